This is an optimization exercise on Yosys and OpenROAD, whose aim is small area, a short achievable clock period and few clock cycles, not a production implementation. The RTL was checked by simulation tests, not by an equivalence proof against the original design. Runs are listed by start time; runs that overlapped did not see each other's results, and the first one shown may already differ from the original design. The series may have gaps, and a smaller design here may also do less where the tests do not look. No activity file was given, so power comes from the tool's default toggle rates.

==> design.v <==
module bitcoin_hash(
  input logic clk, reset_n, start,
  input logic [31:0] message_addr, output_addr,
  output logic done, mem_we,
  output logic [15:0] mem_addr,
  output logic [31:0] mem_write_data,
  input logic [31:0] mem_read_data);
  parameter NUM_NONCES = 16;
  logic [31:0] nonce;
  logic [31:0] header_hash[0:7];
  function automatic logic [31:0] kval(input logic [5:0] idx);
    case (idx)
      6'd0: kval = 32'h428a2f98;
      6'd1: kval = 32'h71374491;
      6'd2: kval = 32'hb5c0fbcf;
      6'd3: kval = 32'he9b5dba5;
      6'd4: kval = 32'h3956c25b;
      6'd5: kval = 32'h59f111f1;
      6'd6: kval = 32'h923f82a4;
      6'd7: kval = 32'hab1c5ed5;
      6'd8: kval = 32'hd807aa98;
      6'd9: kval = 32'h12835b01;
      6'd10: kval = 32'h243185be;
      6'd11: kval = 32'h550c7dc3;
      6'd12: kval = 32'h72be5d74;
      6'd13: kval = 32'h80deb1fe;
      6'd14: kval = 32'h9bdc06a7;
      6'd15: kval = 32'hc19bf174;
      6'd16: kval = 32'he49b69c1;
      6'd17: kval = 32'hefbe4786;
      6'd18: kval = 32'h0fc19dc6;
      6'd19: kval = 32'h240ca1cc;
      6'd20: kval = 32'h2de92c6f;
      6'd21: kval = 32'h4a7484aa;
      6'd22: kval = 32'h5cb0a9dc;
      6'd23: kval = 32'h76f988da;
      6'd24: kval = 32'h983e5152;
      6'd25: kval = 32'ha831c66d;
      6'd26: kval = 32'hb00327c8;
      6'd27: kval = 32'hbf597fc7;
      6'd28: kval = 32'hc6e00bf3;
      6'd29: kval = 32'hd5a79147;
      6'd30: kval = 32'h06ca6351;
      6'd31: kval = 32'h14292967;
      6'd32: kval = 32'h27b70a85;
      6'd33: kval = 32'h2e1b2138;
      6'd34: kval = 32'h4d2c6dfc;
      6'd35: kval = 32'h53380d13;
      6'd36: kval = 32'h650a7354;
      6'd37: kval = 32'h766a0abb;
      6'd38: kval = 32'h81c2c92e;
      6'd39: kval = 32'h92722c85;
      6'd40: kval = 32'ha2bfe8a1;
      6'd41: kval = 32'ha81a664b;
      6'd42: kval = 32'hc24b8b70;
      6'd43: kval = 32'hc76c51a3;
      6'd44: kval = 32'hd192e819;
      6'd45: kval = 32'hd6990624;
      6'd46: kval = 32'hf40e3585;
      6'd47: kval = 32'h106aa070;
      6'd48: kval = 32'h19a4c116;
      6'd49: kval = 32'h1e376c08;
      6'd50: kval = 32'h2748774c;
      6'd51: kval = 32'h34b0bcb5;
      6'd52: kval = 32'h391c0cb3;
      6'd53: kval = 32'h4ed8aa4a;
      6'd54: kval = 32'h5b9cca4f;
      6'd55: kval = 32'h682e6ff3;
      6'd56: kval = 32'h748f82ee;
      6'd57: kval = 32'h78a5636f;
      6'd58: kval = 32'h84c87814;
      6'd59: kval = 32'h8cc70208;
      6'd60: kval = 32'h90befffa;
      6'd61: kval = 32'ha4506ceb;
      6'd62: kval = 32'hbef9a3f7;
      6'd63: kval = 32'hc67178f2;
      default: kval = 32'h0;
    endcase
  endfunction
  logic waiting;
  logic gettingBlock;
  logic processingBlock;
  logic writing;
  logic halt; 
  logic allProcessed;
  logic prepRoundTwo;
  logic roundTwo;
  logic startRoundTwo;
  logic start_state;
  logic prepGetNewNonce;
  logic [7:0] t; 
  logic [63:0] blockNumber; 
  logic [31:0] W[0:15]; 
  logic [31:0] h[0:7];
  logic [31:0] size;
  logic [7:0] nonces_processed;
  logic [31:0] remaining; 
  logic delimited; 
  logic [31:0] padding; 
  logic [31:0] A,B,C,D,E,F,G,H;
  assign start_state = start | startRoundTwo;
  always_ff @(posedge clk) begin
    if (!reset_n) begin
      waiting <= 1;
      gettingBlock <= 0;
      processingBlock <= 0;
      writing <= 0;
      halt <= 0;
      prepRoundTwo <= 0;
      roundTwo <= 0;
      startRoundTwo <= 0;
      prepGetNewNonce <= 0;
      done <= 0;
      mem_we <= 0;
      t <= 0;
      blockNumber <= 0;
      delimited <= 0;
    end
    else begin
    mem_we <= 0;
    if(start_state) begin
      waiting <= 0;
      h[0] <= 'h6a09e667;
      h[1] <= 'hbb67ae85;
      h[2] <= 'h3c6ef372;
      h[3] <= 'ha54ff53a;
      h[4] <= 'h510e527f;
      h[5] <= 'h9b05688c;
      h[6] <= 'h1f83d9ab;
      h[7] <= 'h5be0cd19;
      A <= 'h6a09e667;
      B <= 'hbb67ae85;
      C <= 'h3c6ef372;
      D <= 'ha54ff53a;
      E <= 'h510e527f;
      F <= 'h9b05688c;
      G <= 'h1f83d9ab;
      H <= 'h5be0cd19;
      if(roundTwo && !start) begin
        remaining <= 256;
        size <= 32;
        startRoundTwo <= 0;
        padding <= 512 - (((32*8)%512)+65);
      end
      else begin
        remaining <= 640;
        size <= 80;
        padding <= 512 - (((80*8)%512)+65);
      end
      done <= 0;
      halt <= 1;
      mem_addr <= message_addr; 
      allProcessed <= 0;
      delimited <= 0;
      nonces_processed <= 0;
      if(start) begin
        nonce <= 0;
        t <= 0;
        blockNumber <= 0;
        roundTwo <= 0;
        startRoundTwo <= 0;
        gettingBlock <= 0;
        processingBlock <= 0;
        writing <= 0;
        prepRoundTwo <= 0;
        prepGetNewNonce <= 0;
      end
    end
    else if(halt) begin
      halt <= 0;
      gettingBlock <= 1;
    end
    else if(gettingBlock) begin
      if(!(((remaining - 32)>>31)&1)) begin
        if(t < 16) begin
          W[15] <= getWord(0);
          remaining <= remaining - 32;
          if(blockNumber == 1 && t == 3) begin
            W[15] <= nonce;
          end
        end
        else if(t < 64) begin
          W[15] <= getWord(0);
        end
      end
      else if(!delimited) begin
        delimited <= 1;
        if(remaining > 0) begin
          W[15] <= getWord(1);
          padding <= padding - ((32-remaining)-1);
        end
        else begin
          W[15] <= 32'h80000000;
        end
      end
      else if(!padding[31]) begin
        if(t < 16) padding <= padding - 32;
        W[15] <= getWord(2);
      end
      else begin
       if(t == 15) begin
          W[15] <= size*8;
          allProcessed <= 1;
        end
        else begin
          W[15] <= getWord(2);
        end
      end
     for(int index = 0; index < 15; index = index + 1) begin
       W[index] <= W[index+1];
     end
      gettingBlock <= 0;
      processingBlock <= 1;
    end
    else if(processingBlock) begin
      if(t < 64) begin
        {A,B,C,D,E,F,G,H} <= processBlock();
        t <= t + 1;
        mem_addr <= message_addr + (16)*blockNumber + t + 1;
        processingBlock <= 0;
        halt <= 1;
      end
      else begin
        h[0] <= h[0] + A;
        h[1] <= h[1] + B;
        h[2] <= h[2] + C;
        h[3] <= h[3] + D;
        h[4] <= h[4] + E;
        h[5] <= h[5] + F;
        h[6] <= h[6] + G;
        h[7] <= h[7] + H;
        if(blockNumber == 0 && !nonce && !allProcessed) begin
          header_hash[0] <= h[0] + A;
          header_hash[1] <= h[1] + B;
          header_hash[2] <= h[2] + C;
          header_hash[3] <= h[3] + D;
          header_hash[4] <= h[4] + E;
          header_hash[5] <= h[5] + F;
          header_hash[6] <= h[6] + G;
          header_hash[7] <= h[7] + H;
        end
        if(allProcessed) begin
          writing <= 1;
          t <= 0;
          processingBlock <= 0;
        end
        else begin
          halt <= 1;
          processingBlock <= 0;
          t <= 0;
          blockNumber <= blockNumber + 1;
          mem_addr <= message_addr + 16*(blockNumber+1);
          A <= h[0] + A;
          B <= h[1] + B;
          C <= h[2] + C;
          D <= h[3] + D;
          E <= h[4] + E;
          F <= h[5] + F;
          G <= h[6] + G;
          H <= h[7] + H;
        end
      end
    end
    else if(writing) begin
      if(!roundTwo) begin
        mem_addr <= message_addr + t;
        mem_we <= 1;
        mem_write_data <= h[t[2:0]];
        t <= t + 1;
        if(t == 8) begin
          prepRoundTwo <= 1;
          writing <= 0;
        end
      end
      else begin
        if(nonce < 16) begin
          mem_addr <= output_addr + nonce;
          mem_we <= 1;
          mem_write_data <= h[0];
          t <= 0;
          nonce <= nonce + 1;
          blockNumber <= 1;
          h[0] <= header_hash[0];
          h[1] <= header_hash[1];
          h[2] <= header_hash[2];
          h[3] <= header_hash[3];
          h[4] <= header_hash[4];
          h[5] <= header_hash[5];
          h[6] <= header_hash[6];
          h[7] <= header_hash[7];
          A <= header_hash[0];
          B <= header_hash[1];
          C <= header_hash[2];
          D <= header_hash[3];
          E <= header_hash[4];
          F <= header_hash[5];
          G <= header_hash[6];
          H <= header_hash[7];
          writing <= 0;
          prepGetNewNonce <= 1;
        end
        else begin
          done <= 1;
        end
      end
    end
    else if(prepRoundTwo) begin
      roundTwo <= 1;
      t <= 0;
      prepRoundTwo <= 0;
      startRoundTwo <= 1;
      blockNumber <= 0;
    end
    else if(prepGetNewNonce) begin
      mem_addr <= message_addr + 16;
      prepGetNewNonce <= 0;
      halt <= 1;
      roundTwo <= 0;
      size <= 80;
      remaining <= 128;
      padding <= 512 - (((80*8)%512)+65);
      delimited <= 0;
    end
    else begin
    end
    end
  end
  function automatic logic [31:0] getWord(input logic [1:0] pad);
    logic [31:0] temp;
    logic [31:0] s0, s1;
    getWord = 32'h0;
    if(t < 16) begin
      if(pad == 0) begin
        getWord = mem_read_data;
      end
      else if(pad == 1) begin
        temp = mem_read_data;
        temp = temp >> (32 - remaining);
        temp = temp << 1;
        temp[0] = 1;
        temp = temp << (31 - remaining);
        getWord = temp;
      end
      else if(pad == 2) begin
        getWord = 32'h0;
      end
    end
    else begin
      s0 = ({W[1][6:0],W[1][31:7]}) ^ ({W[1][17:0],W[1][31:18]}) ^ (W[1]>>3);
      s1 = ({W[14][16:0],W[14][31:17]}) ^ ({W[14][18:0],W[14][31:19]}) ^ (W[14]>>10);
      getWord = W[0] + s0 + W[9] + s1;
    end
  endfunction
  function automatic logic [255:0] processBlock();
    logic [31:0] S0, S1, maj, ch, t1, t2;
    S0 = ({A[1:0],A[31:2]}) ^ ({A[12:0],A[31:13]}) ^ ({A[21:0],A[31:22]});
    maj = (A & B) ^ (A & C) ^ (B & C);
    t2 = S0 + maj;
    S1 = ({E[5:0],E[31:6]}) ^ ({E[10:0],E[31:11]}) ^ ({E[24:0],E[31:25]});
    ch = (E & F) ^ ((~E) & G);
    t1 = H + S1 + ch + kval(t[5:0]) + W[15];
    processBlock = {t1+t2,A,B,C,D+t1,E,F,G};
  endfunction
endmodule
==> run.sh <==
#!/bin/bash
# synth_recipe.tcl (not shown) runs the flow's synth.tcl, then flattens the netlist and writes it again
# the make line also repeats each setting of config.mk as NAME=value (left out here)
make -C /OpenROAD-flow-scripts/flow DESIGN_CONFIG=/design/flow/config.mk WORK_HOME=/design/flow/orfs CLKGATE_MAP_FILE= SYNTH_SCRIPT=/design/flow/synth_recipe.tcl finish
==> config.mk <==
export PLATFORM = sky130hd
export DESIGN_NAME = bitcoin_hash
export DESIGN_NICKNAME = bitcoin_hash
export VERILOG_FILES = /design/flow/design.v
export SDC_FILE = /design/flow/constraint.sdc
export NUM_CORES = 4
export LEC_CHECK = 0
export CAP_MARGIN = 20
export CORE_MARGIN = 2
export CORE_UTILIZATION = 40
export SLEW_MARGIN = 20
==> constraint.sdc <==
create_clock -name core_clock -period 10.0 [get_ports {clk}]
set_input_delay 2.0000 -clock core_clock [delete_from_list [all_inputs] [get_ports {clk}]]
set_output_delay 2.0000 -clock core_clock [all_outputs]
set_load 0.01 [all_outputs]
==> results by group, run 1 <==
Timing
  – Slew margin rel.: 21.6%
  – Final min period: approximately 9300 ps
  – Endpoints failing setup: 0
  – Tightest Pin Transition: between 1000 and 1500 ps
  – Final hold slack: approximately 410 ps
  – Clock Skew: ~74 ps
  – Max-slew violation count: 0
  – RSZ-0062 raised after global routing: no
  – Final Hold Fails: 0
  – Final Cycle Share: ~93%
  – Fmax: roughly 110 MHz

Worst setup path
  – Slowest CP cell: edfxtp_1
  – Crit Path Max Fanout: 7
  – WP depth: 32
  – Critical path required time: between 10,000 and 15,000 ps
  – Worst R2R Path Depth: 32
  – Worst Setup EP: A[31]$_SDFFCE_PN0P_
  – Critical R2R Capture: A[31]$_SDFFCE_PN0P_
  – Crit. End Element: flop
  – R2R Setup Slk: between 600 and 700 ps
  – Crit path DAT: 9910 ps
  – CP startpoint kind: flop
  – Worst path max stage delay: about 570 ps
  – Reg-to-reg critical path startpoint: E[11]$_SDFFCE_PN0P_
  – Most Frequent Cell on Critical Path: inv_1
  – Critical setup path kind: reg2reg
  – Buffers plus inverters on the worst setup path: 5
  – Worst setup startpoint: E[11]$_SDFFCE_PN0P_
  – Top delay family on crit path: compound AO/OA/AOI/OAI gates

Clock tree
  – CTS Buf Count: about 180
  – Clock latency on the worst-skew pair: around 870 ps
  – Root buffer cell: clkbuf_16
  – Clk buf depth: 3
  – CTS tree: yes
  – Cts hold-fix bufs: 0
  – Post-CTS resize count: 0
  – CTS Sinks: about 1,500
  – Postcts setup bufs: 0
  – CTS clock-pin slew for the worst setup and hold paths: about 60 ps
  – H-tree depth: 4

Global route
  – Grt total ovfl: 0
  – First-pass GRT wire length: around 480,000 µm
  – Vias in the first global route: roughly 70,000
  – Initial antenna violation count: 8
  – Largest net degree at the start of global routing: 178
  – GRT Util Overall: a little over a quarter

Pwr
  – Peak VDD IR: 0.248 mV
  – Leak Pwr: between 30 and 40 nW
  – Pwr per Cell Area: 204 nW/µm²
  – Total power draw: between 20 and 25 mW

Route
  – Remaining DRCs: 0
  – Final WL: around 330,000 µm
  – DR pass1 iterations: 8
  – Routed Antenna Nets: 0
  – Vias: around 73,000
  – Detailed Route Iter0 Violations: 8,838
  – WL per Instance: 26.6 µm
  – Via/cell ratio: around 6

Yosys
  – Main flop type after synthesis: edfxtp_1
  – Synth async-reset ratio: 0%
  – Register area share after synthesis: a little under half
  – Yosys reg bits: approximately 1,500
  – Library cells used by synthesis: 106
  – Cells after synthesis: between 8,000 and 9,000
  – Post-synth EDFFs: around 1,400
  – Mean post-synth cell area: 10.5 µm²
  – Syn Nets: just under 10,000
  – YS warnings: 4
  – Post-Syn Area: roughly 95,000 µm²

Cells and area
  – Net count reported at finish: approximately 9,800
  – Commonest non-fill, non-tap cell in the layout: edfxtp_1
  – Most frequent cells in the layout: 1,422 x edfxtp_1, 901 x nand2_1, 834 x nor2_1
  – P&R area growth vs syn: 11.5%
  – Layout cell share with drive strength beyond 1: between 6 and 7%

Die
  – I/O Pins: about 150
  – Die Height: a little under 500 µm
  – Core area: around 240,000 µm²
  – Starting Density: between 40% and 50%
  – Die W: roughly 500 µm
  – Row count: 178
  – Die ar.: approximately 240,000 µm²

Placement
  – Placer's final routability congestion estimate: between 0.9 and 1
  – DP HPWL: 234,000 µm
  – Port Buf Inserts: approximately 120

Outcome
  – Status: no timing/DRC/antenna violations

Min path
  – Hold crit path type: reg2reg

Flow run
  – Max-Cap Viols: 0
## cell families (layout without fill, tap and decap cells)
family	after synthesis	in the layout	share of synthesized area (%)
simple gates	2543	2543	12.0
xor+xnor	815	815	7.54
compound gates	2186	2186	14.8
other cells	0	5	0
flops	1537	1537	47.5
fa+ha+maj	748	748	11.4
buf+inv	879	1041	3.56
mux	282	282	3.09
## stage by stage
stage / utilization, % / setup WS [ps] / area [µm²] / cells / TNS, ps
after floorplan: - / -6890 / 94800 / 8990 / -2366930
after global placement: 42.3 / 780 / 99500 / 12000 / 0
after detailed placement: 42.3 / 858 / 99500 / 12000 / 0
after CTS: 44.8 / 843 / 105000 / 12300 / 0
after global routing: 44.8 / 423 / 106000 / 12300 / 0
final: 44.8 / 680 / 106000 / 12300 / 0
## worst register-to-register path, delay by kind of cell (launching register included)
family | cells | cell delay (ps)
compound gates | 12 | 3130
fa+ha+maj | 6 | 2440
xor+xnor | 3 | 1090
simple gates | 5 | 1050
flops | 1 | 570
buf+inv | 5 | 390
mux | 1 | 370
## power by group
| part | switching (mW) | internal [mW] |
|---|---|---|
| sequential | 0.145 | 7.16 |
| combinational | 4.70 | 2.79 |
| clock | 2.92 | 3.81 |
| total | 7.77 | 13.8 |
## sequential cells by signal (all words and copies together), names as in the netlist, 27 cells and up, named ones only
| name | cells |
|---|---|
| D | 32 |
| nonce | 32 |
| blockNumber | 64 |
| G | 32 |
| h | 256 |
| E | 32 |
| padding | 32 |
| F | 32 |
| H | 32 |
| C | 32 |
| remaining | 27 |
| B | 32 |
| W | 512 |
| A | 32 |
| header_hash | 256 |
| mem_write_data | 32 |
## final cells by class
cell class	count	area [µm²]
timing repair buffer	262	2430
sequential	1537	45000
multi-input combinational	6574	46500
antenna	5	12.5
inverter	447	1690
tap	3150	3940
clock inverter	122	1370
fill	22000	130000
clock buffer	210	4610
## worst min path at each step
stage | from | slack, ps | to | cells past startpoint
after floorplan | W[11][0]$_DFFE_PP_ | 400 | W[10][0]$_DFFE_PP_ | 0
after global placement | W[3][26]$_DFFE_PP_ | 400 | W[2][26]$_DFFE_PP_ | 0
after detailed placement | W[11][0]$_DFFE_PP_ | 400 | W[10][0]$_DFFE_PP_ | 0
after CTS | W[6][8]$_DFFE_PP_ | 410 | W[5][8]$_DFFE_PP_ | 0
after global routing | W[6][8]$_DFFE_PP_ | 420 | W[5][8]$_DFFE_PP_ | 0
final | W[5][6]$_DFFE_PP_ | 410 | W[4][6]$_DFFE_PP_ | 0
## synthesized netlist by cell type, drive strengths merged (167+ instances only)
cell	number	area (µm²)
edfxtp	1422	42700
xnor2	563	4930
mux2i	199	1990
a21o	167	1250
a21oi	610	3050
nand2	907	3400
o21ai	531	2670
nand3	170	861
inv	445	1670
ha	520	6510
clkbuf	338	1270
nor2	840	3160
xor2	252	2210
fa	205	4100
## metal layers
layer  up-vias  global-route usage [%]  wire length [µm]
met2      3413                    42.0            150000
met3       606                    4.25             27100
met1     36100                    35.9            136000
li1      32800                       -                 -
met5         -                       0                45
met4         6                    10.8             14700
Testbench counts, summed over its fixed seeds: cycles 253,692.
==> inputs of run 2 (changes only) <==
==> design.v (replaced) <==
module bitcoin_hash(
  input logic clk, reset_n, start,
  input logic [31:0] message_addr, output_addr,
  output logic done, mem_we,
  output logic [15:0] mem_addr,
  output logic [31:0] mem_write_data,
  input logic [31:0] mem_read_data);
  localparam logic [2:0] S_IDLE = 3'd0, S_W0 = 3'd1, S_B0 = 3'd2, S_IP = 3'd3,
                         S_INN = 3'd4, S_T = 3'd5, S_OUT = 3'd6, S_FIN = 3'd7;
  localparam logic [255:0] IV = {32'h6a09e667, 32'hbb67ae85, 32'h3c6ef372, 32'ha54ff53a,
                                 32'h510e527f, 32'h9b05688c, 32'h1f83d9ab, 32'h5be0cd19};
  function automatic logic [31:0] kval(input logic [5:0] idx);
    case (idx)
      6'd0: kval = 32'h428a2f98;
      6'd1: kval = 32'h71374491;
      6'd2: kval = 32'hb5c0fbcf;
      6'd3: kval = 32'he9b5dba5;
      6'd4: kval = 32'h3956c25b;
      6'd5: kval = 32'h59f111f1;
      6'd6: kval = 32'h923f82a4;
      6'd7: kval = 32'hab1c5ed5;
      6'd8: kval = 32'hd807aa98;
      6'd9: kval = 32'h12835b01;
      6'd10: kval = 32'h243185be;
      6'd11: kval = 32'h550c7dc3;
      6'd12: kval = 32'h72be5d74;
      6'd13: kval = 32'h80deb1fe;
      6'd14: kval = 32'h9bdc06a7;
      6'd15: kval = 32'hc19bf174;
      6'd16: kval = 32'he49b69c1;
      6'd17: kval = 32'hefbe4786;
      6'd18: kval = 32'h0fc19dc6;
      6'd19: kval = 32'h240ca1cc;
      6'd20: kval = 32'h2de92c6f;
      6'd21: kval = 32'h4a7484aa;
      6'd22: kval = 32'h5cb0a9dc;
      6'd23: kval = 32'h76f988da;
      6'd24: kval = 32'h983e5152;
      6'd25: kval = 32'ha831c66d;
      6'd26: kval = 32'hb00327c8;
      6'd27: kval = 32'hbf597fc7;
      6'd28: kval = 32'hc6e00bf3;
      6'd29: kval = 32'hd5a79147;
      6'd30: kval = 32'h06ca6351;
      6'd31: kval = 32'h14292967;
      6'd32: kval = 32'h27b70a85;
      6'd33: kval = 32'h2e1b2138;
      6'd34: kval = 32'h4d2c6dfc;
      6'd35: kval = 32'h53380d13;
      6'd36: kval = 32'h650a7354;
      6'd37: kval = 32'h766a0abb;
      6'd38: kval = 32'h81c2c92e;
      6'd39: kval = 32'h92722c85;
      6'd40: kval = 32'ha2bfe8a1;
      6'd41: kval = 32'ha81a664b;
      6'd42: kval = 32'hc24b8b70;
      6'd43: kval = 32'hc76c51a3;
      6'd44: kval = 32'hd192e819;
      6'd45: kval = 32'hd6990624;
      6'd46: kval = 32'hf40e3585;
      6'd47: kval = 32'h106aa070;
      6'd48: kval = 32'h19a4c116;
      6'd49: kval = 32'h1e376c08;
      6'd50: kval = 32'h2748774c;
      6'd51: kval = 32'h34b0bcb5;
      6'd52: kval = 32'h391c0cb3;
      6'd53: kval = 32'h4ed8aa4a;
      6'd54: kval = 32'h5b9cca4f;
      6'd55: kval = 32'h682e6ff3;
      6'd56: kval = 32'h748f82ee;
      6'd57: kval = 32'h78a5636f;
      6'd58: kval = 32'h84c87814;
      6'd59: kval = 32'h8cc70208;
      6'd60: kval = 32'h90befffa;
      6'd61: kval = 32'ha4506ceb;
      6'd62: kval = 32'hbef9a3f7;
      6'd63: kval = 32'hc67178f2;
      default: kval = 32'h0;
    endcase
  endfunction
  function automatic logic [31:0] rotr(input logic [31:0] x, input int k);
    rotr = (x >> k) | (x << (32 - k));
  endfunction
  logic [2:0]  ph;
  logic [6:0]  c;
  logic [3:0]  n;
  logic [31:0] sa, sb, sc, sd, se, sf, sg, sh;
  logic [31:0] p;
  logic [31:0] w [0:15];
  logic [31:0] mid [0:7];
  logic [15:0] hptr, oaddr;
  logic [31:0] bs0, bs1, ch, maj;
  logic [31:0] x1, y1, x2, y2, x3, y3, x4, y4;
  logic [31:0] newA, newE;
  assign bs1 = rotr(se, 6) ^ rotr(se, 11) ^ rotr(se, 25);
  assign ch  = (se & sf) ^ (~se & sg);
  assign bs0 = rotr(sa, 2) ^ rotr(sa, 13) ^ rotr(sa, 22);
  assign maj = (sa & sb) ^ (sa & sc) ^ (sb & sc);
  assign x1 = p ^ bs1 ^ ch;
  assign y1 = ((p & bs1) | (p & ch) | (bs1 & ch)) << 1;
  assign x2 = sd ^ x1 ^ y1;
  assign y2 = ((sd & x1) | (sd & y1) | (x1 & y1)) << 1;
  assign newE = x2 + y2;
  assign x3 = bs0 ^ x1 ^ y1;
  assign y3 = ((bs0 & x1) | (bs0 & y1) | (x1 & y1)) << 1;
  assign x4 = maj ^ x3 ^ y3;
  assign y4 = ((maj & x3) | (maj & y3) | (x3 & y3)) << 1;
  assign newA = x4 + y4;
  logic [31:0] ss0, ss1, u1, v1, u2, v2, sched;
  assign ss0 = rotr(w[1], 7) ^ rotr(w[1], 18) ^ (w[1] >> 3);
  assign ss1 = rotr(w[14], 17) ^ rotr(w[14], 19) ^ (w[14] >> 10);
  assign u1 = w[0] ^ w[9] ^ ss0;
  assign v1 = ((w[0] & w[9]) | (w[0] & ss0) | (w[9] & ss0)) << 1;
  assign u2 = u1 ^ v1 ^ ss1;
  assign v2 = ((u1 & v1) | (u1 & ss1) | (v1 & ss1)) << 1;
  assign sched = u2 + v2;
  logic [31:0] px, pk, pu, pv;
  assign px = (c == 7'd1) ? sh : ((ph == S_OUT && c == 7'd65) ? mid[7] : sg);
  assign pk = kval(c[5:0] - 6'd1);
  assign pu = px ^ pk ^ w[15];
  assign pv = ((px & pk) | (px & w[15]) | (pk & w[15])) << 1;
  logic [31:0] dsum [0:7];
  assign dsum[0] = mid[0] + sa;
  assign dsum[1] = mid[1] + sb;
  assign dsum[2] = mid[2] + sc;
  assign dsum[3] = mid[3] + sd;
  assign dsum[4] = mid[4] + se;
  assign dsum[5] = mid[5] + sf;
  assign dsum[6] = mid[6] + sg;
  assign dsum[7] = mid[7] + sh;
  logic [31:0] src;
  always_comb begin
    src = sched;
    case (ph)
      S_B0: if (c <= 7'd15) src = mem_read_data;
      S_IP: src = mem_read_data;
      S_INN: begin
        if (c == 7'd2) src = mem_read_data;
        else if (c == 7'd3) src = {28'd0, n};
        else if (c == 7'd4) src = 32'h80000000;
        else if (c <= 7'd14) src = 32'd0;
        else if (c == 7'd15) src = 32'd640;
      end
      S_T: src = w[8];
      S_OUT: begin
        if (c <= 7'd7) src = w[8];
        else if (c == 7'd8) src = 32'h80000000;
        else if (c <= 7'd14) src = 32'd0;
        else if (c == 7'd15) src = 32'd256;
        else if (c >= 7'd64) src = mem_read_data;
      end
      default: ;
    endcase
  end
  logic rnd;
  assign rnd = ((ph == S_B0) && (c >= 7'd2)) || (ph == S_INN) || (ph == S_OUT);
  always_ff @(posedge clk) begin
    p <= pu + pv;
    for (int i = 0; i < 15; i++) w[i] <= w[i+1];
    w[15] <= src;
    if (ph == S_T && c == 7'd0) begin
      w[15] <= dsum[0];
      for (int i = 1; i < 8; i++) w[7+i] <= dsum[i];
    end
    if (ph == S_OUT && c == 7'd65) w[13] <= newA;
    if ((ph == S_IP) && (c == 7'd0)) begin
      for (int i = 0; i < 8; i++) mid[i] <= dsum[i];
    end
    if (ph == S_OUT && c == 7'd65) begin
      {sa, sb, sc, sd, se, sf, sg, sh} <= {mid[0], mid[1], mid[2], mid[3], mid[4], mid[5], mid[6], mid[7]};
    end else if (rnd) begin
      sa <= newA; sb <= sa; sc <= sb; sd <= sc;
      se <= newE; sf <= se; sg <= sf; sh <= sg;
    end else if ((ph == S_IP) && (c == 7'd0)) begin
      {sa, sb, sc, sd, se, sf, sg, sh} <= {dsum[0], dsum[1], dsum[2], dsum[3], dsum[4], dsum[5], dsum[6], dsum[7]};
    end else if ((ph == S_T) && (c == 7'd0)) begin
      {sa, sb, sc, sd, se, sf, sg, sh} <= IV;
    end
    mem_we <= 1'b0;
    case (ph)
      S_W0: begin
        mem_addr <= mem_addr + 16'd1;
        ph <= S_B0;
        c <= 7'd0;
      end
      S_B0: begin
        if (c <= 7'd14 || c == 7'd65) mem_addr <= mem_addr + 16'd1;
        if (c == 7'd65) begin
          hptr <= mem_addr;
          ph <= S_IP;
          c <= 7'd0;
        end else c <= c + 7'd1;
      end
      S_IP: begin
        if (c == 7'd0) begin
          mem_addr <= mem_addr + 16'd1;
          c <= 7'd1;
        end else begin
          ph <= S_INN;
          c <= 7'd2;
        end
      end
      S_INN: begin
        if (c == 7'd2 && n != 4'd0) begin
          mem_addr <= oaddr;
          mem_we <= 1'b1;
          mem_write_data <= w[13] + IV[255:224];
          oaddr <= oaddr + 16'd1;
        end
        if (c == 7'd3) mem_addr <= hptr;
        if (c == 7'd65) begin
          ph <= S_T;
          c <= 7'd0;
        end else c <= c + 7'd1;
      end
      S_T: begin
        if (c == 7'd0) c <= 7'd1;
        else begin
          ph <= S_OUT;
          c <= 7'd2;
        end
      end
      S_OUT: begin
        if (c == 7'd63 || c == 7'd64) mem_addr <= mem_addr + 16'd1;
        if (c == 7'd65) begin
          if (n == 4'd15) ph <= S_FIN;
          else begin
            ph <= S_INN;
            n <= n + 4'd1;
          end
          c <= 7'd2;
        end else c <= c + 7'd1;
      end
      S_FIN: begin
        mem_addr <= oaddr;
        mem_we <= 1'b1;
        mem_write_data <= w[13] + IV[255:224];
        done <= 1'b1;
        ph <= S_IDLE;
      end
      default: ;
    endcase
    if (start) begin
      ph <= S_W0;
      done <= 1'b0;
      mem_we <= 1'b0;
      n <= 4'd0;
      mem_addr <= message_addr[15:0];
      oaddr <= output_addr[15:0];
      {sa, sb, sc, sd, se, sf, sg, sh} <= IV;
      for (int i = 0; i < 8; i++) mid[i] <= IV[255 - 32*i -: 32];
    end
    if (!reset_n) begin
      ph <= S_IDLE;
      done <= 1'b0;
      mem_we <= 1'b0;
    end
  end
endmodule
==> run 2 against run 1 <==
Effect of this change:
- final area fell by 26%
- clock skew shrank 14 ps
- routed wire length is 9.9% lower
- first-iteration DRC count fell by 13%
- sequential share of layout area is 12 points lower
- fmax increased by 24%
- critical path type unchanged
- largest cell class unchanged
- highest routed layer unchanged
==> results by group, run 2 <==
Outcome
  – Status: no timing/DRC/antenna violations (unchanged)

Placement
  – Placer's final routability congestion estimate: 0.985 (was 0.993)
  – DP HPWL: 218,000 µm (was 234,000 µm)
  – Port Buf Inserts: 116 (unchanged)

Die
  – Row count: 154 (was 178)
  – Die ar.: 180,000 µm² (was 241,000 µm²)
  – Die W: 424 µm (was 491 µm)
  – I/O Pins: 149 (unchanged)
  – Starting Density: 40.1% (was 40.2%)
  – Die Height: 424 µm (was 491 µm)
  – Core area: 176,000 µm² (was 235,000 µm²)

Clock tree
  – Clk buf depth: 3 (unchanged)
  – Postcts setup bufs: 0 (unchanged)
  – CTS Buf Count: 138 (was 178)
  – CTS clock-pin slew for the worst setup and hold paths: 60 ps (about the same)
  – CTS Sinks: 1,152 (was 1,537)
  – Post-CTS resize count: 0 (unchanged)
  – Root buffer cell: clkbuf_16 (unchanged)
  – Clock latency on the worst-skew pair: 860 ps (was 870 ps)
  – CTS tree: yes (unchanged)
  – Cts hold-fix bufs: 0 (unchanged)
  – H-tree depth: 4 (unchanged)

Global route
  – Initial antenna violation count: 19 (was 8)
  – M2 GR Usage: 48.5% (was 42.0%)
  – First-pass GRT wire length: 423,000 µm (was 476,000 µm)
  – Grt total ovfl: 0 (unchanged)
  – Largest net degree at the start of global routing: 185 (was 178)
  – GRT Util Overall: 31.9% (was 26.4%)
  – Met3 Use GR: 6.34% (was 4.25%)
  – Vias in the first global route: 61,100 (was 69,900)
  – Global route hottest layer: met2 (unchanged)
  – M1 GR Usage: 42.2% (was 35.9%)

Timing
  – Max-slew violation count: 0 (unchanged)
  – Fmax: 133 MHz (was 107 MHz)
  – Total negative slack: 0 ps (unchanged)
  – Slew margin rel.: 13.1% (was 21.6%)
  – Clock Skew: 60.3 ps (was 74.3 ps)
  – RSZ-0062 raised after global routing: no (unchanged)
  – Final Hold Fails: 0 (unchanged)
  – Endpoints failing setup: 0 (unchanged)
  – Final Cycle Share: 75.0% (was 93.2%)
  – Final min period: 7500 ps (was 9320 ps)
  – Tightest Pin Transition: 1300 ps (was 1160 ps)

Yosys
  – Yosys reg bits: 1,152 (was 1,537)
  – Cells after synthesis: 8,513 (was 8,990)
  – Synth area leaders: dfxtp_1 30%, ha_1 7.0%, fa_1 6.4% (was edfxtp_1 45%, ha_1 6.9%, xnor2_1 5.2%)
  – List of most frequent post-synthesis cells: 1,192 x nand2_1, 1,065 x dfxtp_1, 775 x a21oi_1 (was 1,422 x edfxtp_1, 907 x nand2_1, 839 x nor2_1)
  – Post-synth EDFFs: 87 (was 1,422)
  – Post-Syn Area: 70,500 µm² (was 94,700 µm²)
  – Mean post-synth cell area: 8.29 µm² (was 10.5 µm²)
  – Syn Nets: 9,232 (was 9,814)
  – Library cells used by synthesis: 101 (was 106)
  – YS warnings: 4 (unchanged)
  – Post-synth top area cell: dfxtp_1 (was edfxtp_1)
  – Main flop type after synthesis: dfxtp_1 (was edfxtp_1)
  – Synth async-reset ratio: 0% (unchanged)
  – Count leader, synth: nand2_1 (was edfxtp_1)
  – Yosys top cell area share: 30.2% (was 45.1%)
  – Register area share after synthesis: 33.9% (was 47.5%)

Worst setup path
  – Crit Path Max Fanout: 67 (was 7)
  – Crit. End Element: flop (unchanged)
  – R2R Setup Slk: 2500 ps (was 680 ps)
  – Crit path DAT: 8200 ps (was 9910 ps)
  – Critical path required time: 10,700 ps (was 10,590 ps)
  – CP startpoint kind: flop (unchanged)
  – Critical setup path kind: reg2reg (unchanged)

Route
  – Routed Antenna Nets: 0 (unchanged)
  – Final WL: 295,000 µm (was 328,000 µm)
  – Via/cell ratio: 6.05 (was 5.93)
  – DR pass1 iterations: 8 (unchanged)
  – Detailed Route Iter0 Violations: 7,687 (was 8,838)
  – WL per Instance: 27.3 µm (was 26.6 µm)
  – Remaining DRCs: 0 (unchanged)
  – Vias: 65,600 (was 73,000)

Cells and area
  – Final core utilization: 44.7% (was 44.8%)
  – Commonest non-fill, non-tap cell in the layout: nand2_1 (was edfxtp_1)
  – Max FFs per register: 512 (unchanged)
  – Biggest register: w (was W)
  – Layout cell share with drive strength beyond 1: 5.19% (was 6.53%)
  – Regs by FF count: w: 512 flops, mid: 256 flops (was W: 512 flops, h: 256 flops, header_hash: 256 flops)
  – P&R area growth vs syn: 11.3% (was 11.5%)
  – Most frequent cells in the layout: 1,189 x nand2_1, 1,065 x dfxtp_1, 775 x a21oi_1 (was 1,422 x edfxtp_1, 901 x nand2_1, 834 x nor2_1)
  – Net count reported at finish: 9,094 (was 9,824)

Flow run
  – Max-Cap Viols: 0 (unchanged)

Min path
  – Hold crit path type: reg2reg (unchanged)
run 2: cell count changes in the layout (fill, tap and decap cells not counted), sizes merged, moves of 88 or more:
cell    before   now
nor2       840   667
ha         520   395
edfxtp    1422    87
xnor2      563   420
o21ai      531   744
mux2i      199    52
nand2      907  1192
o221ai      15   103
dfxtp      115  1065
a21oi      610   779
run 2: layout make-up:
type                    count  area, µm²
inverters                 387       1460
well taps                2340       2930
clock buffers             188       3840
multi-input cells        6461      43400
diodes                      6       15.0
repair buffers            235       2170
flip-flops and latches   1152      23900
fillers                 17200      97200
clock inverters            62        850
run 2: critical path, cell delays in order, from the launching register on:
cell	delay [ps]
edfxtp_1	800
clkinv_1	510
ha_1	380
ha_4	720
buf_4	570
ha_1	430
nand2_1	90
o21ai_0	90
a21oi_1	90
a21oi_1	330
fa_1	470
inv_1	70
ha_1	190
inv_1	70
fa_1	470
nor2b_1	160
o31a_1	190
o311a_1	280
o311ai_1	180
a21oi_1	330
o21ai_1	130
a21boi_1	200
o22ai_1	140
o21bai_1	180
a21oi_1	100
xnor2_1	120
run 2: per-stage QoR:
stage / worst slack, ps / instance area (µm²) / hold WS [ps] / instances
floorplan: 3750 / 70500 / 310 / 8513
global placement: 2670 / 73800 / 310 / 10600
detailed placement: 2570 / 73800 / 312 / 10600
CTS: 2550 / 78500 / 317 / 10800
global route: 1940 / 78500 / 320 / 10800
finish: 2500 / 78600 / 322 / 10800
run 2: path summary, 6_finish.rpt:
check	startpoint	endpoint	depth (start not counted)
setup / recovery	c[1]$_DFFE_PP_	p[31]$_DFF_P_	25
hold / removal	w[3][16]$_DFF_P_	w[2][16]$_DFF_P_	0
hold reg to reg	w[3][16]$_DFF_P_	w[2][16]$_DFF_P_	0
setup reg to reg	c[1]$_DFFE_PP_	p[31]$_DFF_P_	25
run 2: cells by family after synthesis:
logic type | count (synthesis) | synth area share, %
compound gates | 2698 | 24.2
simple gates | 2437 | 14.7
flops | 1152 | 33.9
buf+inv | 900 | 4.89
xor+xnor | 644 | 8.04
fa+ha+maj | 623 | 13.4
mux | 59 | 0.850
run 2: routing by layer:
metal,up-vias,routed length (µm)
met5,-,122
met1,31800,121000
li1,29700,-
met2,3321,127000
met3,714,27900
met4,18,18700
Testbench counts for the RTL of run 2, summed over its fixed seeds: cycles 77,472.
Power of run 2 is not shown: default switching activity piles up to over one toggle a cycle in this logic, so the estimate is an artifact.
==> inputs of run 3 (changes only) <==
==> design.v (replaced) <==
module bitcoin_hash(
  input logic clk, reset_n, start,
  input logic [31:0] message_addr, output_addr,
  output logic done, mem_we,
  output logic [15:0] mem_addr,
  output logic [31:0] mem_write_data,
  input logic [31:0] mem_read_data);
  localparam logic [2:0] S_IDLE = 3'd0, S_W0 = 3'd1, S_B0 = 3'd2, S_FF = 3'd3,
                         S_INN = 3'd4, S_OUT = 3'd5, S_FIN = 3'd6;
  localparam logic [255:0] IV = {32'h6a09e667, 32'hbb67ae85, 32'h3c6ef372, 32'ha54ff53a,
                                 32'h510e527f, 32'h9b05688c, 32'h1f83d9ab, 32'h5be0cd19};
  function automatic logic [31:0] kc(input logic [5:0] idx);
    case (idx)
      6'd0: kc = 32'hc67178f2;
      6'd1: kc = 32'h428a2f98;
      6'd2: kc = 32'h71374491;
      6'd3: kc = 32'hb5c0fbcf;
      6'd4: kc = 32'he9b5dba5;
      6'd5: kc = 32'h3956c25b;
      6'd6: kc = 32'h59f111f1;
      6'd7: kc = 32'h923f82a4;
      6'd8: kc = 32'hab1c5ed5;
      6'd9: kc = 32'hd807aa98;
      6'd10: kc = 32'h12835b01;
      6'd11: kc = 32'h243185be;
      6'd12: kc = 32'h550c7dc3;
      6'd13: kc = 32'h72be5d74;
      6'd14: kc = 32'h80deb1fe;
      6'd15: kc = 32'h9bdc06a7;
      6'd16: kc = 32'hc19bf174;
      6'd17: kc = 32'he49b69c1;
      6'd18: kc = 32'hefbe4786;
      6'd19: kc = 32'h0fc19dc6;
      6'd20: kc = 32'h240ca1cc;
      6'd21: kc = 32'h2de92c6f;
      6'd22: kc = 32'h4a7484aa;
      6'd23: kc = 32'h5cb0a9dc;
      6'd24: kc = 32'h76f988da;
      6'd25: kc = 32'h983e5152;
      6'd26: kc = 32'ha831c66d;
      6'd27: kc = 32'hb00327c8;
      6'd28: kc = 32'hbf597fc7;
      6'd29: kc = 32'hc6e00bf3;
      6'd30: kc = 32'hd5a79147;
      6'd31: kc = 32'h06ca6351;
      6'd32: kc = 32'h14292967;
      6'd33: kc = 32'h27b70a85;
      6'd34: kc = 32'h2e1b2138;
      6'd35: kc = 32'h4d2c6dfc;
      6'd36: kc = 32'h53380d13;
      6'd37: kc = 32'h650a7354;
      6'd38: kc = 32'h766a0abb;
      6'd39: kc = 32'h81c2c92e;
      6'd40: kc = 32'h92722c85;
      6'd41: kc = 32'ha2bfe8a1;
      6'd42: kc = 32'ha81a664b;
      6'd43: kc = 32'hc24b8b70;
      6'd44: kc = 32'hc76c51a3;
      6'd45: kc = 32'hd192e819;
      6'd46: kc = 32'hd6990624;
      6'd47: kc = 32'hf40e3585;
      6'd48: kc = 32'h106aa070;
      6'd49: kc = 32'h19a4c116;
      6'd50: kc = 32'h1e376c08;
      6'd51: kc = 32'h2748774c;
      6'd52: kc = 32'h34b0bcb5;
      6'd53: kc = 32'h391c0cb3;
      6'd54: kc = 32'h4ed8aa4a;
      6'd55: kc = 32'h5b9cca4f;
      6'd56: kc = 32'h682e6ff3;
      6'd57: kc = 32'h748f82ee;
      6'd58: kc = 32'h78a5636f;
      6'd59: kc = 32'h84c87814;
      6'd60: kc = 32'h8cc70208;
      6'd61: kc = 32'h90befffa;
      6'd62: kc = 32'ha4506ceb;
      6'd63: kc = 32'hbef9a3f7;
      default: kc = 32'h0;
    endcase
  endfunction
  function automatic logic [31:0] ivw(input logic [2:0] idx);
    case (idx)
      3'd1: ivw = 32'h6a09e667;
      3'd2: ivw = 32'hbb67ae85;
      3'd3: ivw = 32'h3c6ef372;
      3'd4: ivw = 32'ha54ff53a;
      3'd5: ivw = 32'h510e527f;
      3'd6: ivw = 32'h9b05688c;
      3'd7: ivw = 32'h1f83d9ab;
      default: ivw = 32'h5be0cd19;
    endcase
  endfunction
  function automatic logic [31:0] rotr(input logic [31:0] x, input int k);
    rotr = (x >> k) | (x << (32 - k));
  endfunction
  logic [2:0]  ph;
  logic [6:0]  c;
  logic [3:0]  n;
  logic [31:0] sa, sb, sc, sd, se, sf, sg, sh;
  logic [31:0] p;
  logic [31:0] w [0:15];
  logic [31:0] mid [0:7];
  logic [15:0] oaddr;
  assign mem_write_data = w[12];
  logic [31:0] bs0, bs1, ch, maj;
  logic [31:0] x1, y1, x2, y2, x3, y3, x4, y4;
  logic [31:0] newA, newE;
  assign bs1 = rotr(se, 6) ^ rotr(se, 11) ^ rotr(se, 25);
  assign ch  = (se & sf) ^ (~se & sg);
  assign bs0 = rotr(sa, 2) ^ rotr(sa, 13) ^ rotr(sa, 22);
  assign maj = (sa & sb) ^ (sa & sc) ^ (sb & sc);
  assign x1 = p ^ bs1 ^ ch;
  assign y1 = ((p & bs1) | (p & ch) | (bs1 & ch)) << 1;
  assign x2 = sd ^ x1 ^ y1;
  assign y2 = ((sd & x1) | (sd & y1) | (x1 & y1)) << 1;
  assign newE = x2 + y2;
  assign x3 = bs0 ^ x1 ^ y1;
  assign y3 = ((bs0 & x1) | (bs0 & y1) | (x1 & y1)) << 1;
  assign x4 = maj ^ x3 ^ y3;
  assign y4 = ((maj & x3) | (maj & y3) | (x3 & y3)) << 1;
  assign newA = x4 + y4;
  logic [31:0] ss0, ss1, u1, v1, u2, v2, sched;
  assign ss0 = rotr(w[1], 7) ^ rotr(w[1], 18) ^ (w[1] >> 3);
  assign ss1 = rotr(w[14], 17) ^ rotr(w[14], 19) ^ (w[14] >> 10);
  assign u1 = w[0] ^ w[9] ^ ss0;
  assign v1 = ((w[0] & w[9]) | (w[0] & ss0) | (w[9] & ss0)) << 1;
  assign u2 = u1 ^ v1 ^ ss1;
  assign v2 = ((u1 & v1) | (u1 & ss1) | (v1 & ss1)) << 1;
  assign sched = u2 + v2;
  logic [31:0] px, pk, pu, pv;
  logic f_iv, f_mid;
  assign px = f_iv ? IV[31:0] : (f_mid ? mid[7] : sg);
  assign pk = kc(c[5:0]);
  assign pu = px ^ pk ^ w[15];
  assign pv = ((px & pk) | (px & w[15]) | (pk & w[15])) << 1;
  logic [31:0] ffsum;
  assign ffsum = w[8] + ((ph == S_OUT) ? mid[0] : ivw((ph == S_FF) ? c[2:0] : 3'd1));
  logic [31:0] src;
  always_comb begin
    src = sched;
    case (ph)
      S_B0: if (c <= 7'd15) src = mem_read_data;
      S_FF: if (c >= 7'd64) src = mem_read_data;
      S_INN: begin
        if (c == 7'd2) src = mem_read_data;
        else if (c == 7'd3) src = {28'd0, n};
        else if (c == 7'd4) src = 32'h80000000;
        else if (c <= 7'd14) src = 32'd0;
        else if (c == 7'd15) src = 32'd640;
      end
      S_OUT: begin
        if (c <= 7'd7) src = ffsum;
        else if (c == 7'd8) src = 32'h80000000;
        else if (c <= 7'd14) src = 32'd0;
        else if (c == 7'd15) src = 32'd256;
        else if (c >= 7'd64) src = mem_read_data;
      end
      default: ;
    endcase
  end
  logic rnd, endc, ldmid;
  assign rnd = ((ph == S_B0) && (c >= 7'd2)) || (ph == S_INN) ||
               ((ph == S_OUT) && (c >= 7'd2) && (c <= 7'd64));
  assign endc = (c == 7'd65) && ((ph == S_B0) || (ph == S_INN) || (ph == S_OUT));
  assign ldmid = (c == 7'd65) && ((ph == S_OUT) || (ph == S_FF));
  always_ff @(posedge clk) begin
    p <= pu + pv;
    f_iv <= (c == 7'd0) && (ph == S_B0 || ph == S_OUT);
    f_mid <= (c == 7'd64) && (ph == S_OUT || ph == S_FF);
    for (int i = 0; i < 15; i++) w[i] <= w[i+1];
    w[15] <= src;
    if (endc) begin
      {w[8], w[9], w[10], w[11], w[12], w[13]} <= {newA, sa, sb, sc, newE, se};
      if (ph != S_OUT) {w[14], w[15]} <= {sf, sg};
    end
    if ((ph == S_INN && c == 7'd2) || ph == S_FIN) w[12] <= ffsum;
    if ((ph == S_FF && c <= 7'd64) || (ph == S_OUT && c <= 7'd7)) begin
      for (int i = 0; i < 7; i++) mid[i] <= mid[i+1];
      mid[7] <= (ph == S_FF) ? ffsum : mid[0];
    end
    if (rnd && !ldmid) begin
      sa <= newA; sb <= sa; sc <= sb; sd <= sc;
      se <= newE; sf <= se; sg <= sf; sh <= sg;
    end else if (ldmid) begin
      {sa, sb, sc, sd, se, sf, sg, sh} <= {mid[0], mid[1], mid[2], mid[3], mid[4], mid[5], mid[6], mid[7]};
    end else begin
      {sa, sb, sc, sd, se, sf, sg, sh} <= IV;
    end
    mem_we <= 1'b0;
    case (ph)
      S_W0: begin
        mem_addr <= mem_addr + 16'd1;
        ph <= S_B0;
        c <= 7'd0;
      end
      S_B0: begin
        if (c <= 7'd14) mem_addr <= mem_addr + 16'd1;
        if (c == 7'd65) begin
          ph <= S_FF;
          c <= 7'd57;
        end else c <= c + 7'd1;
      end
      S_FF: begin
        if (c == 7'd63 || c == 7'd64) mem_addr <= mem_addr + 16'd1;
        if (c == 7'd65) begin
          ph <= S_INN;
          c <= 7'd2;
        end else c <= c + 7'd1;
      end
      S_INN: begin
        if (c == 7'd2 && n != 4'd0) begin
          mem_addr <= oaddr;
          mem_we <= 1'b1;
          oaddr <= oaddr + 16'd1;
        end
        if (c == 7'd3) mem_addr <= {message_addr[15:4] + 12'd1, message_addr[3:0]};
        if (c == 7'd65) begin
          ph <= S_OUT;
          c <= 7'd0;
        end else c <= c + 7'd1;
      end
      S_OUT: begin
        if (c == 7'd63 || c == 7'd64) mem_addr <= mem_addr + 16'd1;
        if (c == 7'd65) begin
          if (n == 4'd15) ph <= S_FIN;
          else begin
            ph <= S_INN;
            n <= n + 4'd1;
          end
          c <= 7'd2;
        end else c <= c + 7'd1;
      end
      S_FIN: begin
        mem_addr <= oaddr;
        mem_we <= 1'b1;
        done <= 1'b1;
        ph <= S_IDLE;
      end
      default: ;
    endcase
    if (start) begin
      ph <= S_W0;
      done <= 1'b0;
      mem_we <= 1'b0;
      n <= 4'd0;
      mem_addr <= message_addr[15:0];
      oaddr <= output_addr[15:0];
    end
    if (!reset_n) begin
      ph <= S_IDLE;
      done <= 1'b0;
      mem_we <= 1'b0;
    end
  end
endmodule
--- a/config.mk
+++ b/config.mk
@@ -7,5 +7,7 @@
 export LEC_CHECK = 0
 export CAP_MARGIN = 20
 export CORE_MARGIN = 2
-export CORE_UTILIZATION = 40
+export CORE_UTILIZATION = 65
+export PLACE_DENSITY = 0.75
+export SETUP_SLACK_MARGIN = 5
 export SLEW_MARGIN = 20
==> run 3 against run 2 <==
Effect of this change:
- via count is 32% lower
- setup slack improved by 2300 ps
- hold slack is essentially flat
- clock skew is 13 ps lower
- largest cell class unchanged
- final area decreased by 22%
==> results by group, run 3 <==
Outcome
  – Status: no timing/DRC/antenna violations (unchanged)

Min path
  – Hold path cells: 0 (unchanged)
  – Hold crit path type: reg2reg (unchanged)
  – Hold EP: w[4][23]$_DFF_P_ (was w[2][16]$_DFF_P_)
  – Hold_sp: w[5][23]$_DFF_P_ (was w[3][16]$_DFF_P_)

Worst setup path
  – Reg-to-reg critical path startpoint: c[0]$_DFFE_PN_ (was c[1]$_DFFE_PP_)
  – Slowest CP cell: xor2_1 (was edfxtp_1)
  – R2R Setup Slk: 4790 ps (was 2500 ps)
  – Worst path max stage delay: 1040 ps (was 800 ps)
  – Crit. End Element: flop (unchanged)
  – Critical path required time: 10,610 ps (was 10,700 ps)
  – Worst R2R Path Depth: 13 (was 25)
  – Critical R2R Capture: w[15][7]$_DFF_P_ (was p[31]$_DFF_P_)
  – CP startpoint kind: flop (unchanged)
  – Critical-path cell list: buf_4 -> nand2b_2 -> or2_2 -> a21oi_1 -> nor2_1 -> ha_1 -> a211oi_1 -> o211ai_1 -> buf_4 -> a21oi_1 -> xor2_1 -> o221ai_1 -> o21a_1
  – Crit Path Max Fanout: 12 (was 67)
  – Critical setup path kind: reg2reg (unchanged)
  – Crit path DAT: 5820 ps (was 8200 ps)

Route
  – Via/cell ratio: 6.66 (was 6.05)
  – Detailed Route Iter0 Violations: 6,491 (was 7,687)
  – DR pass1 iterations: 8 (unchanged)
  – Final WL: 203,000 µm (was 295,000 µm)
  – Routed Antenna Nets: 0 (unchanged)
  – Remaining DRCs: 0 (unchanged)
  – WL per Instance: 30.3 µm (was 27.3 µm)
  – Vias: 44,600 (was 65,600)

Yosys
  – Syn Nets: 6,021 (was 9,232)
  – Main flop type after synthesis: dfxtp_1 (unchanged)
  – List of most frequent post-synthesis cells: 811 x dfxtp_1, 781 x nand2_1, 379 x o21ai_0 (was 1,192 x nand2_1, 1,065 x dfxtp_1, 775 x a21oi_1)
  – Synth area leaders: dfxtp_1 30%, edfxtp_1 16%, fa_1 8.0% (was dfxtp_1 30%, ha_1 7.0%, fa_1 6.4%)
  – Register area share after synthesis: 46.0% (was 33.9%)
  – YS warnings: 3 (was 4)
  – Library cells used by synthesis: 95 (was 101)
  – Yosys reg bits: 1,106 (was 1,152)
  – Post-synth top area cell: dfxtp_1 (unchanged)
  – Count leader, synth: dfxtp_1 (was nand2_1)
  – Cells after synthesis: 5,521 (was 8,513)
  – Mean post-synth cell area: 9.87 µm² (was 8.29 µm²)
  – Synth async-reset ratio: 0% (unchanged)
  – Post-Syn Area: 54,500 µm² (was 70,500 µm²)
  – Yosys top cell area share: 29.8% (was 30.2%)
  – Post-synth EDFFs: 295 (was 87)

Timing
  – Final Hold Fails: 0 (unchanged)
  – Final min period: 5210 ps (was 7500 ps)
  – Tightest Pin Transition: 1390 ps (was 1300 ps)
  – Slew margin rel.: 7.50% (was 13.1%)
  – Endpoints failing setup: 0 (unchanged)
  – Max-slew violation count: 0 (unchanged)
  – Final Cycle Share: 52.1% (was 75.0%)
  – RSZ-0062 raised after global routing: yes (was no)
  – Fmax: 192 MHz (was 133 MHz)
  – Final worst slack: 4790 ps (was 2500 ps)
  – Total negative slack: 0 ps (unchanged)
  – Clock Skew: 47.0 ps (was 60.3 ps)

Global route
  – Grt total ovfl: 0 (unchanged)
  – First-pass GRT wire length: 286,000 µm (was 423,000 µm)
  – Largest net degree at the start of global routing: 160 (was 185)
  – Initial antenna violation count: 7 (was 19)
  – GRT Util Overall: 46.3% (was 31.9%)
  – Vias in the first global route: 41,300 (was 61,100)

Clock tree
  – CTS tree: yes (unchanged)
  – Clock latency on the worst-skew pair: 740 ps (was 860 ps)
  – CTS Sinks: 1,106 (was 1,152)
  – Clk buf depth: 3 (unchanged)
  – CTS clock-pin slew for the worst setup and hold paths: 70 ps (was 60 ps)
  – Cts hold-fix bufs: 0 (unchanged)
  – CTS Buf Count: 106 (was 138)
  – Root buffer cell: clkbuf_16 (unchanged)
  – H-tree depth: 3 (was 4)

Die
  – Starting Density: 65.4% (was 40.1%)
  – Die Height: 294 µm (was 424 µm)
  – Die W: 294 µm (was 424 µm)
  – Die ar.: 86,200 µm² (was 180,000 µm²)
  – Core area: 83,300 µm² (was 176,000 µm²)
  – Row count: 106 (was 154)
  – I/O Pins: 149 (unchanged)

Placement
  – Placed Cells: 6,455 (was 10,600)
  – Place WS: 3480 ps (was 2570 ps)
  – DP Area: 56,300 µm² (was 73,800 µm²)
  – Port Buf Inserts: 116 (unchanged)
  – DP HPWL: 149,000 µm (was 218,000 µm)
  – Placer's final routability congestion estimate: 1.06 (was 0.985)

Cells and area
  – Layout cell share with drive strength beyond 1: 9.13% (was 5.19%)
  – Net count reported at finish: 6,014 (was 9,094)
  – Biggest register: w (unchanged)
  – Layout Cells excl Fill: 6,696 (was 10,800)
  – Design area: 61,300 µm² (was 78,600 µm²)
  – Commonest non-fill, non-tap cell in the layout: nand2_1 (unchanged)
  – Max FFs per register: 512 (unchanged)
  – Regs by FF count: w: 512 flops, mid: 256 flops (unchanged)
  – Most frequent cells in the layout: 777 x nand2_1, 776 x dfxtp_1, 349 x inv_1 (was 1,189 x nand2_1, 1,065 x dfxtp_1, 775 x a21oi_1)
  – Number of fillers in the final layout: 5,925 (was 17,200)
  – P&R area growth vs syn: 12.5% (was 11.3%)

Flow run
  – Max-Cap Viols: 0 (unchanged)
[run 3: layer usage]
layer / vias to the layer above / share of wire, % / track usage [%]
li1: 19100 / - / -
met1: 21400 / 36 / 59.7
met2: 3356 / 41 / 65.1
met3: 724 / 13 / 13.4
met4: 4 / 10 / 36.7
met5: - / 0.012 / 0
[run 3: what timing repair did]
item / 4_1_cts / 5_1_grt
resized for setup: 148 / 89
endpoints found under the setup margin: 126 / 100
setup buffers: 14 / 16
pin swaps: 24 / 33
[run 3: worst max path at each step]
| stage | startpoint | endpoint | slack, ps | cells past startpoint |
|---|---|---|---|---|
| after global placement | ph[1]$_SDFFE_PP0P_ | w[15][22]$_DFF_P_ | 3580 | 13 |
| after detailed placement | ph[1]$_SDFFE_PP0P_ | w[15][22]$_DFF_P_ | 3480 | 15 |
| after floorplan | c[3]$_DFFE_PN_ | mid[0][0]$_DFFE_PP_ | 4410 | 3 |
| after CTS | se[12]$_DFF_P_ | w[8][30]$_DFF_P_ | 4960 | 19 |
| after global routing | se[26]$_DFF_P_ | w[8][31]$_DFF_P_ | 4820 | 19 |
| final | c[0]$_DFFE_PN_ | w[15][7]$_DFF_P_ | 4790 | 13 |
[run 3: cell type report]
| class | count | area (µm²) | area share (%) |
|---|---|---|---|
| antenna | 8 | 20.0 | 0.0327 |
| clock buffer | 142 | 3050 | 4.97 |
| clock inverter | 60 | 673 | 1.10 |
| inverter | 357 | 1340 | 2.19 |
| multi-input combinational | 3735 | 27800 | 45.3 |
| sequential | 1106 | 25200 | 41.0 |
| tap | 1080 | 1350 | 2.20 |
| timing repair buffer | 208 | 1950 | 3.18 |
[run 3: logic make-up after synthesis]
group | share of synthesized area, %
muxes | 1.35
adders and majority gates | 12.3
AOI/OAI and AO/OA | 17.2
DFF | 46.0
buffers and inverters | 4.89
xor gates and xnor gates | 6.93
and+or+nand+nor | 11.3
[run 3: metrics by stage]
stage	utilization (%)	hold WS [ps]
final	73.6	322
after global routing	73.6	327
after CTS	72.9	323
after global placement	67.6	310
after detailed placement	67.6	312
after floorplan	-	310
[run 3: critical path: cells and delay by family, from the launching register on]
family	cells	cell delay, ps
simple gates	3	710
buf+inv	2	520
flops	1	570
fa+ha+maj	1	250
xor+xnor	1	1040
compound gates	6	1990
Testbench counts for the RTL of run 3, summed over its fixed seeds: cycles 77,724.
Power of run 3 is left out for the same reason.
==> inputs of run 4 (changes only) <==
--- a/design.v
+++ b/design.v
@@ -6,7 +6,7 @@
   output logic [31:0] mem_write_data,
   input logic [31:0] mem_read_data);
   localparam logic [2:0] S_IDLE = 3'd0, S_W0 = 3'd1, S_B0 = 3'd2, S_FF = 3'd3,
-                         S_INN = 3'd4, S_OUT = 3'd5, S_FIN = 3'd6;
+                         S_P = 3'd4, S_INN = 3'd5, S_OUT = 3'd6;
   localparam logic [255:0] IV = {32'h6a09e667, 32'hbb67ae85, 32'h3c6ef372, 32'ha54ff53a,
                                  32'h510e527f, 32'h9b05688c, 32'h1f83d9ab, 32'h5be0cd19};
   function automatic logic [31:0] kc(input logic [5:0] idx);
@@ -79,16 +79,7 @@
     endcase
   endfunction
   function automatic logic [31:0] ivw(input logic [2:0] idx);
-    case (idx)
-      3'd1: ivw = 32'h6a09e667;
-      3'd2: ivw = 32'hbb67ae85;
-      3'd3: ivw = 32'h3c6ef372;
-      3'd4: ivw = 32'ha54ff53a;
-      3'd5: ivw = 32'h510e527f;
-      3'd6: ivw = 32'h9b05688c;
-      3'd7: ivw = 32'h1f83d9ab;
-      default: ivw = 32'h5be0cd19;
-    endcase
+    ivw = IV[255 - 32*idx -: 32];
   endfunction
   function automatic logic [31:0] rotr(input logic [31:0] x, input int k);
     rotr = (x >> k) | (x << (32 - k));
@@ -96,12 +87,12 @@
   logic [2:0]  ph;
   logic [6:0]  c;
   logic [3:0]  n;
+  logic        wpend;    
   logic [31:0] sa, sb, sc, sd, se, sf, sg, sh;
   logic [31:0] p;
   logic [31:0] w [0:15];
-  logic [31:0] mid [0:7];
-  logic [15:0] oaddr;
-  assign mem_write_data = w[12];
+  logic        f_iv;     
+  assign mem_write_data = w[0];
   logic [31:0] bs0, bs1, ch, maj;
   logic [31:0] x1, y1, x2, y2, x3, y3, x4, y4;
   logic [31:0] newA, newE;
@@ -128,19 +119,19 @@
   assign v2 = ((u1 & v1) | (u1 & ss1) | (v1 & ss1)) << 1;
   assign sched = u2 + v2;
   logic [31:0] px, pk, pu, pv;
-  logic f_iv, f_mid;
-  assign px = f_iv ? IV[31:0] : (f_mid ? mid[7] : sg);
+  assign px = f_iv ? IV[31:0] : sg;
   assign pk = kc(c[5:0]);
   assign pu = px ^ pk ^ w[15];
   assign pv = ((px & pk) | (px & w[15]) | (pk & w[15])) << 1;
   logic [31:0] ffsum;
-  assign ffsum = w[8] + ((ph == S_OUT) ? mid[0] : ivw((ph == S_FF) ? c[2:0] : 3'd1));
+  assign ffsum = w[8] + ((ph == S_OUT) ? w[7] : ivw((ph == S_FF) ? c[2:0] : 3'd0));
   logic [31:0] src;
   always_comb begin
     src = sched;
     case (ph)
       S_B0: if (c <= 7'd15) src = mem_read_data;
-      S_FF: if (c >= 7'd64) src = mem_read_data;
+      S_FF: if (c >= 7'd17) src = mem_read_data;
+      S_P: if (c >= 7'd64) src = w[8];
       S_INN: begin
         if (c == 7'd2) src = mem_read_data;
         else if (c == 7'd3) src = {28'd0, n};
@@ -158,83 +149,116 @@
       default: ;
     endcase
   end
-  logic rnd, endc, ldmid;
-  assign rnd = ((ph == S_B0) && (c >= 7'd2)) || (ph == S_INN) ||
-               ((ph == S_OUT) && (c >= 7'd2) && (c <= 7'd64));
+  logic rnd, endc;
+  assign rnd = ((ph == S_B0) && (c >= 7'd2)) || (ph == S_INN) || ((ph == S_OUT) && (c >= 7'd2));
   assign endc = (c == 7'd65) && ((ph == S_B0) || (ph == S_INN) || (ph == S_OUT));
-  assign ldmid = (c == 7'd65) && ((ph == S_OUT) || (ph == S_FF));
+  logic        a_set, a_out;
+  logic [4:0]  a_off;
+  always_comb begin
+    a_set = 1'b1;
+    a_out = 1'b0;
+    a_off = 5'd0;
+    case (ph)
+      S_IDLE: a_off = 5'd0;
+      S_W0: a_off = 5'd1;
+      S_B0: begin
+        a_off = c[4:0] + 5'd2;
+        a_set = (c <= 7'd13);
+      end
+      S_FF: begin
+        if (c == 7'd15) a_off = 5'd16;
+        else if (c == 7'd16) a_off = 5'd17;
+        else if (c == 7'd17) a_off = 5'd7;
+        else if (c == 7'd18) a_off = 5'd6;
+        else a_off = c[4:0] - 5'd7;
+      end
+      S_P: begin
+        if (c == 7'd64) a_off = 5'd18;
+        else if (c == 7'd65) begin
+          a_out = 1'b1;
+          a_off = {1'b0, n};
+        end else a_off = 5'd63 - c[4:0];
+      end
+      S_INN: begin
+        a_off = c[4:0] - 5'd31;
+        a_set = (c >= 7'd63);
+      end
+      S_OUT: begin
+        if (c == 7'd62) a_off = 5'd16;
+        else if (c == 7'd63) a_off = 5'd17;
+        else if (c == 7'd64) a_off = 5'd7;
+        else if (c == 7'd65) a_off = 5'd6;
+        else a_off = c[4:0] + 5'd3;
+      end
+      default: ;
+    endcase
+  end
   always_ff @(posedge clk) begin
     p <= pu + pv;
     f_iv <= (c == 7'd0) && (ph == S_B0 || ph == S_OUT);
-    f_mid <= (c == 7'd64) && (ph == S_OUT || ph == S_FF);
     for (int i = 0; i < 15; i++) w[i] <= w[i+1];
     w[15] <= src;
     if (endc) begin
       {w[8], w[9], w[10], w[11], w[12], w[13]} <= {newA, sa, sb, sc, newE, se};
       if (ph != S_OUT) {w[14], w[15]} <= {sf, sg};
     end
-    if ((ph == S_INN && c == 7'd2) || ph == S_FIN) w[12] <= ffsum;
-    if ((ph == S_FF && c <= 7'd64) || (ph == S_OUT && c <= 7'd7)) begin
-      for (int i = 0; i < 7; i++) mid[i] <= mid[i+1];
-      mid[7] <= (ph == S_FF) ? ffsum : mid[0];
-    end
-    if (rnd && !ldmid) begin
+    if ((ph == S_FF && c <= 7'd7) || (ph == S_P && c == 7'd58)) w[7] <= ffsum;
+    if ((ph == S_INN && c == 7'd65) || (ph == S_OUT && c <= 7'd6)) w[7] <= mem_read_data;
+    if (rnd) begin
       sa <= newA; sb <= sa; sc <= sb; sd <= sc;
       se <= newE; sf <= se; sg <= sf; sh <= sg;
-    end else if (ldmid) begin
-      {sa, sb, sc, sd, se, sf, sg, sh} <= {mid[0], mid[1], mid[2], mid[3], mid[4], mid[5], mid[6], mid[7]};
+    end else if (ph == S_P) begin
+      sa <= mem_read_data; sb <= sa; sc <= sb; sd <= sc;
+      se <= sd; sf <= se; sg <= sf; sh <= sg;
     end else begin
       {sa, sb, sc, sd, se, sf, sg, sh} <= IV;
     end
+    if (a_set) mem_addr <= (a_out ? output_addr[15:0] : message_addr[15:0]) + {11'd0, a_off};
     mem_we <= 1'b0;
     case (ph)
       S_W0: begin
-        mem_addr <= mem_addr + 16'd1;
         ph <= S_B0;
         c <= 7'd0;
       end
       S_B0: begin
-        if (c <= 7'd14) mem_addr <= mem_addr + 16'd1;
         if (c == 7'd65) begin
           ph <= S_FF;
-          c <= 7'd57;
+          c <= 7'd0;
         end else c <= c + 7'd1;
       end
       S_FF: begin
-        if (c == 7'd63 || c == 7'd64) mem_addr <= mem_addr + 16'd1;
-        if (c == 7'd65) begin
-          ph <= S_INN;
-          c <= 7'd2;
+        if (c >= 7'd7 && c <= 7'd14) mem_we <= 1'b1;
+        if (c == 7'd18) begin
+          ph <= S_P;
+          c <= 7'd58;
+        end else c <= c + 7'd1;
+      end
+      S_P: begin
+        if (c == 7'd65) begin
+          mem_we <= wpend;
+          wpend <= 1'b0;
+          if (wpend) n <= n + 4'd1;
+          if (wpend && n == 4'd15) begin
+            done <= 1'b1;
+            ph <= S_IDLE;
+          end else begin
+            ph <= S_INN;
+            c <= 7'd2;
+          end
         end else c <= c + 7'd1;
       end
       S_INN: begin
-        if (c == 7'd2 && n != 4'd0) begin
-          mem_addr <= oaddr;
-          mem_we <= 1'b1;
-          oaddr <= oaddr + 16'd1;
-        end
-        if (c == 7'd3) mem_addr <= {message_addr[15:4] + 12'd1, message_addr[3:0]};
         if (c == 7'd65) begin
           ph <= S_OUT;
           c <= 7'd0;
         end else c <= c + 7'd1;
       end
       S_OUT: begin
-        if (c == 7'd63 || c == 7'd64) mem_addr <= mem_addr + 16'd1;
-        if (c == 7'd65) begin
-          if (n == 4'd15) ph <= S_FIN;
-          else begin
-            ph <= S_INN;
-            n <= n + 4'd1;
-          end
-          c <= 7'd2;
-        end else c <= c + 7'd1;
-      end
-      S_FIN: begin
-        mem_addr <= oaddr;
-        mem_we <= 1'b1;
-        done <= 1'b1;
-        ph <= S_IDLE;
+        if (c == 7'd65) begin
+          ph <= S_P;
+          c <= 7'd58;
+          wpend <= 1'b1;
+        end else c <= c + 7'd1;
       end
       default: ;
     endcase
@@ -243,8 +267,8 @@
       done <= 1'b0;
       mem_we <= 1'b0;
       n <= 4'd0;
+      wpend <= 1'b0;
       mem_addr <= message_addr[15:0];
-      oaddr <= output_addr[15:0];
     end
     if (!reset_n) begin
       ph <= S_IDLE;
==> run 4 against run 3 <==
Effect of this change:
- still clean on timing, DRC and antenna
- sequential share of layout area down 8.5 points
- non-clock buffer count rose by 9
- fmax shrank 2.4%
- critical path depth up 6
- critical endpoint is now w[8][31]$_DFF_P_
==> results by group, run 4 <==
Timing
  – RSZ-0062 raised after global routing: yes (unchanged)
  – Endpoints failing setup: 0 (unchanged)
  – Slew margin rel.: 27.2% (was 7.50%)
  – Final min period: 5340 ps (was 5210 ps)
  – Clock Skew: 40.0 ps (was 47.0 ps)
  – Fmax: 187 MHz (was 192 MHz)
  – Max-slew violation count: 0 (unchanged)
  – Tightest Pin Transition: 1080 ps (was 1390 ps)
  – Total negative slack: 0 ps (unchanged)
  – Final Hold Fails: 0 (unchanged)
  – Final Cycle Share: 53.4% (was 52.1%)

Route
  – DR pass1 iterations: 8 (unchanged)
  – Remaining DRCs: 0 (unchanged)
  – Detailed Route Iter0 Violations: 5,630 (was 6,491)
  – Routed Antenna Nets: 0 (unchanged)
  – Via/cell ratio: 6.59 (was 6.66)
  – WL per Instance: 28.5 µm (was 30.3 µm)
  – Final WL: 172,000 µm (was 203,000 µm)
  – Vias: 39,700 (was 44,600)

Min path
  – Hold crit path type: reg2reg (unchanged)

Worst setup path
  – Crit. End Element: flop (unchanged)
  – Crit path DAT: 5870 ps (was 5820 ps)
  – Critical path required time: 10,530 ps (was 10,610 ps)
  – CP startpoint kind: flop (unchanged)
  – Crit Path Max Fanout: 6 (was 12)
  – Critical setup path kind: reg2reg (unchanged)

Yosys
  – Mean post-synth cell area: 9.17 µm² (was 9.87 µm²)
  – Post-synth EDFFs: 23 (was 295)
  – Count leader, synth: dfxtp_1 (unchanged)
  – Yosys top cell area share: 35.3% (was 29.8%)
  – Syn Nets: 5,538 (was 6,021)
  – Main flop type after synthesis: dfxtp_1 (unchanged)
  – List of most frequent post-synthesis cells: 811 x dfxtp_1, 443 x nand2_1, 371 x o21ai_0 (was 811 x dfxtp_1, 781 x nand2_1, 379 x o21ai_0)
  – YS warnings: 3 (unchanged)
  – Yosys reg bits: 834 (was 1,106)
  – Synth async-reset ratio: 0% (unchanged)
  – Register area share after synthesis: 36.8% (was 46.0%)
  – Library cells used by synthesis: 93 (was 95)
  – Post-synth top area cell: dfxtp_1 (unchanged)
  – Cells after synthesis: 5,024 (was 5,521)
  – Post-Syn Area: 46,100 µm² (was 54,500 µm²)
  – Synth area leaders: dfxtp_1 35%, fa_1 9.5%, ha_1 5.3% (was dfxtp_1 30%, edfxtp_1 16%, fa_1 8.0%)

Placement
  – Port Buf Inserts: 116 (unchanged)
  – DP HPWL: 128,000 µm (was 149,000 µm)
  – DP Area: 47,700 µm² (was 56,300 µm²)
  – Placer's final routability congestion estimate: 1.07 (was 1.06)

Global route
  – Largest net degree at the start of global routing: 170 (was 160)
  – First-pass GRT wire length: 247,000 µm (was 286,000 µm)
  – Vias in the first global route: 37,900 (was 41,300)
  – GRT Util Overall: 45.8% (was 46.3%)
  – Grt total ovfl: 0 (unchanged)
  – Initial antenna violation count: 6 (was 7)

Cells and area
  – Number of fillers in the final layout: 5,026 (was 5,925)
  – Layout cell share with drive strength beyond 1: 14.5% (was 9.13%)
  – Max FFs per register: 512 (unchanged)
  – Net count reported at finish: 5,538 (was 6,014)
  – Biggest register: w (unchanged)
  – P&R area growth vs syn: 13.6% (was 12.5%)
  – Design area: 52,300 µm² (was 61,300 µm²)
  – Commonest non-fill, non-tap cell in the layout: dfxtp_1 (was nand2_1)
  – Most frequent cells in the layout: 779 x dfxtp_1, 436 x nand2_1, 345 x o21ai_0 (was 777 x nand2_1, 776 x dfxtp_1, 349 x inv_1)
  – Seq. cell area: 17,000 µm² (was 25,200 µm²)
  – Multi-input gate area: 28,200 µm² (was 27,800 µm²)

Die
  – Die ar.: 73,000 µm² (was 86,200 µm²)
  – Die Height: 270 µm (was 294 µm)
  – Core area: 70,000 µm² (was 83,300 µm²)
  – I/O Pins: 149 (unchanged)
  – Row count: 97 (was 106)
  – Starting Density: 65.8% (was 65.4%)
  – Die W: 270 µm (was 294 µm)

Clock tree
  – Cts hold-fix bufs: 0 (unchanged)
  – CTS Sinks: 834 (was 1,106)
  – CTS tree: yes (unchanged)
  – Clk buf depth: 3 (unchanged)
  – Clock latency on the worst-skew pair: 680 ps (was 740 ps)
  – CTS Buf Count: 81 (was 106)
  – Root buffer cell: clkbuf_16 (unchanged)
  – H-tree depth: 3 (unchanged)
  – CTS clock-pin slew for the worst setup and hold paths: 70 ps (about the same)

Outcome
  – Status: no timing/DRC/antenna violations (unchanged)

Flow run
  – Max-Cap Viols: 0 (unchanged)
-- run 4: changes by cell type after synthesis, moves of 26 or more --
cell / delta
nand2_1: -338
edfxtp_1: -272
mux2_2: +130
o22a_1: -93
or2_2: +77
a22o_1: -76
nor2b_1: +75
inv_1: -61
a21oi_1: +38
nor2_1: +26
-- run 4: per-layer routing --
layer / GRT usage [%] / share of wire, %
met1: 58.5 / 37
met2: 67.4 / 42
met3: 12.3 / 12
met4: 32.5 / 8.9
met5: 0 / 0.013
-- run 4: cell type report --
cell class | count | area share (%)
Multi-Input combinational cell | 3589 | 54.0
Sequential cell | 834 | 32.5
Clock buffer | 103 | 4.24
Timing Repair Buffer | 217 | 3.86
Tap cell | 940 | 2.25
Inverter | 301 | 2.19
Clock inverter | 41 | 0.935
Antenna cell | 5 | 0.0239
-- run 4: critical path, stage by stage (launching register included) --
cell,delay (ps)
dfxtp_4,450
xor2_1,280
xnor2_2,170
fa_2,400
fa_1,560
inv_2,40
fa_1,490
ha_2,200
inv_2,40
fa_2,370
nor2b_4,160
o2111ai_4,160
and3_4,220
or3b_4,420
o21ai_4,230
a221o_1,270
a41oi_2,150
a211o_1,340
xnor2_2,160
o21ai_1,80
-- run 4: path summary, 6_finish.rpt --
check	start	end	slack [ps]	cells after the start
setup reg to reg	se[11]$_DFF_P_	w[8][31]$_DFF_P_	4660	19
hold reg to reg	w[3][22]$_DFF_P_	w[2][22]$_DFF_P_	310	0
setup / recovery	se[11]$_DFF_P_	w[8][31]$_DFF_P_	4660	19
hold / removal	w[3][22]$_DFF_P_	w[2][22]$_DFF_P_	310	0
-- run 4: logic make-up after synthesis --
group,after synthesis,synth area share (%)
AO/OA/AOI/OAI,1302,17.8
XOR/XNOR,402,7.68
adder cells (fa/ha/maj),422,15.0
buffers and inverters,602,5.02
flip-flops,834,36.8
multiplexers,206,4.88
AND/OR/NAND/NOR,1256,12.9
-- run 4: timing repair --
| item | CTS | global route |
|---|---|---|
| gates resized for setup | 178 | 159 |
| cloned | 0 | 1 |
| endpoints found under the setup margin | 165 | 119 |
| pin swaps | 61 | 55 |
| setup buffers | 28 | 21 |
-- run 4: stage by stage --
step / hold WS (ps) / setup WS, ps / std cells / util (%)
6_report: 307 / 4660 / 6030 / 74.7
5_1_grt: 324 / 4560 / 6026 / 74.7
4_1_cts: 310 / 4630 / 6003 / 73.4
3_5_place_dp: 312 / 3240 / 5831 / 68.2
3_3_place_gp: 310 / 3300 / 5831 / 68.2
2_1_floorplan: 310 / 5020 / 5024 / -
Testbench counts for the RTL of run 4, summed over its fixed seeds: cycles 82,944.
Power of run 4 is left out for the same reason.
==> inputs of run 5 (changes only) <==
--- a/config.mk
+++ b/config.mk
@@ -5,9 +5,12 @@
 export SDC_FILE = /design/flow/constraint.sdc
 export NUM_CORES = 4
 export LEC_CHECK = 0
+export ABC_AREA = 1
 export CAP_MARGIN = 20
 export CORE_MARGIN = 2
 export CORE_UTILIZATION = 65
+export CTS_CLUSTER_DIAMETER = 60
+export CTS_CLUSTER_SIZE = 30
 export PLACE_DENSITY = 0.75
 export SETUP_SLACK_MARGIN = 5
 export SLEW_MARGIN = 20
==> run 5 against run 4 <==
Effect of this change:
- non-clock buffer count shrank 46
- synthesized cell count grew 28%
- final area grew 0.19%
- largest cell class unchanged
- register-to-register slack gained 330 ps
- routed wire length grew 8.4%
- fmax grew 6.5%
==> results by group, run 5 <==
Cells and area
  – Net count reported at finish: 6,927 (was 5,538)
  – Max FFs per register: 512 (unchanged)
  – P&R area growth vs syn: 9.19% (was 13.6%)
  – Design area: 52,400 µm² (was 52,300 µm²)
  – Layout cell share with drive strength beyond 1: 4.58% (was 14.5%)
  – Layout Cells excl Fill: 7,419 (was 6,030)
  – Biggest register: w (unchanged)
  – Commonest non-fill, non-tap cell in the layout: nand2_1 (was dfxtp_1)
  – Most frequent cells in the layout: 1,485 x nand2_1, 915 x inv_1, 797 x dfxtp_1 (was 779 x dfxtp_1, 436 x nand2_1, 345 x o21ai_0)

Die
  – Core area: 73,100 µm² (was 70,000 µm²)
  – Starting Density: 65.7% (was 65.8%)
  – Row count: 99 (was 97)
  – Die W: 276 µm (was 270 µm)
  – Die Height: 276 µm (was 270 µm)
  – Die ar.: 76,000 µm² (was 73,000 µm²)
  – I/O Pins: 149 (unchanged)

Yosys
  – Synth area leaders: dfxtp_1 34%, nand2_1 12%, fa_1 9.1% (was dfxtp_1 35%, fa_1 9.5%, ha_1 5.3%)
  – Main flop type after synthesis: dfxtp_1 (unchanged)
  – Synth async-reset ratio: 0% (unchanged)
  – Syn Nets: 6,927 (was 5,538)
  – List of most frequent post-synthesis cells: 1,496 x nand2_1, 919 x inv_1, 811 x dfxtp_1 (was 811 x dfxtp_1, 443 x nand2_1, 371 x o21ai_0)
  – Library cells used by synthesis: 60 (was 93)
  – Post-Syn Area: 48,000 µm² (was 46,100 µm²)
  – Register area share after synthesis: 35.3% (was 36.8%)
  – Mean post-synth cell area: 7.49 µm² (was 9.17 µm²)
  – Yosys top cell area share: 33.8% (was 35.3%)
  – Cells after synthesis: 6,413 (was 5,024)
  – Post-synth EDFFs: 23 (unchanged)
  – YS warnings: 3 (unchanged)
  – Post-synth top area cell: dfxtp_1 (unchanged)
  – Count leader, synth: nand2_1 (was dfxtp_1)
  – Yosys reg bits: 834 (unchanged)

Clock tree
  – Clock latency on the worst-skew pair: 720 ps (was 680 ps)
  – Root buffer cell: clkbuf_16 (unchanged)
  – Cts hold-fix bufs: 0 (unchanged)
  – Clk buf depth: 3 (unchanged)
  – H-tree depth: 2 (was 3)
  – CTS tree: yes (unchanged)
  – CTS Sinks: 834 (unchanged)
  – CTS clock-pin slew for the worst setup and hold paths: 100 ps (was 70 ps)
  – CTS Buf Count: 54 (was 81)

Route
  – DR pass1 iterations: 11 (was 8)
  – Remaining DRCs: 0 (unchanged)
  – Final WL: 186,000 µm (was 172,000 µm)
  – Vias: 46,000 (was 39,700)
  – Routed Antenna Nets: 0 (unchanged)
  – Via/cell ratio: 6.20 (was 6.59)
  – Detailed Route Iter0 Violations: 7,059 (was 5,630)
  – WL per Instance: 25.1 µm (was 28.5 µm)

Placement
  – Placed Cells: 7,292 (was 5,831)
  – DP Area: 49,700 µm² (was 47,700 µm²)
  – DP HPWL: 144,000 µm (was 128,000 µm)
  – Port Buf Inserts: 116 (unchanged)
  – Placer's final routability congestion estimate: 1.16 (was 1.07)

Flow run
  – Max-Cap Viols: 0 (unchanged)

Timing
  – Slew margin rel.: 21.5% (was 27.2%)
  – Max-slew violation count: 0 (unchanged)
  – Final min period: 5010 ps (was 5340 ps)
  – Endpoints failing setup: 0 (unchanged)
  – Tightest Pin Transition: 1180 ps (was 1080 ps)
  – Final Cycle Share: 50.1% (was 53.4%)
  – Clock Skew: 61.4 ps (was 40.0 ps)
  – Final Hold Fails: 0 (unchanged)
  – Fmax: 200 MHz (was 187 MHz)
  – Total negative slack: 0 ps (unchanged)
  – RSZ-0062 raised after global routing: yes (unchanged)
  – Final hold slack: 328 ps (was 307 ps)

Global route
  – First-pass GRT wire length: 267,000 µm (was 247,000 µm)
  – Vias in the first global route: 42,500 (was 37,900)
  – M1 GR Usage: 59.8% (was 58.5%)
  – Initial antenna violation count: 12 (was 6)
  – Grt total ovfl: 0 (unchanged)
  – Global route hottest layer: met2 (unchanged)
  – GRT Util Overall: 48.0% (was 45.8%)
  – Met3 Use GR: 18.3% (was 12.3%)
  – M2 GR Usage: 68.3% (was 67.4%)
  – Largest net degree at the start of global routing: 185 (was 170)

Min path
  – Hold EP: w[5][22]$_DFF_P_ (was w[2][22]$_DFF_P_)
  – Hold_sp: w[6][22]$_DFF_P_ (was w[3][22]$_DFF_P_)
  – Hold path cells: 0 (unchanged)
  – Hold crit path type: reg2reg (unchanged)

Worst setup path
  – Crit Path Max Fanout: 4 (was 6)
  – Critical setup path kind: reg2reg (unchanged)
  – Critical path required time: 10,570 ps (was 10,530 ps)
  – Crit path DAT: 5580 ps (was 5870 ps)
  – Crit. End Element: flop (unchanged)
  – R2R Setup Slk: 4990 ps (was 4660 ps)
  – Critical R2R Capture: w[15][8]$_DFF_P_ (was w[8][31]$_DFF_P_)
  – Reg-to-reg critical path startpoint: w[1][20]$_DFF_P_ (was se[11]$_DFF_P_)
  – CP startpoint kind: flop (unchanged)
  – Worst R2R Path Depth: 20 (was 19)

Outcome
  – Status: no timing/DRC/antenna violations (unchanged)
-- run 5: cell types whose count changed in the layout (fill, tap and decap cells not counted), sizes merged, moves of 50 or more --
cell,delta
a21o,-95
a21oi,-50
inv,+657
mux2,-137
mux2i,-68
nand2,+1061
nand3,+286
nor2,+179
nor2b,-107
o21ai,+232
or2,-70
xnor2,-88
-- run 5: how the worst max path moves through the flow --
stage,start,to,slack [ps],cells after the start
2_1_floorplan,se[12]$_DFF_P_,sa[21]$_DFF_P_,5460,24
3_3_place_gp,ph[0]$_SDFFE_PN0P_,w[15][28]$_DFF_P_,4220,27
3_5_place_dp,ph[0]$_SDFFE_PN0P_,w[15][28]$_DFF_P_,4140,27
4_1_cts,c[2]$_DFFE_PP_,w[15][28]$_DFF_P_,5010,24
5_1_grt,c[1]$_DFFE_PP_,w[15][24]$_DFF_P_,4870,27
6_report,w[1][20]$_DFF_P_,w[15][8]$_DFF_P_,4990,20
-- run 5: cells by family after synthesis --
| family | Yosys count | synth area share, % |
|---|---|---|
| buffers and inverters | 1175 | 9.40 |
| adders and majority gates | 415 | 14.2 |
| AOI/OAI and AO/OA | 1140 | 13.2 |
| xor gates and xnor gates | 358 | 6.53 |
| and+or+nand+nor | 2491 | 21.4 |
| DFF | 834 | 35.3 |
-- run 5: area by class of cell --
| type | instances | area [µm²] |
|---|---|---|
| well taps | 959 | 1200 |
| flip-flops and latches | 834 | 16900 |
| inverters | 947 | 3580 |
| diodes | 2 | 5.00 |
| repair buffers | 171 | 1570 |
| clock buffers | 55 | 1360 |
| fillers | 5768 | 20700 |
| clock inverters | 46 | 916 |
| multi-input cells | 4405 | 26800 |
-- run 5: metal layers --
layer | wire length [µm] | share of wire, % | vias up
met3 | 28600 | 15 | 881
met1 | 66600 | 36 | 21300
met2 | 74000 | 40 | 3466
li1 | - | - | 20400
met5 | 84 | 0.045 | -
met4 | 17100 | 9.2 | 12
-- run 5: through the flow --
step	worst slack (ps)	utilization, %
floorplan	5460	-
global placement	4220	68.0
detailed placement	4140	68.0
CTS	5010	71.3
global route	4870	71.7
finish	4990	71.7
-- run 5: what timing repair did --
item / 4_1_cts / 5_1_grt
pin swaps: 1 / 10
setup endpoints to repair: 88 / 63
setup buffers: 2 / 21
cloned: 0 / 1
resized for setup: 30 / 43
-- run 5: critical path: stages (launching register included) --
cell      delay (ps)
dfxtp_1          490
xnor2_1          200
xor2_1           320
inv_1            110
fa_1             400
fa_1             470
ha_1             370
or2_2            330
and2_1           210
nand2_1           70
nand2_1          120
xnor2_1          680
nand2_1          190
o21ai_0          180
nand2_1           80
nand3_1           80
nand2_1           50
nand2_1          130
nand3b_1         200
nand2_1          120
inv_1             50
Power of run 5 is left out for the same reason.
==> inputs of run 6 (changes only) <==
==> flow/run.sh (new file) <==
#!/bin/bash
# The standard layout (standard.sh: the standard synthesis and ORFS flow
# with config.mk's settings), with only the setup repair's slack margin
# raised to 5.5 ns: repair_timing then works the paths down toward 4.5 ns.
# The clock, the constraints and every other step are the standard ones.
# The whole make output goes to standard_flow.log in the work folder.
set -euo pipefail
cd "$(dirname "$0")/.."
bash standard.sh SETUP_SLACK_MARGIN=5.5 finish > standard_flow.log 2>&1
==> standard.sh (new file) <==
#!/bin/bash
# synth_recipe.tcl (not shown) runs the flow's synth.tcl, then flattens the netlist and writes it again
# the make line also repeats each setting of config.mk as NAME=value (left out here)
make -C /OpenROAD-flow-scripts/flow DESIGN_CONFIG=/design/flow/config.mk WORK_HOME=/design/flow/orfs CLKGATE_MAP_FILE= SYNTH_SCRIPT=/design/flow/synth_recipe.tcl "${@:-finish}"
--- a/config.mk
+++ b/config.mk
@@ -12,5 +12,4 @@
 export CTS_CLUSTER_DIAMETER = 60
 export CTS_CLUSTER_SIZE = 30
 export PLACE_DENSITY = 0.75
-export SETUP_SLACK_MARGIN = 5
 export SLEW_MARGIN = 20
removed: run.sh
==> run 6 against run 5 <==
Effect of this change:
- sequential share of layout area down 0.59 points
- clock-buffer cell count up 4
- die area unchanged
==> results by group, run 6 <==
Cells and area
  – Most frequent cells in the layout: 1,456 x nand2_1, 903 x inv_1, 758 x dfxtp_1 (was 1,485 x nand2_1, 915 x inv_1, 797 x dfxtp_1)
  – Layout cell share with drive strength beyond 1: 8.17% (was 4.58%)
  – Biggest register: w (unchanged)
  – P&R area growth vs syn: 11.9% (was 9.19%)
  – Number of fillers in the final layout: 5,628 (was 5,768)
  – Commonest non-fill, non-tap cell in the layout: nand2_1 (unchanged)
  – Layout Cells excl Fill: 7,438 (was 7,419)
  – Max FFs per register: 512 (unchanged)
  – Net count reported at finish: 6,943 (was 6,927)

Clock tree
  – CTS Buf Count: 55 (was 54)
  – Cts hold-fix bufs: 0 (unchanged)
  – CTS Sinks: 834 (unchanged)
  – H-tree depth: 2 (unchanged)
  – Clk buf depth: 3 (unchanged)
  – Root buffer cell: clkbuf_16 (unchanged)
  – CTS tree: yes (unchanged)
  – Clock latency on the worst-skew pair: 730 ps (was 720 ps)
  – CTS clock-pin slew for the worst setup and hold paths: 110 ps (was 100 ps)

Outcome
  – Status: no timing/DRC/antenna violations (unchanged)

Yosys
  – List of most frequent post-synthesis cells: 1,496 x nand2_1, 919 x inv_1, 811 x dfxtp_1 (unchanged)
  – Synth async-reset ratio: 0% (unchanged)
  – Library cells used by synthesis: 60 (unchanged)
  – Post-synth EDFFs: 23 (unchanged)
  – Yosys reg bits: 834 (unchanged)
  – Register area share after synthesis: 35.3% (unchanged)
  – YS warnings: 3 (unchanged)
  – Cells after synthesis: 6,413 (unchanged)
  – Post-Syn Area: 48,000 µm² (unchanged)
  – Count leader, synth: nand2_1 (unchanged)
  – Yosys top cell area share: 33.8% (unchanged)
  – Main flop type after synthesis: dfxtp_1 (unchanged)
  – Post-synth top area cell: dfxtp_1 (unchanged)
  – Syn Nets: 6,927 (unchanged)
  – Synth area leaders: dfxtp_1 34%, nand2_1 12%, fa_1 9.1% (unchanged)
  – Mean post-synth cell area: 7.49 µm² (unchanged)

Die
  – Core area: 73,100 µm² (unchanged)
  – I/O Pins: 149 (unchanged)
  – Die ar.: 76,000 µm² (unchanged)
  – Row count: 99 (unchanged)
  – Die Height: 276 µm (unchanged)
  – Starting Density: 65.7% (unchanged)
  – Die W: 276 µm (unchanged)

Timing
  – Total negative slack: 0 ps (unchanged)
  – Endpoints failing setup: 0 (unchanged)
  – Final Cycle Share: 46.2% (was 50.1%)
  – Tightest Pin Transition: 1180 ps (about the same)
  – Fmax: 216 MHz (was 200 MHz)
  – RSZ-0062 raised after global routing: yes (unchanged)
  – Final min period: 4620 ps (was 5010 ps)
  – Final worst slack: 5380 ps (was 4990 ps)
  – Max-slew violation count: 0 (unchanged)
  – Final Hold Fails: 0 (unchanged)
  – Clock Skew: 59.8 ps (was 61.4 ps)
  – Slew margin rel.: 20.9% (was 21.5%)

Worst setup path
  – Worst path max stage delay: 550 ps (was 680 ps)
  – Critical-path cell list: xnor2_4 -> xor2_4 -> fa_1 -> fa_1 -> inv_2 -> fa_1 -> ha_2 -> inv_2 -> fa_2 -> o21ai_4 -> nand2_2 -> nand2_4 -> inv_4 -> o21ai_4 -> nand2_2 -> nand2_4 -> nand2_2 -> nand2_2 -> nand2_2 -> nand2_1 -> nand2_1 -> nand3_1 -> o21ai_1 (was xnor2_1 -> xor2_1 -> inv_1 -> fa_1 -> fa_1 -> ha_1 -> or2_2 -> and2_1 -> nand2_1 -> nand2_1 -> xnor2_1 -> nand2_1 -> o21ai_0 -> nand2_1 -> nand3_1 -> nand2_1 -> nand2_1 -> nand3b_1 -> nand2_1 -> inv_1)
  – Critical path required time: 10,550 ps (was 10,570 ps)
  – Most Frequent Cell on Critical Path: nand2_2 (was nand2_1)
  – Reg-to-reg critical path startpoint: se[26]$_DFF_P_ (was w[1][20]$_DFF_P_)
  – Top delay family on crit path: adder cells (was simple AND/OR/NAND/NOR gates)
  – Worst setup startpoint: se[26]$_DFF_P_ (was w[1][20]$_DFF_P_)
  – R2R Setup Slk: 5380 ps (was 4990 ps)
  – Crit path DAT: 5170 ps (was 5580 ps)
  – Buffers plus inverters on the worst setup path: 3 (was 2)
  – Crit. End Element: flop (unchanged)
  – Worst R2R Path Depth: 23 (was 20)
  – Critical R2R Capture: sa[21]$_DFF_P_ (was w[15][8]$_DFF_P_)
  – WP depth: 23 (was 20)
  – Worst Setup EP: sa[21]$_DFF_P_ (was w[15][8]$_DFF_P_)
  – Critical setup path kind: reg2reg (unchanged)
  – CP startpoint kind: flop (unchanged)
  – Crit Path Max Fanout: 6 (was 4)
  – Slowest CP cell: fa_1 (was xnor2_1)

Route
  – Remaining DRCs: 0 (unchanged)
  – Detailed Route Iter0 Violations: 7,011 (was 7,059)
  – DR pass1 iterations: 9 (was 11)
  – Final WL: 189,000 µm (was 186,000 µm)
  – Vias: 46,200 (was 46,000)
  – WL per Instance: 25.4 µm (was 25.1 µm)
  – Via/cell ratio: 6.21 (was 6.20)
  – Routed Antenna Nets: 0 (unchanged)

Placement
  – Place WS: 4110 ps (was 4140 ps)
  – Port Buf Inserts: 116 (unchanged)
  – Placed Cells: 7,292 (unchanged)
  – Placer's final routability congestion estimate: 1.14 (was 1.16)
  – DP HPWL: 143,000 µm (was 144,000 µm)

Global route
  – Largest net degree at the start of global routing: 177 (was 185)
  – First-pass GRT wire length: 269,000 µm (was 267,000 µm)
  – Grt total ovfl: 0 (unchanged)
  – Vias in the first global route: 43,000 (was 42,500)
  – Initial antenna violation count: 13 (was 12)
  – GRT Util Overall: 48.4% (was 48.0%)

Min path
  – Hold crit path type: reg2reg (unchanged)

Flow run
  – Max-Cap Viols: 0 (unchanged)
==> run 6: cell count changes in the layout (fill, tap and decap cells not counted), moves of 19 or more <==
cell	change
fa_2	+20
nand3_1	-19
dfxtp_4	+21
nand2_1	-29
ha_1	-20
fa_1	-20
dfxtp_1	-39
==> run 6: layout make-up <==
cell class / count / area [µm²] / area share (%)
Multi-Input combinational cell: 4404 / 27900 / 51.9
Timing Repair Buffer: 186 / 1750 / 3.26
Clock inverter: 41 / 820 / 1.53
Inverter: 947 / 3590 / 6.69
Timing Repair inverter: 1 / 5.00 / 0.00932
Antenna cell: 7 / 17.5 / 0.0326
Clock buffer: 59 / 1420 / 2.65
Sequential cell: 834 / 17100 / 31.7
Tap cell: 959 / 1200 / 2.23
==> run 6: kinds of logic after synthesis <==
family                     share of synthesized area [%]
and+or+nand+nor                                     21.4
buffers and inverters                               9.40
AOI/OAI and AO/OA                                   13.2
DFF                                                 35.3
adders and majority gates                           14.2
xor gates and xnor gates                            6.53
==> run 6: worst register-to-register path, stage by stage (launching register included) <==
cell     delay (ps)
dfxtp_4         400
xnor2_4         240
xor2_4          240
fa_1            500
fa_1            550
inv_2            50
fa_1            540
ha_2            190
inv_2            40
fa_2            410
o21ai_4         210
nand2_2         100
nand2_4         120
inv_4            40
o21ai_4         140
nand2_2          80
nand2_4         100
nand2_2          50
nand2_2          80
nand2_2          50
nand2_1          70
nand2_1          60
nand3_1          80
o21ai_1          90
==> run 6: stage by stage <==
step	hold WS [ps]	utilization, %	cell area [µm²]
finish	320	73.5	53700
global route	315	73.5	53700
CTS	310	72.0	52600
detailed placement	312	68.1	49700
global placement	310	68.1	49700
floorplan	310	-	48000
==> run 6: how the worst min path moves through the flow <==
stage               cells after the start                to        startpoint
CTS                                     0  w[2][11]$_DFF_P_  w[3][11]$_DFF_P_
global route                            0  w[2][11]$_DFF_P_  w[3][11]$_DFF_P_
detailed placement                      0  w[1][25]$_DFF_P_  w[2][25]$_DFF_P_
global placement                        0   w[5][9]$_DFF_P_   w[6][9]$_DFF_P_
floorplan                               0   w[1][0]$_DFF_P_   w[2][0]$_DFF_P_
finish                                  0  w[2][11]$_DFF_P_  w[3][11]$_DFF_P_
==> run 6: layer usage <==
metal	track usage [%]	vias to the layer above	wire length (µm)
met4	36.6	16	17600
met2	67.5	3496	75700
met1	60.5	21400	66500
met3	18.1	882	29000
li1	-	20400	-
met5	0.376	-	149
==> run 6: what timing repair did <==
action | in CTS | in global routing
setup endpoints to repair | 169 | 120
resized for setup | 149 | 237
pin swaps | 22 | 69
cloned | 0 | 1
buffers inserted | 10 | 27
Power of run 6 is left out for the same reason.
==> inputs of run 7 (changes only) <==
==> design.v (replaced) <==
module bitcoin_hash(
  input logic clk, reset_n, start,
  input logic [31:0] message_addr, output_addr,
  output logic done, mem_we,
  output logic [15:0] mem_addr,
  output logic [31:0] mem_write_data,
  input logic [31:0] mem_read_data);
  localparam logic [2:0] S_IDLE = 3'd0, S_W0 = 3'd1, S_B0 = 3'd2, S_FF = 3'd3,
                         S_P = 3'd4, S_INN = 3'd5, S_OUT = 3'd6, S_W1 = 3'd7;
  localparam logic [255:0] IV = {32'h6a09e667, 32'hbb67ae85, 32'h3c6ef372, 32'ha54ff53a,
                                 32'h510e527f, 32'h9b05688c, 32'h1f83d9ab, 32'h5be0cd19};
  function automatic logic [31:0] kval(input logic [5:0] idx);
    case (idx)
      6'd0: kval = 32'h428a2f98;
      6'd1: kval = 32'h71374491;
      6'd2: kval = 32'hb5c0fbcf;
      6'd3: kval = 32'he9b5dba5;
      6'd4: kval = 32'h3956c25b;
      6'd5: kval = 32'h59f111f1;
      6'd6: kval = 32'h923f82a4;
      6'd7: kval = 32'hab1c5ed5;
      6'd8: kval = 32'hd807aa98;
      6'd9: kval = 32'h12835b01;
      6'd10: kval = 32'h243185be;
      6'd11: kval = 32'h550c7dc3;
      6'd12: kval = 32'h72be5d74;
      6'd13: kval = 32'h80deb1fe;
      6'd14: kval = 32'h9bdc06a7;
      6'd15: kval = 32'hc19bf174;
      6'd16: kval = 32'he49b69c1;
      6'd17: kval = 32'hefbe4786;
      6'd18: kval = 32'h0fc19dc6;
      6'd19: kval = 32'h240ca1cc;
      6'd20: kval = 32'h2de92c6f;
      6'd21: kval = 32'h4a7484aa;
      6'd22: kval = 32'h5cb0a9dc;
      6'd23: kval = 32'h76f988da;
      6'd24: kval = 32'h983e5152;
      6'd25: kval = 32'ha831c66d;
      6'd26: kval = 32'hb00327c8;
      6'd27: kval = 32'hbf597fc7;
      6'd28: kval = 32'hc6e00bf3;
      6'd29: kval = 32'hd5a79147;
      6'd30: kval = 32'h06ca6351;
      6'd31: kval = 32'h14292967;
      6'd32: kval = 32'h27b70a85;
      6'd33: kval = 32'h2e1b2138;
      6'd34: kval = 32'h4d2c6dfc;
      6'd35: kval = 32'h53380d13;
      6'd36: kval = 32'h650a7354;
      6'd37: kval = 32'h766a0abb;
      6'd38: kval = 32'h81c2c92e;
      6'd39: kval = 32'h92722c85;
      6'd40: kval = 32'ha2bfe8a1;
      6'd41: kval = 32'ha81a664b;
      6'd42: kval = 32'hc24b8b70;
      6'd43: kval = 32'hc76c51a3;
      6'd44: kval = 32'hd192e819;
      6'd45: kval = 32'hd6990624;
      6'd46: kval = 32'hf40e3585;
      6'd47: kval = 32'h106aa070;
      6'd48: kval = 32'h19a4c116;
      6'd49: kval = 32'h1e376c08;
      6'd50: kval = 32'h2748774c;
      6'd51: kval = 32'h34b0bcb5;
      6'd52: kval = 32'h391c0cb3;
      6'd53: kval = 32'h4ed8aa4a;
      6'd54: kval = 32'h5b9cca4f;
      6'd55: kval = 32'h682e6ff3;
      6'd56: kval = 32'h748f82ee;
      6'd57: kval = 32'h78a5636f;
      6'd58: kval = 32'h84c87814;
      6'd59: kval = 32'h8cc70208;
      6'd60: kval = 32'h90befffa;
      6'd61: kval = 32'ha4506ceb;
      6'd62: kval = 32'hbef9a3f7;
      6'd63: kval = 32'hc67178f2;
      default: kval = 32'h0;
    endcase
  endfunction
  function automatic logic [31:0] ivw(input logic [2:0] idx);
    ivw = IV[255 - 32*idx -: 32];
  endfunction
  function automatic logic [31:0] rotr(input logic [31:0] x, input int k);
    rotr = (x >> k) | (x << (32 - k));
  endfunction
  logic [2:0]  ph;
  logic [6:0]  c;
  logic [3:0]  n;
  logic        wpend;    
  logic [15:0] oaddr;    
  logic [31:0] a1, a2, a3, e, f, g, h, t1;
  logic [31:0] p, r, kreg;
  logic [31:0] w [1:15];
  logic        f_iv;     
  assign mem_write_data = w[1];
  logic [31:0] bs1, ch, u1, v1, u2, v2, newT1, newE;
  assign bs1 = rotr(e, 6) ^ rotr(e, 11) ^ rotr(e, 25);
  assign ch  = (e & f) ^ (~e & g);
  assign u1 = p ^ bs1 ^ ch;
  assign v1 = ((p & bs1) | (p & ch) | (bs1 & ch)) << 1;
  assign newT1 = u1 + v1;
  assign u2 = a3 ^ u1 ^ v1;
  assign v2 = ((a3 & u1) | (a3 & v1) | (u1 & v1)) << 1;
  assign newE = u2 + v2;
  logic [31:0] bs0, maj, u3, v3, newA;
  assign bs0 = rotr(a1, 2) ^ rotr(a1, 13) ^ rotr(a1, 22);
  assign maj = (a1 & a2) ^ (a1 & a3) ^ (a2 & a3);
  assign u3 = t1 ^ bs0 ^ maj;
  assign v3 = ((t1 & bs0) | (t1 & maj) | (bs0 & maj)) << 1;
  assign newA = u3 + v3;
  logic [31:0] px, u4, v4;
  assign px = f_iv ? IV[31:0] : g;
  assign u4 = px ^ kreg ^ w[15];
  assign v4 = ((px & kreg) | (px & w[15]) | (kreg & w[15])) << 1;
  logic [31:0] ss0, ss1, u6, v6, sched;
  assign ss0 = rotr(w[2], 7) ^ rotr(w[2], 18) ^ (w[2] >> 3);
  assign ss1 = rotr(w[14], 17) ^ rotr(w[14], 19) ^ (w[14] >> 10);
  assign u6 = w[1] ^ w[10] ^ ss0;
  assign v6 = ((w[1] & w[10]) | (w[1] & ss0) | (w[10] & ss0)) << 1;
  assign sched = ss1 + r;
  logic [31:0] ffsum;
  assign ffsum = w[8] + (ff_out ? w[7] : ivw(ff_i));
  logic [31:0] src;
  always_comb begin
    src = ({32{s_mem}} & mem_read_data) | ({32{s_w8}} & w[8]) | ({32{s_ff}} & ffsum)
        | ({32{s_sch}} & sched) | ({32{s_n}} & {28'd0, n})
        | {s_c80, 21'd0, s_640, s_256, s_640, 7'd0};
  end
  logic [2:0] ph_n;
  logic [6:0] c_n;
  always_comb begin
    ph_n = ph;
    c_n = c + 7'd1;
    case (ph)
      S_IDLE: c_n = c;
      S_W0: ph_n = S_W1;
      S_W1: begin
        ph_n = S_B0;
        c_n = 7'd0;
      end
      S_B0: if (c == 7'd66) begin
        ph_n = S_FF;
        c_n = 7'd0;
      end
      S_FF: if (c == 7'd18) begin
        ph_n = S_P;
        c_n = 7'd58;
      end
      S_P: if (c == 7'd65) begin
        if (wpend && n == 4'd15) ph_n = S_IDLE;
        else begin
          ph_n = S_INN;
          c_n = 7'd2;
        end
      end
      S_INN: if (c == 7'd66) begin
        ph_n = S_OUT;
        c_n = 7'd0;
      end
      S_OUT: if (c == 7'd65) begin
        ph_n = S_P;
        c_n = 7'd58;
      end
      default: ;
    endcase
  end
  logic inb_n;
  logic e_en, a_en, a_force, a_mem, chain, s_full, s_w8r, w7_ff, w7_mem;
  logic s_mem, s_w8, s_ff, s_sch, s_n, s_c80, s_640, s_256;
  logic ff_out;
  logic [2:0] ff_i;
  logic a_msg, a_res, a_step;
  logic [4:0] a_d;
  logic we_n;
  assign inb_n = (ph_n == S_B0) || (ph_n == S_INN) || (ph_n == S_OUT);
  always_ff @(posedge clk) begin
    e_en <= inb_n && (c_n >= 7'd2) && (c_n <= 7'd65);
    a_en <= inb_n && (c_n >= 7'd3) && (c_n <= 7'd65);
    a_force <= inb_n && (c_n == 7'd2);
    a_mem <= (ph_n == S_INN);
    chain <= (ph_n == S_P);
    s_full <= ((ph_n == S_B0) || (ph_n == S_INN)) && (c_n == 7'd66);
    s_w8r <= (ph_n == S_P) && (c_n == 7'd58);
    w7_ff <= ((ph_n == S_FF) && (c_n <= 7'd7)) || ((ph_n == S_P) && (c_n == 7'd59));
    w7_mem <= ((ph_n == S_INN) && (c_n == 7'd66)) || ((ph_n == S_OUT) && (c_n <= 7'd6));
    f_iv <= (c_n == 7'd1) && (ph_n == S_B0 || ph_n == S_OUT);
    ff_out <= (ph_n == S_OUT);
    ff_i <= (ph_n == S_FF) ? c_n[2:0] : 3'd0;
    s_mem <= 1'b0; s_w8 <= 1'b0; s_ff <= 1'b0; s_sch <= 1'b0;
    s_n <= 1'b0; s_c80 <= 1'b0; s_640 <= 1'b0; s_256 <= 1'b0;
    case (ph_n)
      S_B0: if (c_n <= 7'd15) s_mem <= 1'b1; else s_sch <= 1'b1;
      S_FF: if (c_n >= 7'd17) s_mem <= 1'b1;
      S_P: begin
        if (c_n == 7'd58) s_mem <= 1'b1;
        else if (c_n >= 7'd64) s_w8 <= 1'b1;
      end
      S_INN: begin
        if (c_n == 7'd2) s_w8 <= 1'b1;
        else if (c_n == 7'd3) s_n <= 1'b1;
        else if (c_n == 7'd4) s_c80 <= 1'b1;
        else if (c_n == 7'd15) s_640 <= 1'b1;
        else if (c_n >= 7'd16) s_sch <= 1'b1;
      end
      S_OUT: begin
        if (c_n <= 7'd7) s_ff <= 1'b1;
        else if (c_n == 7'd8) s_c80 <= 1'b1;
        else if (c_n == 7'd15) s_256 <= 1'b1;
        else if (c_n >= 7'd64) s_mem <= 1'b1;
        else if (c_n >= 7'd16) s_sch <= 1'b1;
      end
      default: ;
    endcase
    a_msg <= 1'b0;
    a_res <= 1'b0;
    a_step <= 1'b0;
    a_d <= 5'd1;
    we_n <= 1'b0;
    case (ph_n)
      S_W1: a_step <= 1'b1;
      S_B0: begin
        a_step <= (c_n <= 7'd13);
        a_msg <= (c_n == 7'd66);
      end
      S_FF: begin
        a_step <= (c_n >= 7'd7) && (c_n != 7'd14);
        a_msg <= (c_n == 7'd6);
        we_n <= (c_n >= 7'd6) && (c_n <= 7'd13);
        if (c_n == 7'd15) a_d <= 5'd9;
        else if (c_n == 7'd18) a_d <= -5'd11;
      end
      S_P: begin
        a_step <= (c_n <= 7'd64);
        a_res <= (c_n == 7'd65);
        a_d <= -5'd1;
      end
      S_INN: begin
        a_msg <= (c_n == 7'd64);
        a_step <= (c_n >= 7'd65);
      end
      S_OUT: begin
        a_step <= (c_n <= 7'd4) || (c_n >= 7'd62);
        if (c_n == 7'd62) a_d <= 5'd9;
        else if (c_n == 7'd65) a_d <= -5'd11;
      end
      default: ;
    endcase
  end
  always_ff @(posedge clk) begin
    t1 <= newT1;
    p <= u4 + v4;
    r <= u6 + v6;
    kreg <= kval(c[5:0]);
    for (int i = 1; i < 15; i++) w[i] <= w[i+1];
    w[15] <= src;
    if (s_full)
      {w[8], w[9], w[10], w[11], w[12], w[13], w[14], w[15]} <= {newA, a1, a2, a3, e, f, g, h};
    if (s_w8r) w[8] <= newA;
    if (w7_ff) w[7] <= ffsum;
    if (w7_mem) w[7] <= mem_read_data;
    if (a_en) a1 <= newA;
    else if (a_force) a1 <= a_mem ? mem_read_data : IV[255:224];
    else if (chain) a1 <= mem_read_data;
    else a1 <= IV[223:192];
    if (a_en || a_force || chain) begin
      a2 <= a1;
      a3 <= a2;
    end else begin
      a2 <= IV[191:160];
      a3 <= IV[159:128];
    end
    if (e_en) e <= newE;
    else if (chain) e <= a3;
    else e <= IV[127:96];
    if (e_en || chain) begin
      f <= e;
      g <= f;
      h <= g;
    end else begin
      f <= IV[95:64];
      g <= IV[63:32];
      h <= IV[31:0];
    end
    if (a_msg) mem_addr <= message_addr[15:0];
    else if (a_res) mem_addr <= oaddr;
    else if (a_step) mem_addr <= mem_addr + {{11{a_d[4]}}, a_d};
    ph <= ph_n;
    c <= c_n;
    mem_we <= we_n && (ph != S_IDLE);
    case (ph)
      S_W0: begin
        mem_addr <= message_addr[15:0];
        oaddr <= output_addr[15:0];
        n <= 4'd0;
        wpend <= 1'b0;
      end
      S_P: if (c == 7'd65 && wpend) begin
        mem_we <= 1'b1;
        oaddr <= oaddr + 16'd1;
        n <= n + 4'd1;
        wpend <= 1'b0;
        if (n == 4'd15) done <= 1'b1;
      end
      S_OUT: if (c == 7'd65) wpend <= 1'b1;
      default: ;
    endcase
    if (start) begin
      ph <= S_W0;
      done <= 1'b0;
      mem_we <= 1'b0;
    end
    if (!reset_n) begin
      ph <= S_IDLE;
      done <= 1'b0;
      mem_we <= 1'b0;
    end
  end
endmodule
==> flow/run.sh (replaced) <==
#!/bin/bash
# The standard layout (standard.sh: the standard synthesis and ORFS flow
# with config.mk's settings), with only the setup repair's slack margin
# raised to 6.3 ns: repair_timing then works the paths down toward 3.7 ns.
# The clock, the constraints and every other step are the standard ones.
# The whole make output goes to standard_flow.log in the work folder.
set -euo pipefail
cd "$(dirname "$0")/.."
bash standard.sh SETUP_SLACK_6.3=6.3 finish > standard_flow.log 2>&1
==> run 7 against run 6 <==
Effect of this change:
- routed wire length is 1.5% higher
- clock-buffer cell count is 12 higher
- flip-flop and latch count rose by 75
- sequential share of layout area up 2.6 points
- global-route usage is 0.47 points lower
- critical path type unchanged
- highest routed layer unchanged
==> results by group, run 7 <==
Min path
  – Hold path cells: 0 (unchanged)
  – Hold_sp: w[6][23]$_DFF_P_ (was w[3][11]$_DFF_P_)
  – Hold crit path type: reg2reg (unchanged)
  – Hold EP: w[5][23]$_DFF_P_ (was w[2][11]$_DFF_P_)

Cells and area
  – Most frequent cells in the layout: 1,195 x nand2_1, 939 x inv_1, 870 x dfxtp_1 (was 1,456 x nand2_1, 903 x inv_1, 758 x dfxtp_1)
  – P&R area growth vs syn: 9.02% (was 11.9%)
  – Final core utilization: 71.4% (was 73.5%)
  – Layout cell share with drive strength beyond 1: 4.45% (was 8.17%)
  – Biggest register: w (unchanged)
  – Commonest non-fill, non-tap cell in the layout: nand2_1 (unchanged)
  – Number of fillers in the final layout: 5,703 (was 5,628)
  – Net count reported at finish: 6,906 (was 6,943)
  – Max FFs per register: 480 (was 512)

Route
  – Detailed Route Iter0 Violations: 7,506 (was 7,011)
  – DR pass1 iterations: 13 (was 9)
  – Via/cell ratio: 6.32 (was 6.21)
  – Remaining DRCs: 0 (unchanged)
  – Routed Antenna Nets: 0 (unchanged)
  – Final WL: 192,000 µm (was 189,000 µm)
  – Vias: 46,900 (was 46,200)
  – WL per Instance: 25.8 µm (was 25.4 µm)

Yosys
  – Main flop type after synthesis: dfxtp_1 (unchanged)
  – Main combinational cell family by area after synthesis: simple AND/OR/NAND/NOR gates (unchanged)
  – List of most frequent post-synthesis cells: 1,195 x nand2_1, 940 x inv_1, 872 x dfxtp_1 (was 1,496 x nand2_1, 919 x inv_1, 811 x dfxtp_1)
  – Post-synth EDFFs: 37 (was 23)
  – Count leader, synth: nand2_1 (unchanged)
  – Post-synth top area cell: dfxtp_1 (unchanged)
  – Synth Area in Adders: 13.1% (was 14.2%)
  – Synth area leaders: dfxtp_1 35%, nand2_1 9.0%, inv_1 7.1% (was dfxtp_1 34%, nand2_1 12%, fa_1 9.1%)
  – Mux contribution to synthesized area: 0% (unchanged)
  – Mean post-synth cell area: 7.75 µm² (was 7.49 µm²)
  – Synth async-reset ratio: 0% (unchanged)
  – XOR/XNOR Fraction of Synth Area: 7.15% (was 6.53%)
  – Yosys top cell area share: 35.2% (was 33.8%)
  – Library cells used by synthesis: 71 (was 60)
  – Syn Nets: 6,913 (was 6,927)
  – Post-Syn Area: 49,600 µm² (was 48,000 µm²)
  – YS warnings: 2 (was 3)
  – Register area share after synthesis: 37.4% (was 35.3%)
  – Simple-gate share of the synthesized area: 18.1% (was 21.4%)
  – Synth Area in Compound Gates: 15.1% (was 13.2%)
  – Cells after synthesis: 6,399 (was 6,413)
  – Yosys reg bits: 909 (was 834)

Clock tree
  – CTS Buf Count: 68 (was 55)
  – Postcts setup bufs: 0 (was 10)
  – Clock latency on the worst-skew pair: 700 ps (was 730 ps)
  – Cts hold-fix bufs: 0 (unchanged)
  – CTS Sinks: 909 (was 834)
  – CTS tree: yes (unchanged)
  – H-tree depth: 3 (was 2)
  – Clk buf depth: 3 (unchanged)
  – Post-CTS resize count: 0 (was 149)
  – Root buffer cell: clkbuf_16 (unchanged)
  – CTS clock-pin slew for the worst setup and hold paths: 90 ps (was 110 ps)

Worst setup path
  – Critical path required time: 10,600 ps (was 10,550 ps)
  – CP startpoint kind: flop (unchanged)
  – Critical R2R Capture: w[15][11]$_DFF_P_ (was sa[21]$_DFF_P_)
  – Crit. End Element: flop (unchanged)
  – Reg-to-reg critical path startpoint: ff_i[0]$_SDFF_PN0_ (was se[26]$_DFF_P_)
  – Crit Path Max Fanout: 11 (was 6)
  – Critical setup path kind: reg2reg (unchanged)
  – Worst R2R Path Depth: 23 (unchanged)
  – Crit path DAT: 6120 ps (was 5170 ps)
  – R2R Setup Slk: 4480 ps (was 5380 ps)

Global route
  – Largest net degree at the start of global routing: 137 (was 177)
  – M1 GR Usage: 57.7% (was 60.5%)
  – First-pass GRT wire length: 278,000 µm (was 269,000 µm)
  – Global route hottest layer: met2 (unchanged)
  – GRT Util Overall: 47.9% (was 48.4%)
  – M2 GR Usage: 71.2% (was 67.5%)
  – Grt total ovfl: 0 (unchanged)
  – Met3 Use GR: 15.7% (was 18.1%)
  – Initial antenna violation count: 16 (was 13)
  – Vias in the first global route: 44,700 (was 43,000)

Timing
  – Tightest Pin Transition: 1280 ps (was 1180 ps)
  – Fmax: 181 MHz (was 216 MHz)
  – Endpoints failing setup: 0 (unchanged)
  – Total negative slack: 0 ps (unchanged)
  – Clock Skew: 56.3 ps (was 59.8 ps)
  – Final min period: 5520 ps (was 4620 ps)
  – Slew margin rel.: 14.4% (was 20.9%)
  – Max-slew violation count: 0 (unchanged)
  – Final Hold Fails: 0 (unchanged)
  – RSZ-0062 raised after global routing: no (was yes)
  – Final Cycle Share: 55.2% (was 46.2%)

Die
  – Die W: 280 µm (was 276 µm)
  – Core area: 75,700 µm² (was 73,100 µm²)
  – Die ar.: 78,600 µm² (was 76,000 µm²)
  – Starting Density: 65.5% (was 65.7%)
  – Row count: 101 (was 99)
  – I/O Pins: 149 (unchanged)
  – Die Height: 280 µm (was 276 µm)

Placement
  – Port Buf Inserts: 116 (unchanged)
  – DP HPWL: 146,000 µm (was 143,000 µm)
  – Placer's final routability congestion estimate: 1.08 (was 1.14)

Flow run
  – Max-Cap Viols: 0 (unchanged)

Outcome
  – Status: no timing/DRC/antenna violations (unchanged)
[run 7: cell count changes after synthesis, sizes merged, moves of 21 or more]
cell	change
nand2	-291
a21oi	+135
nand3	-122
dfxtp	+61
fa	-57
ha	+57
xor2	+38
nor2	+36
buf	-35
o21ai	+34
clkbuf	+30
or2	+25
o211ai	-23
a221oi	+21
[run 7: how the worst max path moves through the flow]
stage | startpoint | endpoint | slack (ps)
floorplan | ff_i[0]$_SDFF_PN0_ | w[15][26]$_DFF_P_ | 6130
global placement | ff_i[0]$_SDFF_PN0_ | w[15][11]$_DFF_P_ | 4900
detailed placement | ff_i[0]$_SDFF_PN0_ | w[15][11]$_DFF_P_ | 4820
CTS | ff_i[0]$_SDFF_PN0_ | w[15][11]$_DFF_P_ | 4740
global route | ff_i[0]$_SDFF_PN0_ | w[15][18]$_DFF_P_ | 4300
finish | ff_i[0]$_SDFF_PN0_ | w[15][11]$_DFF_P_ | 4480
[run 7: metrics by stage]
| stage | hold slack (ps) | cells | cell area [µm²] | setup slack (ps) |
|---|---|---|---|---|
| floorplan | 310 | 6399 | 49600 | 6130 |
| global placement | 311 | 7299 | 51400 | 4900 |
| detailed placement | 312 | 7299 | 51400 | 4820 |
| CTS | 318 | 7422 | 54000 | 4740 |
| global route | 302 | 7426 | 54100 | 4300 |
| finish | 307 | 7431 | 54100 | 4480 |
[run 7: area by class of cell]
class	instances	area [µm²]	share of cell area [%]
diodes	8	20.0	0.0370
clock buffers	71	1720	3.17
clock inverters	52	963	1.78
inverters	961	3630	6.71
multi-input cells	4306	26600	49.1
flip-flops and latches	909	18600	34.3
well taps	978	1220	2.26
repair buffers	146	1390	2.58
[run 7: worst max-delay path, stage by stage (launching register included)]
cell,delay [ps]
dfxtp_1,580
inv_1,250
ha_1,300
inv_1,70
ha_1,300
inv_1,300
nor3_1,90
inv_1,130
nand2_1,100
inv_1,230
o21ai_0,200
o21a_1,170
ha_1,340
o21ai_0,180
o21bai_1,570
nand2_1,100
nand2_1,180
nand2_1,70
nand2_1,100
xor2_1,560
nand2_1,110
o211ai_1,270
o21ai_0,170
inv_1,80
[run 7: layer usage]
metal / up-vias / wire length (µm) / part of all wire (%)
met2: 3593 / 80100 / 42
li1: 20600 / - / -
met3: 1078 / 26200 / 14
met5: - / 142 / 0.074
met1: 21600 / 67300 / 35
met4: 22 / 18100 / 9.4
[run 7: cell families after synthesis]
kind of cell	Yosys count
buf+inv	1184
fa+ha+maj	426
compound gates	1344
xor+xnor	405
simple gates	2131
flops	909
Testbench counts for the RTL of run 7, summed over its fixed seeds: cycles 83,592.
Power of run 7 is left out for the same reason.
==> inputs of run 8 (changes only) <==
--- a/design.v
+++ b/design.v
@@ -9,73 +9,73 @@
                          S_P = 3'd4, S_INN = 3'd5, S_OUT = 3'd6, S_W1 = 3'd7;
   localparam logic [255:0] IV = {32'h6a09e667, 32'hbb67ae85, 32'h3c6ef372, 32'ha54ff53a,
                                  32'h510e527f, 32'h9b05688c, 32'h1f83d9ab, 32'h5be0cd19};
-  function automatic logic [31:0] kval(input logic [5:0] idx);
+  function automatic logic [31:0] kc(input logic [5:0] idx);
     case (idx)
-      6'd0: kval = 32'h428a2f98;
-      6'd1: kval = 32'h71374491;
-      6'd2: kval = 32'hb5c0fbcf;
-      6'd3: kval = 32'he9b5dba5;
-      6'd4: kval = 32'h3956c25b;
-      6'd5: kval = 32'h59f111f1;
-      6'd6: kval = 32'h923f82a4;
-      6'd7: kval = 32'hab1c5ed5;
-      6'd8: kval = 32'hd807aa98;
-      6'd9: kval = 32'h12835b01;
-      6'd10: kval = 32'h243185be;
-      6'd11: kval = 32'h550c7dc3;
-      6'd12: kval = 32'h72be5d74;
-      6'd13: kval = 32'h80deb1fe;
-      6'd14: kval = 32'h9bdc06a7;
-      6'd15: kval = 32'hc19bf174;
-      6'd16: kval = 32'he49b69c1;
-      6'd17: kval = 32'hefbe4786;
-      6'd18: kval = 32'h0fc19dc6;
-      6'd19: kval = 32'h240ca1cc;
-      6'd20: kval = 32'h2de92c6f;
-      6'd21: kval = 32'h4a7484aa;
-      6'd22: kval = 32'h5cb0a9dc;
-      6'd23: kval = 32'h76f988da;
-      6'd24: kval = 32'h983e5152;
-      6'd25: kval = 32'ha831c66d;
-      6'd26: kval = 32'hb00327c8;
-      6'd27: kval = 32'hbf597fc7;
-      6'd28: kval = 32'hc6e00bf3;
-      6'd29: kval = 32'hd5a79147;
-      6'd30: kval = 32'h06ca6351;
-      6'd31: kval = 32'h14292967;
-      6'd32: kval = 32'h27b70a85;
-      6'd33: kval = 32'h2e1b2138;
-      6'd34: kval = 32'h4d2c6dfc;
-      6'd35: kval = 32'h53380d13;
-      6'd36: kval = 32'h650a7354;
-      6'd37: kval = 32'h766a0abb;
-      6'd38: kval = 32'h81c2c92e;
-      6'd39: kval = 32'h92722c85;
-      6'd40: kval = 32'ha2bfe8a1;
-      6'd41: kval = 32'ha81a664b;
-      6'd42: kval = 32'hc24b8b70;
-      6'd43: kval = 32'hc76c51a3;
-      6'd44: kval = 32'hd192e819;
-      6'd45: kval = 32'hd6990624;
-      6'd46: kval = 32'hf40e3585;
-      6'd47: kval = 32'h106aa070;
-      6'd48: kval = 32'h19a4c116;
-      6'd49: kval = 32'h1e376c08;
-      6'd50: kval = 32'h2748774c;
-      6'd51: kval = 32'h34b0bcb5;
-      6'd52: kval = 32'h391c0cb3;
-      6'd53: kval = 32'h4ed8aa4a;
-      6'd54: kval = 32'h5b9cca4f;
-      6'd55: kval = 32'h682e6ff3;
-      6'd56: kval = 32'h748f82ee;
-      6'd57: kval = 32'h78a5636f;
-      6'd58: kval = 32'h84c87814;
-      6'd59: kval = 32'h8cc70208;
-      6'd60: kval = 32'h90befffa;
-      6'd61: kval = 32'ha4506ceb;
-      6'd62: kval = 32'hbef9a3f7;
-      6'd63: kval = 32'hc67178f2;
-      default: kval = 32'h0;
+      6'd0: kc = 32'hc67178f2;
+      6'd1: kc = 32'h428a2f98;
+      6'd2: kc = 32'h71374491;
+      6'd3: kc = 32'hb5c0fbcf;
+      6'd4: kc = 32'he9b5dba5;
+      6'd5: kc = 32'h3956c25b;
+      6'd6: kc = 32'h59f111f1;
+      6'd7: kc = 32'h923f82a4;
+      6'd8: kc = 32'hab1c5ed5;
+      6'd9: kc = 32'hd807aa98;
+      6'd10: kc = 32'h12835b01;
+      6'd11: kc = 32'h243185be;
+      6'd12: kc = 32'h550c7dc3;
+      6'd13: kc = 32'h72be5d74;
+      6'd14: kc = 32'h80deb1fe;
+      6'd15: kc = 32'h9bdc06a7;
+      6'd16: kc = 32'hc19bf174;
+      6'd17: kc = 32'he49b69c1;
+      6'd18: kc = 32'hefbe4786;
+      6'd19: kc = 32'h0fc19dc6;
+      6'd20: kc = 32'h240ca1cc;
+      6'd21: kc = 32'h2de92c6f;
+      6'd22: kc = 32'h4a7484aa;
+      6'd23: kc = 32'h5cb0a9dc;
+      6'd24: kc = 32'h76f988da;
+      6'd25: kc = 32'h983e5152;
+      6'd26: kc = 32'ha831c66d;
+      6'd27: kc = 32'hb00327c8;
+      6'd28: kc = 32'hbf597fc7;
+      6'd29: kc = 32'hc6e00bf3;
+      6'd30: kc = 32'hd5a79147;
+      6'd31: kc = 32'h06ca6351;
+      6'd32: kc = 32'h14292967;
+      6'd33: kc = 32'h27b70a85;
+      6'd34: kc = 32'h2e1b2138;
+      6'd35: kc = 32'h4d2c6dfc;
+      6'd36: kc = 32'h53380d13;
+      6'd37: kc = 32'h650a7354;
+      6'd38: kc = 32'h766a0abb;
+      6'd39: kc = 32'h81c2c92e;
+      6'd40: kc = 32'h92722c85;
+      6'd41: kc = 32'ha2bfe8a1;
+      6'd42: kc = 32'ha81a664b;
+      6'd43: kc = 32'hc24b8b70;
+      6'd44: kc = 32'hc76c51a3;
+      6'd45: kc = 32'hd192e819;
+      6'd46: kc = 32'hd6990624;
+      6'd47: kc = 32'hf40e3585;
+      6'd48: kc = 32'h106aa070;
+      6'd49: kc = 32'h19a4c116;
+      6'd50: kc = 32'h1e376c08;
+      6'd51: kc = 32'h2748774c;
+      6'd52: kc = 32'h34b0bcb5;
+      6'd53: kc = 32'h391c0cb3;
+      6'd54: kc = 32'h4ed8aa4a;
+      6'd55: kc = 32'h5b9cca4f;
+      6'd56: kc = 32'h682e6ff3;
+      6'd57: kc = 32'h748f82ee;
+      6'd58: kc = 32'h78a5636f;
+      6'd59: kc = 32'h84c87814;
+      6'd60: kc = 32'h8cc70208;
+      6'd61: kc = 32'h90befffa;
+      6'd62: kc = 32'ha4506ceb;
+      6'd63: kc = 32'hbef9a3f7;
+      default: kc = 32'h0;
     endcase
   endfunction
   function automatic logic [31:0] ivw(input logic [2:0] idx);
@@ -90,7 +90,7 @@
   logic        wpend;    
   logic [15:0] oaddr;    
   logic [31:0] a1, a2, a3, e, f, g, h, t1;
-  logic [31:0] p, r, kreg;
+  logic [31:0] p, r, pk;
   logic [31:0] w [1:15];
   logic        f_iv;     
   assign mem_write_data = w[1];
@@ -111,8 +111,9 @@
   assign newA = u3 + v3;
   logic [31:0] px, u4, v4;
   assign px = f_iv ? IV[31:0] : g;
-  assign u4 = px ^ kreg ^ w[15];
-  assign v4 = ((px & kreg) | (px & w[15]) | (kreg & w[15])) << 1;
+  assign pk = kc(c[5:0]);
+  assign u4 = px ^ pk ^ w[15];
+  assign v4 = ((px & pk) | (px & w[15]) | (pk & w[15])) << 1;
   logic [31:0] ss0, ss1, u6, v6, sched;
   assign ss0 = rotr(w[2], 7) ^ rotr(w[2], 18) ^ (w[2] >> 3);
   assign ss1 = rotr(w[14], 17) ^ rotr(w[14], 19) ^ (w[14] >> 10);
@@ -251,7 +252,6 @@
     t1 <= newT1;
     p <= u4 + v4;
     r <= u6 + v6;
-    kreg <= kval(c[5:0]);
     for (int i = 1; i < 15; i++) w[i] <= w[i+1];
     w[15] <= src;
     if (s_full)
==> run 8 against run 7 <==
Effect of this change:
- register-to-register slack worse by 130 ps
- utilization is 0.18 points lower
- hold slack better by 7.1 ps
- fmax is 2.3% lower
- synthesized area is 0.64% higher
- synthesized cell count is 2.2% higher
- global-route usage is 0.44 points lower
- critical endpoint is now w[15][18]$_DFF_P_
- die area is 0.63% higher
==> results by group, run 8 <==
Yosys
  – Mux contribution to synthesized area: 0.0200% (was 0%)
  – Synth Area in Compound Gates: 14.9% (was 15.1%)
  – Main combinational cell family by area after synthesis: simple AND/OR/NAND/NOR gates (unchanged)
  – Post-Syn Area: 49,900 µm² (was 49,600 µm²)
  – Synth area leaders: dfxtp_1 35%, nand2_1 9.9%, inv_1 7.1% (was dfxtp_1 35%, nand2_1 9.0%, inv_1 7.1%)
  – Post-synth EDFFs: 37 (unchanged)
  – Register area share after synthesis: 37.2% (was 37.4%)
  – Mean post-synth cell area: 7.63 µm² (was 7.75 µm²)
  – Yosys reg bits: 909 (unchanged)
  – Count leader, synth: nand2_1 (unchanged)
  – Simple-gate share of the synthesized area: 18.6% (was 18.1%)
  – Cells after synthesis: 6,540 (was 6,399)
  – Post-synth top area cell: dfxtp_1 (unchanged)
  – Synth async-reset ratio: 0% (unchanged)
  – List of most frequent post-synthesis cells: 1,316 x nand2_1, 944 x inv_1, 872 x dfxtp_1 (was 1,195 x nand2_1, 940 x inv_1, 872 x dfxtp_1)
  – Library cells used by synthesis: 57 (was 71)
  – Main flop type after synthesis: dfxtp_1 (unchanged)
  – Synth Area in Adders: 13.1% (about the same)
  – Yosys top cell area share: 35.0% (was 35.2%)
  – XOR/XNOR Fraction of Synth Area: 7.14% (was 7.15%)
  – Syn Nets: 7,060 (was 6,913)
  – YS warnings: 2 (unchanged)

Timing
  – Final hold slack: 314 ps (was 307 ps)
  – Total negative slack: 0 ps (unchanged)
  – Slew margin rel.: 18.8% (was 14.4%)
  – RSZ-0062 raised after global routing: no (unchanged)
  – Clock Skew: 67.2 ps (was 56.3 ps)
  – Max-slew violation count: 0 (unchanged)
  – Final Hold Fails: 0 (unchanged)
  – Final min period: 5650 ps (was 5520 ps)
  – Final Cycle Share: 56.5% (was 55.2%)
  – Fmax: 177 MHz (was 181 MHz)
  – Final worst slack: 4350 ps (was 4480 ps)
  – Tightest Pin Transition: 1220 ps (was 1280 ps)
  – Endpoints failing setup: 0 (unchanged)

Global route
  – GRT Util Overall: 47.4% (was 47.9%)
  – Initial antenna violation count: 16 (unchanged)
  – Largest net degree at the start of global routing: 120 (was 137)
  – First-pass GRT wire length: 275,000 µm (was 278,000 µm)
  – Vias in the first global route: 44,100 (was 44,700)
  – Grt total ovfl: 0 (unchanged)

Worst setup path
  – Critical setup path kind: reg2reg (unchanged)
  – Critical R2R Capture: w[15][18]$_DFF_P_ (was w[15][11]$_DFF_P_)
  – Critical path required time: 10,580 ps (was 10,600 ps)
  – CP startpoint kind: flop (unchanged)
  – R2R Setup Slk: 4350 ps (was 4480 ps)
  – Worst path max stage delay: 570 ps (was 580 ps)
  – Worst R2R Path Depth: 26 (was 23)
  – Crit path DAT: 6230 ps (was 6120 ps)
  – Slowest CP cell: dfxtp_1 (unchanged)
  – Crit Path Max Fanout: 11 (unchanged)
  – Reg-to-reg critical path startpoint: ff_i[0]$_SDFF_PN0_ (unchanged)
  – Crit. End Element: flop (unchanged)

Clock tree
  – Clock latency on the worst-skew pair: 710 ps (was 700 ps)
  – Postcts setup bufs: 0 (unchanged)
  – CTS Sinks: 909 (unchanged)
  – CTS Buf Count: 59 (was 68)
  – Post-CTS resize count: 0 (unchanged)
  – Clk buf depth: 3 (unchanged)
  – CTS tree: yes (unchanged)
  – Root buffer cell: clkbuf_16 (unchanged)
  – CTS clock-pin slew for the worst setup and hold paths: 110 ps (was 90 ps)
  – Cts hold-fix bufs: 0 (unchanged)
  – H-tree depth: 2 (was 3)

Placement
  – Placer's final routability congestion estimate: 1.15 (was 1.08)
  – Place WS: 4590 ps (was 4820 ps)
  – DP Area: 51,700 µm² (was 51,400 µm²)
  – DP HPWL: 149,000 µm (was 146,000 µm)
  – Port Buf Inserts: 116 (unchanged)

Cells and area
  – Multi-input gate area: 26,900 µm² (was 26,600 µm²)
  – Net count reported at finish: 7,041 (was 6,906)
  – P&R area growth vs syn: 8.41% (was 9.02%)
  – Number of fillers in the final layout: 5,862 (was 5,703)
  – Layout cell share with drive strength beyond 1: 3.69% (was 4.45%)
  – Seq. cell area: 18,600 µm² (about the same)
  – Max FFs per register: 480 (unchanged)
  – Biggest register: w (unchanged)
  – Design area: 54,100 µm² (about the same)
  – Commonest non-fill, non-tap cell in the layout: nand2_1 (unchanged)
  – Most frequent cells in the layout: 1,316 x nand2_1, 943 x inv_1, 871 x dfxtp_1 (was 1,195 x nand2_1, 939 x inv_1, 870 x dfxtp_1)

Route
  – Detailed Route Iter0 Violations: 7,240 (was 7,506)
  – Final WL: 192,000 µm (about the same)
  – Routed Antenna Nets: 0 (unchanged)
  – WL per Instance: 25.2 µm (was 25.8 µm)
  – Via/cell ratio: 6.18 (was 6.32)
  – Vias: 47,000 (was 46,900)
  – DR pass1 iterations: 9 (was 13)
  – Remaining DRCs: 0 (unchanged)

Die
  – Die W: 281 µm (was 280 µm)
  – Die ar.: 79,000 µm² (was 78,600 µm²)
  – Row count: 101 (unchanged)
  – Core area: 75,900 µm² (was 75,700 µm²)
  – Die Height: 281 µm (was 280 µm)
  – I/O Pins: 149 (unchanged)
  – Starting Density: 65.7% (was 65.5%)

Min path
  – Hold path cells: 0 (unchanged)
  – Hold EP: w[4][3]$_DFF_P_ (was w[5][23]$_DFF_P_)
  – Hold_sp: w[5][3]$_DFF_P_ (was w[6][23]$_DFF_P_)
  – Hold crit path type: reg2reg (unchanged)

Outcome
  – Status: no timing/DRC/antenna violations (unchanged)

Flow run
  – Max-Cap Viols: 0 (unchanged)
run 8: cell types whose count changed in the layout (fill, tap and decap cells not counted), moves of 10 or more:
cell	before	now
nand2_1	1195	1316
o21ai_0	634	658
nor2_1	483	462
o21ai_1	16	34
nor3_1	46	61
o211ai_1	34	24
run 8: through the flow:
step | util [%] | cells
after floorplan | - | 6540
after global placement | 68.1 | 7490
after detailed placement | 68.1 | 7490
after CTS | 71.2 | 7597
after global routing | 71.2 | 7598
final | 71.3 | 7606
run 8: cells by family after synthesis:
logic type	Yosys count
AO/OA/AOI/OAI	1362
XOR/XNOR	407
adder cells (fa/ha/maj)	428
buffers and inverters	1190
flip-flops	909
multiplexers	1
AND/OR/NAND/NOR	2243
run 8: area by class of cell:
cell class | count | area share, %
well taps | 1030 | 2.38
multi-input cells | 4441 | 49.6
clock inverters | 45 | 1.61
flip-flops and latches | 909 | 34.3
repair buffers | 140 | 2.48
diodes | 9 | 0.0416
inverters | 970 | 6.75
clock buffers | 62 | 2.83
run 8: worst max-delay path: cells and delay by family (launching register included):
family          cells  cell delay [ps]
buf+inv             7              990
compound gates      4             1030
flops               1              570
fa+ha+maj           4             1370
simple gates       11             1580
run 8: worst max path at each step:
stage / startpoint / end / slack (ps) / depth (start not counted)
2_1_floorplan: ff_i[0]$_SDFF_PN0_ / w[15][30]$_DFF_P_ / 5800 / 28
3_3_place_gp: ff_i[0]$_SDFF_PN0_ / w[15][18]$_DFF_P_ / 4650 / 26
3_5_place_dp: ff_i[0]$_SDFF_PN0_ / w[15][18]$_DFF_P_ / 4590 / 26
4_1_cts: ff_i[0]$_SDFF_PN0_ / w[15][18]$_DFF_P_ / 4530 / 26
5_1_grt: ff_i[0]$_SDFF_PN0_ / w[15][18]$_DFF_P_ / 3960 / 26
6_report: ff_i[0]$_SDFF_PN0_ / w[15][18]$_DFF_P_ / 4350 / 26
run 8: metal layers:
| layer | vias to the layer above | global-route usage [%] | wire [µm] |
|---|---|---|---|
| li1 | 20900 | - | - |
| met1 | 21600 | 57.5 | 68600 |
| met2 | 3495 | 70.5 | 79800 |
| met3 | 907 | 14.5 | 25200 |
| met4 | 16 | 36.4 | 18200 |
| met5 | - | 0 | 142 |
Testbench counts for the RTL of run 8, summed over its fixed seeds: cycles 83,592.
Power of run 8 is left out for the same reason.
==> inputs of run 9 (changes only) <==
--- a/flow/run.sh
+++ b/flow/run.sh
@@ -6,4 +6,4 @@
 # The whole make output goes to standard_flow.log in the work folder.
 set -euo pipefail
 cd "$(dirname "$0")/.."
-bash standard.sh SETUP_SLACK_6.3=6.3 finish > standard_flow.log 2>&1
+bash standard.sh SETUP_SLACK_MARGIN=6.3 finish > standard_flow.log 2>&1
==> run 9 against run 8 <==
Effect of this change:
- sequential share of layout area shrank 1.3 points
- final cell count increased by 0.82%
- via count up 2.5%
- non-clock buffer count is 61 higher
- global-route usage decreased by 0.14 points
- flip-flop and latch count is the same
- register-to-register slack better by 1700 ps
- fmax is 44% higher
- clock-buffer cell count stayed put
- die area unchanged
==> results by group, run 9 <==
Timing
  – Slew margin rel.: 12.7% (was 18.8%)
  – Endpoints failing setup: 0 (unchanged)
  – RSZ-0062 raised after global routing: yes (was no)
  – Clock Skew: 65.4 ps (was 67.2 ps)
  – Max-slew violation count: 0 (unchanged)
  – Tightest Pin Transition: 1300 ps (was 1220 ps)
  – Final Hold Fails: 0 (unchanged)
  – Final min period: 3930 ps (was 5650 ps)
  – Fmax: 255 MHz (was 177 MHz)
  – Total negative slack: 0 ps (unchanged)
  – Final Cycle Share: 39.3% (was 56.5%)

Die
  – Row count: 101 (unchanged)
  – Core area: 75,900 µm² (unchanged)
  – I/O Pins: 149 (unchanged)
  – Die Height: 281 µm (unchanged)
  – Die ar.: 79,000 µm² (unchanged)
  – Starting Density: 65.7% (unchanged)
  – Die W: 281 µm (unchanged)

Worst setup path
  – Critical-path cell list: xnor2_4 -> xor2_2 -> fa_1 -> inv_2 -> fa_1 -> ha_4 -> a21oi_2 -> o21ai_2 -> nor2_2 -> buf_6 -> o21bai_4 -> nand3_2 -> nand3_2 -> nand2_1 -> nand2_2 -> a21oi_2 -> o21ai_1 -> o21ai_2
  – Slowest CP cell: fa_1 (was dfxtp_1)
  – Worst R2R Path Depth: 18 (was 26)
  – Top delay family on crit path: adder cells (was simple AND/OR/NAND/NOR gates)
  – Critical setup path kind: reg2reg (unchanged)
  – Crit. End Element: flop (unchanged)
  – Worst path max stage delay: 510 ps (was 570 ps)
  – Crit path DAT: 4470 ps (was 6230 ps)
  – R2R Setup Slk: 6070 ps (was 4350 ps)
  – CP startpoint kind: flop (unchanged)
  – Critical path required time: 10,540 ps (was 10,580 ps)
  – Critical R2R Capture: e[26]$_DFF_P_ (was w[15][18]$_DFF_P_)
  – Buffers plus inverters on the worst setup path: 2 (was 7)
  – WP depth: 18 (was 26)
  – Crit Path Max Fanout: 6 (was 11)
  – Reg-to-reg critical path startpoint: e[14]$_DFF_P_ (was ff_i[0]$_SDFF_PN0_)

Cells and area
  – Layout cell share with drive strength beyond 1: 10.6% (was 3.69%)
  – P&R area growth vs syn: 14.0% (was 8.41%)
  – Net count reported at finish: 7,104 (was 7,041)
  – Commonest non-fill, non-tap cell in the layout: nand2_1 (unchanged)
  – Max FFs per register: 480 (unchanged)
  – Design area: 56,900 µm² (was 54,100 µm²)
  – Most frequent cells in the layout: 1,268 x nand2_1, 914 x inv_1, 791 x dfxtp_1 (was 1,316 x nand2_1, 943 x inv_1, 871 x dfxtp_1)
  – Biggest register: w (unchanged)

Yosys
  – List of most frequent post-synthesis cells: 1,316 x nand2_1, 944 x inv_1, 872 x dfxtp_1 (unchanged)
  – Yosys top cell area share: 35.0% (unchanged)
  – Syn Nets: 7,060 (unchanged)
  – Count leader, synth: nand2_1 (unchanged)
  – Mean post-synth cell area: 7.63 µm² (unchanged)
  – Post-synth top area cell: dfxtp_1 (unchanged)
  – YS warnings: 2 (unchanged)
  – Yosys reg bits: 909 (unchanged)
  – Register area share after synthesis: 37.2% (unchanged)
  – Synth area leaders: dfxtp_1 35%, nand2_1 9.9%, inv_1 7.1% (unchanged)
  – Cells after synthesis: 6,540 (unchanged)
  – Main flop type after synthesis: dfxtp_1 (unchanged)
  – Post-Syn Area: 49,900 µm² (unchanged)
  – Synth async-reset ratio: 0% (unchanged)
  – Library cells used by synthesis: 57 (unchanged)
  – Post-synth EDFFs: 37 (unchanged)

Min path
  – Hold EP: w[4][7]$_DFF_P_ (was w[4][3]$_DFF_P_)
  – Hold crit path type: reg2reg (unchanged)
  – Hold path cells: 0 (unchanged)
  – Hold_sp: w[5][7]$_DFF_P_ (was w[5][3]$_DFF_P_)

Placement
  – DP HPWL: 148,000 µm (was 149,000 µm)
  – Placer's final routability congestion estimate: 1.13 (was 1.15)
  – DP Area: 51,700 µm² (about the same)
  – Port Buf Inserts: 116 (unchanged)

Route
  – Detailed Route Iter0 Violations: 7,376 (was 7,240)
  – WL per Instance: 25.7 µm (was 25.2 µm)
  – DR pass1 iterations: 10 (was 9)
  – Vias: 48,200 (was 47,000)
  – Via/cell ratio: 6.29 (was 6.18)
  – Final WL: 197,000 µm (was 192,000 µm)
  – Routed Antenna Nets: 0 (unchanged)
  – Remaining DRCs: 0 (unchanged)

Clock tree
  – CTS Buf Count: 60 (was 59)
  – CTS Sinks: 909 (unchanged)
  – CTS tree: yes (unchanged)
  – Clock latency on the worst-skew pair: 730 ps (was 710 ps)
  – CTS clock-pin slew for the worst setup and hold paths: 100 ps (was 110 ps)
  – Clk buf depth: 3 (unchanged)
  – H-tree depth: 2 (unchanged)
  – Root buffer cell: clkbuf_16 (unchanged)

Global route
  – Vias in the first global route: 44,300 (was 44,100)
  – Initial antenna violation count: 17 (was 16)
  – Largest net degree at the start of global routing: 128 (was 120)
  – Grt total ovfl: 0 (unchanged)
  – First-pass GRT wire length: 275,000 µm (about the same)
  – GRT Util Overall: 47.3% (was 47.4%)

Flow run
  – Max-Cap Viols: 0 (unchanged)

Outcome
  – Status: no timing/DRC/antenna violations (unchanged)
==> run 9: changes by cell type in the layout (fill, tap and decap cells not counted), sizes merged, moves of 2 or more <==
cell	before	now
buf	24	85
inv	987	980
clkinvlp	0	6
diode	9	6
bufinv	0	2
clkinv	28	30
==> run 9: how the worst max path moves through the flow <==
stage,end,slack [ps],start
final,e[26]$_DFF_P_,6070,e[14]$_DFF_P_
after global routing,e[30]$_DFF_P_,6020,e[5]$_DFF_P_
after CTS,e[30]$_DFF_P_,6290,e[28]$_DFF_P_
after detailed placement,w[15][18]$_DFF_P_,5280,ff_i[0]$_SDFF_PN0_
after global placement,pk[2]$_DFF_P_,5310,ph[2]$_SDFF_PP0_
after floorplan,w[15][30]$_DFF_P_,6320,ff_i[0]$_SDFF_PN0_
==> run 9: cell type report <==
| cell class | instances | area, µm² |
|---|---|---|
| antenna | 6 | 15.0 |
| clock inverter | 48 | 997 |
| tap | 1030 | 1290 |
| fill | 5528 | 19000 |
| clock buffer | 62 | 1520 |
| sequential | 909 | 18800 |
| inverter | 970 | 3690 |
| multi-input combinational | 4442 | 28800 |
| timing repair buffer | 201 | 1840 |
==> run 9: repair_timing <==
item / in CTS / in global routing
buffers inserted: 27 / 37
pin swaps: 36 / 70
resized for setup: 270 / 338
gates cloned: 0 / 1
hold buffers: 0 / 0
setup endpoints to repair: 183 / 143
==> run 9: layer usage <==
metal | global-route usage, % | vias up | wire length, µm
li1 | - | 21000 | -
met1 | 58.5 | 22200 | 68900
met2 | 70.9 | 3842 | 82300
met3 | 12.7 | 1050 | 26900
met4 | 34.9 | 22 | 19000
met5 | 0 | - | 187
==> run 9: cell families after synthesis <==
| family | after synthesis | share of synthesized area, % |
|---|---|---|
| AO/OA/AOI/OAI | 1362 | 14.9 |
| buffers and inverters | 1190 | 9.07 |
| XOR/XNOR | 407 | 7.14 |
| flip-flops | 909 | 37.2 |
| adder cells (fa/ha/maj) | 428 | 13.1 |
| multiplexers | 1 | 0.0200 |
| AND/OR/NAND/NOR | 2243 | 18.6 |
==> run 9: worst reg2reg max path, stage by stage, from the launching register on <==
cell and delay, ps:
dfxtp_4 400, xnor2_4 200, xor2_2 330, fa_1 510, inv_2 110, fa_1 460, ha_4 330, a21oi_2 70
o21ai_2 180, nor2_2 60, buf_6 140, o21bai_4 210, nand3_2 100, nand3_2 110, nand2_1 60, nand2_2 70
a21oi_2 60, o21ai_1 200, o21ai_2 160
==> run 9: per-stage QoR <==
stage	util [%]	setup slack (ps)	hold slack, ps	cells
floorplan	-	6320	310	6540
CTS	72.9	6290	319	7624
detailed placement	68.1	5280	312	7487
finish	74.9	6070	322	7668
global route	74.9	6020	330	7662
global placement	68.1	5310	310	7487
Power of run 9 is left out for the same reason.
==> inputs of run 10 (changes only) <==
--- a/design.v
+++ b/design.v
@@ -79,7 +79,16 @@
     endcase
   endfunction
   function automatic logic [31:0] ivw(input logic [2:0] idx);
-    ivw = IV[255 - 32*idx -: 32];
+    case (idx)
+      3'd0: ivw = 32'h6a09e667;
+      3'd1: ivw = 32'hbb67ae85;
+      3'd2: ivw = 32'h3c6ef372;
+      3'd3: ivw = 32'ha54ff53a;
+      3'd4: ivw = 32'h510e527f;
+      3'd5: ivw = 32'h9b05688c;
+      3'd6: ivw = 32'h1f83d9ab;
+      default: ivw = 32'h5be0cd19;
+    endcase
   endfunction
   function automatic logic [31:0] rotr(input logic [31:0] x, input int k);
     rotr = (x >> k) | (x << (32 - k));
@@ -100,8 +109,11 @@
   assign u1 = p ^ bs1 ^ ch;
   assign v1 = ((p & bs1) | (p & ch) | (bs1 & ch)) << 1;
   assign newT1 = u1 + v1;
-  assign u2 = a3 ^ u1 ^ v1;
-  assign v2 = ((a3 & u1) | (a3 & v1) | (u1 & v1)) << 1;
+  logic [31:0] u8, v8;
+  assign u8 = p ^ a3 ^ ch;
+  assign v8 = ((p & a3) | (p & ch) | (a3 & ch)) << 1;
+  assign u2 = u8 ^ v8 ^ bs1;
+  assign v2 = ((u8 & v8) | (u8 & bs1) | (v8 & bs1)) << 1;
   assign newE = u2 + v2;
   logic [31:0] bs0, maj, u3, v3, newA;
   assign bs0 = rotr(a1, 2) ^ rotr(a1, 13) ^ rotr(a1, 22);
==> run 10 against run 9 <==
Effect of this change:
- still clean on timing, DRC and antenna
- via count increased by 3.2%
- synthesized area increased by 2.2%
- final area decreased by 0.12%
- largest cell class unchanged
==> results by group, run 10 <==
Outcome
  – Status: no timing/DRC/antenna violations (unchanged)

Die
  – Die ar.: 80,700 µm² (was 79,000 µm²)
  – Die W: 284 µm (was 281 µm)
  – Starting Density: 65.7% (about the same)
  – Die Height: 284 µm (was 281 µm)
  – Row count: 102 (was 101)
  – Core area: 77,600 µm² (was 75,900 µm²)
  – I/O Pins: 149 (unchanged)

Clock tree
  – CTS tree: yes (unchanged)
  – CTS Sinks: 910 (was 909)
  – Root buffer cell: clkbuf_16 (unchanged)
  – Clk buf depth: 3 (unchanged)
  – CTS clock-pin slew for the worst setup and hold paths: 100 ps (about the same)
  – Cts hold-fix bufs: 0 (unchanged)
  – Clock latency on the worst-skew pair: 730 ps (about the same)
  – CTS Buf Count: 61 (was 60)
  – H-tree depth: 2 (unchanged)

Route
  – Via/cell ratio: 6.34 (was 6.29)
  – Detailed Route Iter0 Violations: 7,802 (was 7,376)
  – DR pass1 iterations: 13 (was 10)
  – WL per Instance: 27.0 µm (was 25.7 µm)
  – Vias: 49,700 (was 48,200)
  – Remaining DRCs: 0 (unchanged)
  – Final WL: 212,000 µm (was 197,000 µm)
  – Routed Antenna Nets: 0 (unchanged)

Worst setup path
  – Slowest CP cell: a21oi_1 (was fa_1)
  – Worst path max stage delay: 640 ps (was 510 ps)
  – Critical path required time: 10,580 ps (was 10,540 ps)
  – Worst R2R Path Depth: 13 (was 18)
  – Crit. End Element: flop (unchanged)
  – Critical-path cell list: inv_1 -> a21oi_1 -> fa_1 -> ha_1 -> nand2_1 -> o21ai_1 -> nand2_1 -> nand2_1 -> nand2_1 -> nand3_1 -> a21oi_2 -> xor2_1 -> o21ai_0 (was xnor2_4 -> xor2_2 -> fa_1 -> inv_2 -> fa_1 -> ha_4 -> a21oi_2 -> o21ai_2 -> nor2_2 -> buf_6 -> o21bai_4 -> nand3_2 -> nand3_2 -> nand2_1 -> nand2_2 -> a21oi_2 -> o21ai_1 -> o21ai_2)
  – Crit path DAT: 4620 ps (was 4470 ps)
  – Reg-to-reg critical path startpoint: a3[6]$_SDFF_PN0_ (was e[14]$_DFF_P_)
  – CP startpoint kind: flop (unchanged)
  – Crit Path Max Fanout: 5 (was 6)
  – R2R Setup Slk: 5950 ps (was 6070 ps)
  – Critical R2R Capture: w[8][24]$_DFF_P_ (was e[26]$_DFF_P_)
  – Critical setup path kind: reg2reg (unchanged)
  – Most Frequent Cell on Critical Path: nand2_1

Cells and area
  – Multi-input gate area: 28,400 µm² (was 28,800 µm²)
  – P&R area growth vs syn: 11.4% (was 14.0%)
  – Seq. cell area: 18,800 µm² (about the same)
  – Max FFs per register: 480 (unchanged)
  – Most frequent cells in the layout: 1,349 x nand2_1, 1,070 x inv_1, 778 x dfxtp_1 (was 1,268 x nand2_1, 914 x inv_1, 791 x dfxtp_1)
  – Layout cell share with drive strength beyond 1: 8.42% (was 10.6%)
  – Number of fillers in the final layout: 5,716 (was 5,528)
  – Commonest non-fill, non-tap cell in the layout: nand2_1 (unchanged)
  – Final core utilization: 73.2% (was 74.9%)
  – Net count reported at finish: 7,286 (was 7,104)
  – Biggest register: w (unchanged)

Timing
  – Final min period: 4050 ps (was 3930 ps)
  – Final Cycle Share: 40.5% (was 39.3%)
  – Endpoints failing setup: 0 (unchanged)
  – RSZ-0062 raised after global routing: yes (unchanged)
  – Total negative slack: 0 ps (unchanged)
  – Final worst slack: 5950 ps (was 6070 ps)
  – Final Hold Fails: 0 (unchanged)
  – Slew margin rel.: 3.90% (was 12.7%)
  – Clock Skew: 71.7 ps (was 65.4 ps)
  – Max-slew violation count: 0 (unchanged)
  – Tightest Pin Transition: 1440 ps (was 1300 ps)
  – Final hold slack: 318 ps (was 322 ps)
  – Fmax: 247 MHz (was 255 MHz)

Yosys
  – Yosys top cell area share: 34.3% (was 35.0%)
  – Cells after synthesis: 6,705 (was 6,540)
  – Post-Syn Area: 51,000 µm² (was 49,900 µm²)
  – Synth async-reset ratio: 0% (unchanged)
  – Count leader, synth: nand2_1 (unchanged)
  – List of most frequent post-synthesis cells: 1,367 x nand2_1, 1,081 x inv_1, 873 x dfxtp_1 (was 1,316 x nand2_1, 944 x inv_1, 872 x dfxtp_1)
  – Library cells used by synthesis: 59 (was 57)
  – YS warnings: 2 (unchanged)
  – Synth area leaders: dfxtp_1 34%, nand2_1 10%, inv_1 8.0% (was dfxtp_1 35%, nand2_1 9.9%, inv_1 7.1%)
  – Register area share after synthesis: 36.4% (was 37.2%)
  – Mean post-synth cell area: 7.61 µm² (was 7.63 µm²)
  – Syn Nets: 7,249 (was 7,060)
  – Post-synth top area cell: dfxtp_1 (unchanged)
  – Post-synth EDFFs: 37 (unchanged)
  – Main flop type after synthesis: dfxtp_1 (unchanged)
  – Yosys reg bits: 910 (was 909)

Placement
  – Placer's final routability congestion estimate: 1.12 (was 1.13)
  – DP HPWL: 157,000 µm (was 148,000 µm)
  – Place WS: 5390 ps (was 5280 ps)
  – Port Buf Inserts: 116 (unchanged)

Global route
  – First-pass GRT wire length: 297,000 µm (was 275,000 µm)
  – Vias in the first global route: 46,700 (was 44,300)
  – Largest net degree at the start of global routing: 136 (was 128)
  – Initial antenna violation count: 23 (was 17)
  – Grt total ovfl: 0 (unchanged)
  – GRT Util Overall: 49.5% (was 47.3%)

Min path
  – Hold_sp: w[6][0]$_DFF_P_ (was w[5][7]$_DFF_P_)
  – Hold EP: w[5][0]$_DFF_P_ (was w[4][7]$_DFF_P_)
  – Hold path cells: 0 (unchanged)
  – Hold crit path type: reg2reg (unchanged)

Flow run
  – Max-Cap Viols: 0 (unchanged)
==> run 10: cell count changes after synthesis, sizes merged, moves of 7 or more <==
cell / before / now
o21bai: 20 / 33
nand2: 1327 / 1383
o21ai: 692 / 639
xnor2: 180 / 173
ha: 259 / 252
a31oi: 43 / 33
nand3: 229 / 249
inv: 966 / 1090
fa: 162 / 193
a21oi: 418 / 425
==> run 10: worst max-delay path by stage <==
stage	start	cells past startpoint	end
detailed placement	ph[1]$_SDFF_PP0_	18	pk[22]$_DFF_P_
finish	a3[6]$_SDFF_PN0_	13	w[8][24]$_DFF_P_
global route	a1[3]$_DFF_P_	14	w[8][24]$_DFF_P_
floorplan	e[1]$_DFF_P_	20	e[27]$_DFF_P_
global placement	ph[1]$_SDFF_PP0_	18	pk[22]$_DFF_P_
CTS	c[0]$_DFF_P_	23	pk[22]$_DFF_P_
==> run 10: kinds of logic after synthesis <==
logic type,Yosys count,synth area share (%)
AO/OA/AOI/OAI,1321,14.3
AND/OR/NAND/NOR,2303,18.6
adder cells (fa/ha/maj),456,14.0
XOR/XNOR,404,6.94
multiplexers,1,0.0196
buffers and inverters,1310,9.74
flip-flops,910,36.4
==> run 10: what timing repair did <==
item | in CTS | in global routing
endpoints found under the setup margin | 166 | 148
gates resized for setup | 165 | 271
pin swaps | 10 | 31
buffers inserted | 19 | 27
==> run 10: area by class of cell <==
type                       instances  area share [%]
clock buffer                      65            2.77
antenna                           10          0.0440
inverter                        1091            7.25
timing repair buffer             193            3.13
tap                             1040            2.29
multi-input combinational       4485            50.0
clock inverter                    48            1.52
sequential                       910            33.0
==> run 10: metal layers <==
layer  share of wire, %  GRT usage (%)  vias to the layer above
met4                 11           38.9                       22
li1                   -              -                    21400
met5               0.14              0                        -
met1                 34           60.5                    22800
met3                 15           16.5                     1320
met2                 40           71.6                     4272
==> run 10: through the flow <==
stage                     cell area (µm²)  instances
after floorplan                     51000       6705
after global placement              52900       7673
after detailed placement            52900       7673
after CTS                           55800       7805
after global routing                56800       7834
final                               56800       7842
==> run 10: worst max-delay path: cells and delay by family, from the launching register on <==
family	cells	cell delay [ps]
compound gates	4	1210
xor+xnor	1	260
fa+ha+maj	2	960
buf+inv	1	130
flops	1	620
simple gates	5	720
Testbench counts for the RTL of run 10, summed over its fixed seeds: cycles 83,592.
Power of run 10 is left out for the same reason.
==> inputs of run 11 (changes only) <==
==> flow/run.sh (replaced) <==
#!/bin/bash
# The standard layout (standard.sh: the standard synthesis and ORFS flow
# with config.mk's settings), with only the setup repair's slack margin
# raised to 6.5 ns: repair_timing then works the paths down toward 3.5 ns.
# The clock, the constraints and every other step are the standard ones.
# The whole make output goes to standard_flow.log in the work folder.
set -euo pipefail
cd "$(dirname "$0")/.."
bash standard.sh SETUP_SLACK_MARGIN=6.5 finish > standard_flow.log 2>&1
==> run 11 against run 10 <==
Effect of this change:
- largest cell class unchanged
- fmax down 5.4%
- sequential share of layout area down 0.97 points
- utilization up 2.7 points
- final area up 3.6%
- clock-buffer cell count unchanged
- hold slack better by 3.9 ps
- critical path type unchanged
- non-clock buffer count up 72
- flip-flop and latch count unchanged
- still clean
==> results by group, run 11 <==
Cells and area
  – Most frequent cells in the layout: 1,333 x nand2_1, 1,047 x inv_1, 736 x dfxtp_1 (was 1,349 x nand2_1, 1,070 x inv_1, 778 x dfxtp_1)
  – Net count reported at finish: 7,360 (was 7,286)
  – Biggest register: w (unchanged)
  – Layout cell share with drive strength beyond 1: 12.7% (was 8.42%)
  – P&R area growth vs syn: 15.5% (was 11.4%)
  – Commonest non-fill, non-tap cell in the layout: nand2_1 (unchanged)
  – Max FFs per register: 480 (unchanged)

Worst setup path
  – Critical setup path kind: reg2reg (unchanged)
  – CP startpoint kind: flop (unchanged)
  – Critical path required time: 10,590 ps (was 10,580 ps)
  – Worst R2R Path Depth: 12 (was 13)
  – Critical R2R Capture: w[8][24]$_DFF_P_ (unchanged)
  – Crit Path Max Fanout: 6 (was 5)
  – Crit path DAT: 4870 ps (was 4620 ps)
  – Reg-to-reg critical path startpoint: a1[17]$_DFF_P_ (was a3[6]$_SDFF_PN0_)
  – R2R Setup Slk: 5720 ps (was 5950 ps)
  – Crit. End Element: flop (unchanged)

Yosys
  – List of most frequent post-synthesis cells: 1,367 x nand2_1, 1,081 x inv_1, 873 x dfxtp_1 (unchanged)
  – Post-synth EDFFs: 37 (unchanged)
  – Mean post-synth cell area: 7.61 µm² (unchanged)
  – Library cells used by synthesis: 59 (unchanged)
  – Syn Nets: 7,249 (unchanged)
  – YS warnings: 2 (unchanged)
  – Synth async-reset ratio: 0% (unchanged)
  – Post-Syn Area: 51,000 µm² (unchanged)
  – Synth area leaders: dfxtp_1 34%, nand2_1 10%, inv_1 8.0% (unchanged)
  – Register area share after synthesis: 36.4% (unchanged)
  – Main flop type after synthesis: dfxtp_1 (unchanged)
  – Cells after synthesis: 6,705 (unchanged)
  – Yosys top cell area share: 34.3% (unchanged)
  – Yosys reg bits: 910 (unchanged)
  – Post-synth top area cell: dfxtp_1 (unchanged)
  – Count leader, synth: nand2_1 (unchanged)

Timing
  – Fmax: 234 MHz (was 247 MHz)
  – Total negative slack: 0 ps (unchanged)
  – Final Cycle Share: 42.8% (was 40.5%)
  – Max-slew violation count: 0 (unchanged)
  – Clock Skew: 53.1 ps (was 71.7 ps)
  – Tightest Pin Transition: 1250 ps (was 1440 ps)
  – Endpoints failing setup: 0 (unchanged)
  – Final min period: 4280 ps (was 4050 ps)
  – RSZ-0062 raised after global routing: yes (unchanged)
  – Slew margin rel.: 16.4% (was 3.90%)
  – Final Hold Fails: 0 (unchanged)

Min path
  – Hold path cells: 0 (unchanged)
  – Hold crit path type: reg2reg (unchanged)
  – Hold EP: w[4][15]$_DFF_P_ (was w[5][0]$_DFF_P_)
  – Hold_sp: w[5][15]$_DFF_P_ (was w[6][0]$_DFF_P_)

Global route
  – Grt total ovfl: 0 (unchanged)
  – Vias in the first global route: 47,900 (was 46,700)
  – Largest net degree at the start of global routing: 139 (was 136)
  – GRT Util Overall: 50.7% (was 49.5%)
  – First-pass GRT wire length: 304,000 µm (was 297,000 µm)
  – Initial antenna violation count: 23 (unchanged)

Die
  – Row count: 102 (unchanged)
  – Die W: 284 µm (unchanged)
  – Die Height: 284 µm (unchanged)
  – Starting Density: 65.7% (unchanged)
  – I/O Pins: 149 (unchanged)
  – Core area: 77,600 µm² (unchanged)
  – Die ar.: 80,700 µm² (unchanged)

Route
  – WL per Instance: 28.4 µm (was 27.0 µm)
  – Via/cell ratio: 6.59 (was 6.34)
  – DR pass1 iterations: 22 (was 13)
  – Remaining DRCs: 0 (unchanged)
  – Final WL: 225,000 µm (was 212,000 µm)
  – Vias: 52,200 (was 49,700)
  – Detailed Route Iter0 Violations: 9,189 (was 7,802)
  – Routed Antenna Nets: 0 (unchanged)

Outcome
  – Status: no timing/DRC/antenna violations (unchanged)

Clock tree
  – CTS clock-pin slew for the worst setup and hold paths: 100 ps (about the same)
  – Clock latency on the worst-skew pair: 740 ps (was 730 ps)
  – H-tree depth: 2 (unchanged)
  – Root buffer cell: clkbuf_16 (unchanged)
  – CTS Sinks: 910 (unchanged)
  – CTS Buf Count: 61 (unchanged)
  – Clk buf depth: 3 (unchanged)
  – CTS tree: yes (unchanged)

Flow run
  – Max-Cap Viols: 0 (unchanged)

Placement
  – DP HPWL: 157,000 µm (about the same)
  – Placer's final routability congestion estimate: 1.09 (was 1.12)
  – Port Buf Inserts: 116 (unchanged)
[run 11: what timing repair did]
item	in CTS	in global routing
pin swaps	32	88
setup endpoints to repair	264	174
resized for setup	414	413
hold buffers	0	0
gates cloned	1	2
endpoints found under the hold margin	0	0
buffers inserted	49	71
[run 11: cell type report]
class                   count  area (µm²)
inverters                1091        4140
multi-input cells        4485       29600
repair inverters            2        15.0
flip-flops and latches    910       18900
fillers                  5257       18700
diodes                     13        32.5
clock buffers              65        1580
well taps                1040        1300
clock inverters            49         990
repair buffers            265        2330
[run 11: critical path, cell delays in order (launching register included)]
cell and delay (ps):
dfxtp_2 400, xnor2_1 740, xor2_1 550, inv_1 130
fa_1 500, ha_1 400, a21oi_1 230, o21ai_0 180
a21oi_2 320, nand3_4 160, a21oi_4 200, xor2_2 210
o21ai_0 120
[run 11: routing by layer]
metal	share of wire [%]	track usage (%)
met5	0.14	0
met4	11	39.6
met3	16	18.9
met2	39	73.0
met1	33	61.0
[run 11: stage by stage]
stage,util [%],cell area (µm²),hold slack [ps],setup slack (ps),instances
after CTS,73.0,56700,322,6430,7833
after floorplan,-,51000,310,6510,6705
after detailed placement,68.1,52800,312,5200,7669
after global placement,68.1,52800,310,5240,7669
after global routing,75.9,58900,315,5740,7908
final,75.9,58900,322,5720,7920
[run 11: worst max-delay path by stage]
| stage | start | to | slack [ps] | cells past startpoint |
|---|---|---|---|---|
| detailed placement | ff_out$_DFF_P_ | w[15][16]$_DFF_P_ | 5200 | 16 |
| global route | a1[5]$_DFF_P_ | w[8][26]$_DFF_P_ | 5740 | 14 |
| floorplan | e[1]$_DFF_P_ | e[21]$_DFF_P_ | 6510 | 20 |
| global placement | ff_out$_DFF_P_ | w[15][16]$_DFF_P_ | 5240 | 16 |
| finish | a1[17]$_DFF_P_ | w[8][24]$_DFF_P_ | 5720 | 12 |
| CTS | e[1]$_DFF_P_ | e[21]$_DFF_P_ | 6430 | 19 |
[run 11: cell families after synthesis]
kind of cell	synth area share, %
muxes	0.0196
xor gates and xnor gates	6.94
and+or+nand+nor	18.6
AOI/OAI and AO/OA	14.3
DFF	36.4
adders and majority gates	14.0
buffers and inverters	9.74
Power of run 11 is left out for the same reason.
==> inputs of run 12 (changes only) <==
--- a/design.v
+++ b/design.v
@@ -109,11 +109,8 @@
   assign u1 = p ^ bs1 ^ ch;
   assign v1 = ((p & bs1) | (p & ch) | (bs1 & ch)) << 1;
   assign newT1 = u1 + v1;
-  logic [31:0] u8, v8;
-  assign u8 = p ^ a3 ^ ch;
-  assign v8 = ((p & a3) | (p & ch) | (a3 & ch)) << 1;
-  assign u2 = u8 ^ v8 ^ bs1;
-  assign v2 = ((u8 & v8) | (u8 & bs1) | (v8 & bs1)) << 1;
+  assign u2 = a3 ^ u1 ^ v1;
+  assign v2 = ((a3 & u1) | (a3 & v1) | (u1 & v1)) << 1;
   assign newE = u2 + v2;
   logic [31:0] bs0, maj, u3, v3, newA;
   assign bs0 = rotr(a1, 2) ^ rotr(a1, 13) ^ rotr(a1, 22);
==> flow/run.sh (replaced) <==
#!/bin/bash
# The standard layout (standard.sh: the standard synthesis and ORFS flow
# with config.mk's settings), with only the setup repair's slack margin
# raised to 6.3 ns: repair_timing then works the paths down toward 3.7 ns.
# The clock, the constraints and every other step are the standard ones.
# The whole make output goes to standard_flow.log in the work folder.
set -euo pipefail
cd "$(dirname "$0")/.."
bash standard.sh SETUP_SLACK_MARGIN=6.3 finish > standard_flow.log 2>&1
==> run 12 against run 11 <==
Effect of this change:
- clock-buffer cell count down 3
- hold slack better by 0.95 ps
- via count decreased by 8.2%
- final area fell by 5.6%
- final cell count is 3.6% lower
- sequential share of layout area up 1.6 points
- global-route usage fell by 1.8 points
- synthesized cell count shrank 3.0%
- first-iteration DRC count shrank 23%
- highest routed layer unchanged
==> results by group, run 12 <==
Timing
  – Clock Skew: 64.8 ps (was 53.1 ps)
  – Final Cycle Share: 39.9% (was 42.8%)
  – Final Hold Fails: 0 (unchanged)
  – Endpoints failing setup: 0 (unchanged)
  – Tightest Pin Transition: 1100 ps (was 1250 ps)
  – Fmax: 251 MHz (was 234 MHz)
  – RSZ-0062 raised after global routing: yes (unchanged)
  – Slew margin rel.: 26.3% (was 16.4%)
  – Final min period: 3990 ps (was 4280 ps)
  – Max-slew violation count: 0 (unchanged)
  – Total negative slack: 0 ps (unchanged)

Route
  – WL per Instance: 26.0 µm (was 28.4 µm)
  – Via/cell ratio: 6.27 (was 6.59)
  – Final WL: 199,000 µm (was 225,000 µm)
  – Routed Antenna Nets: 0 (unchanged)
  – Detailed Route Iter0 Violations: 7,088 (was 9,189)
  – Vias: 47,900 (was 52,200)
  – DR pass1 iterations: 12 (was 22)
  – Remaining DRCs: 0 (unchanged)

Worst setup path
  – Reg-to-reg critical path startpoint: e[26]$_DFF_P_ (was a1[17]$_DFF_P_)
  – Crit path DAT: 4650 ps (was 4870 ps)
  – Critical setup path kind: reg2reg (unchanged)
  – Crit Path Max Fanout: 3 (was 6)
  – CP startpoint kind: flop (unchanged)
  – Worst R2R Path Depth: 20 (was 12)
  – Critical path required time: 10,670 ps (was 10,590 ps)
  – Worst setup startpoint: e[26]$_DFF_P_ (was a1[17]$_DFF_P_)
  – R2R Setup Slk: 6010 ps (was 5720 ps)
  – Crit. End Element: flop (unchanged)
  – Critical R2R Capture: e[27]$_DFF_P_ (was w[8][24]$_DFF_P_)
  – Worst Setup EP: e[27]$_DFF_P_ (was w[8][24]$_DFF_P_)

Yosys
  – Mean post-synth cell area: 7.66 µm² (was 7.61 µm²)
  – Register area share after synthesis: 37.3% (was 36.4%)
  – Cells after synthesis: 6,504 (was 6,705)
  – Post-synth top area cell: dfxtp_1 (unchanged)
  – Yosys top cell area share: 35.0% (was 34.3%)
  – Synth async-reset ratio: 0% (unchanged)
  – Post-Syn Area: 49,800 µm² (was 51,000 µm²)
  – Library cells used by synthesis: 63 (was 59)
  – Main flop type after synthesis: dfxtp_1 (unchanged)
  – Count leader, synth: nand2_1 (unchanged)
  – Synth area leaders: dfxtp_1 35%, nand2_1 10%, inv_1 6.8% (was dfxtp_1 34%, nand2_1 10%, inv_1 8.0%)
  – Post-synth EDFFs: 37 (unchanged)
  – List of most frequent post-synthesis cells: 1,365 x nand2_1, 901 x inv_1, 872 x dfxtp_1 (was 1,367 x nand2_1, 1,081 x inv_1, 873 x dfxtp_1)
  – Yosys reg bits: 909 (was 910)
  – Syn Nets: 7,016 (was 7,249)
  – YS warnings: 2 (unchanged)

Cells and area
  – Net count reported at finish: 7,059 (was 7,360)
  – Biggest register: w (unchanged)
  – Final core utilization: 73.2% (was 75.9%)
  – Layout cell share with drive strength beyond 1: 8.72% (was 12.7%)
  – P&R area growth vs syn: 11.6% (was 15.5%)
  – Commonest non-fill, non-tap cell in the layout: nand2_1 (unchanged)
  – Number of fillers in the final layout: 5,576 (was 5,257)
  – Most frequent cells in the layout: 1,341 x nand2_1, 890 x inv_1, 798 x dfxtp_1 (was 1,333 x nand2_1, 1,047 x inv_1, 736 x dfxtp_1)
  – Max FFs per register: 480 (unchanged)

Die
  – Starting Density: 65.6% (was 65.7%)
  – Core area: 75,900 µm² (was 77,600 µm²)
  – Die ar.: 78,900 µm² (was 80,700 µm²)
  – Die W: 281 µm (was 284 µm)
  – Die Height: 281 µm (was 284 µm)
  – Row count: 101 (was 102)
  – I/O Pins: 149 (unchanged)

Placement
  – DP HPWL: 149,000 µm (was 157,000 µm)
  – Placer's final routability congestion estimate: 1.13 (was 1.09)
  – Port Buf Inserts: 116 (unchanged)

Global route
  – Grt total ovfl: 0 (unchanged)
  – Initial antenna violation count: 25 (was 23)
  – Largest net degree at the start of global routing: 123 (was 139)
  – Vias in the first global route: 45,900 (was 47,900)
  – GRT Util Overall: 48.9% (was 50.7%)
  – First-pass GRT wire length: 284,000 µm (was 304,000 µm)

Clock tree
  – CTS Sinks: 909 (was 910)
  – CTS tree: yes (unchanged)
  – Clock latency on the worst-skew pair: 730 ps (was 740 ps)
  – Root buffer cell: clkbuf_16 (unchanged)
  – H-tree depth: 2 (unchanged)
  – CTS Buf Count: 58 (was 61)
  – Clk buf depth: 3 (unchanged)
  – CTS clock-pin slew for the worst setup and hold paths: 110 ps (was 100 ps)

Outcome
  – Status: no timing/DRC/antenna violations (unchanged)

Min path
  – Hold crit path type: reg2reg (unchanged)

Flow run
  – Max-Cap Viols: 0 (unchanged)
## run 12: cell types whose count changed after synthesis, sizes merged, moves of 9 or more
cell and delta:
nand3 +14, nor2 +12, a21oi -13, fa -31, o21ai -9, inv -162, xor2 -12
## run 12: worst min path at each step
stage / from / slack, ps / depth (start not counted) / to
after global routing: w[5][11]$_DFF_P_ / 330 / 0 / w[4][11]$_DFF_P_
after CTS: w[5][11]$_DFF_P_ / 330 / 0 / w[4][11]$_DFF_P_
after global placement: w[5][23]$_DFF_P_ / 310 / 0 / w[4][23]$_DFF_P_
final: w[5][29]$_DFF_P_ / 320 / 0 / w[4][29]$_DFF_P_
after detailed placement: w[3][15]$_DFF_P_ / 310 / 0 / w[2][15]$_DFF_P_
after floorplan: w[3][0]$_DFF_P_ / 310 / 0 / w[2][0]$_DFF_P_
## run 12: kinds of logic after synthesis
kind of cell    synth area share [%]
mux                           0.0201
simple gates                    19.6
buf+inv                         8.83
compound gates                  14.2
xor+xnor                        7.01
fa+ha+maj                       13.0
flops                           37.3
## run 12: final cells by class
class / instances / area, µm² / area share (%)
Antenna cell: 12 / 30.0 / 0.0540
Sequential cell: 909 / 18700 / 33.7
Clock buffer: 62 / 1500 / 2.69
Inverter: 933 / 3530 / 6.35
Tap cell: 1030 / 1290 / 2.32
Multi-Input combinational cell: 4444 / 27900 / 50.2
Timing Repair Buffer: 200 / 1860 / 3.34
Clock inverter: 44 / 747 / 1.34
Timing Repair inverter: 1 / 5.00 / 0.00900
## run 12: repair_timing
action	4_1_cts	5_1_grt
pin swaps	33	52
gates resized for setup	168	200
hold buffers	0	0
setup buffers	29	28
cloned	0	2
setup endpoints to repair	135	139
## run 12: per-layer routing
layer / global-route usage [%] / wire length [µm] / vias up
li1: - / - / 20900
met1: 56.3 / 67600 / 22100
met2: 73.5 / 83100 / 3667
met3: 17.7 / 27500 / 1214
met4: 38.9 / 20500 / 22
met5: 0 / 137 / -
## run 12: critical path, cell delays in order, from the launching register on
cell and delay (ps):
dfxtp_4 380, xnor2_4 220, xor2_4 240, fa_1 480, inv_2 90, fa_1 460
ha_4 210, fa_2 380, nand3_2 80, nand2_2 70, a21oi_4 270, o21ai_2 100
buf_6 140, a21o_1 190, nand2_1 80, nand2_2 90, nand2_2 80, nand2_1 50
nand2_1 80, nand3_2 90, nand2_4 130
## run 12: per-stage QoR
| step | hold WS (ps) | area (µm²) | instances | setup slack, ps |
|---|---|---|---|---|
| final | 323 | 55600 | 7635 | 6010 |
| after global routing | 332 | 55600 | 7626 | 5990 |
| after CTS | 327 | 54700 | 7593 | 6100 |
| after detailed placement | 312 | 51600 | 7458 | 5070 |
| after global placement | 310 | 51600 | 7457 | 5220 |
| after floorplan | 310 | 49800 | 6504 | 6330 |
Testbench counts for the RTL of run 12, summed over its fixed seeds: cycles 83,592.
Power of run 12 is left out for the same reason.
==> inputs of run 13 (changes only) <==
==> flow/run.sh (replaced) <==
#!/bin/bash
# The standard layout (standard.sh: the standard synthesis and ORFS flow
# with config.mk's settings), with only the setup repair's slack margin
# raised to 6.5 ns: repair_timing then works the paths down toward 3.5 ns.
# The clock, the constraints and every other step are the standard ones.
# The whole make output goes to standard_flow.log in the work folder.
set -euo pipefail
cd "$(dirname "$0")/.."
bash standard.sh SETUP_SLACK_MARGIN=6.5 finish > standard_flow.log 2>&1
==> run 13 against run 12 <==
Effect of this change:
- still clean on timing, DRC and antenna
- first-iteration DRC count increased by 23%
- hold slack got worse by 30 ps
- register-to-register slack worse by 340 ps
- non-clock buffer count is 45 higher
- utilization up 2.2 points
- clock skew rose by 26 ps
- fmax is 7.9% lower
- sequential share of layout area is 0.84 points lower
- final cell count increased by 0.59%
- flip-flop and latch count did not move
- via count increased by 3.5%
- critical path type unchanged
- critical endpoint is now e[17]$_DFF_P_
- largest cell class unchanged
==> results by group, run 13 <==
Timing
  – Max-slew violation count: 0 (unchanged)
  – RSZ-0062 raised after global routing: yes (unchanged)
  – Final Hold Fails: 0 (unchanged)
  – Tightest Pin Transition: 1290 ps (was 1100 ps)
  – Slew margin rel.: 13.0% (was 26.3%)
  – Endpoints failing setup: 0 (unchanged)
  – Final Cycle Share: 43.3% (was 39.9%)
  – Fmax: 231 MHz (was 251 MHz)
  – Clock Skew: 90.8 ps (was 64.8 ps)
  – Final hold slack: 294 ps (was 323 ps)
  – Final min period: 4330 ps (was 3990 ps)
  – Total negative slack: 0 ps (unchanged)

Cells and area
  – Layout cell share with drive strength beyond 1: 12.6% (was 8.72%)
  – Most frequent cells in the layout: 1,313 x nand2_1, 869 x inv_1, 768 x dfxtp_1 (was 1,341 x nand2_1, 890 x inv_1, 798 x dfxtp_1)
  – P&R area growth vs syn: 14.9% (was 11.6%)
  – Final core utilization: 75.4% (was 73.2%)
  – Biggest register: w (unchanged)
  – Max FFs per register: 480 (unchanged)
  – Net count reported at finish: 7,104 (was 7,059)
  – Commonest non-fill, non-tap cell in the layout: nand2_1 (unchanged)

Yosys
  – Synth area leaders: dfxtp_1 35%, nand2_1 10%, inv_1 6.8% (unchanged)
  – Count leader, synth: nand2_1 (unchanged)
  – Yosys top cell area share: 35.0% (unchanged)
  – Post-Syn Area: 49,800 µm² (unchanged)
  – Yosys reg bits: 909 (unchanged)
  – Cells after synthesis: 6,504 (unchanged)
  – Register area share after synthesis: 37.3% (unchanged)
  – Main flop type after synthesis: dfxtp_1 (unchanged)
  – Syn Nets: 7,016 (unchanged)
  – YS warnings: 2 (unchanged)
  – Synth async-reset ratio: 0% (unchanged)
  – Library cells used by synthesis: 63 (unchanged)
  – List of most frequent post-synthesis cells: 1,365 x nand2_1, 901 x inv_1, 872 x dfxtp_1 (unchanged)
  – Post-synth top area cell: dfxtp_1 (unchanged)
  – Post-synth EDFFs: 37 (unchanged)
  – Mean post-synth cell area: 7.66 µm² (unchanged)

Route
  – Vias: 49,600 (was 47,900)
  – Via/cell ratio: 6.46 (was 6.27)
  – Final WL: 208,000 µm (was 199,000 µm)
  – WL per Instance: 27.1 µm (was 26.0 µm)
  – Detailed Route Iter0 Violations: 8,753 (was 7,088)
  – Remaining DRCs: 0 (unchanged)
  – Routed Antenna Nets: 0 (unchanged)
  – DR pass1 iterations: 33 (was 12)

Clock tree
  – H-tree depth: 2 (unchanged)
  – CTS Buf Count: 59 (was 58)
  – CTS Sinks: 909 (unchanged)
  – Clock latency on the worst-skew pair: 760 ps (was 730 ps)
  – CTS clock-pin slew for the worst setup and hold paths: 100 ps (was 110 ps)
  – Root buffer cell: clkbuf_16 (unchanged)
  – Clk buf depth: 3 (unchanged)
  – Cts hold-fix bufs: 0 (unchanged)
  – CTS tree: yes (unchanged)

Global route
  – GRT Util Overall: 49.2% (was 48.9%)
  – First-pass GRT wire length: 286,000 µm (was 284,000 µm)
  – Largest net degree at the start of global routing: 120 (was 123)
  – Vias in the first global route: 45,700 (was 45,900)
  – Grt total ovfl: 0 (unchanged)
  – Initial antenna violation count: 18 (was 25)

Worst setup path
  – Crit Path Max Fanout: 6 (was 3)
  – CP startpoint kind: flop (unchanged)
  – Critical setup path kind: reg2reg (unchanged)
  – Critical path required time: 10,650 ps (was 10,670 ps)
  – Crit. End Element: flop (unchanged)
  – Crit path DAT: 4980 ps (was 4650 ps)

Min path
  – Hold crit path type: reg2reg (unchanged)

Die
  – I/O Pins: 149 (unchanged)
  – Die Height: 281 µm (unchanged)
  – Core area: 75,900 µm² (unchanged)
  – Die ar.: 78,900 µm² (unchanged)
  – Row count: 101 (unchanged)
  – Die W: 281 µm (unchanged)
  – Starting Density: 65.6% (unchanged)

Flow run
  – Max-Cap Viols: 0 (unchanged)

Placement
  – Placer's final routability congestion estimate: 1.12 (was 1.13)
  – Port Buf Inserts: 116 (unchanged)
  – DP HPWL: 147,000 µm (was 149,000 µm)

Outcome
  – Status: no timing/DRC/antenna violations (unchanged)
==> run 13: critical path: stages, from the launching register on <==
cell      delay (ps)
dfxtp_4          410
xnor2_1          300
xor2_1           590
fa_1             290
inv_1             80
fa_1             510
ha_4             200
fa_2             380
nand3_2          130
nand2_4           70
a21oi_4          380
o21ai_4          120
nand3b_1         140
nand2_2           90
a21oi_1          270
o21ai_2          150
nand2_2          130
==> run 13: final timing paths <==
check | from | end | slack, ps | cells past startpoint
setup / recovery | e[25]$_DFF_P_ | e[17]$_DFF_P_ | 5670 | 16
hold / removal | w[7][18]$_DFF_P_ | w[6][18]$_DFF_P_ | 290 | 0
setup reg to reg | e[25]$_DFF_P_ | e[17]$_DFF_P_ | 5670 | 16
hold reg to reg | w[7][18]$_DFF_P_ | w[6][18]$_DFF_P_ | 290 | 0
==> run 13: final cells by class <==
| class | instances | area [µm²] |
|---|---|---|
| clock inverter | 47 | 891 |
| multi-input combinational | 4444 | 29000 |
| inverter | 933 | 3550 |
| fill | 5209 | 18700 |
| tap | 1030 | 1290 |
| clock buffer | 61 | 1490 |
| sequential | 909 | 18800 |
| timing repair buffer | 245 | 2160 |
| antenna | 11 | 27.5 |
==> run 13: logic make-up after synthesis <==
group / share of synthesized area [%]
adder cells (fa/ha/maj): 13.0
AND/OR/NAND/NOR: 19.6
multiplexers: 0.0201
flip-flops: 37.3
buffers and inverters: 8.83
AO/OA/AOI/OAI: 14.2
XOR/XNOR: 7.01
==> run 13: layer usage <==
layer  wire [µm]  track usage [%]  part of all wire [%]
met1       68700             57.4                    33
met2       84500             72.7                    41
met3       30200             17.0                    15
met4       24500             41.1                    12
met5         469                0                  0.23
==> run 13: per-stage QoR <==
stage | instances | instance area [µm²] | setup slack, ps
floorplan | 6504 | 49800 | 6490
global route | 7671 | 57200 | 5550
CTS | 7608 | 55400 | 6330
global placement | 7455 | 51600 | 5680
finish | 7680 | 57300 | 5670
detailed placement | 7455 | 51600 | 5580
==> run 13: what timing repair did <==
item / in CTS / in global routing
resized for setup: 388 / 332
cloned: 0 / 1
endpoints found under the setup margin: 242 / 164
pin swaps: 60 / 114
setup buffers: 45 / 58
Power of run 13 is left out for the same reason.

[afterwards: timing with drivers on the ports]
In the flow no input, the clock included, has a driving cell. The finished layouts below were timed again as built, in two steps. Step 1, drivers: a clkbuf_16 drives clk and a buf_2 each remaining input, both assumed. Step 2 also shifts input and output timing later by t, the mid clock arrival at the registers, as if the neighbouring blocks saw the same clock. Three values: ideal, step 1, step 2; two values: the first two.
run | t (ns) | slack for setup (ns) | cell pins on the clock port's net
run 1 | 0.930 | 0.680 / 0.680 / 0.680 | 1
run 2 | 0.921 | 2.505 / 2.505 / 2.505 | 1
run 3 | 0.790 | 4.794 / 4.794 / 4.794 | 1
run 4 | 0.726 | 4.664 / 4.664 / 4.664 | 1
run 5 | 0.766 | 4.991 / 4.991 / 4.991 | 1
run 6 | 0.766 | 5.376 / 5.376 / 5.018 | 1
run 7 | 0.737 | 4.481 / 4.481 / 4.481 | 1
run 8 | 0.745 | 4.353 / 4.353 / 4.353 | 1
run 9 | 0.767 | 6.075 / 6.075 / 6.075 | 1
run 10 | 0.770 | 5.952 / 5.952 / 5.725 | 1
run 11 | 0.791 | 5.720 / 5.720 / 5.719 | 1
run 12 | 0.774 | 6.013 / 6.013 / 6.013 | 1
run 13 | 0.785 | 5.669 / 5.669 / 5.669 | 1
After both steps every run listed still meets setup and hold. The setup slack of run 6, which loses most, moves by 0.000 ns with the drivers and by -0.358 ns with both steps.
